What follows belongs to an exercise in optimizing a design on an open flow for small area, a short achievable clock period and few clock cycles per item; a production flow would make more cautious choices.
Only simulation tests tie the RTL to the original design; equivalence was not proved.
Order is by start time. A run may have started before the one above it ended, and the first run may already hold edits.
Not every run is shown, and edits may drop behaviour that the tests do not exercise.

<file path="constraint.sdc">
create_clock -name core_clock -period 17.0 [get_ports {clk}]
set_input_delay 3.4000 -clock core_clock [delete_from_list [all_inputs] [get_ports {clk}]]
set_output_delay 3.4000 -clock core_clock [all_outputs]
set_load 0.01 [all_outputs]
</file>
<file path="config.mk">
export PLATFORM = sky130hd
export DESIGN_NAME = PixelSolverMultiCore
export DESIGN_NICKNAME = PixelSolverMultiCore
export VERILOG_FILES = /design/flow/design.v
export SDC_FILE = /design/flow/constraint.sdc
export NUM_CORES = 4
export LEC_CHECK = 0
export CAP_MARGIN = 20
export CORE_MARGIN = 2
export CORE_UTILIZATION = 40
export SLEW_MARGIN = 20
</file>
<file path="design.v">
`timescale 1ns/1ps
module PixelSolverMultiCore (
  input               io_cmd_valid,
  output              io_cmd_ready,
  input      [27:0]   io_cmd_payload_x,
  input      [27:0]   io_cmd_payload_y,
  output              io_rsp_valid,
  input               io_rsp_ready,
  output     [5:0]    io_rsp_payload_iteration,
  input               clk,
  input               reset
);
  reg                 streamDemux_1_io_outputs_0_ready;
  reg                 streamDemux_1_io_outputs_1_ready;
  reg                 streamDemux_1_io_outputs_2_ready;
  reg                 streamDemux_1_io_outputs_3_ready;
  reg                 pixelTaskSolver_0_io_rsp_ready;
  reg                 pixelTaskSolver_1_io_rsp_ready;
  reg                 pixelTaskSolver_2_io_rsp_ready;
  reg                 pixelTaskSolver_3_io_rsp_ready;
  wire                streamDemux_1_io_input_ready;
  wire                streamDemux_1_io_outputs_0_valid;
  wire       [27:0]   streamDemux_1_io_outputs_0_payload_x;
  wire       [27:0]   streamDemux_1_io_outputs_0_payload_y;
  wire                streamDemux_1_io_outputs_1_valid;
  wire       [27:0]   streamDemux_1_io_outputs_1_payload_x;
  wire       [27:0]   streamDemux_1_io_outputs_1_payload_y;
  wire                streamDemux_1_io_outputs_2_valid;
  wire       [27:0]   streamDemux_1_io_outputs_2_payload_x;
  wire       [27:0]   streamDemux_1_io_outputs_2_payload_y;
  wire                streamDemux_1_io_outputs_3_valid;
  wire       [27:0]   streamDemux_1_io_outputs_3_payload_x;
  wire       [27:0]   streamDemux_1_io_outputs_3_payload_y;
  wire                pixelTaskSolver_0_io_cmd_ready;
  wire                pixelTaskSolver_0_io_rsp_valid;
  wire       [5:0]    pixelTaskSolver_0_io_rsp_payload_iteration;
  wire                pixelTaskSolver_1_io_cmd_ready;
  wire                pixelTaskSolver_1_io_rsp_valid;
  wire       [5:0]    pixelTaskSolver_1_io_rsp_payload_iteration;
  wire                pixelTaskSolver_2_io_cmd_ready;
  wire                pixelTaskSolver_2_io_rsp_valid;
  wire       [5:0]    pixelTaskSolver_2_io_rsp_payload_iteration;
  wire                pixelTaskSolver_3_io_cmd_ready;
  wire                pixelTaskSolver_3_io_rsp_valid;
  wire       [5:0]    pixelTaskSolver_3_io_rsp_payload_iteration;
  wire                streamMux_1_io_inputs_0_ready;
  wire                streamMux_1_io_inputs_1_ready;
  wire                streamMux_1_io_inputs_2_ready;
  wire                streamMux_1_io_inputs_3_ready;
  wire                streamMux_1_io_output_valid;
  wire       [5:0]    streamMux_1_io_output_payload_iteration;
  wire       [1:0]    _zz__zz_io_select_1;
  wire       [0:0]    _zz__zz_io_select_1_1;
  wire       [1:0]    _zz__zz_io_select_4;
  wire       [0:0]    _zz__zz_io_select_4_1;
  reg                 _zz_io_select;
  reg        [1:0]    _zz_io_select_1;
  reg        [1:0]    _zz_io_select_2;
  wire                io_cmd_fire;
  wire                pixelResults_0_valid;
  wire                pixelResults_0_ready;
  wire       [5:0]    pixelResults_0_payload_iteration;
  reg                 pixelTaskSolver_0_io_rsp_rValid;
  reg        [5:0]    pixelTaskSolver_0_io_rsp_rData_iteration;
  wire                when_Stream_l368;
  wire                pixelResults_1_valid;
  wire                pixelResults_1_ready;
  wire       [5:0]    pixelResults_1_payload_iteration;
  reg                 pixelTaskSolver_1_io_rsp_rValid;
  reg        [5:0]    pixelTaskSolver_1_io_rsp_rData_iteration;
  wire                when_Stream_l368_1;
  wire                pixelResults_2_valid;
  wire                pixelResults_2_ready;
  wire       [5:0]    pixelResults_2_payload_iteration;
  reg                 pixelTaskSolver_2_io_rsp_rValid;
  reg        [5:0]    pixelTaskSolver_2_io_rsp_rData_iteration;
  wire                when_Stream_l368_2;
  wire                pixelResults_3_valid;
  wire                pixelResults_3_ready;
  wire       [5:0]    pixelResults_3_payload_iteration;
  reg                 pixelTaskSolver_3_io_rsp_rValid;
  reg        [5:0]    pixelTaskSolver_3_io_rsp_rData_iteration;
  wire                when_Stream_l368_3;
  reg                 _zz_io_select_3;
  reg        [1:0]    _zz_io_select_4;
  reg        [1:0]    _zz_io_select_5;
  wire                streamMux_1_io_output_fire;
  wire                streamDemux_1_io_outputs_0_m2sPipe_valid;
  wire                streamDemux_1_io_outputs_0_m2sPipe_ready;
  wire       [27:0]   streamDemux_1_io_outputs_0_m2sPipe_payload_x;
  wire       [27:0]   streamDemux_1_io_outputs_0_m2sPipe_payload_y;
  reg                 streamDemux_1_io_outputs_0_rValid;
  reg        [27:0]   streamDemux_1_io_outputs_0_rData_x;
  reg        [27:0]   streamDemux_1_io_outputs_0_rData_y;
  wire                when_Stream_l368_4;
  wire                streamDemux_1_io_outputs_1_m2sPipe_valid;
  wire                streamDemux_1_io_outputs_1_m2sPipe_ready;
  wire       [27:0]   streamDemux_1_io_outputs_1_m2sPipe_payload_x;
  wire       [27:0]   streamDemux_1_io_outputs_1_m2sPipe_payload_y;
  reg                 streamDemux_1_io_outputs_1_rValid;
  reg        [27:0]   streamDemux_1_io_outputs_1_rData_x;
  reg        [27:0]   streamDemux_1_io_outputs_1_rData_y;
  wire                when_Stream_l368_5;
  wire                streamDemux_1_io_outputs_2_m2sPipe_valid;
  wire                streamDemux_1_io_outputs_2_m2sPipe_ready;
  wire       [27:0]   streamDemux_1_io_outputs_2_m2sPipe_payload_x;
  wire       [27:0]   streamDemux_1_io_outputs_2_m2sPipe_payload_y;
  reg                 streamDemux_1_io_outputs_2_rValid;
  reg        [27:0]   streamDemux_1_io_outputs_2_rData_x;
  reg        [27:0]   streamDemux_1_io_outputs_2_rData_y;
  wire                when_Stream_l368_6;
  wire                streamDemux_1_io_outputs_3_m2sPipe_valid;
  wire                streamDemux_1_io_outputs_3_m2sPipe_ready;
  wire       [27:0]   streamDemux_1_io_outputs_3_m2sPipe_payload_x;
  wire       [27:0]   streamDemux_1_io_outputs_3_m2sPipe_payload_y;
  reg                 streamDemux_1_io_outputs_3_rValid;
  reg        [27:0]   streamDemux_1_io_outputs_3_rData_x;
  reg        [27:0]   streamDemux_1_io_outputs_3_rData_y;
  wire                when_Stream_l368_7;
  assign _zz__zz_io_select_1_1 = _zz_io_select;
  assign _zz__zz_io_select_1 = {1'd0, _zz__zz_io_select_1_1};
  assign _zz__zz_io_select_4_1 = _zz_io_select_3;
  assign _zz__zz_io_select_4 = {1'd0, _zz__zz_io_select_4_1};
  StreamDemux streamDemux_1 (
    .io_select              (_zz_io_select_2[1:0]                      ),  
    .io_input_valid         (io_cmd_valid                              ),  
    .io_input_ready         (streamDemux_1_io_input_ready              ),  
    .io_input_payload_x     (io_cmd_payload_x[27:0]                    ),  
    .io_input_payload_y     (io_cmd_payload_y[27:0]                    ),  
    .io_outputs_0_valid     (streamDemux_1_io_outputs_0_valid          ),  
    .io_outputs_0_ready     (streamDemux_1_io_outputs_0_ready          ),  
    .io_outputs_0_payload_x (streamDemux_1_io_outputs_0_payload_x[27:0]),  
    .io_outputs_0_payload_y (streamDemux_1_io_outputs_0_payload_y[27:0]),  
    .io_outputs_1_valid     (streamDemux_1_io_outputs_1_valid          ),  
    .io_outputs_1_ready     (streamDemux_1_io_outputs_1_ready          ),  
    .io_outputs_1_payload_x (streamDemux_1_io_outputs_1_payload_x[27:0]),  
    .io_outputs_1_payload_y (streamDemux_1_io_outputs_1_payload_y[27:0]),  
    .io_outputs_2_valid     (streamDemux_1_io_outputs_2_valid          ),  
    .io_outputs_2_ready     (streamDemux_1_io_outputs_2_ready          ),  
    .io_outputs_2_payload_x (streamDemux_1_io_outputs_2_payload_x[27:0]),  
    .io_outputs_2_payload_y (streamDemux_1_io_outputs_2_payload_y[27:0]),  
    .io_outputs_3_valid     (streamDemux_1_io_outputs_3_valid          ),  
    .io_outputs_3_ready     (streamDemux_1_io_outputs_3_ready          ),  
    .io_outputs_3_payload_x (streamDemux_1_io_outputs_3_payload_x[27:0]),  
    .io_outputs_3_payload_y (streamDemux_1_io_outputs_3_payload_y[27:0])   
  );
  PixelSolver pixelTaskSolver_0 (
    .io_cmd_valid             (streamDemux_1_io_outputs_0_m2sPipe_valid          ),  
    .io_cmd_ready             (pixelTaskSolver_0_io_cmd_ready                    ),  
    .io_cmd_payload_x         (streamDemux_1_io_outputs_0_m2sPipe_payload_x[27:0]),  
    .io_cmd_payload_y         (streamDemux_1_io_outputs_0_m2sPipe_payload_y[27:0]),  
    .io_rsp_valid             (pixelTaskSolver_0_io_rsp_valid                    ),  
    .io_rsp_ready             (pixelTaskSolver_0_io_rsp_ready                    ),  
    .io_rsp_payload_iteration (pixelTaskSolver_0_io_rsp_payload_iteration[5:0]   ),  
    .clk                      (clk                                               ),  
    .reset                    (reset                                             )   
  );
  PixelSolver pixelTaskSolver_1 (
    .io_cmd_valid             (streamDemux_1_io_outputs_1_m2sPipe_valid          ),  
    .io_cmd_ready             (pixelTaskSolver_1_io_cmd_ready                    ),  
    .io_cmd_payload_x         (streamDemux_1_io_outputs_1_m2sPipe_payload_x[27:0]),  
    .io_cmd_payload_y         (streamDemux_1_io_outputs_1_m2sPipe_payload_y[27:0]),  
    .io_rsp_valid             (pixelTaskSolver_1_io_rsp_valid                    ),  
    .io_rsp_ready             (pixelTaskSolver_1_io_rsp_ready                    ),  
    .io_rsp_payload_iteration (pixelTaskSolver_1_io_rsp_payload_iteration[5:0]   ),  
    .clk                      (clk                                               ),  
    .reset                    (reset                                             )   
  );
  PixelSolver pixelTaskSolver_2 (
    .io_cmd_valid             (streamDemux_1_io_outputs_2_m2sPipe_valid          ),  
    .io_cmd_ready             (pixelTaskSolver_2_io_cmd_ready                    ),  
    .io_cmd_payload_x         (streamDemux_1_io_outputs_2_m2sPipe_payload_x[27:0]),  
    .io_cmd_payload_y         (streamDemux_1_io_outputs_2_m2sPipe_payload_y[27:0]),  
    .io_rsp_valid             (pixelTaskSolver_2_io_rsp_valid                    ),  
    .io_rsp_ready             (pixelTaskSolver_2_io_rsp_ready                    ),  
    .io_rsp_payload_iteration (pixelTaskSolver_2_io_rsp_payload_iteration[5:0]   ),  
    .clk                      (clk                                               ),  
    .reset                    (reset                                             )   
  );
  PixelSolver pixelTaskSolver_3 (
    .io_cmd_valid             (streamDemux_1_io_outputs_3_m2sPipe_valid          ),  
    .io_cmd_ready             (pixelTaskSolver_3_io_cmd_ready                    ),  
    .io_cmd_payload_x         (streamDemux_1_io_outputs_3_m2sPipe_payload_x[27:0]),  
    .io_cmd_payload_y         (streamDemux_1_io_outputs_3_m2sPipe_payload_y[27:0]),  
    .io_rsp_valid             (pixelTaskSolver_3_io_rsp_valid                    ),  
    .io_rsp_ready             (pixelTaskSolver_3_io_rsp_ready                    ),  
    .io_rsp_payload_iteration (pixelTaskSolver_3_io_rsp_payload_iteration[5:0]   ),  
    .clk                      (clk                                               ),  
    .reset                    (reset                                             )   
  );
  StreamMux streamMux_1 (
    .io_select                     (_zz_io_select_5[1:0]                        ),  
    .io_inputs_0_valid             (pixelResults_0_valid                        ),  
    .io_inputs_0_ready             (streamMux_1_io_inputs_0_ready               ),  
    .io_inputs_0_payload_iteration (pixelResults_0_payload_iteration[5:0]       ),  
    .io_inputs_1_valid             (pixelResults_1_valid                        ),  
    .io_inputs_1_ready             (streamMux_1_io_inputs_1_ready               ),  
    .io_inputs_1_payload_iteration (pixelResults_1_payload_iteration[5:0]       ),  
    .io_inputs_2_valid             (pixelResults_2_valid                        ),  
    .io_inputs_2_ready             (streamMux_1_io_inputs_2_ready               ),  
    .io_inputs_2_payload_iteration (pixelResults_2_payload_iteration[5:0]       ),  
    .io_inputs_3_valid             (pixelResults_3_valid                        ),  
    .io_inputs_3_ready             (streamMux_1_io_inputs_3_ready               ),  
    .io_inputs_3_payload_iteration (pixelResults_3_payload_iteration[5:0]       ),  
    .io_output_valid               (streamMux_1_io_output_valid                 ),  
    .io_output_ready               (io_rsp_ready                                ),  
    .io_output_payload_iteration   (streamMux_1_io_output_payload_iteration[5:0])   
  );
  always @(*) begin
    _zz_io_select = 1'b0;
    if(io_cmd_fire) begin
      _zz_io_select = 1'b1;
    end
  end
  always @(*) begin
    _zz_io_select_1 = (_zz_io_select_2 + _zz__zz_io_select_1);
    if(1'b0) begin
      _zz_io_select_1 = 2'b00;
    end
  end
  assign io_cmd_fire = (io_cmd_valid && io_cmd_ready);
  assign io_cmd_ready = streamDemux_1_io_input_ready;
  always @(*) begin
    pixelTaskSolver_0_io_rsp_ready = pixelResults_0_ready;
    if(when_Stream_l368) begin
      pixelTaskSolver_0_io_rsp_ready = 1'b1;
    end
  end
  assign when_Stream_l368 = (! pixelResults_0_valid);
  assign pixelResults_0_valid = pixelTaskSolver_0_io_rsp_rValid;
  assign pixelResults_0_payload_iteration = pixelTaskSolver_0_io_rsp_rData_iteration;
  always @(*) begin
    pixelTaskSolver_1_io_rsp_ready = pixelResults_1_ready;
    if(when_Stream_l368_1) begin
      pixelTaskSolver_1_io_rsp_ready = 1'b1;
    end
  end
  assign when_Stream_l368_1 = (! pixelResults_1_valid);
  assign pixelResults_1_valid = pixelTaskSolver_1_io_rsp_rValid;
  assign pixelResults_1_payload_iteration = pixelTaskSolver_1_io_rsp_rData_iteration;
  always @(*) begin
    pixelTaskSolver_2_io_rsp_ready = pixelResults_2_ready;
    if(when_Stream_l368_2) begin
      pixelTaskSolver_2_io_rsp_ready = 1'b1;
    end
  end
  assign when_Stream_l368_2 = (! pixelResults_2_valid);
  assign pixelResults_2_valid = pixelTaskSolver_2_io_rsp_rValid;
  assign pixelResults_2_payload_iteration = pixelTaskSolver_2_io_rsp_rData_iteration;
  always @(*) begin
    pixelTaskSolver_3_io_rsp_ready = pixelResults_3_ready;
    if(when_Stream_l368_3) begin
      pixelTaskSolver_3_io_rsp_ready = 1'b1;
    end
  end
  assign when_Stream_l368_3 = (! pixelResults_3_valid);
  assign pixelResults_3_valid = pixelTaskSolver_3_io_rsp_rValid;
  assign pixelResults_3_payload_iteration = pixelTaskSolver_3_io_rsp_rData_iteration;
  always @(*) begin
    _zz_io_select_3 = 1'b0;
    if(streamMux_1_io_output_fire) begin
      _zz_io_select_3 = 1'b1;
    end
  end
  always @(*) begin
    _zz_io_select_4 = (_zz_io_select_5 + _zz__zz_io_select_4);
    if(1'b0) begin
      _zz_io_select_4 = 2'b00;
    end
  end
  assign pixelResults_0_ready = streamMux_1_io_inputs_0_ready;
  assign pixelResults_1_ready = streamMux_1_io_inputs_1_ready;
  assign pixelResults_2_ready = streamMux_1_io_inputs_2_ready;
  assign pixelResults_3_ready = streamMux_1_io_inputs_3_ready;
  assign streamMux_1_io_output_fire = (streamMux_1_io_output_valid && io_rsp_ready);
  always @(*) begin
    streamDemux_1_io_outputs_0_ready = streamDemux_1_io_outputs_0_m2sPipe_ready;
    if(when_Stream_l368_4) begin
      streamDemux_1_io_outputs_0_ready = 1'b1;
    end
  end
  assign when_Stream_l368_4 = (! streamDemux_1_io_outputs_0_m2sPipe_valid);
  assign streamDemux_1_io_outputs_0_m2sPipe_valid = streamDemux_1_io_outputs_0_rValid;
  assign streamDemux_1_io_outputs_0_m2sPipe_payload_x = streamDemux_1_io_outputs_0_rData_x;
  assign streamDemux_1_io_outputs_0_m2sPipe_payload_y = streamDemux_1_io_outputs_0_rData_y;
  assign streamDemux_1_io_outputs_0_m2sPipe_ready = pixelTaskSolver_0_io_cmd_ready;
  always @(*) begin
    streamDemux_1_io_outputs_1_ready = streamDemux_1_io_outputs_1_m2sPipe_ready;
    if(when_Stream_l368_5) begin
      streamDemux_1_io_outputs_1_ready = 1'b1;
    end
  end
  assign when_Stream_l368_5 = (! streamDemux_1_io_outputs_1_m2sPipe_valid);
  assign streamDemux_1_io_outputs_1_m2sPipe_valid = streamDemux_1_io_outputs_1_rValid;
  assign streamDemux_1_io_outputs_1_m2sPipe_payload_x = streamDemux_1_io_outputs_1_rData_x;
  assign streamDemux_1_io_outputs_1_m2sPipe_payload_y = streamDemux_1_io_outputs_1_rData_y;
  assign streamDemux_1_io_outputs_1_m2sPipe_ready = pixelTaskSolver_1_io_cmd_ready;
  always @(*) begin
    streamDemux_1_io_outputs_2_ready = streamDemux_1_io_outputs_2_m2sPipe_ready;
    if(when_Stream_l368_6) begin
      streamDemux_1_io_outputs_2_ready = 1'b1;
    end
  end
  assign when_Stream_l368_6 = (! streamDemux_1_io_outputs_2_m2sPipe_valid);
  assign streamDemux_1_io_outputs_2_m2sPipe_valid = streamDemux_1_io_outputs_2_rValid;
  assign streamDemux_1_io_outputs_2_m2sPipe_payload_x = streamDemux_1_io_outputs_2_rData_x;
  assign streamDemux_1_io_outputs_2_m2sPipe_payload_y = streamDemux_1_io_outputs_2_rData_y;
  assign streamDemux_1_io_outputs_2_m2sPipe_ready = pixelTaskSolver_2_io_cmd_ready;
  always @(*) begin
    streamDemux_1_io_outputs_3_ready = streamDemux_1_io_outputs_3_m2sPipe_ready;
    if(when_Stream_l368_7) begin
      streamDemux_1_io_outputs_3_ready = 1'b1;
    end
  end
  assign when_Stream_l368_7 = (! streamDemux_1_io_outputs_3_m2sPipe_valid);
  assign streamDemux_1_io_outputs_3_m2sPipe_valid = streamDemux_1_io_outputs_3_rValid;
  assign streamDemux_1_io_outputs_3_m2sPipe_payload_x = streamDemux_1_io_outputs_3_rData_x;
  assign streamDemux_1_io_outputs_3_m2sPipe_payload_y = streamDemux_1_io_outputs_3_rData_y;
  assign streamDemux_1_io_outputs_3_m2sPipe_ready = pixelTaskSolver_3_io_cmd_ready;
  assign io_rsp_valid = streamMux_1_io_output_valid;
  assign io_rsp_payload_iteration = streamMux_1_io_output_payload_iteration;
  always @(posedge clk or posedge reset) begin
    if(reset) begin
      _zz_io_select_2 <= 2'b00;
      pixelTaskSolver_0_io_rsp_rValid <= 1'b0;
      pixelTaskSolver_1_io_rsp_rValid <= 1'b0;
      pixelTaskSolver_2_io_rsp_rValid <= 1'b0;
      pixelTaskSolver_3_io_rsp_rValid <= 1'b0;
      _zz_io_select_5 <= 2'b00;
      streamDemux_1_io_outputs_0_rValid <= 1'b0;
      streamDemux_1_io_outputs_1_rValid <= 1'b0;
      streamDemux_1_io_outputs_2_rValid <= 1'b0;
      streamDemux_1_io_outputs_3_rValid <= 1'b0;
    end else begin
      _zz_io_select_2 <= _zz_io_select_1;
      if(pixelTaskSolver_0_io_rsp_ready) begin
        pixelTaskSolver_0_io_rsp_rValid <= pixelTaskSolver_0_io_rsp_valid;
      end
      if(pixelTaskSolver_1_io_rsp_ready) begin
        pixelTaskSolver_1_io_rsp_rValid <= pixelTaskSolver_1_io_rsp_valid;
      end
      if(pixelTaskSolver_2_io_rsp_ready) begin
        pixelTaskSolver_2_io_rsp_rValid <= pixelTaskSolver_2_io_rsp_valid;
      end
      if(pixelTaskSolver_3_io_rsp_ready) begin
        pixelTaskSolver_3_io_rsp_rValid <= pixelTaskSolver_3_io_rsp_valid;
      end
      _zz_io_select_5 <= _zz_io_select_4;
      if(streamDemux_1_io_outputs_0_ready) begin
        streamDemux_1_io_outputs_0_rValid <= streamDemux_1_io_outputs_0_valid;
      end
      if(streamDemux_1_io_outputs_1_ready) begin
        streamDemux_1_io_outputs_1_rValid <= streamDemux_1_io_outputs_1_valid;
      end
      if(streamDemux_1_io_outputs_2_ready) begin
        streamDemux_1_io_outputs_2_rValid <= streamDemux_1_io_outputs_2_valid;
      end
      if(streamDemux_1_io_outputs_3_ready) begin
        streamDemux_1_io_outputs_3_rValid <= streamDemux_1_io_outputs_3_valid;
      end
    end
  end
  always @(posedge clk) begin
    if(pixelTaskSolver_0_io_rsp_ready) begin
      pixelTaskSolver_0_io_rsp_rData_iteration <= pixelTaskSolver_0_io_rsp_payload_iteration;
    end
    if(pixelTaskSolver_1_io_rsp_ready) begin
      pixelTaskSolver_1_io_rsp_rData_iteration <= pixelTaskSolver_1_io_rsp_payload_iteration;
    end
    if(pixelTaskSolver_2_io_rsp_ready) begin
      pixelTaskSolver_2_io_rsp_rData_iteration <= pixelTaskSolver_2_io_rsp_payload_iteration;
    end
    if(pixelTaskSolver_3_io_rsp_ready) begin
      pixelTaskSolver_3_io_rsp_rData_iteration <= pixelTaskSolver_3_io_rsp_payload_iteration;
    end
    if(streamDemux_1_io_outputs_0_ready) begin
      streamDemux_1_io_outputs_0_rData_x <= streamDemux_1_io_outputs_0_payload_x;
      streamDemux_1_io_outputs_0_rData_y <= streamDemux_1_io_outputs_0_payload_y;
    end
    if(streamDemux_1_io_outputs_1_ready) begin
      streamDemux_1_io_outputs_1_rData_x <= streamDemux_1_io_outputs_1_payload_x;
      streamDemux_1_io_outputs_1_rData_y <= streamDemux_1_io_outputs_1_payload_y;
    end
    if(streamDemux_1_io_outputs_2_ready) begin
      streamDemux_1_io_outputs_2_rData_x <= streamDemux_1_io_outputs_2_payload_x;
      streamDemux_1_io_outputs_2_rData_y <= streamDemux_1_io_outputs_2_payload_y;
    end
    if(streamDemux_1_io_outputs_3_ready) begin
      streamDemux_1_io_outputs_3_rData_x <= streamDemux_1_io_outputs_3_payload_x;
      streamDemux_1_io_outputs_3_rData_y <= streamDemux_1_io_outputs_3_payload_y;
    end
  end
endmodule
module StreamMux (
  input      [1:0]    io_select,
  input               io_inputs_0_valid,
  output              io_inputs_0_ready,
  input      [5:0]    io_inputs_0_payload_iteration,
  input               io_inputs_1_valid,
  output              io_inputs_1_ready,
  input      [5:0]    io_inputs_1_payload_iteration,
  input               io_inputs_2_valid,
  output              io_inputs_2_ready,
  input      [5:0]    io_inputs_2_payload_iteration,
  input               io_inputs_3_valid,
  output              io_inputs_3_ready,
  input      [5:0]    io_inputs_3_payload_iteration,
  output              io_output_valid,
  input               io_output_ready,
  output     [5:0]    io_output_payload_iteration
);
  reg                 _zz_io_output_valid;
  reg        [5:0]    _zz_io_output_payload_iteration;
  always @(*) begin
    case(io_select)
      2'b00 : begin
        _zz_io_output_valid = io_inputs_0_valid;
        _zz_io_output_payload_iteration = io_inputs_0_payload_iteration;
      end
      2'b01 : begin
        _zz_io_output_valid = io_inputs_1_valid;
        _zz_io_output_payload_iteration = io_inputs_1_payload_iteration;
      end
      2'b10 : begin
        _zz_io_output_valid = io_inputs_2_valid;
        _zz_io_output_payload_iteration = io_inputs_2_payload_iteration;
      end
      default : begin
        _zz_io_output_valid = io_inputs_3_valid;
        _zz_io_output_payload_iteration = io_inputs_3_payload_iteration;
      end
    endcase
  end
  assign io_inputs_0_ready = ((io_select == 2'b00) && io_output_ready);
  assign io_inputs_1_ready = ((io_select == 2'b01) && io_output_ready);
  assign io_inputs_2_ready = ((io_select == 2'b10) && io_output_ready);
  assign io_inputs_3_ready = ((io_select == 2'b11) && io_output_ready);
  assign io_output_valid = _zz_io_output_valid;
  assign io_output_payload_iteration = _zz_io_output_payload_iteration;
endmodule
module PixelSolver (
  input               io_cmd_valid,
  output reg          io_cmd_ready,
  input      [27:0]   io_cmd_payload_x,
  input      [27:0]   io_cmd_payload_y,
  output reg          io_rsp_valid,
  input               io_rsp_ready,
  output     [5:0]    io_rsp_payload_iteration,
  input               clk,
  input               reset
);
  wire       [55:0]   _zz_when_PixelSolver_l46;
  wire       [55:0]   _zz_when_PixelSolver_l46_1;
  wire       [35:0]   _zz_x;
  wire       [55:0]   _zz_x_1;
  wire       [55:0]   _zz_x_2;
  wire       [55:0]   _zz_x_3;
  wire       [47:0]   _zz_x_4;
  wire       [36:0]   _zz_y;
  wire       [55:0]   _zz_y_1;
  wire       [55:0]   _zz_y_2;
  wire       [46:0]   _zz_y_3;
  reg        [27:0]   x;
  reg        [27:0]   y;
  reg        [5:0]    iteration;
  wire       [55:0]   xx;
  wire       [55:0]   yy;
  wire       [55:0]   xy;
  wire                when_PixelSolver_l46;
  assign _zz_when_PixelSolver_l46 = 56'h00040000000000;
  assign _zz_when_PixelSolver_l46_1 = ($signed(xx) + $signed(yy));
  assign _zz_x = (_zz_x_1 >>> 20);
  assign _zz_x_1 = ($signed(_zz_x_2) + $signed(_zz_x_3));
  assign _zz_x_2 = ($signed(xx) - $signed(yy));
  assign _zz_x_4 = ({20'd0,io_cmd_payload_x} <<< 20);
  assign _zz_x_3 = {{8{_zz_x_4[47]}}, _zz_x_4};
  assign _zz_y = (_zz_y_1 >>> 19);
  assign _zz_y_1 = ($signed(xy) + $signed(_zz_y_2));
  assign _zz_y_3 = ({19'd0,io_cmd_payload_y} <<< 19);
  assign _zz_y_2 = {{9{_zz_y_3[46]}}, _zz_y_3};
  assign xx = ($signed(x) * $signed(x));
  assign yy = ($signed(y) * $signed(y));
  assign xy = ($signed(x) * $signed(y));
  always @(*) begin
    io_cmd_ready = 1'b0;
    if(io_cmd_valid) begin
      if(when_PixelSolver_l46) begin
        if(io_rsp_ready) begin
          io_cmd_ready = 1'b1;
        end
      end
    end
  end
  always @(*) begin
    io_rsp_valid = 1'b0;
    if(io_cmd_valid) begin
      if(when_PixelSolver_l46) begin
        io_rsp_valid = 1'b1;
      end
    end
  end
  assign io_rsp_payload_iteration = iteration;
  assign when_PixelSolver_l46 = (($signed(_zz_when_PixelSolver_l46) <= $signed(_zz_when_PixelSolver_l46_1)) || (iteration == 6'h3f));
  always @(posedge clk or posedge reset) begin
    if(reset) begin
      x <= 28'h0;
      y <= 28'h0;
      iteration <= 6'h0;
    end else begin
      if(io_cmd_valid) begin
        if(when_PixelSolver_l46) begin
          if(io_rsp_ready) begin
            x <= 28'h0;
            y <= 28'h0;
            iteration <= 6'h0;
          end
        end else begin
          x <= _zz_x[27:0];
          y <= _zz_y[27:0];
          iteration <= (iteration + 6'h01);
        end
      end
    end
  end
endmodule
module StreamDemux (
  input      [1:0]    io_select,
  input               io_input_valid,
  output reg          io_input_ready,
  input      [27:0]   io_input_payload_x,
  input      [27:0]   io_input_payload_y,
  output reg          io_outputs_0_valid,
  input               io_outputs_0_ready,
  output     [27:0]   io_outputs_0_payload_x,
  output     [27:0]   io_outputs_0_payload_y,
  output reg          io_outputs_1_valid,
  input               io_outputs_1_ready,
  output     [27:0]   io_outputs_1_payload_x,
  output     [27:0]   io_outputs_1_payload_y,
  output reg          io_outputs_2_valid,
  input               io_outputs_2_ready,
  output     [27:0]   io_outputs_2_payload_x,
  output     [27:0]   io_outputs_2_payload_y,
  output reg          io_outputs_3_valid,
  input               io_outputs_3_ready,
  output     [27:0]   io_outputs_3_payload_x,
  output     [27:0]   io_outputs_3_payload_y
);
  wire                when_Stream_l827;
  wire                when_Stream_l827_1;
  wire                when_Stream_l827_2;
  wire                when_Stream_l827_3;
  always @(*) begin
    io_input_ready = 1'b0;
    if(!when_Stream_l827) begin
      io_input_ready = io_outputs_0_ready;
    end
    if(!when_Stream_l827_1) begin
      io_input_ready = io_outputs_1_ready;
    end
    if(!when_Stream_l827_2) begin
      io_input_ready = io_outputs_2_ready;
    end
    if(!when_Stream_l827_3) begin
      io_input_ready = io_outputs_3_ready;
    end
  end
  assign io_outputs_0_payload_x = io_input_payload_x;
  assign io_outputs_0_payload_y = io_input_payload_y;
  assign when_Stream_l827 = (2'b00 != io_select);
  always @(*) begin
    if(when_Stream_l827) begin
      io_outputs_0_valid = 1'b0;
    end else begin
      io_outputs_0_valid = io_input_valid;
    end
  end
  assign io_outputs_1_payload_x = io_input_payload_x;
  assign io_outputs_1_payload_y = io_input_payload_y;
  assign when_Stream_l827_1 = (2'b01 != io_select);
  always @(*) begin
    if(when_Stream_l827_1) begin
      io_outputs_1_valid = 1'b0;
    end else begin
      io_outputs_1_valid = io_input_valid;
    end
  end
  assign io_outputs_2_payload_x = io_input_payload_x;
  assign io_outputs_2_payload_y = io_input_payload_y;
  assign when_Stream_l827_2 = (2'b10 != io_select);
  always @(*) begin
    if(when_Stream_l827_2) begin
      io_outputs_2_valid = 1'b0;
    end else begin
      io_outputs_2_valid = io_input_valid;
    end
  end
  assign io_outputs_3_payload_x = io_input_payload_x;
  assign io_outputs_3_payload_y = io_input_payload_y;
  assign when_Stream_l827_3 = (2'b11 != io_select);
  always @(*) begin
    if(when_Stream_l827_3) begin
      io_outputs_3_valid = 1'b0;
    end else begin
      io_outputs_3_valid = io_input_valid;
    end
  end
endmodule
</file>
<file path="run.sh">
#!/bin/bash
# synth_recipe.tcl (not shown) runs the flow's synth.tcl, then flattens the netlist and writes it again
# the make line also repeats each setting of config.mk as NAME=value (left out here)
make -C /OpenROAD-flow-scripts/flow DESIGN_CONFIG=/design/flow/config.mk WORK_HOME=/design/flow/orfs CLKGATE_MAP_FILE= SYNTH_SCRIPT=/design/flow/synth_recipe.tcl finish
</file>
==> results.toml, run 1 <==
[status]
outcome = "complete, no violations"

[routing]
drc = 0
postRouteAntennaNets = 0
avgViaCountPerCell = 5.088
dr.first_iter.drc_count = 15828
drt_wl_total_um = 1018000
wl_per_cell_um = 21.88
num_vias = 236768
drtPass1Iterations = 6

[global_route]
grt_pass1_vias = 264507
antenna_found_initial = 85
grt_pass1_wl_um = 1591000
grt_use_total_pct = 24.45
grt_start_max_net_pins = 73
overflow = 0

[synthesis]
async_flop_share_pct = 51.18
synth-edff-count = 248
synth_top_area_cell = "fa_1"
syn_inst = 35474
synth_flop_cell = "dfrtp_1"
synth_top_area_share_pct = 54.44
seq_area_frac_synth_pct = 4.142
synth_area_um2 = 336900
yosysWarnings = 4
ys_types = 114
avgSynthCellArea_um2 = 9.497
ys_top_cells_by_area = "fa_1 (54%), inv_1 (11%), ha_1 (10%)"
synth-seq-cells = 508

[setup_path]
start_kind = "flop"
slowest_delay_ns = 0.65
critical_path_arrival_ns = 13.20
worstPathRequired_ns = 13.60
r2r_cells = 44
criticalPathCategory = "reg2out"
worstPathMaxFanout = 17
crit_path_frequent_cell = "fa_1"
critPathSlowestCell = "or4_4"
end_kind = "output pin"

[sta]
setup_tns_ns = 0
tightestPinTransition_ns = 1.120
fin_crit_ns = 16.60
slew_violations = 0
fin_skew_ns = 0.1047
fmax_mhz = 60.23
setup_slack_ns = 0.3964
relSlewSlack_pct = 25.33
fin_crit_sh_pct = 97.67
hold_viol = 0
setup_viol = 0

[floorplanning]
io_pins = 68
rows = 337
start_util_pct = 40.07
dieHeight_um = 921.8
dieArea_um2 = 849600
die_w_um = 921.8
core-area_um2 = 840800

[final_layout]
fin_util_pct = 42.72
area_delta_synth_final_pct = 6.603
drive_above_1_share_pct = 4.921
fin_area_um2 = 359200
final_nets = 47066
n_fill_cell = 81927

[job]
cap_violations = 0

[clocking]
cts_tree = "built"
hold_buffers = 0
clk_pin_slew_worst_paths_ns = 0.06
clk_latency_ns = 0.92
cts_root_buf = "clkbuf_16"
cts_sinks = 508
htree_levels = 3
tritoncts.num_buffers = 89
cts_buffer_depth = 4

[hold_path]
hp-class = "reg2reg"
hold_depth = 0

[placement]
pre_cts_ws_ns = -0.06201
placed_area_um2 = 352200
place_congestion = 0.9443
dp_hpwl_um = 850800
portBuffers = 67
[final timing paths]
check | startpoint | end | slack (ns)
hold reg to reg | pixelTaskSolver_3.iteration[1] | pixelTaskSolver_3_io_rsp_rData_iteration[1] | 0.52
max in group asynchronous | reset | pixelTaskSolver_3.y[27] | 11.94
setup reg to reg | pixelTaskSolver_1.x[9] | pixelTaskSolver_1.x[1] | 3.72
hold / removal | pixelTaskSolver_3.iteration[1] | pixelTaskSolver_3_io_rsp_rData_iteration[1] | 0.52
min in group asynchronous | reset | pixelTaskSolver_0.x[21] | 3.02
setup / recovery | pixelTaskSolver_1.x[9] | io_cmd_ready | 0.40
[worst max-delay path, delay by kind of cell, from the launching register on]
kind,cells,cell delay (ns)
fa+ha+maj,12,5.33
flops,1,0.58
compound gates,12,2.47
buf+inv,9,1.13
simple gates,10,2.47
xor+xnor,1,0.29
[synthesized netlist by cell type (71+ instances only)]
library cell	number
a211oi_1	73
a21o_1	339
a21oi_1	611
a22o_1	71
a31oi_1	73
and2_1	1544
and3_1	88
clkbuf_1	1351
dfrtp_1	260
edfxtp_1	248
fa_1	9162
ha_1	2714
inv_1	10062
nand2_1	4553
nand2b_1	210
nand3_1	205
nand4_1	76
nor2_1	855
nor2b_1	269
nor3_1	151
o21a_1	108
o21ai_0	447
o21bai_1	106
xnor2_1	694
xor2_1	256
[area by class of cell]
cell class | count | area, um^2 | share of cell area, %
antenna | 150 | 375.4 | 0.1045
inverter | 10113 | 38040 | 10.59
sequential | 508 | 14390 | 4.006
timing repair buffer | 996 | 8579 | 2.389
tap | 11187 | 14000 | 3.897
clock buffer | 128 | 2609 | 0.7264
clock inverter | 32 | 300.3 | 0.08361
multi-input combinational | 23422 | 280900 | 78.20
[stage by stage]
| stage | hold slack [ns] | std cells |
|---|---|---|
| 4_1_cts | 0.5158 | 46245 |
| 5_1_grt | 0.5253 | 46429 |
| 6_report | 0.5163 | 46536 |
| 3_5_place_dp | 0.5004 | 46055 |
| 2_1_floorplan | 0.4486 | 35474 |
| 3_3_place_gp | 0.4881 | 46054 |
[cells by family (layout without fill, tap and decap cells)]
kind of cell             Yosys count  after routing  synth area share (%)
adder cells (fa/ha/maj)        11888          11888                 64.56
flip-flops                       508            508                 4.142
other                              0            150                     0
buffers and inverters          11544          11269                 12.88
AO/OA/AOI/OAI                   2357           2357                 4.666
XOR/XNOR                         954            954                 2.491
AND/OR/NAND/NOR                 8168           8168                 11.07
multiplexers                      55             55                0.1957
[flip-flops by register name, summed over array words and instances (netlist names), 28 cells and up]
name                                cells
pixelTaskSolver_0.x                    28
pixelTaskSolver_0.y                    28
pixelTaskSolver_1.x                    28
pixelTaskSolver_1.y                    28
pixelTaskSolver_2.x                    28
pixelTaskSolver_2.y                    28
pixelTaskSolver_3.x                    28
pixelTaskSolver_3.y                    28
streamDemux_1_io_outputs_0_rData_x     28
streamDemux_1_io_outputs_0_rData_y     28
streamDemux_1_io_outputs_1_rData_x     28
streamDemux_1_io_outputs_1_rData_y     28
streamDemux_1_io_outputs_2_rData_x     28
streamDemux_1_io_outputs_2_rData_y     28
streamDemux_1_io_outputs_3_rData_x     28
streamDemux_1_io_outputs_3_rData_y     28
[metal layers]
metal / share of wire [%] / vias to the layer above / routed length (um) / GRT usage (%)
li1: - / 102076 / - / -
met1: 40 / 124047 / 402700 / 31.95
met2: 48 / 8757 / 485600 / 40.11
met3: 8.2 / 1866 / 83860 / 4.692
met4: 4.5 / 22 / 46080 / 9.998
met5: 0.015 / - / 151 / 0
[what timing repair did]
action                                  4_1_cts  5_1_grt
cloned                                        0        4
endpoints found under the setup margin        1        1
setup buffers                                30      137
pin swaps                                    11       76
resized for setup                            86      384
[layout by cell type, fill, tap and decap left out, types with 49 or more instances in the layout]
cell type | synthesis | final
nand2b_1 | 210 | 209
xor2_1 | 256 | 250
dfrtp_2 | 0 | 150
and3_1 | 88 | 87
fa_1 | 9162 | 9145
and2_1 | 1544 | 1540
o31ai_1 | 70 | 63
a21o_1 | 339 | 338
nor2b_1 | 269 | 269
nand3_1 | 205 | 201
buf_4 | 0 | 792
o21ai_0 | 447 | 420
nand2_1 | 4553 | 4543
dfrtp_4 | 0 | 66
a31oi_1 | 73 | 68
o211ai_1 | 50 | 50
a211oi_1 | 73 | 66
a21oi_1 | 611 | 581
ha_1 | 2714 | 2695
inv_1 | 10062 | 10043
a22o_1 | 71 | 71
or2_2 | 49 | 49
nand4_1 | 76 | 76
o21ai_1 | 35 | 52
buf_6 | 6 | 55
nor2_1 | 855 | 825
diode_2 | 0 | 150
xnor2_1 | 694 | 679
edfxtp_1 | 248 | 248
o21bai_1 | 106 | 105
or3_1 | 60 | 57
nor3_1 | 151 | 142
o21a_1 | 108 | 108
clkbuf_16 | 0 | 97
Testbench counts, summed over its fixed seeds: cycles 72,940, items 7,200.
Power of run 1 is not shown: default switching activity piles up to over one toggle a cycle in this logic, so the estimate is an artifact.
## Run 2: large edit since run 1, in outline
design.v: 608 -> 2722 lines; modules unchanged: 0
  PixelSolverMultiCore: edited, 392 -> 113 lines
  dp1: new, 2609 lines, shown in part
  removed: StreamMux, PixelSolver, StreamDemux
  code outside the modules changed too, not shown
==> module PixelSolverMultiCore as of run 2 <==
module PixelSolverMultiCore (
  input               io_cmd_valid,
  output              io_cmd_ready,
  input      [27:0]   io_cmd_payload_x,
  input      [27:0]   io_cmd_payload_y,
  output              io_rsp_valid,
  input               io_rsp_ready,
  output     [5:0]    io_rsp_payload_iteration,
  input               clk,
  input               reset
);
  reg         bv;
  reg  [27:0] bx, by;
  wire        ld;
  assign io_cmd_ready = ~bv;
  always @(posedge clk or posedge reset) begin
    if (reset) bv <= 1'b0;
    else if (bv) bv <= ~ld;
    else bv <= io_cmd_valid;
  end
  always @(posedge clk) begin
    if (!bv) begin
      bx <= io_cmd_payload_x;
      by <= io_cmd_payload_y;
    end
  end
  wire bbig = (bx[27:21] != {7{bx[21]}}) | (by[27:21] != {7{by[21]}});
  wire bcorner = (bx == 28'h8000000) & (by == 28'h8000000);
  reg  [3:0]  head, tail;
  reg  [7:0]  rob_v;
  reg  [5:0]  rob_d [0:7];
  wire robfull = (tail[3] != head[3]) & (tail[2:0] == head[2:0]);
  reg         v1;
  reg  [21:0] x1, y1, x01, y01;
  reg  [5:0]  it1;
  reg  [2:0]  tag1;
  assign ld = ~v1 & bv & ~robfull;
  wire [21:0] xs  = v1 ? x1  : bx[21:0];
  wire [21:0] ys  = v1 ? y1  : by[21:0];
  wire [21:0] x0s = v1 ? x01 : bx[21:0];
  wire [21:0] y0s = v1 ? y01 : by[21:0];
  wire [45:0] s0, s1, d0, d1, p0, p1;
  dp1 u_dp1 (.x(xs), .y(ys), .x0(x0s), .y0(y0s),
             .s0(s0), .s1(s1), .d0(d0), .d1(d1), .p0(p0), .p1(p1));
  wire [20:0] dlo = {1'b0, d0[19:0]} + {1'b0, d1[19:0]};
  wire [20:0] plo = {1'b0, p0[19:0]} + {1'b0, p1[19:0]};
  wire [42:0] slo = {1'b0, s0[41:0]} + {1'b0, s1[41:0]};
  reg         v2, fd2;
  reg  [23:0] d0h, d1h;
  reg  [24:0] p0h, p1h;
  reg  [1:0]  s0h, s1h;
  reg         cd, cp, cs;
  reg  [21:0] x02, y02;
  reg  [5:0]  it2;
  reg  [2:0]  tag2;
  always @(posedge clk or posedge reset) begin
    if (reset) v2 <= 1'b0;
    else v2 <= v1 | ld;
  end
  always @(posedge clk) begin
    d0h <= d0[43:20]; d1h <= d1[43:20]; cd <= dlo[20];
    p0h <= p0[44:20]; p1h <= p1[44:20]; cp <= plo[20];
    s0h <= s0[43:42]; s1h <= s1[43:42]; cs <= slo[42];
    x02 <= x0s; y02 <= y0s;
    it2  <= v1 ? it1 : (bcorner ? 6'd63 : 6'd1);
    tag2 <= v1 ? tag1 : tail[2:0];
    fd2  <= ~v1 & bbig;
  end
  wire [23:0] dh = d0h + d1h + {23'd0, cd};
  wire [24:0] ph = p0h + p1h + {24'd0, cp};
  wire [1:0]  sh = s0h + s1h + {1'b0, cs};
  wire esc  = sh != 2'd0;
  wire oob  = (dh[23:21] != {3{dh[21]}}) | (ph[24:21] != {4{ph[21]}});
  wire done = fd2 | esc | oob | (it2 == 6'd62);
  wire [5:0] it2p = it2 + 6'd1;
  wire [5:0] res  = (fd2 | esc) ? it2 : it2p;
  always @(posedge clk or posedge reset) begin
    if (reset) v1 <= 1'b0;
    else v1 <= v2 & ~done;
  end
  always @(posedge clk) begin
    x1 <= dh[21:0]; y1 <= ph[21:0];
    x01 <= x02; y01 <= y02;
    it1 <= it2p; tag1 <= tag2;
  end
  reg        ov;
  reg  [5:0] od;
  wire take = ~ov | io_rsp_ready;
  wire hv   = rob_v[head[2:0]];
  assign io_rsp_valid = ov;
  assign io_rsp_payload_iteration = od;
  integer i;
  always @(posedge clk or posedge reset) begin
    if (reset) begin
      ov <= 1'b0; head <= 4'd0; tail <= 4'd0; rob_v <= 8'd0;
    end else begin
      if (ld) tail <= tail + 4'd1;
      if (take) begin
        ov <= hv;
        if (hv) head <= head + 4'd1;
      end
      for (i = 0; i < 8; i = i + 1) begin
        if (v2 & done & (tag2 == i)) rob_v[i] <= 1'b1;
        else if (take & hv & (head[2:0] == i)) rob_v[i] <= 1'b0;
      end
    end
  end
  always @(posedge clk) begin
    if (take & hv) od <= rob_d[head[2:0]];
    for (i = 0; i < 8; i = i + 1)
      if (v2 & done & (tag2 == i)) rob_d[i] <= res;
  end
endmodule
==> module dp1 as of run 2, first 69 of 2609 lines <==
module dp1(input [21:0] x, input [21:0] y, input [21:0] x0, input [21:0] y0,
  output [45:0] s0, output [45:0] s1, output [45:0] d0, output [45:0] d1, output [45:0] p0, output [45:0] p1);
  wire n1 = x[0] ^ x[21];
  wire n2 = x[1] ^ x[21];
  wire n3 = x[2] ^ x[21];
  wire n4 = x[3] ^ x[21];
  wire n5 = x[4] ^ x[21];
  wire n6 = x[5] ^ x[21];
  wire n7 = x[6] ^ x[21];
  wire n8 = x[7] ^ x[21];
  wire n9 = x[8] ^ x[21];
  wire n10 = x[9] ^ x[21];
  wire n11 = x[10] ^ x[21];
  wire n12 = x[11] ^ x[21];
  wire n13 = x[12] ^ x[21];
  wire n14 = x[13] ^ x[21];
  wire n15 = x[14] ^ x[21];
  wire n16 = x[15] ^ x[21];
  wire n17 = x[16] ^ x[21];
  wire n18 = x[17] ^ x[21];
  wire n19 = x[18] ^ x[21];
  wire n20 = x[19] ^ x[21];
  wire n21 = x[20] ^ x[21];
  wire n22 = n1 & n2;
  wire n23 = n1 & n3;
  wire n24 = n1 & n4;
  wire n25 = n1 & n5;
  wire n26 = n1 & n6;
  wire n27 = n1 & n7;
  wire n28 = n1 & n8;
  wire n29 = n1 & n9;
  wire n30 = n1 & n10;
  wire n31 = n1 & n11;
  wire n32 = n1 & n12;
  wire n33 = n1 & n13;
  wire n34 = n1 & n14;
  wire n35 = n1 & n15;
  wire n36 = n1 & n16;
  wire n37 = n1 & n17;
  wire n38 = n1 & n18;
  wire n39 = n1 & n19;
  wire n40 = n1 & n20;
  wire n41 = n1 & n21;
  wire n42 = n2 & n3;
  wire n43 = n2 & n4;
  wire n44 = n2 & n5;
  wire n45 = n2 & n6;
  wire n46 = n2 & n7;
  wire n47 = n2 & n8;
  wire n48 = n2 & n9;
  wire n49 = n2 & n10;
  wire n50 = n2 & n11;
  wire n51 = n2 & n12;
  wire n52 = n2 & n13;
  wire n53 = n2 & n14;
  wire n54 = n2 & n15;
  wire n55 = n2 & n16;
  wire n56 = n2 & n17;
  wire n57 = n2 & n18;
  wire n58 = n2 & n19;
  wire n59 = n2 & n20;
  wire n60 = n2 & n21;
  wire n61 = n3 & n4;
  wire n62 = n3 & n5;
  wire n63 = n3 & n6;
  wire n64 = n3 & n7;
  wire n65 = n3 & n8;
  wire n66 = n3 & n9;
  wire n67 = n3 & n10;
==> results.toml, run 2 <==
[status]
outcome = "complete, no violations"

[sta]
tightestPinTransition_ns = 1.158
setup_viol = 0
slew_violations = 0
fin_skew_ns = 0.03167
relSlewSlack_pct = 22.53
hold_viol = 0
fin_crit_sh_pct = 53.95
setup_tns_ns = 0
fin_crit_ns = 9.172
rsz0062_at_grt = "false"
fmax_mhz = 109.0

[synthesis]
syn_inst = 5149
async_flop_share_pct = 5.263
synth_top_area_cell = "fa_1"
synthTopCellsByCount = "inv_1 (971), fa_1 (728), o21ai_0 (377), clkbuf_1 (354)"
ys_top_cells_by_area = "fa_1 (32%), dfxtp_1 (11%), inv_1 (8.0%)"
yosysWarnings = 2
synth.most_common_cell = "inv_1"
synth_flop_cell = "dfxtp_1"
ys_types = 69
synth_area_um2 = 45540
avgSynthCellArea_um2 = 8.844
synth-seq-cells = 380
seq_area_frac_synth_pct = 19.34
synth_top_area_share_pct = 32.00
synth-edff-count = 110

[clocking]
tritoncts.num_buffers = 40
cts_root_buf = "clkbuf_16"
cts_sinks = 380
cts_setup_buffers = 0
clk_pin_slew_worst_paths_ns = 0.07
htree_levels = 2
hold_buffers = 0
cts_resized = 0
cts_buffer_depth = 3
cts_tree = "built"
clk_latency_ns = 0.60

[setup_path]
start_kind = "flop"
worstPathRequired_ns = 17.47
criticalPathCategory = "reg2reg"
worstPathMaxFanout = 64
end_kind = "flop"
critical_path_arrival_ns = 9.64

[routing]
dr.first_iter.drc_count = 4402
wl_per_cell_um = 22.27
drt_wl_total_um = 145000
drc = 0
postRouteAntennaNets = 0
avgViaCountPerCell = 5.679
drtPass1Iterations = 6
num_vias = 36970

[global_route]
grt_pass1_wl_um = 223600
overflow = 0
grt_pass1_vias = 36720
grt_start_max_net_pins = 73
antenna_found_initial = 1
grt_use_total_pct = 24.84

[final_layout]
regMostFlops = "rob_d"
final_nets = 6050
seqCellArea_um2 = 8812
n_fill_cell = 11152
final_common_cell = "inv_1"
layout_common_cells = "inv_1 (969), fa_1 (728), o21ai_0 (377), nor2_1 (343), nand2_1 (338)"
area_delta_synth_final_pct = 7.369
reg_top3 = "rob_d (48), bx (28), by (28)"
largest_reg_flops = 48
multi_input_area_um2 = 31640
drive_above_1_share_pct = 5.330

[floorplanning]
dieHeight_um = 341.4
dieArea_um2 = 116600
rows = 123
die_w_um = 341.4
core-area_um2 = 112700
start_util_pct = 40.42
io_pins = 68

[placement]
portBuffers = 67
dp_hpwl_um = 110100
place_congestion = 0.9568

[job]
cap_violations = 0

[hold_path]
hp-class = "reg2reg"
[run 2: changes by cell type in the layout (fill, tap and decap cells not counted), sizes merged, moves of 236 or more]
cell	change
inv	-9087
fa	-8434
a21oi	-377
xor2	-236
nand2	-4209
xnor2	-613
dfxtp	+250
dfrtp	-240
a21o	-302
and2	-1537
buf	-863
nor2	-513
ha	-2429
[run 2: metal layers]
metal	part of all wire [%]	GRT usage, %	vias to the layer above
met5	0.0097	0	-
met4	4.2	9.425	2
met3	9.2	4.261	375
met2	44	38.54	1902
met1	42	34.73	18247
li1	-	-	16444
[run 2: metrics by stage]
step	setup slack [ns]	hold WS [ns]	utilization, %	instances	area, um^2
floorplan	8.992	0.3096	-	5149	45540
global placement	8.034	0.3096	42.16	6435	47490
detailed placement	7.939	0.3121	42.16	6435	47490
CTS	7.902	0.3044	43.39	6509	48890
global route	7.394	0.3060	43.40	6509	48890
finish	7.828	0.3077	43.40	6510	48890
[run 2: worst max-delay path, stage by stage, from the launching register on]
cell	delay (ns)
dfrtp_4	0.82
nand2b_1	0.21
and2_1	0.12
buf_4	0.38
clkinv_1	0.53
buf_4	0.45
ha_1	0.77
inv_1	0.31
ha_1	0.40
fa_1	0.39
fa_1	0.50
inv_1	0.06
fa_1	0.52
fa_1	0.53
inv_1	0.07
fa_1	0.49
inv_1	0.04
ha_1	0.30
a21o_1	0.19
a21o_1	0.17
a21oi_1	0.13
o21ai_0	0.12
a21o_1	0.19
a221oi_1	0.27
o21ai_0	0.22
a21oi_1	0.45
o31ai_1	0.12
a21o_1	0.18
[run 2: layout make-up]
type / count / share of cell area [%]
multi-input cells: 3390 / 64.72
well taps: 1500 / 3.839
flip-flops and latches: 380 / 18.02
clock inverters: 20 / 0.5118
clock buffers: 54 / 2.344
diodes: 1 / 0.005118
inverters: 999 / 7.669
repair buffers: 166 / 2.892
[run 2: worst paths after layout]
path,slack [ns],startpoint,cells past startpoint,endpoint
setup / recovery,7.83,v1,27,cs
hold / removal,0.31,y02[13],0,y01[13]
setup reg to reg,7.83,v1,27,cs
hold reg to reg,0.31,y02[13],0,y01[13]
max in group asynchronous,13.13,reset,2,v1
min in group asynchronous,3.27,reset,2,tail[0]
[run 2: cell families after synthesis]
family                   synth area share [%]
buffers and inverters                   11.38
AO/OA/AOI/OAI                           16.73
AND/OR/NAND/NOR                         10.12
adder cells (fa/ha/maj)                 39.84
flip-flops                              19.34
XOR/XNOR                                2.000
multiplexers                           0.5852
Testbench counts for the RTL of run 2, summed over its fixed seeds: cycles 141,818, items 7,200.
Power of run 2 is left out for the same reason.
## Run 3: large edit since run 2, in outline
design.v: 2722 -> 2772 lines; modules unchanged: 0
  PixelSolverMultiCore: edited, 113 -> 117 lines
  dp1: edited, 2609 -> 2127 lines, shown in part
  dp2: new, 528 lines, not shown
==> module PixelSolverMultiCore as of run 3 <==
module PixelSolverMultiCore (
  input               io_cmd_valid,
  output              io_cmd_ready,
  input      [27:0]   io_cmd_payload_x,
  input      [27:0]   io_cmd_payload_y,
  output              io_rsp_valid,
  input               io_rsp_ready,
  output     [5:0]    io_rsp_payload_iteration,
  input               clk,
  input               reset
);
  reg         bv;
  reg  [27:0] bx, by;
  wire        ld;
  assign io_cmd_ready = ~bv;
  always @(posedge clk or posedge reset) begin
    if (reset) bv <= 1'b0;
    else if (bv) bv <= ~ld;
    else bv <= io_cmd_valid;
  end
  always @(posedge clk) begin
    if (!bv) begin
      bx <= io_cmd_payload_x;
      by <= io_cmd_payload_y;
    end
  end
  wire bbig = (bx[27:21] != {7{bx[21]}}) | (by[27:21] != {7{by[21]}});
  wire bcorner = (bx == 28'h8000000) & (by == 28'h8000000);
  reg  [3:0]  head, tail;
  reg  [7:0]  rob_v;
  reg  [5:0]  rob_d [0:7];
  wire robfull = (tail[3] != head[3]) & (tail[2:0] == head[2:0]);
  reg         v1, fd1;
  reg  [21:0] x1, y1, x01, y01;
  reg  [5:0]  it1;
  reg  [2:0]  tag1;
  wire [42:0] a0, a1, b0, b1;
  wire [44:0] p0, p1;
  dp1 u_dp1 (.x(x1), .y(y1), .y0(y01),
             .a0(a0), .a1(a1), .b0(b0), .b1(b1), .p0(p0), .p1(p1));
  reg         v2, fd2;
  reg  [42:0] a0r, a1r, b0r, b1r;
  reg  [44:0] p0r, p1r;
  reg  [21:0] x02, y02;
  reg  [5:0]  it2;
  reg  [2:0]  tag2;
  always @(posedge clk or posedge reset) begin
    if (reset) v2 <= 1'b0;
    else v2 <= v1;
  end
  always @(posedge clk) begin
    a0r <= a0; a1r <= a1; b0r <= b0; b1r <= b1;
    p0r <= p0; p1r <= p1;
    x02 <= x01; y02 <= y01;
    it2 <= it1; tag2 <= tag1; fd2 <= fd1;
  end
  wire [43:0] s0r, s1r, d0r, d1r;
  dp2 u_dp2 (.a0(a0r), .a1(a1r), .b0(b0r), .b1(b1r), .x0(x02),
             .s0(s0r), .s1(s1r), .d0(d0r), .d1(d1r));
  wire [43:0] dsum = d0r + d1r;
  wire [44:0] psum = p0r + p1r;
  wire [43:0] ssum = s0r + s1r;
  wire [23:0] dh = dsum[43:20];
  wire [24:0] ph = psum[44:20];
  wire [1:0]  sh = ssum[43:42];
  wire esc  = sh != 2'd0;
  wire oob  = (dh[23:21] != {3{dh[21]}}) | (ph[24:21] != {4{ph[21]}});
  wire done = fd2 | esc | oob | (it2 == 6'd62);
  wire [5:0] it2p = it2 + 6'd1;
  wire [5:0] res  = (fd2 | esc) ? it2 : it2p;
  wire free = ~v2 | done;
  assign ld = free & bv & ~robfull;
  always @(posedge clk or posedge reset) begin
    if (reset) v1 <= 1'b0;
    else v1 <= ~free | ld;
  end
  always @(posedge clk) begin
    if (ld) begin
      x1 <= {bx[21], bx[20:0] ^ {21{bx[21]}}};
      y1 <= {by[21], by[20:0] ^ {21{by[21]}}};
      x01 <= bx[21:0]; y01 <= by[21:0];
      it1 <= bcorner ? 6'd63 : 6'd1; tag1 <= tail[2:0]; fd1 <= bbig;
    end else begin
      x1 <= {dh[21], dh[20:0] ^ {21{dh[21]}}};
      y1 <= {ph[21], ph[20:0] ^ {21{ph[21]}}};
      x01 <= x02; y01 <= y02;
      it1 <= it2p; tag1 <= tag2; fd1 <= 1'b0;
    end
  end
  reg        ov;
  reg  [5:0] od;
  wire take = ~ov | io_rsp_ready;
  wire hv   = rob_v[head[2:0]];
  assign io_rsp_valid = ov;
  assign io_rsp_payload_iteration = od;
  integer i;
  always @(posedge clk or posedge reset) begin
    if (reset) begin
      ov <= 1'b0; head <= 4'd0; tail <= 4'd0; rob_v <= 8'd0;
    end else begin
      if (ld) tail <= tail + 4'd1;
      if (take) begin
        ov <= hv;
        if (hv) head <= head + 4'd1;
      end
      for (i = 0; i < 8; i = i + 1) begin
        if (v2 & done & (tag2 == i)) rob_v[i] <= 1'b1;
        else if (take & hv & (head[2:0] == i)) rob_v[i] <= 1'b0;
      end
    end
  end
  always @(posedge clk) begin
    if (take & hv) od <= rob_d[head[2:0]];
    for (i = 0; i < 8; i = i + 1)
      if (v2 & done & (tag2 == i)) rob_d[i] <= res;
  end
endmodule
==> module dp1 as of run 3, first 62 of 2127 lines <==
module dp1(input [21:0] x, input [21:0] y, input [21:0] y0,
  output [42:0] a0, output [42:0] a1, output [42:0] b0, output [42:0] b1, output [44:0] p0, output [44:0] p1);
  wire n1 = x[0] ^ x[21];
  wire n2 = x[1] ^ x[21];
  wire n3 = x[2] ^ x[21];
  wire n4 = x[3] ^ x[21];
  wire n5 = x[4] ^ x[21];
  wire n6 = x[5] ^ x[21];
  wire n7 = x[6] ^ x[21];
  wire n8 = x[7] ^ x[21];
  wire n9 = x[8] ^ x[21];
  wire n10 = x[9] ^ x[21];
  wire n11 = x[10] ^ x[21];
  wire n12 = x[11] ^ x[21];
  wire n13 = x[12] ^ x[21];
  wire n14 = x[13] ^ x[21];
  wire n15 = x[14] ^ x[21];
  wire n16 = x[15] ^ x[21];
  wire n17 = x[16] ^ x[21];
  wire n18 = x[17] ^ x[21];
  wire n19 = x[18] ^ x[21];
  wire n20 = x[19] ^ x[21];
  wire n21 = x[20] ^ x[21];
  wire n22 = y[0] ^ y[21];
  wire n23 = y[1] ^ y[21];
  wire n24 = y[2] ^ y[21];
  wire n25 = y[3] ^ y[21];
  wire n26 = y[4] ^ y[21];
  wire n27 = y[5] ^ y[21];
  wire n28 = y[6] ^ y[21];
  wire n29 = y[7] ^ y[21];
  wire n30 = y[8] ^ y[21];
  wire n31 = y[9] ^ y[21];
  wire n32 = y[10] ^ y[21];
  wire n33 = y[11] ^ y[21];
  wire n34 = y[12] ^ y[21];
  wire n35 = y[13] ^ y[21];
  wire n36 = y[14] ^ y[21];
  wire n37 = y[15] ^ y[21];
  wire n38 = y[16] ^ y[21];
  wire n39 = y[17] ^ y[21];
  wire n40 = y[18] ^ y[21];
  wire n41 = y[19] ^ y[21];
  wire n42 = y[20] ^ y[21];
  wire n43 = x[0] & x[1];
  wire n44 = x[0] & x[2];
  wire n45 = x[0] & x[3];
  wire n46 = x[0] & x[4];
  wire n47 = x[0] & x[5];
  wire n48 = x[0] & x[6];
  wire n49 = x[0] & x[7];
  wire n50 = x[0] & x[8];
  wire n51 = x[0] & x[9];
  wire n52 = x[0] & x[10];
  wire n53 = x[0] & x[11];
  wire n54 = x[0] & x[12];
  wire n55 = x[0] & x[13];
  wire n56 = x[0] & x[14];
  wire n57 = x[0] & x[15];
  wire n58 = x[0] & x[16];
  wire n59 = x[0] & x[17];
  wire n60 = x[0] & x[18];
removed: run.sh
==> flow/run.sh (new file) <==
#!/bin/bash
# Standard ORFS layout, with repair_timing asked to over-fix setup by a
# margin, so that the layout is optimised below the design's clock period.
set -euo pipefail
export SETUP_SLACK_MARGIN=12
bash standard.sh > flow_make.log 2>&1
==> standard.sh (new file) <==
#!/bin/bash
# synth_recipe.tcl (not shown) runs the flow's synth.tcl, then flattens the netlist and writes it again
# the make line also repeats each setting of config.mk as NAME=value (left out here)
make -C /OpenROAD-flow-scripts/flow DESIGN_CONFIG=/design/flow/config.mk WORK_HOME=/design/flow/orfs CLKGATE_MAP_FILE= SYNTH_SCRIPT=/design/flow/synth_recipe.tcl "${@:-finish}"
==> results.toml, run 3 <==
[status]
outcome = "complete, no violations"

[final_layout]
instances_no_fill = 6253
final_nets = 5792
reg_top3 = "rob_d (48), p0r (43)"
drive_above_1_share_pct = 10.17
area_delta_synth_final_pct = 14.39
regMostFlops = "rob_d"
final_common_cell = "inv_1"
layout_common_cells = "inv_1 (952), fa_1 (725), dfxtp_1 (387), ha_1 (305), and2_1 (303)"
n_fill_cell = 10727
largest_reg_flops = 48
fin_area_um2 = 53850

[placement]
place_congestion = 0.8942
portBuffers = 67
dp_cells = 6069
dp_hpwl_um = 93000
placed_area_um2 = 49510

[clocking]
cts_tree = "built"
hold_buffers = 0
cts_buffer_depth = 3
tritoncts.num_buffers = 56
cts_root_buf = "clkbuf_16"
cts_sinks = 531
clk_pin_slew_worst_paths_ns = 0.06
clk_latency_ns = 0.69
htree_levels = 2

[hold_path]
hp-class = "reg2reg"
hold_depth = 0
hold_end = "x02[19]"
hold_start = "x01[19]"

[floorplanning]
core-area_um2 = 116500
io_pins = 68
dieArea_um2 = 120400
dieHeight_um = 347.1
start_util_pct = 40.40
die_w_um = 347.1
rows = 125

[routing]
wl_per_cell_um = 20.96
drtPass1Iterations = 8
drc = 0
num_vias = 32247
postRouteAntennaNets = 0
dr.first_iter.drc_count = 2550
drt_wl_total_um = 131000
avgViaCountPerCell = 5.157

[sta]
rsz0062_at_grt = "true"
fmax_mhz = 185.3
hold_viol = 0
slew_violations = 0
relSlewSlack_pct = 25.34
setup_tns_ns = 0
fin_crit_sh_pct = 31.74
fin_crit_ns = 5.396
setup_viol = 0
fin_skew_ns = 0.09444
tightestPinTransition_ns = 1.110

[synthesis]
synth_top_area_cell = "fa_1"
synth_fa_ha_area_share_pct = 39.52
seq_area_frac_synth_pct = 25.13
synth_top_area_share_pct = 30.96
synth-xor-area-share_pct = 7.014
synth-edff-count = 110
avgSynthCellArea_um2 = 10.22
synth_area_um2 = 47080
ys_types = 69
synthMuxAreaShare_pct = 1.417
async_flop_share_pct = 3.766
synthTopCellsByCount = "inv_1 (957), fa_1 (728), dfxtp_1 (401), ha_1 (322), and2_1 (304)"
syn_inst = 4607
synth_top_family_by_area = "adder cells"
synth_flop_cell = "dfxtp_1"
yosysWarnings = 2
synth.most_common_cell = "inv_1"
synth-seq-cells = 531
ys_top_cells_by_area = "fa_1 (31%), dfxtp_1 (17%), ha_1 (8.6%)"
synthSimpleGateAreaFrac_pct = 8.917
synth-compound-area-share_pct = 8.394

[setup_path]
worstPathRequired_ns = 17.54
worstPathMaxFanout = 8
start_kind = "flop"
criticalPathCategory = "reg2reg"
critical_path_arrival_ns = 5.94
r2r-start = "a0r[23]"
r2r_slack_ns = 11.60
end_kind = "flop"
reg2reg_to = "x01[6]"
r2r_cells = 21

[global_route]
use_met3_pct = 3.573
met2_usage_pct = 33.88
grt_pass1_wl_um = 203100
antenna_found_initial = 7
grtUsageMet1_pct = 31.59
busiest_layer = "met2"
grt_pass1_vias = 33916
grt_use_total_pct = 21.82
overflow = 0
grt_start_max_net_pins = 57

[job]
cap_violations = 0
## run 3: changes by cell type after synthesis, sizes merged, moves of 117 or more
cell | previous run | this run
o21ai | 385 | 95
nor2 | 343 | 110
o221ai | 122 | 5
o22ai | 166 | 1
xnor2 | 83 | 239
and2 | 10 | 304
dfxtp | 250 | 401
a22oi | 89 | 217
xor2 | 21 | 138
nand2 | 344 | 208
clkbuf | 354 | 184
## run 3: layer usage
metal / vias up / part of all wire [%] / wire (um)
li1: 14508 / - / -
met1: 16311 / 45 / 59610
met2: 1200 / 44 / 58200
met3: 222 / 7.6 / 9976
met4: 6 / 2.5 / 3216
met5: - / 0.022 / 29
## run 3: how the worst max path moves through the flow
stage	startpoint	end	slack, ns	cells past startpoint
final	a0r[23]	x01[6]	11.60	21
after floorplan	bv	io_cmd_ready	12.07	1
after detailed placement	a0r[22]	x01[6]	9.55	19
after CTS	a0r[23]	x01[6]	11.68	21
after global routing	a0r[31]	y1[0]	11.47	23
after global placement	a0r[23]	x01[1]	9.60	19
## run 3: worst max-delay path: stages, from the launching register on
cell and delay (ns):
dfxtp_2 0.34, inv_2 0.04, fa_2 0.37, fa_1 0.50, inv_2 0.04, fa_1 0.52
ha_4 0.22, a21o_1 0.20, a21o_1 0.18, a221oi_4 0.27, buf_6 0.16, nand4_1 0.39
a21oi_1 0.26, nor2_1 0.07, xor2_1 0.22, nand2_1 0.10, o21ba_4 0.27, o31ai_4 0.31
buf_12 0.20, buf_12 0.12, buf_16 0.13, mux2_2 0.34
## run 3: stage by stage
step           setup WS [ns]  hold WS [ns]  utilization, %
2_1_floorplan          12.07        0.3096               -
3_3_place_gp           9.604        0.3095           42.49
3_5_place_dp           9.549        0.3121           42.49
4_1_cts                11.68        0.3240           45.27
5_1_grt                11.47        0.3283           46.21
6_report               11.60        0.3223           46.22
## run 3: area by class of cell
cell class / count / area [um^2] / area share (%)
sequential: 531 / 11850 / 22.01
multi-input combinational: 2886 / 31730 / 58.92
timing repair buffer: 248 / 2790 / 5.181
tap: 1524 / 1907 / 3.541
antenna: 1 / 2.502 / 0.004647
clock buffer: 76 / 1623 / 3.014
clock inverter: 28 / 340.3 / 0.6320
inverter: 959 / 3608 / 6.701
## run 3: cell families (layout without fill, tap and decap cells)
family	after synthesis	after routing
adder cells (fa/ha/maj)	1050	1050
flip-flops	531	531
other	0	1
multiplexers	58	58
AND/OR/NAND/NOR	806	806
XOR/XNOR	377	377
buffers and inverters	1190	1311
AO/OA/AOI/OAI	595	595
## run 3: repair_timing
item	in CTS	in global routing
cloned	13	12
buffers inserted	30	24
setup endpoints to repair	200	172
gates resized for setup	175	169
pin swaps	42	31
Testbench counts for the RTL of run 3, summed over its fixed seeds: cycles 141,970, items 7,200.
Power of run 3 is left out for the same reason.
==> run 4, diff against run 3 <==
--- a/design.v
+++ b/design.v
@@ -32,6 +32,7 @@
   wire robfull = (tail[3] != head[3]) & (tail[2:0] == head[2:0]);
   reg         v1, fd1;
   reg  [21:0] x1, y1, x01, y01;
+  reg  [21:0] sx1, sy1;
   reg  [5:0]  it1;
   reg  [2:0]  tag1;
   wire [42:0] a0, a1, b0, b1;
@@ -42,6 +43,8 @@
   reg  [42:0] a0r, a1r, b0r, b1r;
   reg  [44:0] p0r, p1r;
   reg  [21:0] x02, y02;
+  reg  [21:0] sx2, sy2;
+  reg         cyc2;
   reg  [5:0]  it2;
   reg  [2:0]  tag2;
   always @(posedge clk or posedge reset) begin
@@ -52,6 +55,12 @@
     a0r <= a0; a1r <= a1; b0r <= b0; b1r <= b1;
     p0r <= p0; p1r <= p1;
     x02 <= x01; y02 <= y01;
+    cyc2 <= (x1 == sx1) & (y1 == sy1) & (it1 != 6'd1);
+    if (it1[1:0] == 2'd0) begin
+      sx2 <= x1; sy2 <= y1;
+    end else begin
+      sx2 <= sx1; sy2 <= sy1;
+    end
     it2 <= it1; tag2 <= tag1; fd2 <= fd1;
   end
   wire [43:0] s0r, s1r, d0r, d1r;
@@ -65,9 +74,9 @@
   wire [1:0]  sh = ssum[43:42];
   wire esc  = sh != 2'd0;
   wire oob  = (dh[23:21] != {3{dh[21]}}) | (ph[24:21] != {4{ph[21]}});
-  wire done = fd2 | esc | oob | (it2 == 6'd62);
+  wire done = fd2 | esc | oob | cyc2 | (it2 == 6'd62);
   wire [5:0] it2p = it2 + 6'd1;
-  wire [5:0] res  = (fd2 | esc) ? it2 : it2p;
+  wire [5:0] res  = (fd2 | esc) ? it2 : (cyc2 ? 6'd63 : it2p);
   wire free = ~v2 | done;
   assign ld = free & bv & ~robfull;
   always @(posedge clk or posedge reset) begin
@@ -78,12 +87,15 @@
     if (ld) begin
       x1 <= {bx[21], bx[20:0] ^ {21{bx[21]}}};
       y1 <= {by[21], by[20:0] ^ {21{by[21]}}};
+      sx1 <= {bx[21], bx[20:0] ^ {21{bx[21]}}};
+      sy1 <= {by[21], by[20:0] ^ {21{by[21]}}};
       x01 <= bx[21:0]; y01 <= by[21:0];
       it1 <= bcorner ? 6'd63 : 6'd1; tag1 <= tail[2:0]; fd1 <= bbig;
     end else begin
       x1 <= {dh[21], dh[20:0] ^ {21{dh[21]}}};
       y1 <= {ph[21], ph[20:0] ^ {21{ph[21]}}};
       x01 <= x02; y01 <= y02;
+      sx1 <= sx2; sy1 <= sy2;
       it1 <= it2p; tag1 <= tag2; fd1 <= 1'b0;
     end
   end
==> results.toml, run 4 <==
[sta]
rsz0062_at_grt = "true"
hold_viol = 0
tightestPinTransition_ns = 1.247
setup_slack_ns = 11.87
relSlewSlack_pct = 16.12
setup_viol = 0
fin_crit_ns = 5.126
fmax_mhz = 195.1
fin_crit_sh_pct = 30.15
setup_tns_ns = 0
slew_violations = 0
fin_skew_ns = 0.03827

[floorplanning]
io_pins = 68
start_util_pct = 40.41
rows = 130
dieHeight_um = 360.9
dieArea_um2 = 130200
core-area_um2 = 126100
die_w_um = 360.9

[routing]
num_vias = 35098
postRouteAntennaNets = 0
avgViaCountPerCell = 5.253
dr.first_iter.drc_count = 2696
drtPass1Iterations = 7
wl_per_cell_um = 22.34
drc = 0
drt_wl_total_um = 149200

[final_layout]
layout_common_cells = "inv_1 (977), fa_1 (724), dfxtp_1 (473), ha_1 (304), and2_1 (302)"
regMostFlops = "rob_d"
fin_area_um2 = 58380
largest_reg_flops = 48
final_nets = 6078
reg_top3 = "rob_d (48), p0r (43)"
area_delta_synth_final_pct = 14.62
n_fill_cell = 11619
drive_above_1_share_pct = 11.05
final_common_cell = "inv_1"

[clocking]
cts_tree = "built"
tritoncts.num_buffers = 74
clk_pin_slew_worst_paths_ns = 0.06
cts_sinks = 620
cts_buffer_depth = 3
htree_levels = 3
cts_root_buf = "clkbuf_16"
clk_latency_ns = 0.67

[placement]
portBuffers = 67
pre_cts_ws_ns = 9.711
dp_hpwl_um = 103100
placed_area_um2 = 53490
place_congestion = 0.9033

[synthesis]
synth_top_area_share_pct = 28.61
seq_area_frac_synth_pct = 26.72
synth_area_um2 = 50940
synth_top_area_cell = "fa_1"
synthTopCellsByCount = "inv_1 (982), fa_1 (728), dfxtp_1 (490), ha_1 (322), and2_1 (303)"
async_flop_share_pct = 3.226
synth-edff-count = 110
synth.most_common_cell = "inv_1"
ys_top_cells_by_area = "fa_1 (29%), dfxtp_1 (19%), ha_1 (7.9%)"
synth-seq-cells = 620
synth_flop_cell = "dfxtp_1"
avgSynthCellArea_um2 = 10.42
ys_types = 77
syn_inst = 4888
yosysWarnings = 2

[hold_path]
hp-class = "reg2reg"

[global_route]
met2_usage_pct = 37.04
grt_pass1_vias = 37324
grt_use_total_pct = 22.85
grt_start_max_net_pins = 48
antenna_found_initial = 3
overflow = 0
use_met3_pct = 3.724
grtUsageMet1_pct = 30.69
busiest_layer = "met2"
grt_pass1_wl_um = 226900

[setup_path]
worstPathRequired_ns = 17.53
cp.buffers_inverters = 6
crit_family = "adder cells"
criticalPathCategory = "reg2reg"
worstPathMaxFanout = 7
end_kind = "flop"
critical_path_arrival_ns = 5.66
slowest_delay_ns = 0.55
crit_chain = "inv_2 > fa_2 > fa_1 > inv_2 > fa_1 > ha_4 > a21o_1 > a311oi_2 > o31ai_4 > a21o_1 > a211o_1 > or3_4 > a21o_1 > mux2i_4 > buf_12 > a41o_4 > buf_8 > buf_12 > buf_16 > mux2_2"
start_kind = "flop"
crit_path_frequent_cell = "a21o_1"
critPathSlowestCell = "fa_1"

[status]
outcome = "complete, no violations"

[job]
cap_violations = 0
-- run 4: cells by family (layout without fill, tap and decap cells) --
family | count (synthesis) | count (layout) | synth area share, %
buffers and inverters | 1243 | 1380 | 9.285
adders and majority gates | 1050 | 1050 | 36.52
DFF | 620 | 620 | 26.72
AOI/OAI and AO/OA | 556 | 560 | 7.632
other | 0 | 1 | 0
muxes | 202 | 202 | 4.372
and+or+nand+nor | 809 | 810 | 8.393
xor gates and xnor gates | 408 | 408 | 7.072
-- run 4: layer usage --
| layer | share of wire (%) | vias to the layer above |
|---|---|---|
| met5 | 0.016 | - |
| met4 | 4.1 | 4 |
| met3 | 6.7 | 311 |
| met2 | 46 | 1241 |
| met1 | 43 | 17969 |
| li1 | - | 15573 |
-- run 4: stage by stage --
stage	std cells	utilization, %	hold slack, ns
detailed placement	6455	42.43	0.3128
global route	6680	46.31	0.3295
finish	6681	46.31	0.3240
floorplan	4888	-	0.3096
global placement	6455	42.43	0.3099
CTS	6652	45.68	0.3243
-- run 4: repair_timing --
| item | in CTS | in global routing |
|---|---|---|
| resized for setup | 168 | 106 |
| endpoints found under the setup margin | 290 | 216 |
| gates cloned | 13 | 11 |
| hold buffers | 0 | 0 |
| setup buffers | 46 | 16 |
| pin swaps | 30 | 17 |
-- run 4: area by class of cell --
type / count / area [um^2] / area share [%]
Multi-Input combinational cell: 3030 / 33530 / 57.43
Sequential cell: 620 / 13640 / 23.36
Inverter: 985 / 3724 / 6.378
Timing Repair Buffer: 256 / 2831 / 4.850
Clock buffer: 104 / 2101 / 3.598
Tap cell: 1650 / 2064 / 3.536
Clock inverter: 34 / 481.7 / 0.8251
Timing Repair inverter: 1 / 8.758 / 0.01500
Antenna cell: 1 / 2.502 / 0.004286
-- run 4: final timing paths --
kind,from,slack (ns),end,cells past startpoint
max,x02[0],11.87,x1[4],20
min,x01[4],0.32,x02[4],0
max reg2reg,x02[0],11.87,x1[4],20
min reg2reg,x01[4],0.32,x02[4],0
max in group asynchronous,reset,13.14,bv,2
min in group asynchronous,reset,3.26,ov,2
Testbench counts for the RTL of run 4, summed over its fixed seeds: cycles 114,659, items 7,200.
Power of run 4 is left out for the same reason.
==> run 5, diff against run 4 <==
--- a/design.v
+++ b/design.v
@@ -84,7 +84,7 @@
     else v1 <= ~free | ld;
   end
   always @(posedge clk) begin
-    if (ld) begin
+    if (free) begin
       x1 <= {bx[21], bx[20:0] ^ {21{bx[21]}}};
       y1 <= {by[21], by[20:0] ^ {21{by[21]}}};
       sx1 <= {bx[21], bx[20:0] ^ {21{bx[21]}}};
==> flow/run.sh (replaced) <==
#!/bin/bash
# Layout flow: the standard synthesis, then an inverter-polarity pass on the
# synthesized netlist (flow/invopt.py: full adders are self-dual, so most
# inverters between them can go), then the standard ORFS layout with
# repair_timing asked to over-fix setup by a margin, so that the layout is
# optimised below the design's clock period.
set -euo pipefail
HERE=$(pwd)
RES=$HERE/orfs/results/$FLOW_PLATFORM/PixelSolverMultiCore/base
bash standard.sh "$RES/1_2_yosys.v" > flow_synth.log 2>&1
cp "$RES/1_2_yosys.v" "$HERE/synth_standard.v"
python3 flow/invopt.py "$HERE/synth_standard.v" "$RES/1_2_yosys.v" > flow_invopt.log 2>&1
export SETUP_SLACK_MARGIN=13
bash standard.sh > flow_make.log 2>&1
==> flow/invopt.py (new file) <==
#!/usr/bin/env python3
"""Inverter polarity optimisation on a Yosys-written sky130hd netlist.

A full adder is self-dual: FA(~a, ~b, ~c) = (~sum, ~cout).  Synthesis leaves
many inverters between full adders.  This pass removes every inverter, then
chooses for each full adder whether it computes its outputs in true or in
complemented form (flipping its inputs accordingly) so that as few signals as
possible are needed in both polarities, and adds back one inverter for each
signal that still is.  Registers, ports and all other cells are unchanged.

usage: invopt.py in.v out.v
"""
import re, sys, collections

OUT_PINS = {"X", "Y", "Q", "Q_N", "SUM", "COUT", "HI", "LO"}
src = open(sys.argv[1]).read()
m = re.search(r"^module\s+(\S+)\s*\((.*?)\);", src, re.S | re.M)
ports = set(p.strip() for p in m.group(2).split(","))
inst_re = re.compile(r"^\s*(sky130_fd_sc_hd__\w+)\s+(\S+(?: )?)\s*\((.*?)\);\s*$", re.S | re.M)
pin_re = re.compile(r"\.(\w+)\(([^()]*)\)")

body_start = src.index(";", m.end() - 1) + 1
cells = []
for im in inst_re.finditer(src):
    typ, name, pins = im.group(1), im.group(2).strip(), im.group(3)
    pl = [(p, n.strip()) for p, n in pin_re.findall(pins)]
    cells.append([typ, name, pl, im.start(), im.end()])
first = cells[0][3]; last = cells[-1][4]
head = src[:first]; tail = src[last:]
assert "assign" not in src[first:last]

def is_inv(c):
    return re.match(r"sky130_fd_sc_hd__(clk)?inv_\d+$", c[0]) is not None
def is_fa(c):
    return re.match(r"sky130_fd_sc_hd__fa_\d+$", c[0]) is not None
def portnet(n):
    base = n.split("[")[0].strip().lstrip("\\")
    return base in ports or n in ports

driver = {}
for i, c in enumerate(cells):
    for p, n in c[2]:
        if p in OUT_PINS:
            driver[n] = (i, p)

# inverters eligible for removal: output not a port net
removable = set()
for i, c in enumerate(cells):
    if is_inv(c):
        y = dict(c[2])["Y"]
        if not portnet(y):
            removable.add(i)

memo = {}
def lit(n):
    """net -> (base net, polarity) following removable inverters."""
    if n in memo: return memo[n]
    d = driver.get(n)
    if d is not None and d[0] in removable:
        a = dict(cells[d[0]][2])["A"]
        b, p = lit(a)
        r = (b, p ^ 1)
    else:
        r = (n, 0)
    memo[n] = r
    return r

fa_ids = [i for i, c in enumerate(cells) if is_fa(c)]
phi = {i: 0 for i in fa_ids}
# FA driving base nets
fa_of_base = {}
for i in fa_ids:
    for p, n in cells[i][2]:
        if p in ("SUM", "COUT"):
            if portnet(n):
                phi[i] = None  # fixed, never flip
            fa_of_base[n] = i
# requirements: base -> list of (cell id or -1, pol)
req = collections.defaultdict(list)
uses = collections.defaultdict(list)  # fa id -> list of bases it consumes
for i, c in enumerate(cells):
    if i in removable: continue
    for p, n in c[2]:
        if p in OUT_PINS: continue
        if n.startswith(("1'", "0'")) or n == "": continue
        b, pol = lit(n)
        req[b].append((i, pol))
        if is_fa(c): uses[i].append(b)
# port nets driven through removable inverters cannot happen (excluded); ports read as outputs are consumers too
def prov(b):
    i = fa_of_base.get(b)
    if i is None or phi[i] is None: return 0
    return phi[i]
def eff(i, pol):
    if i in phi and phi[i]: return pol ^ 1
    return pol
def cost(b):
    p = prov(b)
    for i, pol in req[b]:
        if eff(i, pol) != p: return 1
    return 0
total0 = sum(cost(b) for b in req)
n_inv0 = len(removable)
changed = True
it = 0
while changed and it < 50:
    changed = False; it += 1
    for i in fa_ids:
        if phi[i] is None: continue
        aff = set(uses[i])
        for p, n in cells[i][2]:
            if p in ("SUM", "COUT"): aff.add(n)
        before = sum(cost(b) for b in aff)
        phi[i] ^= 1
        after = sum(cost(b) for b in aff)
        if after < before:
            changed = True
        else:
            phi[i] ^= 1
total1 = sum(cost(b) for b in req)
print(f"inverters removed {n_inv0}, signals needing inverters before {total0} after {total1}, passes {it}", file=sys.stderr)

# emit
def esc(n):
    return n + " " if n.startswith("\\") else n
inv_net = {}
new_cells = []
k = 0
for b in req:
    if cost(b):
        k += 1
        nn = f"_invopt_{k}_"
        inv_net[b] = nn
        new_cells.append(f"  sky130_fd_sc_hd__inv_1 _invopt_c{k}_ (\n    .A({esc(b)}),\n    .Y({nn})\n  );\n")
out = []
for i, c in enumerate(cells):
    if i in removable: continue
    lines = []
    for p, n in c[2]:
        if p not in OUT_PINS and not n.startswith(("1'", "0'")) and n != "":
            b, pol = lit(n)
            e = eff(i, pol)
            n = b if e == prov(b) else inv_net[b]
        lines.append(f"    .{p}({esc(n)})")
    out.append(f"  {c[0]} {esc(c[1])} (\n" + ",\n".join(lines) + "\n  );\n")
decl = "".join(f"  wire _invopt_{j}_;\n" for j in range(1, k + 1))
open(sys.argv[2], "w").write(head + decl + "".join(out) + "".join(new_cells) + tail)
==> results.toml, run 5 <==
[final_layout]
largest_reg_flops = 48
layout_common_cells = "fa_1 (629), dfxtp_1 (474), inv_1 (340), and2_1 (302), ha_1 (282)"
area_delta_synth_final_pct = 20.24
reg_top3 = "rob_d (48), p0r (43)"
drive_above_1_share_pct = 19.09
final_common_cell = "fa_1"
n_fill_cell = 10825
regMostFlops = "rob_d"
final_nets = 5622

[sta]
fmax_mhz = 197.2
slew_violations = 0
setup_viol = 0
hold_viol = 0
relSlewSlack_pct = 32.79
tightestPinTransition_ns = 0.9998
setup_tns_ns = 0
setup_slack_ns = 11.93
fin_crit_ns = 5.072
fin_skew_ns = 0.05190
fin_crit_sh_pct = 29.83
rsz0062_at_grt = "true"

[setup_path]
cp-endpoint = "x01[2]"
start_kind = "flop"
crit_start = "a0r[40]"
worstPathMaxFanout = 7
r2r_cells = 17
r2r-start = "a0r[40]"
critical_path_arrival_ns = 5.60
criticalPathCategory = "reg2reg"
end_kind = "flop"
reg2reg_to = "x01[2]"
worstPathRequired_ns = 17.53
r2r_slack_ns = 11.93

[clocking]
tritoncts.num_buffers = 73
cts_root_buf = "clkbuf_16"
clk_latency_ns = 0.68
cts_buffer_depth = 3
clk_pin_slew_worst_paths_ns = 0.06
cts_sinks = 620
cts_tree = "built"
htree_levels = 3

[global_route]
grt_use_total_pct = 24.34
grt_pass1_vias = 36436
antenna_found_initial = 3
grt_start_max_net_pins = 47
overflow = 0
grt_pass1_wl_um = 230400

[floorplanning]
core-area_um2 = 121700
io_pins = 68
rows = 128
dieArea_um2 = 125400
start_util_pct = 40.29
dieHeight_um = 354.1
die_w_um = 354.1

[routing]
avgViaCountPerCell = 5.520
dr.first_iter.drc_count = 3065
postRouteAntennaNets = 0
drt_wl_total_um = 152600
wl_per_cell_um = 24.62
num_vias = 34212
drtPass1Iterations = 8
drc = 0

[synthesis]
synth_area_um2 = 49040
yosysWarnings = 2
syn_inst = 4323
avgSynthCellArea_um2 = 11.34

[placement]
place_congestion = 0.9130
dp_hpwl_um = 102300
pre_cts_ws_ns = 9.875
portBuffers = 67

[status]
outcome = "complete, no violations"

[hold_path]
hp-class = "reg2reg"

[job]
cap_violations = 0
run 5: cell types whose count changed in the layout (fill, tap and decap cells not counted), sizes merged, moves of 9 or more:
cell,change
a21oi,+25
mux2,-43
nand3,-9
and3,+10
buf,+122
xor2,-17
xnor2,+22
nor3,-14
inv,-623
mux2i,+40
clkbuf,-13
run 5: metal layers:
layer / global-route usage [%] / wire, um / vias up
met5: 0 / 0 / -
met4: 8.593 / 5636 / 0
met3: 5.254 / 12900 / 335
met2: 37.75 / 68440 / 1438
met1: 33.66 / 65620 / 17668
li1: - / - / 14771
run 5: cell type report:
type                       count  area [um^2]  area share (%)
multi-input combinational   3087        34870           59.14
sequential                   620        13650           23.15
timing repair buffer         367         4479           7.597
tap                         1625         2033           3.448
clock buffer                  98         2026           3.436
inverter                     361         1375           2.332
clock inverter                37        514.2          0.8722
timing repair inverter         2        12.51         0.02122
antenna                        1        2.502        0.004244
run 5: metrics by stage:
step           std cells  utilization [%]  hold slack [ns]  instance area [um^2]
3_3_place_gp        5849            42.54           0.3103                 51780
6_report            6198            48.44           0.3039                 58960
4_1_cts             6156            47.64           0.3012                 57980
2_1_floorplan       4323                -           0.3096                 49580
3_5_place_dp        5849            42.54           0.3121                 51780
5_1_grt             6197            48.44           0.3244                 58960
run 5: critical path, stage by stage, from the launching register on:
cell and delay [ns]:
dfxtp_4 0.35, fa_2 0.57, fa_1 0.42, ha_1 0.30
nand4_1 0.19, or4_4 0.60, nor4_4 0.19, o211ai_1 0.12
o211ai_1 0.30, mux2i_4 0.31, buf_12 0.16, nand3_4 0.09
and3b_4 0.37, o211a_4 0.21, buf_12 0.14, buf_6 0.11
buf_16 0.14, mux2_2 0.34
run 5: timing repair:
action / 4_1_cts / 5_1_grt
gates cloned: 35 / 3
hold buffers: 0 / 0
setup buffers: 137 / 38
pin swaps: 127 / 81
resized for setup: 392 / 139
endpoints found under the setup margin: 326 / 306
run 5: worst min-delay path by stage:
stage | from | to | slack, ns | depth (start not counted)
after floorplan | fd1 | fd2 | 0.31 | 0
after global placement | x01[14] | x02[14] | 0.31 | 0
after detailed placement | x01[11] | x02[11] | 0.31 | 0
after CTS | x01[2] | x02[2] | 0.30 | 0
after global routing | x01[2] | x02[2] | 0.32 | 0
final | x01[2] | x02[2] | 0.30 | 0
Testbench counts for the RTL of run 5, summed over its fixed seeds: cycles 114,659, items 7,200.
Power of run 5 is left out for the same reason.
==> run 6, diff against run 5 <==
--- a/design.v
+++ b/design.v
@@ -9,23 +9,26 @@
   input               clk,
   input               reset
 );
-  reg         bv;
-  reg  [27:0] bx, by;
+  reg  [21:0] bx, by;
+  reg         bbig, bcorner;
   wire        ld;
-  assign io_cmd_ready = ~bv;
+  reg         rdy;
+  wire        bv = ~rdy;
+  assign io_cmd_ready = rdy;
   always @(posedge clk or posedge reset) begin
-    if (reset) bv <= 1'b0;
-    else if (bv) bv <= ~ld;
-    else bv <= io_cmd_valid;
+    if (reset) rdy <= 1'b1;
+    else if (!rdy) rdy <= ld;
+    else rdy <= ~io_cmd_valid;
   end
   always @(posedge clk) begin
-    if (!bv) begin
-      bx <= io_cmd_payload_x;
-      by <= io_cmd_payload_y;
+    if (rdy) begin
+      bx <= io_cmd_payload_x[21:0];
+      by <= io_cmd_payload_y[21:0];
+      bbig <= (io_cmd_payload_x[27:21] != {7{io_cmd_payload_x[21]}}) |
+              (io_cmd_payload_y[27:21] != {7{io_cmd_payload_y[21]}});
+      bcorner <= (io_cmd_payload_x == 28'h8000000) & (io_cmd_payload_y == 28'h8000000);
     end
   end
-  wire bbig = (bx[27:21] != {7{bx[21]}}) | (by[27:21] != {7{by[21]}});
-  wire bcorner = (bx == 28'h8000000) & (by == 28'h8000000);
   reg  [3:0]  head, tail;
   reg  [7:0]  rob_v;
   reg  [5:0]  rob_d [0:7];
@@ -89,7 +92,7 @@
       y1 <= {by[21], by[20:0] ^ {21{by[21]}}};
       sx1 <= {bx[21], bx[20:0] ^ {21{bx[21]}}};
       sy1 <= {by[21], by[20:0] ^ {21{by[21]}}};
-      x01 <= bx[21:0]; y01 <= by[21:0];
+      x01 <= bx; y01 <= by;
       it1 <= bcorner ? 6'd63 : 6'd1; tag1 <= tail[2:0]; fd1 <= bbig;
     end else begin
       x1 <= {dh[21], dh[20:0] ^ {21{dh[21]}}};
--- a/flow/run.sh
+++ b/flow/run.sh
@@ -10,5 +10,5 @@
 bash standard.sh "$RES/1_2_yosys.v" > flow_synth.log 2>&1
 cp "$RES/1_2_yosys.v" "$HERE/synth_standard.v"
 python3 flow/invopt.py "$HERE/synth_standard.v" "$RES/1_2_yosys.v" > flow_invopt.log 2>&1
-export SETUP_SLACK_MARGIN=13
+export SETUP_SLACK_MARGIN=12.2
 bash standard.sh > flow_make.log 2>&1
==> results.toml, run 6 <==
[status]
outcome = "complete, no violations"

[floorplanning]
dieArea_um2 = 123500
dieHeight_um = 351.4
rows = 127
start_util_pct = 40.28
die_w_um = 351.4
core-area_um2 = 119800
io_pins = 68

[placement]
pre_cts_ws_ns = 10.34
dp_cells = 5889
place_congestion = 0.9148
portBuffers = 67
dp_hpwl_um = 101800

[setup_path]
cp.buffers_inverters = 5
reg2reg_to = "x01[2]"
criticalPathCategory = "reg2reg"
critical_path_arrival_ns = 5.75
r2r_cells = 18
critPathSlowestCell = "fa_1"
worstPathMaxFanout = 8
start_kind = "flop"
crit_family = "adder cells"
worstPathRequired_ns = 17.53
r2r_slack_ns = 11.78
crit_chain = "fa_2 > fa_1 > fa_1 > ha_4 > and3_4 > and4_4 > o211ai_1 > buf_4 > a31oi_4 > buf_12 > o21a_4 > o211ai_4 > or4_4 > a2111oi_4 > buf_6 > buf_12 > buf_16 > mux2_2"
end_kind = "flop"
slowest_delay_ns = 0.53
r2r-start = "a0r[22]"

[sta]
whs_ns = 0.3264
fin_skew_ns = 0.03664
fmax_mhz = 191.5
rsz0062_at_grt = "true"
setup_slack_ns = 11.78
fin_crit_ns = 5.221
fin_crit_sh_pct = 30.71
hold_viol = 0
slew_violations = 0
setup_tns_ns = 0
relSlewSlack_pct = 24.24
tightestPinTransition_ns = 1.126
setup_viol = 0

[global_route]
grt_start_max_net_pins = 48
antenna_found_initial = 3
grt_use_total_pct = 23.76
grt_pass1_vias = 35360
grt_pass1_wl_um = 220400
overflow = 0

[clocking]
tritoncts.num_buffers = 70
htree_levels = 3
clk_latency_ns = 0.66
cts_tree = "built"
cts_root_buf = "clkbuf_16"
cts_buffer_depth = 3
cts_sinks = 610
clk_pin_slew_worst_paths_ns = 0.06

[hold_path]
hold_depth = 0
hold_end = "x02[17]"
hp-class = "reg2reg"
hold_start = "x01[17]"

[routing]
avgViaCountPerCell = 5.479
postRouteAntennaNets = 0
wl_per_cell_um = 23.95
drtPass1Iterations = 6
dr.first_iter.drc_count = 2625
num_vias = 33589
drt_wl_total_um = 146800
drc = 0

[final_layout]
final_common_cell = "fa_1"
layout_common_cells = "fa_1 (715), dfxtp_1 (483), inv_1 (357), and2_1 (305), ha_1 (301)"
n_fill_cell = 10982
reg_top3 = "rob_d (48), p0r (43)"
n_antenna_cell = 0
largest_reg_flops = 48
drive_above_1_share_pct = 12.79
final_nets = 5569
instances_no_fill = 6130
area_delta_synth_final_pct = 15.47
regMostFlops = "rob_d"

[synthesis]
synth_area_um2 = 48260
avgSynthCellArea_um2 = 11.04
syn_inst = 4372
yosysWarnings = 2

[job]
cap_violations = 0
==> run 6: worst max path at each step <==
stage	from	endpoint	slack [ns]	depth (start not counted)
6_report	a0r[22]	x01[2]	11.78	18
2_1_floorplan	x02[0]	x01[17]	12.19	15
5_1_grt	a0r[21]	x01[6]	11.69	18
4_1_cts	x02[11]	x01[1]	11.89	16
3_5_place_dp	a0r[21]	x01[0]	10.34	16
3_3_place_gp	a0r[21]	x01[0]	10.42	16
==> run 6: routing by layer <==
| metal | vias to the layer above | wire, um | global-route usage, % |
|---|---|---|---|
| met5 | - | 13 | 0 |
| met4 | 2 | 4772 | 8.294 |
| met3 | 235 | 11430 | 4.341 |
| met2 | 1322 | 67270 | 37.67 |
| met1 | 17338 | 63340 | 32.64 |
| li1 | 14692 | - | - |
==> run 6: layout make-up <==
type	count	area [um^2]	share of cell area, %
multi-input combinational	3133	33370	59.88
tap	1612	2017	3.619
inverter	361	1366	2.452
sequential	610	13330	23.92
clock inverter	34	431.7	0.7746
clock buffer	95	1958	3.514
timing repair buffer	285	3257	5.844
==> run 6: timing repair <==
item                                    in CTS  in global routing
setup buffers                               42                 36
hold buffers                                 0                  0
pin swaps                                   35                 20
gates cloned                                19                 15
endpoints found under the setup margin     297                259
gates resized for setup                    201                 84
==> run 6: worst register-to-register path: cells and delay by family (launching register included) <==
kind,cells,cell delay (ns)
buffers and inverters,5,0.85
AO/OA/AOI/OAI,5,0.91
AND/OR/NAND/NOR,3,0.94
adder cells (fa/ha/maj),4,1.71
multiplexers,1,0.36
flip-flops,1,0.34
==> run 6: per-stage QoR <==
step	util, %	area (um^2)
floorplan	-	48340
global placement	42.37	50760
detailed placement	42.37	50770
CTS	45.77	54840
global route	46.51	55730
finish	46.51	55730
Testbench counts for the RTL of run 6, summed over its fixed seeds: cycles 114,659, items 7,200.
Power of run 6 is left out for the same reason.
==> run 7, diff against run 6 <==
--- a/config.mk
+++ b/config.mk
@@ -7,5 +7,7 @@
 export LEC_CHECK = 0
 export CAP_MARGIN = 20
 export CORE_MARGIN = 2
-export CORE_UTILIZATION = 40
+export CORE_UTILIZATION = 55
+export CTS_CLUSTER_DIAMETER = 100
+export CTS_CLUSTER_SIZE = 30
 export SLEW_MARGIN = 20
==> results.toml, run 7 <==
[floorplanning]
core-area_um2 = 86890
io_pins = 68
start_util_pct = 55.55
rows = 108
die_w_um = 300.2
dieHeight_um = 300.2
dieArea_um2 = 90140

[sta]
fin_skew_ns = 0.04676
slew_violations = 0
setup_viol = 0
fin_crit_sh_pct = 30.81
tightestPinTransition_ns = 1.271
hold_viol = 0
fin_crit_ns = 5.238
rsz0062_at_grt = "true"
setup_tns_ns = 0
fmax_mhz = 190.9
relSlewSlack_pct = 14.13

[synthesis]
yosysWarnings = 2
avgSynthCellArea_um2 = 11.04
syn_inst = 4372
synth_area_um2 = 48260

[hold_path]
hold_depth = 0
hold_end = "x02[4]"
hp-class = "reg2reg"
hold_start = "x01[4]"

[setup_path]
end_kind = "flop"
crit_chain = "fa_2 > fa_1 > fa_1 > ha_4 > and3_4 > and4_4 > o211ai_1 > a31oi_4 > o21a_1 > o211ai_4 > or4_4 > a2111oi_4 > buf_6 > buf_16 > buf_12 > mux2_4"
reg2reg_to = "x01[9]"
critPathSlowestCell = "fa_1"
critical_path_arrival_ns = 5.81
crit_path_frequent_cell = "fa_1"
worstPathRequired_ns = 17.57
start_kind = "flop"
crit_family = "adder cells"
r2r_slack_ns = 11.76
r2r_cells = 16
criticalPathCategory = "reg2reg"
worstPathMaxFanout = 5
slowest_delay_ns = 0.53
r2r-start = "x02[2]"
cp.buffers_inverters = 3

[global_route]
grt_start_max_net_pins = 48
use_met3_pct = 4.719
overflow = 0
grtUsageMet1_pct = 47.33
busiest_layer = "met2"
grt_use_total_pct = 32.47
grt_pass1_vias = 34447
met2_usage_pct = 50.68
antenna_found_initial = 3
grt_pass1_wl_um = 218900

[final_layout]
regMostFlops = "rob_d"
area_delta_synth_final_pct = 12.59
reg_top3 = "rob_d (48), p0r (43)"
largest_reg_flops = 48
final_common_cell = "fa_1"
final_nets = 5537
drive_above_1_share_pct = 12.87
layout_common_cells = "fa_1 (719), dfxtp_1 (480), inv_1 (360), and2_1 (305), ha_1 (300)"

[status]
outcome = "complete, no violations"

[routing]
drt_wl_total_um = 148400
dr.first_iter.drc_count = 2827
drtPass1Iterations = 5
avgViaCountPerCell = 5.958
drc = 0
postRouteAntennaNets = 0
num_vias = 33416
wl_per_cell_um = 26.46

[clocking]
tritoncts.num_buffers = 30
hold_buffers = 0
clk_pin_slew_worst_paths_ns = 0.11
clk_latency_ns = 0.69
cts_tree = "built"
cts_sinks = 610
htree_levels = 1
cts_root_buf = "clkbuf_16"
cts_buffer_depth = 3

[job]
cap_violations = 0

[placement]
dp_hpwl_um = 101100
place_congestion = 0.9037
portBuffers = 67
## run 7: stage by stage
stage                     setup slack (ns)  hold WS [ns]  utilization [%]  std cells  cell area, um^2
after floorplan                      12.19        0.3096                -       4372            48340
after global placement               10.29        0.3101            57.81       5439            50230
after detailed placement             10.24        0.3121            57.81       5439            50230
after CTS                            11.85        0.3285            61.19       5564            53170
after global routing                 11.62        0.3392            62.54       5607            54340
final                                11.76        0.3317            62.54       5609            54340
## run 7: cell type report
class                   count  area, um^2
repair buffers            293        3443
well taps                1155        1445
clock inverters            17       271.5
fillers                  7119       32550
clock buffers              37       777.0
flip-flops and latches    610       13340
diodes                      3       7.507
inverters                 361        1359
multi-input cells        3133       33700
## run 7: metal layers
metal / vias to the layer above / share of wire [%]
li1: 14577 / -
met1: 17270 / 44
met2: 1359 / 45
met3: 210 / 7.8
met4: 0 / 3.3
met5: - / 0
## run 7: timing repair
item,CTS,global route
gates resized for setup,227,171
endpoints found under the setup margin,294,265
pin swaps,62,39
setup buffers,50,25
gates cloned,21,17
## run 7: worst max-delay path by stage
stage	start	end	slack [ns]	cells past startpoint
finish	x02[2]	x01[9]	11.76	16
floorplan	x02[0]	x01[17]	12.19	15
detailed placement	a0r[32]	x01[7]	10.24	15
global placement	a0r[30]	x01[4]	10.29	15
CTS	x02[11]	x01[9]	11.85	16
global route	a0r[35]	x01[9]	11.62	16
## run 7: worst register-to-register path: stages, from the launching register on
cell and delay (ns):
dfxtp_2 0.35, fa_2 0.40, fa_1 0.53, fa_1 0.46, ha_4 0.32, and3_4 0.20
and4_4 0.24, o211ai_1 0.17, a31oi_4 0.38, o21a_1 0.23, o211ai_4 0.14, or4_4 0.48
a2111oi_4 0.41, buf_6 0.23, buf_16 0.16, buf_12 0.14, mux2_4 0.30
Power of run 7 is left out for the same reason.
## Run 8: large edit since run 7, in outline
design.v: 2787 -> 3422 lines; modules unchanged: 0
  PixelSolverMultiCore: edited, 132 -> 143 lines
  dp1: edited, 2127 -> 2196 lines, shown in part
  dp2: edited, 528 -> 532 lines, not shown
  add44: new, 272 lines, not shown
  add45: new, 279 lines, not shown
==> module PixelSolverMultiCore as of run 8 <==
module PixelSolverMultiCore (
  input               io_cmd_valid,
  output              io_cmd_ready,
  input      [27:0]   io_cmd_payload_x,
  input      [27:0]   io_cmd_payload_y,
  output              io_rsp_valid,
  input               io_rsp_ready,
  output     [5:0]    io_rsp_payload_iteration,
  input               clk,
  input               reset
);
  reg  [21:0] bx, by;
  reg         bbig, bcorner;
  wire        ld;
  reg         bv;
  assign io_cmd_ready = ~bv;
  always @(posedge clk or posedge reset) begin
    if (reset) bv <= 1'b0;
    else if (bv) bv <= ~ld;
    else bv <= io_cmd_valid;
  end
  always @(posedge clk) begin
    if (!bv) begin
      bx <= io_cmd_payload_x[21:0];
      by <= io_cmd_payload_y[21:0];
      bbig <= (io_cmd_payload_x[27:21] != {7{io_cmd_payload_x[21]}}) |
              (io_cmd_payload_y[27:21] != {7{io_cmd_payload_y[21]}});
      bcorner <= (io_cmd_payload_x == 28'h8000000) & (io_cmd_payload_y == 28'h8000000);
    end
  end
  reg  [3:0]  head, tail;
  reg  [7:0]  rob_v;
  reg  [5:0]  rob_d [0:7];
  wire robfull = (tail[3] != head[3]) & (tail[2:0] == head[2:0]);
  reg         v1, new1;
  reg  [21:0] x1, y1, x01, y01;
  reg  [21:0] sx1, sy1;
  reg  [5:0]  it1;
  reg  [2:0]  tag1;
  wire [21:0] bxq = {bx[21], bx[20:0] ^ {21{bx[21]}}};
  wire [21:0] byq = {by[21], by[20:0] ^ {21{by[21]}}};
  wire [21:0] x0s = new1 ? bx : x01;
  wire [21:0] y0s = new1 ? by : y01;
  wire [43:0] a0, a1, b0, b1;
  wire [44:0] p0, p1;
  dp1 u_dp1 (.x(x1), .y(y1), .x0(x0s), .y0(y0s),
             .a0(a0), .a1(a1), .b0(b0), .b1(b1), .p0(p0), .p1(p1));
  reg         v2, fd2;
  reg  [43:0] a0r, a1r, b0r, b1r;
  reg  [44:0] p0r, p1r;
  reg  [21:0] x02, y02;
  reg  [21:0] sx2, sy2;
  reg         cyc2;
  reg  [5:0]  it2;
  reg  [2:0]  tag2;
  always @(posedge clk or posedge reset) begin
    if (reset) v2 <= 1'b0;
    else v2 <= v1;
  end
  always @(posedge clk) begin
    a0r <= a0; a1r <= a1; b0r <= b0; b1r <= b1;
    p0r <= p0; p1r <= p1;
    x02 <= x0s; y02 <= y0s;
    cyc2 <= ~new1 & (x1 == sx1) & (y1 == sy1);
    if (new1) begin
      sx2 <= bxq; sy2 <= byq;
      it2 <= bcorner ? 6'd63 : 6'd1;
      tag2 <= tail[2:0] - 3'd1;
      fd2 <= bbig;
    end else begin
      if (it1[1:0] == 2'd0) begin
        sx2 <= x1; sy2 <= y1;
      end else begin
        sx2 <= sx1; sy2 <= sy1;
      end
      it2 <= it1; tag2 <= tag1; fd2 <= 1'b0;
    end
  end
  wire [43:0] s0r, s1r, d0r, d1r;
  dp2 u_dp2 (.a0(a0r), .a1(a1r), .b0(b0r), .b1(b1r),
             .s0(s0r), .s1(s1r), .d0(d0r), .d1(d1r));
  wire [43:0] dsum, ssum;
  wire [44:0] psum;
  add44 u_dadd (.a(d0r), .b(d1r), .s(dsum));
  add45 u_padd (.a(p0r), .b(p1r), .s(psum));
  add44 u_sadd (.a(s0r), .b(s1r), .s(ssum));
  wire [23:0] dh = dsum[43:20];
  wire [24:0] ph = psum[44:20];
  wire [1:0]  sh = ssum[43:42];
  wire esc  = sh != 2'd0;
  wire oob  = (dh[23:21] != {3{dh[21]}}) | (ph[24:21] != {4{ph[21]}});
  wire done = fd2 | esc | oob | cyc2 | (it2 == 6'd62);
  wire [5:0] it2p = it2 + 6'd1;
  wire [5:0] res  = (fd2 | esc) ? it2 : (cyc2 ? 6'd63 : it2p);
  wire free = ~v2 | done;
  assign ld = free & bv & ~robfull;
  always @(posedge clk or posedge reset) begin
    if (reset) begin
      v1 <= 1'b0; new1 <= 1'b0;
    end else begin
      v1 <= ~free | ld;
      new1 <= ld;
    end
  end
  always @(posedge clk) begin
    if (free) begin
      x1 <= bxq; y1 <= byq;
    end else begin
      x1 <= {dh[21], dh[20:0] ^ {21{dh[21]}}};
      y1 <= {ph[21], ph[20:0] ^ {21{ph[21]}}};
    end
    x01 <= x02; y01 <= y02;
    sx1 <= sx2; sy1 <= sy2;
    it1 <= it2p; tag1 <= tag2;
  end
  reg        ov;
  reg  [5:0] od;
  wire take = ~ov | io_rsp_ready;
  wire hv   = rob_v[head[2:0]];
  assign io_rsp_valid = ov;
  assign io_rsp_payload_iteration = od;
  integer i;
  always @(posedge clk or posedge reset) begin
    if (reset) begin
      ov <= 1'b0; head <= 4'd0; tail <= 4'd0; rob_v <= 8'd0;
    end else begin
      if (ld) tail <= tail + 4'd1;
      if (take) begin
        ov <= hv;
        if (hv) head <= head + 4'd1;
      end
      for (i = 0; i < 8; i = i + 1) begin
        if (v2 & done & (tag2 == i)) rob_v[i] <= 1'b1;
        else if (take & hv & (head[2:0] == i)) rob_v[i] <= 1'b0;
      end
    end
  end
  always @(posedge clk) begin
    if (take & hv) od <= rob_d[head[2:0]];
    for (i = 0; i < 8; i = i + 1)
      if (v2 & done & (tag2 == i)) rob_d[i] <= res;
  end
endmodule
==> module dp1 as of run 8, first 61 of 2196 lines <==
module dp1(input [21:0] x, input [21:0] y, input [21:0] x0, input [21:0] y0,
  output [43:0] a0, output [43:0] a1, output [43:0] b0, output [43:0] b1, output [44:0] p0, output [44:0] p1);
  wire n1 = x[0] ^ x[21];
  wire n2 = x[1] ^ x[21];
  wire n3 = x[2] ^ x[21];
  wire n4 = x[3] ^ x[21];
  wire n5 = x[4] ^ x[21];
  wire n6 = x[5] ^ x[21];
  wire n7 = x[6] ^ x[21];
  wire n8 = x[7] ^ x[21];
  wire n9 = x[8] ^ x[21];
  wire n10 = x[9] ^ x[21];
  wire n11 = x[10] ^ x[21];
  wire n12 = x[11] ^ x[21];
  wire n13 = x[12] ^ x[21];
  wire n14 = x[13] ^ x[21];
  wire n15 = x[14] ^ x[21];
  wire n16 = x[15] ^ x[21];
  wire n17 = x[16] ^ x[21];
  wire n18 = x[17] ^ x[21];
  wire n19 = x[18] ^ x[21];
  wire n20 = x[19] ^ x[21];
  wire n21 = x[20] ^ x[21];
  wire n22 = y[0] ^ y[21];
  wire n23 = y[1] ^ y[21];
  wire n24 = y[2] ^ y[21];
  wire n25 = y[3] ^ y[21];
  wire n26 = y[4] ^ y[21];
  wire n27 = y[5] ^ y[21];
  wire n28 = y[6] ^ y[21];
  wire n29 = y[7] ^ y[21];
  wire n30 = y[8] ^ y[21];
  wire n31 = y[9] ^ y[21];
  wire n32 = y[10] ^ y[21];
  wire n33 = y[11] ^ y[21];
  wire n34 = y[12] ^ y[21];
  wire n35 = y[13] ^ y[21];
  wire n36 = y[14] ^ y[21];
  wire n37 = y[15] ^ y[21];
  wire n38 = y[16] ^ y[21];
  wire n39 = y[17] ^ y[21];
  wire n40 = y[18] ^ y[21];
  wire n41 = y[19] ^ y[21];
  wire n42 = y[20] ^ y[21];
  wire n43 = x[0] & x[1];
  wire n44 = x[0] & x[2];
  wire n45 = x[0] & x[3];
  wire n46 = x[0] & x[4];
  wire n47 = x[0] & x[5];
  wire n48 = x[0] & x[6];
  wire n49 = x[0] & x[7];
  wire n50 = x[0] & x[8];
  wire n51 = x[0] & x[9];
  wire n52 = x[0] & x[10];
  wire n53 = x[0] & x[11];
  wire n54 = x[0] & x[12];
  wire n55 = x[0] & x[13];
  wire n56 = x[0] & x[14];
  wire n57 = x[0] & x[15];
  wire n58 = x[0] & x[16];
  wire n59 = x[0] & x[17];
--- a/flow/run.sh
+++ b/flow/run.sh
@@ -10,5 +10,5 @@
 bash standard.sh "$RES/1_2_yosys.v" > flow_synth.log 2>&1
 cp "$RES/1_2_yosys.v" "$HERE/synth_standard.v"
 python3 flow/invopt.py "$HERE/synth_standard.v" "$RES/1_2_yosys.v" > flow_invopt.log 2>&1
-export SETUP_SLACK_MARGIN=12.2
+export SETUP_SLACK_MARGIN=12.3
 bash standard.sh > flow_make.log 2>&1
--- a/config.mk
+++ b/config.mk
@@ -8,6 +8,4 @@
 export CAP_MARGIN = 20
 export CORE_MARGIN = 2
 export CORE_UTILIZATION = 55
-export CTS_CLUSTER_DIAMETER = 100
-export CTS_CLUSTER_SIZE = 30
 export SLEW_MARGIN = 20
==> results.toml, run 8 <==
[placement]
placed_area_um2 = 49740
place_congestion = 0.8986
portBuffers = 67
dp_hpwl_um = 97190
pre_cts_ws_ns = 10.73

[global_route]
grt_start_max_net_pins = 129
grt_pass1_wl_um = 208800
grt_pass1_vias = 33469
overflow = 0
antenna_found_initial = 6
grt_use_total_pct = 31.37

[floorplanning]
io_pins = 68
dieHeight_um = 298.3
die_w_um = 298.3
start_util_pct = 55.67
core-area_um2 = 85550
rows = 107
dieArea_um2 = 88960

[synthesis]
avgSynthCellArea_um2 = 11.37
yosysWarnings = 2
syn_inst = 4187
synth_area_um2 = 47630

[setup_path]
crit_family = "adder cells"
critPathSlowestCell = "or4_4"
r2r_slack_ns = 12.03
worstPathRequired_ns = 17.52
start_kind = "flop"
end_kind = "flop"
r2r_cells = 18
slowest_delay_ns = 0.52
worstPathMaxFanout = 7
cp.depth = 18
crit_chain = "ha_2 > fa_1 > fa_1 > ha_1 > and3_4 > a221o_1 > a221oi_4 > o31ai_4 > a21oi_4 > buf_12 > o31ai_4 > and4_1 > or4_4 > nor4_4 > buf_6 > nand2_8 > buf_12 > mux2_4"
criticalPathCategory = "reg2reg"
cp.buffers_inverters = 3
critical_path_arrival_ns = 5.49

[final_layout]
drive_above_1_share_pct = 10.20
fin_area_um2 = 53740
final_common_cell = "fa_1"
area_delta_synth_final_pct = 12.84
n_fill_cell = 6934
fin_util_pct = 62.82
final_nets = 5410
n_antenna_cell = 0
regMostFlops = "rob_d"
largest_reg_flops = 48
layout_common_cells = "fa_1 (749), dfxtp_1 (483), inv_1 (410), ha_1 (307), xnor2_1 (265)"

[routing]
dr.first_iter.drc_count = 2831
avgViaCountPerCell = 5.796
drc = 0
postRouteAntennaNets = 0
drtPass1Iterations = 6
num_vias = 31737
wl_per_cell_um = 25.26
drt_wl_total_um = 138300

[clocking]
hold_buffers = 0
clk_latency_ns = 0.65
cts_root_buf = "clkbuf_16"
cts_sinks = 614
htree_levels = 3
cts_buffer_depth = 3
clk_pin_slew_worst_paths_ns = 0.06
cts_tree = "built"
tritoncts.num_buffers = 72

[sta]
setup_slack_ns = 12.03
fin_crit_ns = 4.970
setup_viol = 0
relSlewSlack_pct = 29.69
tightestPinTransition_ns = 1.055
hold_viol = 0
fmax_mhz = 201.2
fin_crit_sh_pct = 29.24
setup_tns_ns = 0
fin_skew_ns = 0.04520
rsz0062_at_grt = "true"
slew_violations = 0

[job]
cap_violations = 0

[hold_path]
hold_depth = 0
hp-class = "reg2reg"

[status]
outcome = "complete, no violations"
-- run 8: worst paths after layout --
check / startpoint / to
setup / recovery: a0r[16] / x1[5]
hold / removal: y02[0] / y01[0]
setup reg to reg: a0r[16] / x1[5]
hold reg to reg: y02[0] / y01[0]
max in group asynchronous: reset / new1
min in group asynchronous: reset / ov
-- run 8: per-stage QoR --
stage	instances	hold WS, ns
6_report	5476	0.3048
3_3_place_gp	5271	0.3099
5_1_grt	5476	0.3105
2_1_floorplan	4187	0.3096
4_1_cts	5437	0.3091
3_5_place_dp	5271	0.3121
-- run 8: final cells by class --
class / count / area, um^2 / share of cell area (%)
clock buffer: 92 / 1979 / 3.683
sequential: 614 / 13420 / 24.97
tap: 1144 / 1431 / 2.663
multi-input combinational: 2917 / 32270 / 60.04
inverter: 413 / 1562 / 2.906
timing repair buffer: 257 / 2685 / 4.996
clock inverter: 39 / 395.4 / 0.7357
-- run 8: timing repair --
action                                  in CTS  in global routing
setup buffers                               30                 25
cloned                                       5                 14
endpoints found under the setup margin     212                136
gates resized for setup                    101                108
pin swaps                                    6                 20
-- run 8: layer usage --
metal,vias to the layer above,track usage (%),part of all wire [%]
li1,13869,-,-
met1,16326,45.52,44
met2,1316,48.34,45
met3,222,5.535,8.6
met4,4,9.249,2.9
met5,-,0,0.017
Testbench counts for the RTL of run 8, summed over its fixed seeds: cycles 114,659, items 7,200.
Power of run 8 is left out for the same reason.
==> run 9, diff against run 8 <==
--- a/config.mk
+++ b/config.mk
@@ -5,6 +5,7 @@
 export SDC_FILE = /design/flow/constraint.sdc
 export NUM_CORES = 4
 export LEC_CHECK = 0
+export ABC_AREA = 1
 export CAP_MARGIN = 20
 export CORE_MARGIN = 2
 export CORE_UTILIZATION = 55
==> results.toml, run 9 <==
[placement]
portBuffers = 67
place_congestion = 0.8908
dp_hpwl_um = 98870

[routing]
drt_wl_total_um = 137400
avgViaCountPerCell = 5.521
wl_per_cell_um = 22.44
num_vias = 33805
dr.first_iter.drc_count = 3002
postRouteAntennaNets = 0
drtPass1Iterations = 6
drc = 0

[sta]
slew_violations = 0
fmax_mhz = 209.7
fin_crit_sh_pct = 28.05
setup_tns_ns = 0
setup_viol = 0
tightestPinTransition_ns = 1.019
hold_viol = 0
relSlewSlack_pct = 31.46
fin_crit_ns = 4.768
fin_skew_ns = 0.02841
rsz0062_at_grt = "true"

[clocking]
clk_latency_ns = 0.65
cts_root_buf = "clkbuf_16"
htree_levels = 3
cts_buffer_depth = 3
cts_tree = "built"
tritoncts.num_buffers = 71
cts_sinks = 614
clk_pin_slew_worst_paths_ns = 0.06

[final_layout]
final_nets = 6045
largest_reg_flops = 48
n_fill_cell = 7327
layout_common_cells = "nand2_1 (845), fa_1 (746), inv_1 (702), dfxtp_1 (491), xor2_1 (369)"
regMostFlops = "rob_d"
final_common_cell = "nand2_1"
drive_above_1_share_pct = 10.13
area_delta_synth_final_pct = 11.91

[synthesis]
yosysWarnings = 2
synth_area_um2 = 48170
syn_inst = 4837
avgSynthCellArea_um2 = 9.958

[job]
cap_violations = 0

[setup_path]
crit_start = "bv"
critical_path_arrival_ns = 1.37
end_kind = "output pin"
r2r-start = "y1[21]"
critPathSlowestCell = "dfrtp_2"
slowest_delay_ns = 0.39
start_kind = "flop"
worstPathMaxFanout = 2
criticalPathCategory = "reg2out"
worstPathRequired_ns = 13.60
crit_family = "flip-flops"
crit_chain = "clkinvlp_4 > buf_12 > buf_6"
cp.buffers_inverters = 3

[floorplanning]
io_pins = 68
dieArea_um2 = 89960
core-area_um2 = 86750
rows = 108
start_util_pct = 55.52
dieHeight_um = 299.9
die_w_um = 299.9

[global_route]
grt_pass1_wl_um = 207700
grt_pass1_vias = 34586
overflow = 0
antenna_found_initial = 1
grt_use_total_pct = 30.59
grt_start_max_net_pins = 72

[hold_path]
hold_start = "y02[10]"
hp-class = "reg2reg"

[status]
outcome = "complete, no violations"
==> run 9: area by class of cell <==
cell class                 count  area [um^2]  share of cell area (%)
timing repair inverter        25        142.6                  0.2646
tap                         1155         1445                   2.681
multi-input combinational   3218        31360                   58.19
sequential                   614        13410                   24.88
timing repair buffer         227         2211                   4.102
clock inverter                31        361.6                  0.6708
antenna                        1        2.502                0.004642
clock buffer                  99         1983                   3.679
inverter                     753         2983                   5.534
==> run 9: stage by stage <==
stage               instance area, um^2  worst slack, ns  utilization, %  instances  hold WS (ns)
finish                            53900            12.23           62.13       6123        0.3163
CTS                               52900            12.20           60.98       6054        0.3195
detailed placement                49840            10.69           57.44       5877        0.3121
global route                      53900            12.19           62.13       6122        0.3234
floorplan                         48170            12.28               -       4837        0.3096
global placement                  49840            10.85           57.44       5877        0.3095
==> run 9: per-layer routing <==
layer | GRT usage (%) | routed length, um | vias to the layer above
li1 | - | - | 15277
met1 | 44.58 | 60380 | 16832
met2 | 47.12 | 61030 | 1422
met3 | 5.709 | 12220 | 274
met4 | 8.321 | 3776 | 0
met5 | 0 | 0 | -
==> run 9: path summary, 6_finish.rpt <==
kind,end,slack (ns),cells past startpoint
worst min-delay path,y01[10],0.32,0
worst min register to register,y01[10],0.32,0
worst max register to register,p1r[29],12.26,15
worst max-delay path,io_cmd_ready,12.23,3
min in group asynchronous,head[2],3.25,2
max in group asynchronous,new1,13.11,2
==> run 9: what timing repair did <==
| action | in CTS | in global routing |
|---|---|---|
| gates cloned | 14 | 17 |
| gates resized for setup | 102 | 112 |
| setup buffers | 33 | 51 |
| hold buffers | 0 | 0 |
| endpoints found under the setup margin | 218 | 129 |
| pin swaps | 5 | 36 |
Power of run 9 is left out for the same reason.
==> run 10: too many edits to list; what changed since run 9 <==
design.v: 3422 -> 3366 lines; modules unchanged: 3
  dp1: edited, 2196 -> 2225 lines, shown in part
  dp2: edited, 532 -> 447 lines, not shown
==> module dp1 as of run 10, first 61 of 2225 lines <==
module dp1(input [21:0] x, input [21:0] y, input [21:0] x0, input [21:0] y0,
  output [43:0] a0, output [43:0] a1, output [43:0] b0, output [43:0] b1, output [44:0] p0, output [44:0] p1);
  wire n1 = x[0] ^ x[21];
  wire n2 = x[1] ^ x[21];
  wire n3 = x[2] ^ x[21];
  wire n4 = x[3] ^ x[21];
  wire n5 = x[4] ^ x[21];
  wire n6 = x[5] ^ x[21];
  wire n7 = x[6] ^ x[21];
  wire n8 = x[7] ^ x[21];
  wire n9 = x[8] ^ x[21];
  wire n10 = x[9] ^ x[21];
  wire n11 = x[10] ^ x[21];
  wire n12 = x[11] ^ x[21];
  wire n13 = x[12] ^ x[21];
  wire n14 = x[13] ^ x[21];
  wire n15 = x[14] ^ x[21];
  wire n16 = x[15] ^ x[21];
  wire n17 = x[16] ^ x[21];
  wire n18 = x[17] ^ x[21];
  wire n19 = x[18] ^ x[21];
  wire n20 = x[19] ^ x[21];
  wire n21 = x[20] ^ x[21];
  wire n22 = y[0] ^ y[21];
  wire n23 = y[1] ^ y[21];
  wire n24 = y[2] ^ y[21];
  wire n25 = y[3] ^ y[21];
  wire n26 = y[4] ^ y[21];
  wire n27 = y[5] ^ y[21];
  wire n28 = y[6] ^ y[21];
  wire n29 = y[7] ^ y[21];
  wire n30 = y[8] ^ y[21];
  wire n31 = y[9] ^ y[21];
  wire n32 = y[10] ^ y[21];
  wire n33 = y[11] ^ y[21];
  wire n34 = y[12] ^ y[21];
  wire n35 = y[13] ^ y[21];
  wire n36 = y[14] ^ y[21];
  wire n37 = y[15] ^ y[21];
  wire n38 = y[16] ^ y[21];
  wire n39 = y[17] ^ y[21];
  wire n40 = y[18] ^ y[21];
  wire n41 = y[19] ^ y[21];
  wire n42 = y[20] ^ y[21];
  wire n43 = x[0] & x[1];
  wire n44 = x[0] & x[2];
  wire n45 = x[0] & x[3];
  wire n46 = x[0] & x[4];
  wire n47 = x[0] & x[5];
  wire n48 = x[0] & x[6];
  wire n49 = x[0] & x[7];
  wire n50 = x[0] & x[8];
  wire n51 = x[0] & x[9];
  wire n52 = x[0] & x[10];
  wire n53 = x[0] & x[11];
  wire n54 = x[0] & x[12];
  wire n55 = x[0] & x[13];
  wire n56 = x[0] & x[14];
  wire n57 = x[0] & x[15];
  wire n58 = x[0] & x[16];
  wire n59 = x[0] & x[17];
==> results.toml, run 10 <==
[status]
outcome = "complete, no violations"

[sta]
hold_viol = 0
setup_viol = 0
relSlewSlack_pct = 31.40
slew_violations = 0
fin_skew_ns = 0.03259
setup_tns_ns = 0
fmax_mhz = 213.9
fin_crit_sh_pct = 27.50
fin_crit_ns = 4.675
rsz0062_at_grt = "true"
tightestPinTransition_ns = 1.020

[placement]
place_congestion = 0.8950
dp_hpwl_um = 99200
portBuffers = 67

[final_layout]
largest_reg_flops = 48
layout_common_cells = "nand2_1 (875), inv_1 (780), fa_1 (756), dfxtp_1 (492), xor2_1 (352)"
final_common_cell = "nand2_1"
final_nets = 6099
regMostFlops = "rob_d"
area_delta_synth_final_pct = 12.45
drive_above_1_share_pct = 10.06

[setup_path]
critical_path_arrival_ns = 5.15
start_kind = "primary input"
r2r_cells = 16
worstPathMaxFanout = 2
worstPathRequired_ns = 17.47
end_kind = "flop"
criticalPathCategory = "in2reg"

[global_route]
grt_pass1_wl_um = 212700
grt_start_max_net_pins = 78
antenna_found_initial = 2
overflow = 0
grt_use_total_pct = 31.43
grt_pass1_vias = 35384

[clocking]
tritoncts.num_buffers = 72
htree_levels = 3
cts_root_buf = "clkbuf_16"
cts_sinks = 616
cts_tree = "built"
clk_pin_slew_worst_paths_ns = 0.06
cts_buffer_depth = 3
clk_latency_ns = 0.64

[routing]
postRouteAntennaNets = 0
drt_wl_total_um = 140600
avgViaCountPerCell = 5.562
wl_per_cell_um = 22.65
dr.first_iter.drc_count = 3426
drtPass1Iterations = 6
drc = 0
num_vias = 34515

[hold_path]
hp-class = "reg2reg"
hold_depth = 0

[synthesis]
syn_inst = 4886
yosysWarnings = 2
synth_area_um2 = 48050
avgSynthCellArea_um2 = 9.835

[floorplanning]
rows = 108
io_pins = 68
die_w_um = 299.6
core-area_um2 = 86620
start_util_pct = 55.48
dieArea_um2 = 89750
dieHeight_um = 299.6

[job]
cap_violations = 0
## run 10: final timing paths
kind                                startpoint       to  slack (ns)
setup / recovery           io_cmd_payload_x[0]  bcorner       12.33
hold / removal                          y02[3]   y01[3]        0.32
setup reg to reg                        y1[21]  p1r[26]       12.35
hold reg to reg                         y02[3]   y01[3]        0.32
max in group asynchronous                reset     new1       13.09
min in group asynchronous                reset       ov        3.26
## run 10: layer usage
layer / vias to the layer above / wire length [um] / global-route usage [%] / part of all wire (%)
met5: - / 0 / 0 / 0
met4: 0 / 4575 / 9.369 / 3.3
met3: 323 / 13660 / 6.864 / 9.7
met2: 1607 / 61850 / 48.47 / 44
met1: 17202 / 60500 / 44.76 / 43
li1: 15383 / - / - / -
## run 10: stage by stage
step	std cells	worst slack [ns]	hold slack, ns	util (%)	area [um^2]
after floorplan	4886	12.31	0.3096	-	48060
after global placement	5921	11.08	0.3096	57.35	49680
after detailed placement	5921	10.96	0.3121	57.35	49680
after CTS	6112	12.26	0.3221	61.07	52900
after global routing	6205	12.24	0.3241	62.38	54030
final	6206	12.33	0.3220	62.38	54030
## run 10: cell type report
class,instances,area [um^2]
Antenna cell,1,2.502
Tap cell,1155,1445
Sequential cell,616,13450
Fill cell,7233,32580
Timing Repair Buffer,260,2389
Inverter,819,3214
Clock buffer,99,2014
Multi-Input combinational cell,3198,31080
Clock inverter,31,272.8
Timing Repair inverter,27,162.7
## run 10: what timing repair did
action                                  4_1_cts  5_1_grt
gates resized for setup                     141       94
endpoints found under the setup margin      208      205
buffers inserted                             40       79
gates cloned                                 21       14
hold buffers                                  0        0
pin swaps                                     7       34
## run 10: critical path, cell delays in order
cell             delay [ns]
clkdlybuf4s50_1        0.57
nor2_4                 0.25
nand3b_1               0.15
nor4b_4                0.29
nand4_1                0.26
nor3_1                 0.22
Testbench counts for the RTL of run 10, summed over its fixed seeds: cycles 114,659, items 7,200.
Power of run 10 is left out for the same reason.
==> run 11, diff against run 10 <==
--- a/config.mk
+++ b/config.mk
@@ -9,4 +9,6 @@
 export CAP_MARGIN = 20
 export CORE_MARGIN = 2
 export CORE_UTILIZATION = 55
+export CTS_CLUSTER_DIAMETER = 70
+export CTS_CLUSTER_SIZE = 20
 export SLEW_MARGIN = 20
==> results.toml, run 11 <==
[synthesis]
synth_area_um2 = 48050
syn_inst = 4886
yosysWarnings = 2
avgSynthCellArea_um2 = 9.835

[setup_path]
slowest_delay_ns = 0.71
r2r-start = "x1[21]"
end_kind = "flop"
criticalPathCategory = "in2reg"
critical_path_arrival_ns = 5.23
crit_start = "io_cmd_payload_x[19]"
cp.buffers_inverters = 1
crit_chain = "clkdlybuf4s50_1 > nor4_1 > nand4_1 > nor3_1"
worstPathMaxFanout = 2
worstPathRequired_ns = 17.50
reg2reg_to = "p1r[28]"
crit_family = "simple AND/OR/NAND/NOR gates"
critPathSlowestCell = "nor4_1"
r2r_cells = 11
r2r_slack_ns = 12.35
start_kind = "primary input"

[routing]
num_vias = 34339
avgViaCountPerCell = 5.590
drc = 0
drtPass1Iterations = 6
wl_per_cell_um = 22.87
dr.first_iter.drc_count = 3283
drt_wl_total_um = 140500
postRouteAntennaNets = 0

[sta]
setup_tns_ns = 0
fin_crit_sh_pct = 27.83
fin_crit_ns = 4.731
hold_viol = 0
fin_skew_ns = 0.05625
fmax_mhz = 211.4
relSlewSlack_pct = 34.01
rsz0062_at_grt = "true"
tightestPinTransition_ns = 0.9808
setup_viol = 0
slew_violations = 0

[clocking]
hold_buffers = 0
cts_buffer_depth = 3
cts_sinks = 616
cts_tree = "built"
clk_pin_slew_worst_paths_ns = 0.08
tritoncts.num_buffers = 49
cts_root_buf = "clkbuf_16"
clk_latency_ns = 0.66
htree_levels = 2

[final_layout]
final_nets = 6052
layout_common_cells = "nand2_1 (875), inv_1 (779), fa_1 (753), dfxtp_1 (491), xor2_1 (350)"
n_fill_cell = 7243
final_common_cell = "nand2_1"
drive_above_1_share_pct = 9.184
area_delta_synth_final_pct = 11.08
largest_reg_flops = 48
regMostFlops = "rob_d"

[floorplanning]
start_util_pct = 55.48
die_w_um = 299.6
rows = 108
io_pins = 68
dieArea_um2 = 89750
core-area_um2 = 86620
dieHeight_um = 299.6

[hold_path]
hold_start = "y02[10]"
hold_end = "y01[10]"
hp-class = "reg2reg"
hold_depth = 0

[global_route]
grt_pass1_vias = 35276
antenna_found_initial = 4
overflow = 0
grt_start_max_net_pins = 78
grt_use_total_pct = 31.48
grt_pass1_wl_um = 213500

[placement]
place_congestion = 0.8950
dp_hpwl_um = 99200
portBuffers = 67

[status]
outcome = "complete, no violations"

[job]
cap_violations = 0
-- run 11: what timing repair did --
action	in CTS	in global routing
pin swaps	10	37
endpoints found under the setup margin	193	203
cloned	26	9
gates resized for setup	161	90
buffers inserted	63	32
-- run 11: layout make-up --
cell class	count	area, um^2	area share [%]
Sequential cell	616	13450	25.21
Multi-Input combinational cell	3197	31080	58.23
Timing Repair Buffer	235	2248	4.212
Inverter	819	3219	6.031
Antenna cell	1	2.502	0.004688
Clock inverter	29	420.4	0.7876
Clock buffer	62	1339	2.508
Timing Repair inverter	29	166.4	0.3118
Tap cell	1155	1445	2.707
-- run 11: how the worst max path moves through the flow --
stage | end | slack, ns | cells after the start
after floorplan | p1r[26] | 12.31 | 17
after detailed placement | p1r[26] | 10.96 | 15
after CTS | io_cmd_ready | 12.25 | 2
after global routing | p1r[21] | 12.24 | 15
after global placement | p1r[26] | 11.08 | 15
final | bcorner | 12.27 | 4
-- run 11: worst reg2reg max path, delay by kind of cell, from the launching register on --
kind	cells	cell delay, ns
buf+inv	4	1.07
compound gates	1	0.18
fa+ha+maj	5	2.43
xor+xnor	1	0.31
flops	1	0.51
-- run 11: layer usage --
layer | GRT usage [%] | vias to the layer above | part of all wire [%]
met5 | 0 | - | 0.0093
met4 | 8.595 | 2 | 3.4
met3 | 6.443 | 337 | 9.4
met2 | 48.77 | 1588 | 44
met1 | 45.24 | 17148 | 43
li1 | - | 15264 | -
-- run 11: per-stage QoR --
step | worst slack (ns) | cell area [um^2] | hold WS (ns) | std cells | utilization (%)
floorplan | 12.31 | 48060 | 0.3096 | 4886 | -
global placement | 11.08 | 49680 | 0.3096 | 5921 | 57.35
detailed placement | 10.96 | 49680 | 0.3121 | 5921 | 57.35
CTS | 12.25 | 52590 | 0.2455 | 6101 | 60.72
global route | 12.24 | 53370 | 0.2640 | 6142 | 61.62
finish | 12.27 | 53380 | 0.2787 | 6143 | 61.62
Power of run 11 is left out for the same reason.
==> run 12, diff against run 11 <==
--- a/design.v
+++ b/design.v
@@ -10,14 +10,17 @@
   input               reset
 );
   reg  [21:0] bx, by;
-  reg         bbig, bcorner;
+  reg         bbig, bcornerhi;
   wire        ld;
-  reg         bv;
-  assign io_cmd_ready = ~bv;
+  reg         bv, rdy;
+  wire        bv_n = bv ? ~ld : (io_cmd_valid & rdy);
+  assign io_cmd_ready = rdy;
   always @(posedge clk or posedge reset) begin
-    if (reset) bv <= 1'b0;
-    else if (bv) bv <= ~ld;
-    else bv <= io_cmd_valid;
+    if (reset) begin
+      bv <= 1'b0; rdy <= 1'b0;
+    end else begin
+      bv <= bv_n; rdy <= ~bv_n;
+    end
   end
   always @(posedge clk) begin
     if (!bv) begin
@@ -25,7 +28,7 @@
       by <= io_cmd_payload_y[21:0];
       bbig <= (io_cmd_payload_x[27:21] != {7{io_cmd_payload_x[21]}}) |
               (io_cmd_payload_y[27:21] != {7{io_cmd_payload_y[21]}});
-      bcorner <= (io_cmd_payload_x == 28'h8000000) & (io_cmd_payload_y == 28'h8000000);
+      bcornerhi <= (io_cmd_payload_x[27:21] == 7'h40) & (io_cmd_payload_y[27:21] == 7'h40);
     end
   end
   reg  [3:0]  head, tail;
@@ -64,7 +67,7 @@
     cyc2 <= ~new1 & (x1 == sx1) & (y1 == sy1);
     if (new1) begin
       sx2 <= bxq; sy2 <= byq;
-      it2 <= bcorner ? 6'd63 : 6'd1;
+      it2 <= (bcornerhi & (bx == 22'd0) & (by == 22'd0)) ? 6'd63 : 6'd1;
       tag2 <= tail[2:0] - 3'd1;
       fd2 <= bbig;
     end else begin
==> results.toml, run 12 <==
[status]
outcome = "complete, no violations"

[routing]
dr.first_iter.drc_count = 2932
avgViaCountPerCell = 5.424
postRouteAntennaNets = 0
wl_per_cell_um = 21.94
drt_wl_total_um = 136600
drc = 0
num_vias = 33771
drtPass1Iterations = 5

[final_layout]
final_nets = 6140
n_antenna_cell = 0
largest_reg_flops = 48
area_delta_synth_final_pct = 10.23
regMostFlops = "rob_d"
layout_common_cells = "nand2_1 (897), inv_1 (855), fa_1 (758), dfxtp_1 (492), xor2_1 (349)"
final_common_cell = "nand2_1"
drive_above_1_share_pct = 7.868

[clocking]
clk_pin_slew_worst_paths_ns = 0.08
cts_buffer_depth = 3
clk_latency_ns = 0.66
cts_sinks = 617
cts_tree = "built"
tritoncts.num_buffers = 49
htree_levels = 2
cts_root_buf = "clkbuf_16"

[synthesis]
synth_area_um2 = 48460
avgSynthCellArea_um2 = 9.676
yosysWarnings = 2
syn_inst = 5008

[setup_path]
cp.buffers_inverters = 1
worstPathRequired_ns = 13.60
critical_path_arrival_ns = 1.25
crit_family = "flip-flops"
start_kind = "flop"
critPathSlowestCell = "edfxtp_1"
worstPathMaxFanout = 1
slowest_delay_ns = 0.36
r2r-start = "y1[21]"
crit_chain = "clkdlybuf4s15_2"
end_kind = "output pin"
criticalPathCategory = "reg2out"
crit_start = "od[3]"

[placement]
place_congestion = 0.9195
dp_hpwl_um = 100400
portBuffers = 67

[sta]
fin_crit_sh_pct = 27.35
setup_viol = 0
fmax_mhz = 215.1
fin_skew_ns = 0.03383
setup_tns_ns = 0
rsz0062_at_grt = "true"
slew_violations = 0
relSlewSlack_pct = 33.44
whs_ns = 0.3041
tightestPinTransition_ns = 0.9984
hold_viol = 0
fin_crit_ns = 4.650

[hold_path]
hold_start = "sx2[1]"
hp-class = "reg2reg"

[floorplanning]
core-area_um2 = 87020
start_util_pct = 55.68
rows = 108
io_pins = 68
dieHeight_um = 300.8
dieArea_um2 = 90490
die_w_um = 300.8

[global_route]
grt_start_max_net_pins = 74
grt_pass1_wl_um = 209500
overflow = 0
grt_use_total_pct = 30.76
antenna_found_initial = 1
grt_pass1_vias = 34895

[job]
cap_violations = 0
-- run 12: layout make-up --
| cell class | count | area (um^2) |
|---|---|---|
| Timing Repair inverter | 13 | 77.57 |
| Sequential cell | 617 | 13470 |
| Tap cell | 1155 | 1445 |
| Inverter | 882 | 3403 |
| Clock buffer | 62 | 1326 |
| Fill cell | 7503 | 33610 |
| Timing Repair Buffer | 212 | 2047 |
| Multi-Input combinational cell | 3256 | 31180 |
| Clock inverter | 29 | 460.4 |
-- run 12: worst paths after layout --
kind	depth (start not counted)	slack [ns]	to
worst min-delay path	0	0.30	sx1[1]
max in group asynchronous	2	13.06	new1
worst max-delay path	1	12.35	io_rsp_payload_iteration[3]
worst min register to register	0	0.30	sx1[1]
worst max register to register	15	12.38	p1r[23]
min in group asynchronous	2	3.26	ov
-- run 12: timing repair --
item                       4_1_cts  5_1_grt
setup buffers                   31       29
pin swaps                       11       32
setup endpoints to repair      181      200
resized for setup              135       84
hold buffers                     0        0
cloned                           9        9
-- run 12: metrics by stage --
step           worst slack, ns  instances  util (%)  area, um^2
5_1_grt                  12.22       6226     61.38       53410
6_report                 12.35       6226     61.38       53410
4_1_cts                  12.28       6188     60.54       52680
2_1_floorplan            12.31       5008         -       48460
3_5_place_dp             10.95       6057     57.66       50180
3_3_place_gp             11.04       6057     57.66       50180
-- run 12: layer usage --
| metal | wire length, um | GRT usage [%] | up-vias |
|---|---|---|---|
| met4 | 5016 | 9.962 | 2 |
| met5 | 13 | 0 | - |
| met2 | 61050 | 47.39 | 1247 |
| li1 | - | - | 15434 |
| met3 | 11320 | 7.309 | 242 |
| met1 | 59180 | 43.09 | 16846 |
Testbench counts for the RTL of run 12, summed over its fixed seeds: cycles 114,659, items 7,200.
Power of run 12 is left out for the same reason.
==> run 13, diff against run 12 <==
--- a/flow/run.sh
+++ b/flow/run.sh
@@ -11,4 +11,5 @@
 cp "$RES/1_2_yosys.v" "$HERE/synth_standard.v"
 python3 flow/invopt.py "$HERE/synth_standard.v" "$RES/1_2_yosys.v" > flow_invopt.log 2>&1
 export SETUP_SLACK_MARGIN=12.3
+export REMOVE_ABC_BUFFERS=1
 bash standard.sh > flow_make.log 2>&1
==> results.toml, run 13 <==
[sta]
setup_viol = 0
tightestPinTransition_ns = 0.9164
relSlewSlack_pct = 38.82
setup_tns_ns = 0
whs_ns = 0.3188
fin_crit_sh_pct = 27.80
hold_viol = 0
fin_skew_ns = 0.06043
rsz0062_at_grt = "true"
slew_violations = 0
fin_crit_ns = 4.727
fmax_mhz = 211.6

[routing]
drc = 0
drtPass1Iterations = 8
wl_per_cell_um = 21.78
drt_wl_total_um = 135900
num_vias = 34023
dr.first_iter.drc_count = 2987
postRouteAntennaNets = 0
avgViaCountPerCell = 5.450

[setup_path]
reg2reg_to = "p1r[18]"
slowest_delay_ns = 0.73
crit_chain = "buf_6 > ha_1 > clkinvlp_2 > o22ai_1 > xor2_1 > fa_1 > fa_1 > fa_1 > fa_1"
r2r_slack_ns = 12.27
critPathSlowestCell = "clkinvlp_2"
end_kind = "flop"
r2r_cells = 9
r2r-start = "x1[21]"
criticalPathCategory = "reg2reg"
critical_path_arrival_ns = 5.20
start_kind = "flop"
worstPathRequired_ns = 17.48
worstPathMaxFanout = 35
crit_path_frequent_cell = "fa_1"

[placement]
portBuffers = 67
dp_hpwl_um = 99260
place_congestion = 0.8967

[clocking]
clk_latency_ns = 0.66
cts_tree = "built"
htree_levels = 2
hold_buffers = 0
cts_buffer_depth = 3
cts_sinks = 617
tritoncts.num_buffers = 46
clk_pin_slew_worst_paths_ns = 0.08
cts_root_buf = "clkbuf_16"

[hold_path]
hold_end = "x01[1]"
hp-class = "reg2reg"
hold_depth = 0
hold_start = "x02[1]"

[global_route]
overflow = 0
grt_pass1_vias = 34783
grt_pass1_wl_um = 209400
grt_use_total_pct = 30.57
grt_start_max_net_pins = 73
antenna_found_initial = 1

[synthesis]
avgSynthCellArea_um2 = 9.676
synth_area_um2 = 48460
yosysWarnings = 2
syn_inst = 5008

[final_layout]
drive_above_1_share_pct = 8.137
final_common_cell = "nand2_1"
n_fill_cell = 7432
n_antenna_cell = 0
final_nets = 6163
regMostFlops = "rob_d"
largest_reg_flops = 48
area_delta_synth_final_pct = 10.25
layout_common_cells = "nand2_1 (901), inv_1 (853), fa_1 (750), dfxtp_1 (492), xor2_1 (348)"

[status]
outcome = "complete, no violations"

[floorplanning]
io_pins = 68
core-area_um2 = 87020
dieHeight_um = 300.8
start_util_pct = 55.68
rows = 108
die_w_um = 300.8
dieArea_um2 = 90490

[job]
cap_violations = 0
## run 13: metal layers
layer	share of wire, %	track usage, %	vias to the layer above
met1	45	46.15	16897
met3	8.8	5.043	223
li1	-	-	15458
met2	43	45.41	1443
met4	3.1	9.038	2
met5	0.0081	0	-
## run 13: layout make-up
type	count	area, um^2	share of cell area (%)
Clock buffer	58	1226	2.295
Clock inverter	24	301.5	0.5645
Inverter	882	3402	6.368
Multi-Input combinational cell	3256	31210	58.43
Sequential cell	617	13480	25.23
Tap cell	1155	1445	2.705
Timing Repair Buffer	239	2286	4.279
Timing Repair inverter	12	70.07	0.1312
## run 13: timing repair
item / in CTS / in global routing
cloned: 9 / 9
endpoints found under the setup margin: 185 / 175
pin swaps: 9 / 28
gates resized for setup: 118 / 103
setup buffers: 39 / 51
## run 13: worst max path at each step
stage,from,end,slack (ns),cells past startpoint
after floorplan,new1,p1r[23],10.85,9
after CTS,y1[21],p1r[27],12.28,19
after global routing,y1[21],p1r[23],12.22,16
after global placement,y1[7],p1r[27],10.82,14
final,x1[21],p1r[18],12.27,9
after detailed placement,y1[7],p1r[27],10.69,14
## run 13: metrics by stage
stage,util (%),cell area (um^2),setup WS [ns],instances
floorplan,-,47440,10.85,4754
global placement,57.63,50150,10.82,6053
detailed placement,57.63,50150,10.69,6053
CTS,60.28,52460,12.28,6183
global route,61.39,53420,12.22,6243
finish,61.39,53420,12.27,6243
## run 13: worst max-delay path: cells and delay by family, from the launching register on
| family | cells | cell delay, ns |
|---|---|---|
| buf+inv | 2 | 1.06 |
| fa+ha+maj | 5 | 2.43 |
| compound gates | 1 | 0.44 |
| flops | 1 | 0.33 |
| xor+xnor | 1 | 0.24 |
Power of run 13 is left out for the same reason.
--- run 14: outline of the changes from run 13 ---
design.v: 3369 -> 3367 lines; modules unchanged: 3
  PixelSolverMultiCore: edited, 146 -> 144 lines
  dp1: edited, 2225 -> 2225 lines, shown in part
==> module PixelSolverMultiCore, changes in run 14 <==
@@ -40,8 +40,6 @@
   reg  [21:0] sx1, sy1;
   reg  [5:0]  it1;
   reg  [2:0]  tag1;
-  wire [21:0] bxq = {bx[21], bx[20:0] ^ {21{bx[21]}}};
-  wire [21:0] byq = {by[21], by[20:0] ^ {21{by[21]}}};
   wire [21:0] x0s = new1 ? bx : x01;
   wire [21:0] y0s = new1 ? by : y01;
   wire [43:0] a0, a1, b0, b1;
@@ -66,7 +64,7 @@
     x02 <= x0s; y02 <= y0s;
     cyc2 <= ~new1 & (x1 == sx1) & (y1 == sy1);
     if (new1) begin
-      sx2 <= bxq; sy2 <= byq;
+      sx2 <= bx; sy2 <= by;
       it2 <= (bcornerhi & (bx == 22'd0) & (by == 22'd0)) ? 6'd63 : 6'd1;
       tag2 <= tail[2:0] - 3'd1;
       fd2 <= bbig;
@@ -107,10 +105,10 @@
   end
   always @(posedge clk) begin
     if (free) begin
-      x1 <= bxq; y1 <= byq;
+      x1 <= bx; y1 <= by;
     end else begin
-      x1 <= {dh[21], dh[20:0] ^ {21{dh[21]}}};
-      y1 <= {ph[21], ph[20:0] ^ {21{ph[21]}}};
+      x1 <= dh[21:0];
+      y1 <= ph[21:0];
     end
     x01 <= x02; y01 <= y02;
     sx1 <= sx2; sy1 <= sy2;
==> module dp1 as of run 14, first 69 of 2225 lines <==
module dp1(input [21:0] x, input [21:0] y, input [21:0] x0, input [21:0] y0,
  output [43:0] a0, output [43:0] a1, output [43:0] b0, output [43:0] b1, output [44:0] p0, output [44:0] p1);
  wire n1 = x[0] ^ x[21];
  wire n2 = x[1] ^ x[21];
  wire n3 = x[2] ^ x[21];
  wire n4 = x[3] ^ x[21];
  wire n5 = x[4] ^ x[21];
  wire n6 = x[5] ^ x[21];
  wire n7 = x[6] ^ x[21];
  wire n8 = x[7] ^ x[21];
  wire n9 = x[8] ^ x[21];
  wire n10 = x[9] ^ x[21];
  wire n11 = x[10] ^ x[21];
  wire n12 = x[11] ^ x[21];
  wire n13 = x[12] ^ x[21];
  wire n14 = x[13] ^ x[21];
  wire n15 = x[14] ^ x[21];
  wire n16 = x[15] ^ x[21];
  wire n17 = x[16] ^ x[21];
  wire n18 = x[17] ^ x[21];
  wire n19 = x[18] ^ x[21];
  wire n20 = x[19] ^ x[21];
  wire n21 = x[20] ^ x[21];
  wire n22 = n1 & n2;
  wire n23 = n1 & n3;
  wire n24 = n1 & n4;
  wire n25 = n1 & n5;
  wire n26 = n1 & n6;
  wire n27 = n1 & n7;
  wire n28 = n1 & n8;
  wire n29 = n1 & n9;
  wire n30 = n1 & n10;
  wire n31 = n1 & n11;
  wire n32 = n1 & n12;
  wire n33 = n1 & n13;
  wire n34 = n1 & n14;
  wire n35 = n1 & n15;
  wire n36 = n1 & n16;
  wire n37 = n1 & n17;
  wire n38 = n1 & n18;
  wire n39 = n1 & n19;
  wire n40 = n1 & n20;
  wire n41 = n1 & n21;
  wire n42 = n2 & n3;
  wire n43 = n2 & n4;
  wire n44 = n2 & n5;
  wire n45 = n2 & n6;
  wire n46 = n2 & n7;
  wire n47 = n2 & n8;
  wire n48 = n2 & n9;
  wire n49 = n2 & n10;
  wire n50 = n2 & n11;
  wire n51 = n2 & n12;
  wire n52 = n2 & n13;
  wire n53 = n2 & n14;
  wire n54 = n2 & n15;
  wire n55 = n2 & n16;
  wire n56 = n2 & n17;
  wire n57 = n2 & n18;
  wire n58 = n2 & n19;
  wire n59 = n2 & n20;
  wire n60 = n2 & n21;
  wire n61 = n3 & n4;
  wire n62 = n3 & n5;
  wire n63 = n3 & n6;
  wire n64 = n3 & n7;
  wire n65 = n3 & n8;
  wire n66 = n3 & n9;
  wire n67 = n3 & n10;
--- a/flow/run.sh
+++ b/flow/run.sh
@@ -11,5 +11,4 @@
 cp "$RES/1_2_yosys.v" "$HERE/synth_standard.v"
 python3 flow/invopt.py "$HERE/synth_standard.v" "$RES/1_2_yosys.v" > flow_invopt.log 2>&1
 export SETUP_SLACK_MARGIN=12.3
-export REMOVE_ABC_BUFFERS=1
 bash standard.sh > flow_make.log 2>&1
==> results.toml, run 14 <==
[synthesis]
synth_area_um2 = 46380
yosysWarnings = 2
syn_inst = 4575
avgSynthCellArea_um2 = 10.14

[setup_path]
critical_path_arrival_ns = 1.25
end_kind = "output pin"
crit_chain = "clkdlybuf4s15_1"
slowest_delay_ns = 0.38
critPathSlowestCell = "dfrtp_1"
r2r_slack_ns = 12.38
crit_family = "flip-flops"
r2r_cells = 11
r2r-start = "y1[15]"
cp.buffers_inverters = 1
crit_start = "rdy"
worstPathRequired_ns = 13.60
start_kind = "flop"
worstPathMaxFanout = 2
reg2reg_to = "b1r[17]"
criticalPathCategory = "reg2out"

[floorplanning]
die_w_um = 294.4
dieArea_um2 = 86660
start_util_pct = 55.51
core-area_um2 = 83560
rows = 106
io_pins = 68
dieHeight_um = 294.4

[clocking]
cts_sinks = 616
tritoncts.num_buffers = 47
cts_buffer_depth = 3
cts_tree = "built"
cts_root_buf = "clkbuf_16"
clk_latency_ns = 0.64
clk_pin_slew_worst_paths_ns = 0.08
htree_levels = 2

[job]
cap_violations = 0

[placement]
place_congestion = 0.9295
dp_hpwl_um = 97470
placed_area_um2 = 48100
portBuffers = 67

[final_layout]
final_common_cell = "fa_1"
layout_common_cells = "fa_1 (764), inv_1 (620), nand2_1 (579), dfxtp_1 (492), nor2_1 (421)"
fin_area_um2 = 49900
final_nets = 5655
regMostFlops = "rob_d"
fin_util_pct = 59.72
largest_reg_flops = 48
drive_above_1_share_pct = 5.466
multi_input_area_um2 = 29780
area_delta_synth_final_pct = 7.597
n_antenna_cell = 0
seqCellArea_um2 = 13450
n_fill_cell = 7178

[sta]
rsz0062_at_grt = "true"
slew_violations = 0
whs_ns = 0.3168
fmax_mhz = 215.2
fin_skew_ns = 0.03055
fin_crit_sh_pct = 27.34
fin_crit_ns = 4.647
tightestPinTransition_ns = 1.019
setup_viol = 0
setup_tns_ns = 0
hold_viol = 0
relSlewSlack_pct = 31.33

[status]
outcome = "complete, no violations"

[hold_path]
hp-class = "reg2reg"
hold_depth = 0
hold_end = "y01[12]"
hold_start = "y02[12]"

[routing]
drtPass1Iterations = 5
num_vias = 31830
wl_per_cell_um = 22.59
dr.first_iter.drc_count = 2426
drt_wl_total_um = 128100
drc = 0
postRouteAntennaNets = 0
avgViaCountPerCell = 5.612

[global_route]
grt_use_total_pct = 30.63
grt_start_max_net_pins = 64
grt_pass1_wl_um = 198400
overflow = 0
grt_pass1_vias = 33431
antenna_found_initial = 0
==> run 14: cell types whose count changed in the layout (fill, tap and decap cells not counted), sizes merged, moves of 17 or more <==
cell | before | now
o21ai | 169 | 198
xor2 | 353 | 296
xnor2 | 42 | 21
buf | 167 | 92
nor2 | 185 | 428
clkinvlp | 32 | 15
or2 | 30 | 4
inv | 876 | 635
nand2 | 917 | 596
==> run 14: layout make-up <==
type | instances | area share, %
well taps | 1080 | 2.708
flip-flops and latches | 616 | 26.95
clock inverters | 30 | 0.6820
repair buffers | 158 | 2.738
inverters | 631 | 4.832
clock buffers | 54 | 2.410
multi-input cells | 3102 | 59.67
repair inverters | 1 | 0.01003
==> run 14: worst max-delay path by stage <==
stage | slack [ns] | depth (start not counted) | endpoint
after floorplan | 12.34 | 13 | b1r[23]
after global placement | 11.90 | 10 | b1r[20]
after detailed placement | 11.77 | 10 | b1r[20]
after CTS | 12.30 | 13 | p1r[26]
after global routing | 12.29 | 10 | b1r[23]
final | 12.35 | 1 | io_cmd_ready
==> run 14: per-stage QoR <==
| stage | instances | worst slack [ns] |
|---|---|---|
| 2_1_floorplan | 4575 | 12.34 |
| 3_3_place_gp | 5570 | 11.90 |
| 3_5_place_dp | 5570 | 11.77 |
| 4_1_cts | 5662 | 12.30 |
| 5_1_grt | 5672 | 12.29 |
| 6_report | 5672 | 12.35 |
==> run 14: per-layer routing <==
metal,routed length (um),vias up,track usage [%]
li1,-,14327,-
met1,51800,16098,40.64
met2,62090,1173,51.23
met3,9366,232,4.887
met4,4861,0,10.63
met5,0,-,0
==> run 14: what timing repair did <==
| action | in CTS | in global routing |
|---|---|---|
| pin swaps | 1 | 1 |
| hold buffers | 0 | 0 |
| cloned | 1 | 2 |
| resized for setup | 31 | 28 |
| setup buffers | 7 | 8 |
| endpoints found under the setup margin | 95 | 112 |
Testbench counts for the RTL of run 14, summed over its fixed seeds: cycles 114,659, items 7,200.
Power of run 14 is left out for the same reason.
==> run 15, diff against run 14 <==
--- a/config.mk
+++ b/config.mk
@@ -8,7 +8,7 @@
 export ABC_AREA = 1
 export CAP_MARGIN = 20
 export CORE_MARGIN = 2
-export CORE_UTILIZATION = 55
+export CORE_UTILIZATION = 65
 export CTS_CLUSTER_DIAMETER = 70
 export CTS_CLUSTER_SIZE = 20
 export SLEW_MARGIN = 20
==> results.toml, run 15 <==
[floorplanning]
start_util_pct = 65.89
dieHeight_um = 271.1
core-area_um2 = 70390
die_w_um = 271.1
dieArea_um2 = 73500
rows = 97
io_pins = 68

[final_layout]
layout_common_cells = "fa_1 (764), inv_1 (620), nand2_1 (582), dfxtp_1 (493), nor2_1 (420)"
regMostFlops = "rob_d"
n_antenna_cell = 0
largest_reg_flops = 48
final_common_cell = "fa_1"
drive_above_1_share_pct = 5.611
n_fill_cell = 5421
area_delta_synth_final_pct = 7.476
instances_no_fill = 5538
final_nets = 5660
multi_input_area_um2 = 29840
seqCellArea_um2 = 13450

[placement]
portBuffers = 67
pre_cts_ws_ns = 11.64
dp_cells = 5427
dp_hpwl_um = 94390
place_congestion = 0.9558

[setup_path]
cp.buffers_inverters = 1
r2r-start = "y1[3]"
criticalPathCategory = "reg2out"
worstPathRequired_ns = 13.60
end_kind = "output pin"
start_kind = "flop"
slowest_delay_ns = 0.37
critical_path_arrival_ns = 1.25
crit_family = "flip-flops"
crit_start = "od[0]"
cp.depth = 1
worstPathMaxFanout = 1
critPathSlowestCell = "edfxtp_1"
r2r_cells = 14
crit_chain = "clkdlybuf4s15_1"

[sta]
fin_skew_ns = 0.02786
hold_viol = 0
setup_tns_ns = 0
rsz0062_at_grt = "true"
fmax_mhz = 215.2
setup_slack_ns = 12.35
tightestPinTransition_ns = 0.9994
slew_violations = 0
fin_crit_ns = 4.646
relSlewSlack_pct = 32.67
setup_viol = 0
fin_crit_sh_pct = 27.33

[routing]
num_vias = 32416
avgViaCountPerCell = 5.853
drt_wl_total_um = 125100
wl_per_cell_um = 22.60
dr.first_iter.drc_count = 3195
drc = 0
drtPass1Iterations = 6
postRouteAntennaNets = 0

[clocking]
cts_sinks = 616
cts_buffer_depth = 3
clk_pin_slew_worst_paths_ns = 0.08
tritoncts.num_buffers = 46
htree_levels = 2
hold_buffers = 0
cts_root_buf = "clkbuf_16"
cts_tree = "built"
clk_latency_ns = 0.64

[global_route]
grt_use_total_pct = 35.21
overflow = 0
grt_pass1_wl_um = 196000
grt_pass1_vias = 34188
antenna_found_initial = 3
grt_start_max_net_pins = 76

[synthesis]
synth_area_um2 = 46380
syn_inst = 4575
avgSynthCellArea_um2 = 10.14
yosysWarnings = 2

[job]
cap_violations = 0

[hold_path]
hold_depth = 0
hold_start = "x02[6]"
hp-class = "reg2reg"

[status]
outcome = "complete, no violations"
[run 15: layout make-up]
| type | instances | area share [%] |
|---|---|---|
| clock inverters | 27 | 0.7279 |
| flip-flops and latches | 616 | 26.97 |
| repair buffers | 164 | 2.849 |
| inverters | 631 | 4.830 |
| multi-input cells | 3102 | 59.86 |
| repair inverters | 1 | 0.01004 |
| well taps | 940 | 2.360 |
| clock buffers | 57 | 2.392 |
[run 15: what timing repair did]
| action | in CTS | in global routing |
|---|---|---|
| endpoints found under the hold margin | 0 | 0 |
| gates resized for setup | 42 | 24 |
| setup buffers | 2 | 22 |
| gates cloned | 2 | 1 |
| pin swaps | 1 | 2 |
| setup endpoints to repair | 165 | 131 |
[run 15: final timing paths]
| path | to | slack (ns) |
|---|---|---|
| min in group asynchronous | rdy | 3.23 |
| min | x01[6] | 0.33 |
| max reg2reg | p1r[24] | 12.43 |
| max | io_rsp_payload_iteration[0] | 12.35 |
| min reg2reg | x01[6] | 0.33 |
| max in group asynchronous | new1 | 13.20 |
[run 15: per-layer routing]
layer | routed length (um) | vias to the layer above | global-route usage [%]
li1 | - | 14362 | -
met1 | 48620 | 16101 | 46.60
met2 | 57840 | 1570 | 56.08
met3 | 11710 | 381 | 7.642
met4 | 6948 | 2 | 16.11
met5 | 13 | - | 0
[run 15: per-stage QoR]
step | hold WS, ns | area (um^2) | utilization (%)
2_1_floorplan | 0.3096 | 46380 | -
3_3_place_gp | 0.3097 | 47890 | 68.04
3_5_place_dp | 0.3121 | 47890 | 68.04
4_1_cts | 0.3188 | 49580 | 70.44
5_1_grt | 0.3219 | 49850 | 70.81
6_report | 0.3264 | 49850 | 70.81
Power of run 15 is left out for the same reason.
==> run 16, diff against run 15 <==
--- a/config.mk
+++ b/config.mk
@@ -8,7 +8,7 @@
 export ABC_AREA = 1
 export CAP_MARGIN = 20
 export CORE_MARGIN = 2
-export CORE_UTILIZATION = 65
+export CORE_UTILIZATION = 75
 export CTS_CLUSTER_DIAMETER = 70
 export CTS_CLUSTER_SIZE = 20
 export SLEW_MARGIN = 20
==> results.toml, run 16 <==
[job]
cap_violations = 0

[routing]
avgViaCountPerCell = 6.210
postRouteAntennaNets = 0
drtPass1Iterations = 7
wl_per_cell_um = 23.63
drt_wl_total_um = 127100
dr.first_iter.drc_count = 3707
drc = 0
num_vias = 33397

[floorplanning]
dieArea_um2 = 63840
start_util_pct = 75.57
rows = 91
io_pins = 68
dieHeight_um = 252.7
die_w_um = 252.7
core-area_um2 = 61370

[setup_path]
crit_family = "flip-flops"
cp-endpoint = "io_rsp_payload_iteration[0]"
crit_start = "od[0]"
end_kind = "output pin"
critical_path_arrival_ns = 1.27
start_kind = "flop"
r2r_cells = 11
criticalPathCategory = "reg2out"
cp.depth = 1
r2r-start = "y1[7]"
critPathSlowestCell = "edfxtp_1"
cp.buffers_inverters = 1
r2r_slack_ns = 12.39
worstPathRequired_ns = 13.60
worstPathMaxFanout = 1
reg2reg_to = "p1r[24]"
slowest_delay_ns = 0.37
crit_chain = "clkdlybuf4s15_1"

[hold_path]
hp-class = "reg2reg"

[final_layout]
layout_common_cells = "fa_1 (764), inv_1 (620), nand2_1 (579), dfxtp_1 (490), nor2_1 (421)"
drive_above_1_share_pct = 5.341
area_delta_synth_final_pct = 6.839
multi_input_area_um2 = 29830
final_nets = 5649
final_common_cell = "fa_1"
largest_reg_flops = 48
seqCellArea_um2 = 13450
n_fill_cell = 3802
fin_area_um2 = 49550
regMostFlops = "rob_d"
fin_util_pct = 80.74

[clocking]
cts_root_buf = "clkbuf_16"
cts_sinks = 616
clk_pin_slew_worst_paths_ns = 0.09
cts_tree = "built"
tritoncts.num_buffers = 45
cts_buffer_depth = 3
hold_buffers = 0
clk_latency_ns = 0.64
htree_levels = 2

[synthesis]
synth_area_um2 = 46380
syn_inst = 4575
yosysWarnings = 2
avgSynthCellArea_um2 = 10.14

[sta]
slew_violations = 0
setup_viol = 0
fmax_mhz = 214.2
hold_viol = 0
setup_tns_ns = 0
tightestPinTransition_ns = 1.060
rsz0062_at_grt = "false"
fin_crit_sh_pct = 27.46
fin_crit_ns = 4.669
relSlewSlack_pct = 29.25
fin_skew_ns = 0.04302

[global_route]
grt_use_total_pct = 41.01
antenna_found_initial = 3
overflow = 0
grt_pass1_wl_um = 196400
grt_pass1_vias = 35215
grt_start_max_net_pins = 68

[status]
outcome = "complete, no violations"

[placement]
placed_area_um2 = 47680
dp_hpwl_um = 95170
place_congestion = 1.019
portBuffers = 67
-- run 16: worst min path at each step --
stage | start | end | slack, ns | cells past startpoint
after floorplan | sx2[0] | sx1[0] | 0.31 | 0
after global placement | sx2[4] | sx1[4] | 0.31 | 0
after detailed placement | sy2[20] | sy1[20] | 0.31 | 0
after CTS | sy2[20] | sy1[20] | 0.32 | 0
after global routing | sy2[20] | sy1[20] | 0.33 | 0
final | x02[19] | x01[19] | 0.32 | 0
-- run 16: per-layer routing --
metal,global-route usage [%],wire length [um]
met1,51.50,45130
met2,64.14,58220
met3,11.81,14750
met4,23.47,8918
met5,0,34
-- run 16: cell type report --
type | instances | share of cell area [%]
timing repair buffer | 154 | 2.712
inverter | 631 | 4.858
timing repair inverter | 1 | 0.01010
clock inverter | 24 | 0.6060
antenna | 1 | 0.005050
clock buffer | 59 | 2.462
multi-input combinational | 3102 | 60.21
tap | 790 | 1.995
sequential | 616 | 27.15
-- run 16: what timing repair did --
| item | CTS | global route |
|---|---|---|
| cloned | 2 | 1 |
| setup buffers | 8 | 8 |
| resized for setup | 43 | 32 |
| hold endpoints to repair | 0 | 0 |
| setup endpoints to repair | 122 | 140 |
| pin swaps | 1 | 0 |
-- run 16: stage by stage --
step	setup slack, ns	cells	hold slack, ns
after detailed placement	11.66	5275	0.3121
after floorplan	12.34	4575	0.3096
after global routing	12.29	5377	0.3291
final	12.33	5378	0.3205
after global placement	11.75	5275	0.3096
after CTS	12.29	5368	0.3226
Power of run 16 is left out for the same reason.
==> run 17, diff against run 16 <==
--- a/config.mk
+++ b/config.mk
@@ -6,9 +6,9 @@
 export NUM_CORES = 4
 export LEC_CHECK = 0
 export ABC_AREA = 1
-export CAP_MARGIN = 20
+export CAP_MARGIN = 10
 export CORE_MARGIN = 2
-export CORE_UTILIZATION = 75
+export CORE_UTILIZATION = 65
 export CTS_CLUSTER_DIAMETER = 70
 export CTS_CLUSTER_SIZE = 20
-export SLEW_MARGIN = 20
+export SLEW_MARGIN = 10
==> results.toml, run 17 <==
[status]
outcome = "complete, no violations"

[placement]
dp_hpwl_um = 94390
portBuffers = 67
place_congestion = 0.9558

[synthesis]
yosysWarnings = 2
synth_area_um2 = 46380
avgSynthCellArea_um2 = 10.14
syn_inst = 4575

[global_route]
antenna_found_initial = 3
grt_start_max_net_pins = 76
grt_pass1_vias = 34188
overflow = 0
grt_pass1_wl_um = 196000
grt_use_total_pct = 35.21

[setup_path]
end_kind = "output pin"
cp.buffers_inverters = 1
start_kind = "flop"
crit_family = "flip-flops"
r2r_cells = 14
slowest_delay_ns = 0.37
critical_path_arrival_ns = 1.25
crit_chain = "clkdlybuf4s15_1"
criticalPathCategory = "reg2out"
worstPathMaxFanout = 1
worstPathRequired_ns = 13.60
critPathSlowestCell = "edfxtp_1"
cp.depth = 1

[routing]
drtPass1Iterations = 6
drt_wl_total_um = 125100
drc = 0
avgViaCountPerCell = 5.853
postRouteAntennaNets = 0
dr.first_iter.drc_count = 3195
wl_per_cell_um = 22.60
num_vias = 32416

[final_layout]
final_common_cell = "fa_1"
layout_common_cells = "fa_1 (764), inv_1 (620), nand2_1 (582), dfxtp_1 (493), nor2_1 (420)"
final_nets = 5660
regMostFlops = "rob_d"
drive_above_1_share_pct = 5.611
n_fill_cell = 5421
area_delta_synth_final_pct = 7.476
largest_reg_flops = 48
n_antenna_cell = 0

[sta]
slew_violations = 0
fmax_mhz = 215.2
hold_viol = 0
rsz0062_at_grt = "true"
fin_crit_sh_pct = 27.33
setup_viol = 0
fin_crit_ns = 4.646
setup_tns_ns = 0
tightestPinTransition_ns = 0.9994
relSlewSlack_pct = 32.67
fin_skew_ns = 0.02786

[hold_path]
hold_depth = 0
hp-class = "reg2reg"

[floorplanning]
dieHeight_um = 271.1
die_w_um = 271.1
dieArea_um2 = 73500
start_util_pct = 65.89
io_pins = 68
core-area_um2 = 70390
rows = 97

[clocking]
tritoncts.num_buffers = 46
cts_buffer_depth = 3
cts_root_buf = "clkbuf_16"
clk_latency_ns = 0.64
cts_sinks = 616
clk_pin_slew_worst_paths_ns = 0.08
htree_levels = 2
cts_tree = "built"

[job]
cap_violations = 0
run 17: path summary, 6_finish.rpt:
kind / to / slack (ns) / startpoint
max reg2reg: p1r[24] / 12.43 / y1[3]
min reg2reg: x01[6] / 0.33 / x02[6]
min: x01[6] / 0.33 / x02[6]
min in group asynchronous: rdy / 3.23 / reset
max in group asynchronous: new1 / 13.20 / reset
max: io_rsp_payload_iteration[0] / 12.35 / od[0]
run 17: layout make-up:
class                           count  area, um^2  area share [%]
Multi-Input combinational cell   3102       29840           59.86
Sequential cell                   616       13450           26.97
Inverter                          631        2407           4.830
Timing Repair Buffer              164        1420           2.849
Clock buffer                       57        1192           2.392
Tap cell                          940        1176           2.360
Clock inverter                     27       362.8          0.7279
Timing Repair inverter              1       5.005         0.01004
run 17: metrics by stage:
| stage | instances | setup slack [ns] | utilization, % | cell area (um^2) | hold slack, ns |
|---|---|---|---|---|---|
| after CTS | 5515 | 12.30 | 70.44 | 49580 | 0.3188 |
| after global routing | 5538 | 12.30 | 70.81 | 49850 | 0.3219 |
| after global placement | 5427 | 11.76 | 68.04 | 47890 | 0.3097 |
| after floorplan | 4575 | 12.34 | - | 46380 | 0.3096 |
| final | 5538 | 12.35 | 70.81 | 49850 | 0.3264 |
| after detailed placement | 5427 | 11.64 | 68.04 | 47890 | 0.3121 |
run 17: repair_timing:
| item | CTS | global route |
|---|---|---|
| endpoints found under the setup margin | 165 | 131 |
| setup buffers | 2 | 22 |
| resized for setup | 42 | 24 |
| pin swaps | 1 | 2 |
| cloned | 2 | 1 |
| hold buffers | 0 | 0 |
run 17: routing by layer:
metal	up-vias	part of all wire [%]	global-route usage, %
li1	14362	-	-
met5	-	0.010	0
met1	16101	39	46.60
met2	1570	46	56.08
met3	381	9.4	7.642
met4	2	5.6	16.11
Power of run 17 is left out for the same reason.
## Run 18: large edit since run 17, in outline
design.v: 3367 -> 3376 lines; modules unchanged: 3
  dp1: edited, 2225 -> 2238 lines, shown in part
  dp2: edited, 447 -> 443 lines, not shown
==> module dp1, changes in run 18, first 48 of 2392 lines <==
@@ -824,14 +824,14 @@
   wire n822 = (((n797 & x[21]) | (n798 & x[21])) ^ n799);
   wire n823 = ~n822;
   wire n824 = ~y0[21];
-  wire n825 = n9 ^ n36;
-  wire n826 = n9 & n36;
-  wire n827 = n37 ^ n55;
-  wire n828 = n37 & n55;
+  wire n825 = n9 ^ n36 ^ n54;
+  wire n826 = (n9 & n36) | (n9 & n54) | (n36 & n54);
+  wire n827 = n37 ^ n55 ^ n72;
+  wire n828 = (n37 & n55) | (n37 & n72) | (n55 & n72);
   wire n829 = n10 ^ n38 ^ n56;
   wire n830 = (n10 & n38) | (n10 & n56) | (n38 & n56);
-  wire n831 = n73 ^ n89;
-  wire n832 = n73 & n89;
+  wire n831 = n73 ^ n89 ^ n104;
+  wire n832 = (n73 & n89) | (n73 & n104) | (n89 & n104);
   wire n833 = x0[0] ^ n39 ^ n57;
   wire n834 = (x0[0] & n39) | (x0[0] & n57) | (n39 & n57);
   wire n835 = n74 ^ n90 ^ n105;
@@ -866,54 +866,54 @@
   wire n864 = (x0[6] & n111) | (x0[6] & n125) | (n111 & n125);
   wire n865 = x0[7] ^ n14 ^ n126;
   wire n866 = (x0[7] & n14) | (x0[7] & n126) | (n14 & n126);
-  wire n867 = n6 ^ n30;
-  wire n868 = n6 & n30;
-  wire n869 = n31 ^ n49;
-  wire n870 = n31 & n49;
+  wire n867 = n6 ^ n30 ^ n48;
+  wire n868 = (n6 & n30) | (n6 & n48) | (n30 & n48);
+  wire n869 = n31 ^ n49 ^ n66;
+  wire n870 = (n31 & n49) | (n31 & n66) | (n49 & n66);
   wire n871 = n7 ^ n32 ^ n50;
   wire n872 = (n7 & n32) | (n7 & n50) | (n32 & n50);
-  wire n873 = n67 ^ n83;
-  wire n874 = n67 & n83;
+  wire n873 = n67 ^ n83 ^ n98;
+  wire n874 = (n67 & n83) | (n67 & n98) | (n83 & n98);
   wire n875 = n33 ^ n51 ^ n68;
   wire n876 = (n33 & n51) | (n33 & n68) | (n51 & n68);
-  wire n877 = n84 ^ n99;
-  wire n878 = n84 & n99;
+  wire n877 = n84 ^ n99 ^ n113;
+  wire n878 = (n84 & n99) | (n84 & n113) | (n99 & n113);
   wire n879 = n8 ^ n34 ^ n52;
   wire n880 = (n8 & n34) | (n8 & n52) | (n34 & n52);
   wire n881 = n69 ^ n85 ^ n100;
--- a/config.mk
+++ b/config.mk
@@ -6,9 +6,9 @@
 export NUM_CORES = 4
 export LEC_CHECK = 0
 export ABC_AREA = 1
-export CAP_MARGIN = 10
+export CAP_MARGIN = 20
 export CORE_MARGIN = 2
 export CORE_UTILIZATION = 65
 export CTS_CLUSTER_DIAMETER = 70
 export CTS_CLUSTER_SIZE = 20
-export SLEW_MARGIN = 10
+export SLEW_MARGIN = 20
==> results.toml, run 18 <==
[synthesis]
yosysWarnings = 2
syn_inst = 4608
avgSynthCellArea_um2 = 10.10
synth_area_um2 = 46550

[sta]
hold_viol = 0
relSlewSlack_pct = 29.28
rsz0062_at_grt = "true"
slew_violations = 0
setup_viol = 0
fin_crit_ns = 4.659
tightestPinTransition_ns = 1.050
setup_tns_ns = 0
fin_crit_sh_pct = 27.41
fmax_mhz = 214.6
fin_skew_ns = 0.03405

[setup_path]
crit_chain = "clkdlybuf4s15_1"
critical_path_arrival_ns = 1.26
start_kind = "flop"
slowest_delay_ns = 0.37
r2r_cells = 10
criticalPathCategory = "reg2out"
crit_family = "flip-flops"
cp.depth = 1
worstPathMaxFanout = 1
cp.buffers_inverters = 1
end_kind = "output pin"
worstPathRequired_ns = 13.60
critPathSlowestCell = "edfxtp_1"

[final_layout]
final_common_cell = "fa_1"
layout_common_cells = "fa_1 (752), inv_1 (671), nand2_1 (574), dfxtp_1 (490), nor2_1 (397)"
n_fill_cell = 5567
final_nets = 5704
regMostFlops = "rob_d"
seqCellArea_um2 = 13470
area_delta_synth_final_pct = 7.163
drive_above_1_share_pct = 5.188
multi_input_area_um2 = 29750
largest_reg_flops = 48
n_antenna_cell = 0

[clocking]
cts_sinks = 617
tritoncts.num_buffers = 45
cts_root_buf = "clkbuf_16"
cts_tree = "built"
clk_latency_ns = 0.64
clk_pin_slew_worst_paths_ns = 0.09
cts_buffer_depth = 3
htree_levels = 2

[global_route]
grt_pass1_wl_um = 195100
overflow = 0
grt_start_max_net_pins = 57
antenna_found_initial = 3
grt_pass1_vias = 33921
grt_use_total_pct = 35.06

[floorplanning]
dieArea_um2 = 73770
rows = 98
start_util_pct = 65.34
dieHeight_um = 271.6
core-area_um2 = 71240
die_w_um = 271.6
io_pins = 68

[job]
cap_violations = 0

[routing]
wl_per_cell_um = 22.48
dr.first_iter.drc_count = 2963
drc = 0
postRouteAntennaNets = 0
drt_wl_total_um = 125300
drtPass1Iterations = 6
avgViaCountPerCell = 5.826
num_vias = 32487

[placement]
dp_hpwl_um = 95930
place_congestion = 0.9452
portBuffers = 67

[hold_path]
hp-class = "reg2reg"
hold_depth = 0

[status]
outcome = "complete, no violations"
## run 18: changes by cell type in the layout (fill, tap and decap cells not counted), sizes merged, moves of 7 or more
cell   change
o22ai      +8
ha        +25
nand3      -9
nor2      -25
inv       +51
nand2      -7
fa        -12
## run 18: area by class of cell
cell class | count | area share [%]
clock buffer | 54 | 2.345
timing repair buffer | 159 | 2.756
tap | 950 | 2.383
clock inverter | 26 | 0.6772
multi-input combinational | 3088 | 59.64
inverter | 681 | 5.187
sequential | 617 | 27.00
timing repair inverter | 1 | 0.01003
## run 18: stage by stage
step / area [um^2] / util, % / setup WS, ns / hold WS (ns) / std cells
floorplan: 46550 / - / 12.43 / 0.3096 / 4608
finish: 49890 / 70.02 / 12.34 / 0.3160 / 5576
detailed placement: 48110 / 67.53 / 11.48 / 0.3121 / 5477
global placement: 48110 / 67.53 / 11.56 / 0.3098 / 5477
CTS: 49720 / 69.80 / 12.30 / 0.3087 / 5563
global route: 49890 / 70.02 / 12.24 / 0.3266 / 5576
## run 18: final timing paths
check                             from                          end  slack [ns]
worst max-delay path             od[3]  io_rsp_payload_iteration[3]       12.34
worst min-delay path            x02[1]                       x01[1]        0.32
worst max register to register  y1[21]                      b1r[27]       12.40
worst min register to register  x02[1]                       x01[1]        0.32
max in group asynchronous        reset                     rob_v[2]       13.22
min in group asynchronous        reset                           ov        3.24
## run 18: timing repair
item	CTS	global route
buffers inserted	4	12
gates resized for setup	31	21
pin swaps	1	2
cloned	2	1
hold buffers	0	0
endpoints found under the setup margin	120	125
## run 18: routing by layer
metal  wire length (um)  GRT usage [%]
met5                 15              0
met2              58440          56.41
met4               6719          15.30
met1              48920          46.65
met3              11240          6.847
Testbench counts for the RTL of run 18, summed over its fixed seeds: cycles 114,659, items 7,200.
Power of run 18 is left out for the same reason.
==> run 19, diff against run 18 <==
--- a/flow/run.sh
+++ b/flow/run.sh
@@ -10,5 +10,5 @@
 bash standard.sh "$RES/1_2_yosys.v" > flow_synth.log 2>&1
 cp "$RES/1_2_yosys.v" "$HERE/synth_standard.v"
 python3 flow/invopt.py "$HERE/synth_standard.v" "$RES/1_2_yosys.v" > flow_invopt.log 2>&1
-export SETUP_SLACK_MARGIN=12.3
+export SETUP_SLACK_MARGIN=12.4
 bash standard.sh > flow_make.log 2>&1
==> results.toml, run 19 <==
[synthesis]
avgSynthCellArea_um2 = 10.10
yosysWarnings = 2
synth_area_um2 = 46550
syn_inst = 4608

[routing]
drc = 0
dr.first_iter.drc_count = 2914
postRouteAntennaNets = 0
avgViaCountPerCell = 5.831
drt_wl_total_um = 125500
wl_per_cell_um = 22.48
drtPass1Iterations = 6
num_vias = 32548

[sta]
fin_crit_ns = 4.567
slew_violations = 0
setup_tns_ns = 0
fmax_mhz = 219.0
fin_skew_ns = 0.03408
setup_viol = 0
relSlewSlack_pct = 27.48
rsz0062_at_grt = "true"
hold_viol = 0
tightestPinTransition_ns = 1.076
fin_crit_sh_pct = 26.86

[setup_path]
cp.buffers_inverters = 1
worstPathRequired_ns = 13.60
r2r-start = "y1[19]"
criticalPathCategory = "reg2out"
critPathSlowestCell = "dfrtp_1"
start_kind = "flop"
critical_path_arrival_ns = 1.17
worstPathMaxFanout = 2
crit_chain = "buf_2"
crit_start = "rdy"
end_kind = "output pin"
crit_family = "flip-flops"
slowest_delay_ns = 0.38

[final_layout]
seqCellArea_um2 = 13470
final_nets = 5709
largest_reg_flops = 48
area_delta_synth_final_pct = 7.314
regMostFlops = "rob_d"
fin_area_um2 = 49960
final_common_cell = "fa_1"
multi_input_area_um2 = 29770
n_fill_cell = 5555
layout_common_cells = "fa_1 (752), inv_1 (667), nand2_1 (571), dfxtp_1 (490), nor2_1 (397)"
drive_above_1_share_pct = 5.593

[job]
cap_violations = 0

[global_route]
grt_pass1_wl_um = 195300
grt_use_total_pct = 35.10
antenna_found_initial = 3
overflow = 0
grt_start_max_net_pins = 57
grt_pass1_vias = 33933

[placement]
placed_area_um2 = 48110
portBuffers = 67
dp_hpwl_um = 95930
place_congestion = 0.9452

[floorplanning]
rows = 98
die_w_um = 271.6
core-area_um2 = 71240
io_pins = 68
dieHeight_um = 271.6
start_util_pct = 65.34
dieArea_um2 = 73770

[hold_path]
hold_start = "x02[1]"
hp-class = "reg2reg"

[clocking]
cts_root_buf = "clkbuf_16"
clk_pin_slew_worst_paths_ns = 0.08
htree_levels = 2
hold_buffers = 0
cts_sinks = 617
cts_tree = "built"
clk_latency_ns = 0.65
cts_buffer_depth = 3
tritoncts.num_buffers = 45

[status]
outcome = "complete, no violations"
[run 19: changes by cell type in the layout (fill, tap and decap cells not counted), sizes merged]
cell	before	now
clkdlybuf4s15	6	0
inv	685	682
diode	0	1
clkinv	10	9
clkbuf	56	54
clkinvlp	11	15
buf	92	105
[run 19: what timing repair did]
| action | 4_1_cts | 5_1_grt |
|---|---|---|
| cloned | 3 | 0 |
| setup endpoints to repair | 134 | 140 |
| resized for setup | 52 | 28 |
| pin swaps | 1 | 3 |
| buffers inserted | 4 | 17 |
[run 19: final timing paths]
path / to / cells after the start / slack, ns
setup / recovery: io_cmd_ready / 1 / 12.43
hold / removal: x01[1] / 0 / 0.32
setup reg to reg: b1r[22] / 10 / 12.46
hold reg to reg: x01[1] / 0 / 0.32
max in group asynchronous: rob_v[2] / 2 / 13.23
min in group asynchronous: rdy / 2 / 3.24
[run 19: metal layers]
| layer | vias to the layer above | wire [um] | global-route usage [%] |
|---|---|---|---|
| li1 | 14470 | - | - |
| met1 | 16233 | 49620 | 46.77 |
| met2 | 1506 | 58710 | 56.51 |
| met3 | 337 | 10700 | 6.802 |
| met4 | 2 | 6423 | 15.20 |
| met5 | - | 15 | 0 |
[run 19: stage by stage]
step	setup slack (ns)	utilization, %	hold WS [ns]	cells
after floorplan	12.43	-	0.3096	4608
after global placement	11.56	67.53	0.3098	5477
after detailed placement	11.48	67.53	0.3121	5477
after CTS	12.38	69.77	0.3087	5564
after global routing	12.36	70.12	0.3266	5581
final	12.43	70.12	0.3232	5582
[run 19: area by class of cell]
type | count | area share (%)
timing repair inverter | 1 | 0.01002
antenna | 1 | 0.005009
inverter | 681 | 5.212
sequential | 617 | 26.96
tap | 950 | 2.379
multi-input combinational | 3088 | 59.60
clock buffer | 54 | 2.342
clock inverter | 26 | 0.6763
timing repair buffer | 164 | 2.815
Power of run 19 is left out for the same reason.
==> run 20, diff against run 19 <==
--- a/config.mk
+++ b/config.mk
@@ -9,6 +9,6 @@
 export CAP_MARGIN = 20
 export CORE_MARGIN = 2
 export CORE_UTILIZATION = 65
-export CTS_CLUSTER_DIAMETER = 70
-export CTS_CLUSTER_SIZE = 20
+export CTS_CLUSTER_DIAMETER = 80
+export CTS_CLUSTER_SIZE = 25
 export SLEW_MARGIN = 20
==> results.toml, run 20 <==
[final_layout]
layout_common_cells = "fa_1 (752), inv_1 (667), nand2_1 (571), dfxtp_1 (490), nor2_1 (397)"
largest_reg_flops = 48
area_delta_synth_final_pct = 6.771
final_common_cell = "fa_1"
final_nets = 5697
drive_above_1_share_pct = 5.265
regMostFlops = "rob_d"

[placement]
portBuffers = 67
dp_hpwl_um = 95930
place_congestion = 0.9452

[setup_path]
cp.buffers_inverters = 1
r2r_cells = 11
start_kind = "flop"
r2r_slack_ns = 12.47
crit_chain = "buf_2"
critPathSlowestCell = "dfrtp_1"
crit_family = "flip-flops"
r2r-start = "y1[5]"
reg2reg_to = "b1r[25]"
worstPathMaxFanout = 2
slowest_delay_ns = 0.40
cp-endpoint = "io_cmd_ready"
crit_start = "rdy"
worstPathRequired_ns = 13.60
end_kind = "output pin"
criticalPathCategory = "reg2out"
critical_path_arrival_ns = 1.17
cp.depth = 1

[routing]
dr.first_iter.drc_count = 2934
num_vias = 32327
drtPass1Iterations = 6
avgViaCountPerCell = 5.808
postRouteAntennaNets = 0
drc = 0
wl_per_cell_um = 22.49
drt_wl_total_um = 125200

[clocking]
cts_buffer_depth = 3
tritoncts.num_buffers = 38
clk_latency_ns = 0.64
htree_levels = 2
cts_sinks = 617
cts_root_buf = "clkbuf_16"
clk_pin_slew_worst_paths_ns = 0.10
cts_tree = "built"

[synthesis]
yosysWarnings = 2
syn_inst = 4608
avgSynthCellArea_um2 = 10.10
synth_area_um2 = 46550

[floorplanning]
die_w_um = 271.6
rows = 98
dieHeight_um = 271.6
dieArea_um2 = 73770
core-area_um2 = 71240
io_pins = 68
start_util_pct = 65.34

[sta]
fin_crit_ns = 4.573
slew_violations = 0
fin_skew_ns = 0.05269
hold_viol = 0
rsz0062_at_grt = "true"
setup_viol = 0
relSlewSlack_pct = 26.61
tightestPinTransition_ns = 1.089
setup_tns_ns = 0
fmax_mhz = 218.6
fin_crit_sh_pct = 26.90

[global_route]
grt_pass1_wl_um = 194700
grt_use_total_pct = 34.97
grt_start_max_net_pins = 57
antenna_found_initial = 4
overflow = 0
grt_pass1_vias = 33719

[hold_path]
hp-class = "reg2reg"

[job]
cap_violations = 0

[status]
outcome = "complete, no violations"
run 20: timing repair:
action                                 in CTS  in global routing
setup buffers                               4                 12
gates cloned                                3                  0
pin swaps                                   1                  3
endpoints found under the hold margin       0                  0
hold buffers                                0                  0
setup endpoints to repair                 138                137
resized for setup                          53                 29
run 20: layer usage:
| metal | global-route usage [%] | wire length, um | vias to the layer above |
|---|---|---|---|
| li1 | - | - | 14436 |
| met1 | 46.90 | 49170 | 16122 |
| met2 | 56.30 | 58640 | 1465 |
| met3 | 6.838 | 11260 | 304 |
| met4 | 14.26 | 6085 | 0 |
| met5 | 0 | 0 | - |
run 20: final cells by class:
| class | instances | area [um^2] |
|---|---|---|
| timing repair buffer | 159 | 1369 |
| clock inverter | 21 | 290.3 |
| timing repair inverter | 1 | 5.005 |
| multi-input combinational | 3088 | 29770 |
| inverter | 681 | 2603 |
| clock buffer | 48 | 998.5 |
| fill | 5602 | 21540 |
| tap | 950 | 1189 |
| antenna | 1 | 2.502 |
| sequential | 617 | 13470 |
run 20: how the worst min path moves through the flow:
| stage | end | start | cells after the start |
|---|---|---|---|
| after CTS | sy1[16] | sy2[16] | 0 |
| after global placement | x01[20] | x02[20] | 0 |
| after global routing | sx1[17] | sx2[17] | 0 |
| after floorplan | sx1[0] | sx2[0] | 0 |
| final | sy1[16] | sy2[16] | 0 |
| after detailed placement | sy1[16] | sy2[16] | 0 |
run 20: worst register-to-register path, stage by stage (launching register included):
cell	delay (ns)
dfxtp_1	0.33
buf_4	0.32
inv_1	0.14
ha_1	0.86
inv_1	0.39
nand2_1	0.20
fa_1	0.43
inv_1	0.07
ha_1	0.23
fa_1	0.46
fa_1	0.56
fa_1	0.40
run 20: through the flow:
step | area [um^2] | cells | util [%] | hold WS (ns) | setup slack (ns)
CTS | 49490 | 5553 | 69.46 | 0.3107 | 12.37
global route | 49700 | 5565 | 69.76 | 0.3190 | 12.36
finish | 49700 | 5566 | 69.77 | 0.3070 | 12.43
detailed placement | 48110 | 5477 | 67.53 | 0.3121 | 11.48
floorplan | 46550 | 4608 | - | 0.3096 | 12.43
global placement | 48110 | 5477 | 67.53 | 0.3098 | 11.56
Power of run 20 is left out for the same reason.
==> run 21, diff against run 20 <==
--- a/flow/run.sh
+++ b/flow/run.sh
@@ -10,5 +10,5 @@
 bash standard.sh "$RES/1_2_yosys.v" > flow_synth.log 2>&1
 cp "$RES/1_2_yosys.v" "$HERE/synth_standard.v"
 python3 flow/invopt.py "$HERE/synth_standard.v" "$RES/1_2_yosys.v" > flow_invopt.log 2>&1
-export SETUP_SLACK_MARGIN=12.4
+export SETUP_SLACK_MARGIN=12.5
 bash standard.sh > flow_make.log 2>&1
--- a/config.mk
+++ b/config.mk
@@ -9,6 +9,6 @@
 export CAP_MARGIN = 20
 export CORE_MARGIN = 2
 export CORE_UTILIZATION = 65
-export CTS_CLUSTER_DIAMETER = 80
-export CTS_CLUSTER_SIZE = 25
+export CTS_CLUSTER_DIAMETER = 70
+export CTS_CLUSTER_SIZE = 20
 export SLEW_MARGIN = 20
==> results.toml, run 21 <==
[hold_path]
hp-class = "reg2reg"

[sta]
tightestPinTransition_ns = 1.029
slew_violations = 0
fin_crit_sh_pct = 26.89
rsz0062_at_grt = "true"
fin_crit_ns = 4.572
whs_ns = 0.3097
hold_viol = 0
relSlewSlack_pct = 30.66
fmax_mhz = 218.7
setup_viol = 0
setup_tns_ns = 0
fin_skew_ns = 0.05421

[routing]
avgViaCountPerCell = 5.864
drtPass1Iterations = 7
num_vias = 32775
wl_per_cell_um = 22.96
drt_wl_total_um = 128400
dr.first_iter.drc_count = 3231
postRouteAntennaNets = 0
drc = 0

[setup_path]
worstPathRequired_ns = 13.60
r2r-start = "y1[15]"
criticalPathCategory = "reg2out"
critical_path_arrival_ns = 1.17
r2r_slack_ns = 12.53
cp-endpoint = "io_rsp_valid"
crit_start = "ov"
reg2reg_to = "p1r[23]"
crit_chain = "buf_2"
slowest_delay_ns = 0.38
cp.depth = 1
cp.buffers_inverters = 1
start_kind = "flop"
end_kind = "output pin"
worstPathMaxFanout = 2
r2r_cells = 13
critPathSlowestCell = "dfrtp_1"
crit_family = "flip-flops"

[global_route]
antenna_found_initial = 2
grt_use_total_pct = 35.76
overflow = 0
grt_pass1_vias = 34240
grt_pass1_wl_um = 198400
grt_start_max_net_pins = 68

[clocking]
tritoncts.num_buffers = 46
cts_buffer_depth = 3
hold_buffers = 0
cts_root_buf = "clkbuf_16"
cts_sinks = 617
cts_tree = "built"
clk_pin_slew_worst_paths_ns = 0.08
clk_latency_ns = 0.66
htree_levels = 2

[final_layout]
layout_common_cells = "fa_1 (752), inv_1 (657), nand2_1 (571), dfxtp_1 (490), nor2_1 (396)"
n_fill_cell = 5450
final_nets = 5713
final_common_cell = "fa_1"
largest_reg_flops = 48
drive_above_1_share_pct = 6.191
area_delta_synth_final_pct = 7.886
regMostFlops = "rob_d"

[synthesis]
yosysWarnings = 2
syn_inst = 4608
avgSynthCellArea_um2 = 10.10
synth_area_um2 = 46550

[job]
cap_violations = 0

[floorplanning]
die_w_um = 271.6
dieHeight_um = 271.6
start_util_pct = 65.34
rows = 98
io_pins = 68
core-area_um2 = 71240
dieArea_um2 = 73770

[placement]
portBuffers = 67
place_congestion = 0.9723
dp_hpwl_um = 96170

[status]
outcome = "complete, no violations"
run 21: timing repair:
| item | in CTS | in global routing |
|---|---|---|
| resized for setup | 87 | 41 |
| endpoints found under the hold margin | 0 | 0 |
| setup buffers | 13 | 17 |
| pin swaps | 1 | 2 |
| gates cloned | 3 | 1 |
| setup endpoints to repair | 147 | 153 |
run 21: routing by layer:
metal	track usage (%)	share of wire [%]	vias up
met1	47.33	39	16249
met4	17.22	5.7	0
met3	7.059	9.1	417
li1	-	-	14463
met2	57.03	46	1646
met5	0	0	-
run 21: layout make-up:
class | instances | area [um^2] | share of cell area, %
Timing Repair Buffer | 166 | 1478 | 2.942
Antenna cell | 3 | 7.507 | 0.01495
Timing Repair inverter | 2 | 10.01 | 0.01993
Clock buffer | 57 | 1224 | 2.437
Clock inverter | 25 | 354.1 | 0.7051
Inverter | 681 | 2629 | 5.234
Tap cell | 950 | 1189 | 2.367
Multi-Input combinational cell | 3088 | 29850 | 59.45
Sequential cell | 617 | 13480 | 26.83
run 21: per-stage QoR:
step / cell area, um^2 / worst slack, ns / util, % / instances
after floorplan: 46550 / 12.53 / - / 4608
after global placement: 48060 / 11.71 / 67.46 / 5470
after detailed placement: 48060 / 11.62 / 67.46 / 5470
after CTS: 49900 / 12.39 / 70.04 / 5568
after global routing: 50210 / 12.39 / 70.49 / 5586
final: 50220 / 12.43 / 70.50 / 5589
run 21: how the worst min path moves through the flow:
stage                     startpoint  endpoint  slack, ns  cells past startpoint
after floorplan               sx2[0]    sx1[0]       0.31                      0
after global placement       x02[17]   x01[17]       0.31                      0
after detailed placement     sy2[21]   sy1[21]       0.31                      0
after CTS                     sy2[8]    sy1[8]       0.30                      0
after global routing          sy2[8]    sy1[8]       0.32                      0
final                         sy2[8]    sy1[8]       0.31                      0
Power of run 21 is left out for the same reason.
==> run 22, diff against run 21 <==
--- a/design.v
+++ b/design.v
@@ -9,11 +9,12 @@
   input               clk,
   input               reset
 );
+  wire        cmd_in = io_cmd_valid & rdy;
   reg  [21:0] bx, by;
   reg         bbig, bcornerhi;
   wire        ld;
   reg         bv, rdy;
-  wire        bv_n = bv ? ~ld : (io_cmd_valid & rdy);
+  wire        bv_n = bv ? ~ld : (cmd_in & ~ld);
   assign io_cmd_ready = rdy;
   always @(posedge clk or posedge reset) begin
     if (reset) begin
@@ -94,7 +95,7 @@
   wire [5:0] it2p = it2 + 6'd1;
   wire [5:0] res  = (fd2 | esc) ? it2 : (cyc2 ? 6'd63 : it2p);
   wire free = ~v2 | done;
-  assign ld = free & bv & ~robfull;
+  assign ld = free & (bv | cmd_in) & ~robfull;
   always @(posedge clk or posedge reset) begin
     if (reset) begin
       v1 <= 1'b0; new1 <= 1'b0;
@@ -105,7 +106,11 @@
   end
   always @(posedge clk) begin
     if (free) begin
-      x1 <= bx; y1 <= by;
+      if (bv) begin
+        x1 <= bx; y1 <= by;
+      end else begin
+        x1 <= io_cmd_payload_x[21:0]; y1 <= io_cmd_payload_y[21:0];
+      end
     end else begin
       x1 <= dh[21:0];
       y1 <= ph[21:0];
--- a/flow/run.sh
+++ b/flow/run.sh
@@ -10,5 +10,5 @@
 bash standard.sh "$RES/1_2_yosys.v" > flow_synth.log 2>&1
 cp "$RES/1_2_yosys.v" "$HERE/synth_standard.v"
 python3 flow/invopt.py "$HERE/synth_standard.v" "$RES/1_2_yosys.v" > flow_invopt.log 2>&1
-export SETUP_SLACK_MARGIN=12.5
+export SETUP_SLACK_MARGIN=12.4
 bash standard.sh > flow_make.log 2>&1
--- a/config.mk
+++ b/config.mk
@@ -9,6 +9,6 @@
 export CAP_MARGIN = 20
 export CORE_MARGIN = 2
 export CORE_UTILIZATION = 65
-export CTS_CLUSTER_DIAMETER = 70
-export CTS_CLUSTER_SIZE = 20
+export CTS_CLUSTER_DIAMETER = 80
+export CTS_CLUSTER_SIZE = 25
 export SLEW_MARGIN = 20
==> results.toml, run 22 <==
[setup_path]
crit_start = "rdy"
start_kind = "flop"
crit_chain = "buf_2"
end_kind = "output pin"
r2r-start = "y1[15]"
crit_family = "flip-flops"
cp.buffers_inverters = 1
critical_path_arrival_ns = 1.13
worstPathMaxFanout = 2
criticalPathCategory = "reg2out"
critPathSlowestCell = "dfrtp_1"
slowest_delay_ns = 0.38
worstPathRequired_ns = 13.60

[floorplanning]
rows = 98
die_w_um = 271.9
dieHeight_um = 271.9
core-area_um2 = 71240
io_pins = 68
start_util_pct = 65.48
dieArea_um2 = 73930

[hold_path]
hold_start = "sx2[0]"
hp-class = "reg2reg"

[clocking]
cts_sinks = 617
htree_levels = 2
tritoncts.num_buffers = 40
clk_latency_ns = 0.62
clk_pin_slew_worst_paths_ns = 0.09
cts_buffer_depth = 3
hold_buffers = 0
cts_root_buf = "clkbuf_16"
cts_tree = "built"

[final_layout]
layout_common_cells = "fa_1 (752), inv_1 (689), nand2_1 (672), dfxtp_1 (533), nor2_1 (430)"
drive_above_1_share_pct = 5.444
regMostFlops = "rob_d"
largest_reg_flops = 48
area_delta_synth_final_pct = 7.459
final_common_cell = "fa_1"
final_nets = 5877
n_fill_cell = 5574

[routing]
drtPass1Iterations = 6
avgViaCountPerCell = 5.825
wl_per_cell_um = 22.52
num_vias = 33466
postRouteAntennaNets = 0
dr.first_iter.drc_count = 3324
drt_wl_total_um = 129400
drc = 0

[global_route]
grt_start_max_net_pins = 45
antenna_found_initial = 1
grt_pass1_wl_um = 200300
grt_pass1_vias = 34541
grt_use_total_pct = 35.94
overflow = 0

[sta]
fmax_mhz = 220.8
fin_skew_ns = 0.04018
setup_viol = 0
hold_viol = 0
relSlewSlack_pct = 31.89
setup_tns_ns = 0
tightestPinTransition_ns = 1.011
rsz0062_at_grt = "false"
slew_violations = 0
fin_crit_sh_pct = 26.65
fin_crit_ns = 4.530

[synthesis]
yosysWarnings = 2
syn_inst = 4782
avgSynthCellArea_um2 = 9.755
synth_area_um2 = 46650

[job]
cap_violations = 0

[placement]
portBuffers = 67
place_congestion = 0.9552
dp_hpwl_um = 97660

[status]
outcome = "complete, no violations"
[run 22: through the flow]
step	cell area (um^2)	cells	hold slack (ns)	setup slack (ns)	util, %
2_1_floorplan	46650	4782	0.3096	12.43	-
3_3_place_gp	48130	5630	0.3098	11.57	67.56
3_5_place_dp	48130	5630	0.3121	11.64	67.56
4_1_cts	49730	5718	0.2992	12.21	69.81
5_1_grt	50130	5744	0.3052	12.40	70.36
6_report	50130	5745	0.2944	12.47	70.37
[run 22: per-layer routing]
layer  global-route usage, %  part of all wire, %  vias to the layer above
li1                        -                    -                    14895
met1                   48.56                   39                    16646
met2                   57.18                   46                     1618
met3                   6.903                  9.2                      307
met4                   15.59                  5.1                        0
met5                       0                    0                        -
[run 22: what timing repair did]
action                                 CTS  global route
gates cloned                             4             2
setup endpoints to repair              192           186
pin swaps                                2             5
setup buffers                           14            24
resized for setup                       66            51
endpoints found under the hold margin    0             0
[run 22: layout make-up]
class                           count  area, um^2  area share (%)
Multi-Input combinational cell   3231       30350           60.55
Sequential cell                   617       13040           26.01
Inverter                          704        2700           5.386
Timing Repair Buffer              171        1454           2.900
Tap cell                          950        1189           2.371
Clock buffer                       46        1045           2.084
Clock inverter                     24       342.8          0.6839
Timing Repair inverter              1       5.005        0.009984
Antenna cell                        1       2.502        0.004992
[run 22: final timing paths]
path / end / slack (ns) / cells after the start
worst max-delay path: io_cmd_ready / 12.47 / 1
worst min-delay path: sx1[0] / 0.29 / 0
worst max register to register: b1r[25] / 12.52 / 11
worst min register to register: sx1[0] / 0.29 / 0
max in group asynchronous: rob_v[3] / 13.21 / 2
min in group asynchronous: tail[3] / 3.26 / 2
Testbench counts for the RTL of run 22, summed over its fixed seeds: cycles 113,812, items 7,200.
Power of run 22 is left out for the same reason.
==> run 23, diff against run 22 <==
--- a/flow/run.sh
+++ b/flow/run.sh
@@ -10,5 +10,5 @@
 bash standard.sh "$RES/1_2_yosys.v" > flow_synth.log 2>&1
 cp "$RES/1_2_yosys.v" "$HERE/synth_standard.v"
 python3 flow/invopt.py "$HERE/synth_standard.v" "$RES/1_2_yosys.v" > flow_invopt.log 2>&1
-export SETUP_SLACK_MARGIN=12.4
+export SETUP_SLACK_MARGIN=12.5
 bash standard.sh > flow_make.log 2>&1
==> results.toml, run 23 <==
[sta]
setup_viol = 0
fmax_mhz = 218.5
fin_skew_ns = 0.04608
whs_ns = 0.3124
setup_tns_ns = 0
relSlewSlack_pct = 28.30
slew_violations = 0
hold_viol = 0
rsz0062_at_grt = "true"
fin_crit_sh_pct = 26.92
tightestPinTransition_ns = 1.064
fin_crit_ns = 4.577

[synthesis]
avgSynthCellArea_um2 = 9.755
synth_area_um2 = 46650
syn_inst = 4782
yosysWarnings = 2

[setup_path]
crit_start = "od[2]"
r2r-start = "y1[13]"
critPathSlowestCell = "edfxtp_1"
end_kind = "output pin"
crit_chain = "buf_2"
criticalPathCategory = "reg2out"
worstPathRequired_ns = 13.60
start_kind = "flop"
critical_path_arrival_ns = 1.18
worstPathMaxFanout = 1
cp.buffers_inverters = 1
slowest_delay_ns = 0.38
crit_family = "flip-flops"

[global_route]
grtUsageMet1_pct = 49.17
met2_usage_pct = 57.06
grt_pass1_wl_um = 202000
grt_use_total_pct = 36.29
overflow = 0
busiest_layer = "met2"
use_met3_pct = 6.859
grt_pass1_vias = 35150
grt_start_max_net_pins = 54
antenna_found_initial = 2

[final_layout]
final_nets = 5888
area_delta_synth_final_pct = 7.931
drive_above_1_share_pct = 5.766
regMostFlops = "rob_d"
largest_reg_flops = 48
final_common_cell = "fa_1"
layout_common_cells = "fa_1 (752), inv_1 (686), nand2_1 (672), dfxtp_1 (537), nor2_1 (430)"

[floorplanning]
io_pins = 68
core-area_um2 = 71240
rows = 98
start_util_pct = 65.48
die_w_um = 271.9
dieHeight_um = 271.9
dieArea_um2 = 73930

[clocking]
tritoncts.num_buffers = 38
clk_latency_ns = 0.65
htree_levels = 2
hold_buffers = 0
cts_tree = "built"
cts_sinks = 617
clk_pin_slew_worst_paths_ns = 0.10
cts_root_buf = "clkbuf_16"
cts_buffer_depth = 3

[placement]
dp_hpwl_um = 97190
portBuffers = 67
place_congestion = 0.9744

[routing]
postRouteAntennaNets = 0
drc = 0
drt_wl_total_um = 130400
wl_per_cell_um = 22.65
num_vias = 33550
dr.first_iter.drc_count = 3216
drtPass1Iterations = 5
avgViaCountPerCell = 5.829

[job]
cap_violations = 0

[status]
outcome = "complete, no violations"

[hold_path]
hold_start = "y02[0]"
hp-class = "reg2reg"
-- run 23: path summary, 6_finish.rpt --
kind	endpoint	slack (ns)	depth (start not counted)
min in group asynchronous	bv	3.22	2
worst min register to register	y01[0]	0.31	0
worst max-delay path	io_rsp_payload_iteration[2]	12.42	1
worst min-delay path	y01[0]	0.31	0
max in group asynchronous	rob_v[2]	13.26	2
worst max register to register	p1r[23]	12.56	14
-- run 23: metrics by stage --
stage / setup WS (ns) / utilization [%] / instance area [um^2] / cells
global placement: 11.50 / 67.67 / 48210 / 5642
detailed placement: 11.41 / 67.67 / 48210 / 5642
finish: 12.42 / 70.68 / 50350 / 5756
floorplan: 12.53 / - / 46650 / 4782
global route: 12.38 / 70.67 / 50340 / 5754
CTS: 12.40 / 69.95 / 49840 / 5728
-- run 23: final cells by class --
cell class | count | area [um^2]
multi-input cells | 3229 | 30400
clock inverters | 21 | 306.5
repair buffers | 186 | 1689
repair inverters | 1 | 5.005
diodes | 2 | 5.005
flip-flops and latches | 617 | 13030
clock buffers | 46 | 1022
fillers | 5488 | 20890
inverters | 704 | 2704
well taps | 950 | 1189
-- run 23: timing repair --
item,in CTS,in global routing
endpoints found under the setup margin,229,215
setup buffers,16,25
gates resized for setup,81,62
gates cloned,3,1
pin swaps,2,4
-- run 23: routing by layer --
| layer | wire length, um | up-vias |
|---|---|---|
| li1 | - | 14907 |
| met1 | 51620 | 16682 |
| met2 | 59980 | 1618 |
| met3 | 11930 | 343 |
| met4 | 6876 | 0 |
| met5 | 0 | - |
Power of run 23 is left out for the same reason.
==> run 24, diff against run 23 <==
--- a/flow/run.sh
+++ b/flow/run.sh
@@ -10,5 +10,5 @@
 bash standard.sh "$RES/1_2_yosys.v" > flow_synth.log 2>&1
 cp "$RES/1_2_yosys.v" "$HERE/synth_standard.v"
 python3 flow/invopt.py "$HERE/synth_standard.v" "$RES/1_2_yosys.v" > flow_invopt.log 2>&1
-export SETUP_SLACK_MARGIN=12.5
+export SETUP_SLACK_MARGIN=12.4
 bash standard.sh > flow_make.log 2>&1
--- a/config.mk
+++ b/config.mk
@@ -5,7 +5,6 @@
 export SDC_FILE = /design/flow/constraint.sdc
 export NUM_CORES = 4
 export LEC_CHECK = 0
-export ABC_AREA = 1
 export CAP_MARGIN = 20
 export CORE_MARGIN = 2
 export CORE_UTILIZATION = 65
==> results.toml, run 24 <==
[setup_path]
critical_path_arrival_ns = 5.29
crit_family = "adder cells"
start_kind = "flop"
crit_path_frequent_cell = "buf_6"
crit_chain = "fa_1 > inv_1 > fa_1 > ha_4 > nand4_1 > buf_6 > buf_6 > nor4_4 > o21ai_2 > buf_6 > a21oi_4 > o21ai_4 > or3_4 > nand3_4 > o2111ai_4 > nor4_4 > buf_4 > buf_12 > buf_16 > mux2_2"
slowest_delay_ns = 0.56
worstPathMaxFanout = 6
criticalPathCategory = "reg2reg"
worstPathRequired_ns = 17.51
critPathSlowestCell = "fa_1"
end_kind = "flop"
cp.buffers_inverters = 7

[sta]
relSlewSlack_pct = 19.51
slew_violations = 0
tightestPinTransition_ns = 1.192
fin_crit_ns = 4.781
fmax_mhz = 209.2
setup_viol = 0
fin_skew_ns = 0.03622
rsz0062_at_grt = "true"
hold_viol = 0
setup_slack_ns = 12.22
setup_tns_ns = 0
fin_crit_sh_pct = 28.12

[clocking]
cts_sinks = 617
cts_root_buf = "clkbuf_16"
cts_tree = "built"
cts_buffer_depth = 3
clk_pin_slew_worst_paths_ns = 0.10
clk_latency_ns = 0.63
tritoncts.num_buffers = 39
htree_levels = 2
hold_buffers = 0

[global_route]
overflow = 0
grt_use_total_pct = 38.66
grt_start_max_net_pins = 90
antenna_found_initial = 4
grt_pass1_wl_um = 236400
grt_pass1_vias = 39427

[final_layout]
area_delta_synth_final_pct = 9.455
layout_common_cells = "fa_1 (750), inv_1 (575), dfxtp_1 (515), nor2_1 (482), a21oi_1 (307)"
drive_above_1_share_pct = 12.88
final_nets = 6249
regMostFlops = "rob_d"
final_common_cell = "fa_1"
largest_reg_flops = 48
n_fill_cell = 5898
instances_no_fill = 6206
fin_area_um2 = 55630

[placement]
place_congestion = 0.9671
pre_cts_ws_ns = 10.68
dp_cells = 6036
portBuffers = 67
placed_area_um2 = 52030
dp_hpwl_um = 109800

[routing]
dr.first_iter.drc_count = 4915
wl_per_cell_um = 24.98
drc = 0
postRouteAntennaNets = 0
avgViaCountPerCell = 6.347
drtPass1Iterations = 8
num_vias = 39387
drt_wl_total_um = 155000

[synthesis]
yosysWarnings = 2
syn_inst = 5239
synth_area_um2 = 50830
avgSynthCellArea_um2 = 9.702

[floorplanning]
die_w_um = 283.6
rows = 102
io_pins = 68
start_util_pct = 65.61
dieArea_um2 = 80450
dieHeight_um = 283.6
core-area_um2 = 77470

[job]
cap_violations = 0

[status]
outcome = "complete, no violations"

[hold_path]
hp-class = "reg2reg"
[run 24: through the flow]
stage | utilization, % | hold WS, ns
after global routing | 71.80 | 0.3379
after detailed placement | 67.16 | 0.3121
final | 71.81 | 0.3159
after floorplan | - | 0.3096
after CTS | 70.68 | 0.3182
after global placement | 67.16 | 0.3095
[run 24: worst reg2reg max path: stages, from the launching register on]
cell and delay (ns):
dfxtp_2 0.34, fa_1 0.56, inv_1 0.06, fa_1 0.49, ha_4 0.30, nand4_1 0.12
buf_6 0.16, buf_6 0.11, nor4_4 0.18, o21ai_2 0.10, buf_6 0.14, a21oi_4 0.20
o21ai_4 0.09, or3_4 0.40, nand3_4 0.11, o2111ai_4 0.16, nor4_4 0.31, buf_4 0.17
buf_12 0.14, buf_16 0.16, mux2_2 0.34
[run 24: routing by layer]
metal  up-vias  track usage [%]  part of all wire [%]
li1      17137                -                     -
met1     19463            51.67                    38
met2      2233            59.45                    45
met3       550            8.256                    11
met4         4            20.70                   6.7
met5         -                0                 0.017
[run 24: timing repair]
item / CTS / global route
cloned: 6 / 2
resized for setup: 211 / 138
setup endpoints to repair: 262 / 228
buffers inserted: 59 / 34
pin swaps: 39 / 25
[run 24: path summary, 6_finish.rpt]
check	to	start	slack, ns	cells past startpoint
worst max register to register	x1[4]	b0r[17]	12.22	20
worst min register to register	sx1[9]	sx2[9]	0.32	0
max in group asynchronous	new1	reset	13.00	2
worst max-delay path	x1[4]	b0r[17]	12.22	20
min in group asynchronous	tail[3]	reset	3.29	2
worst min-delay path	sx1[9]	sx2[9]	0.32	0
[run 24: cell type report]
cell class | count | area, um^2 | share of cell area, %
clock buffers | 44 | 1005 | 1.806
clock inverters | 22 | 345.3 | 0.6207
flip-flops and latches | 617 | 13070 | 23.48
multi-input cells | 3624 | 35030 | 62.97
inverters | 596 | 2312 | 4.156
repair buffers | 260 | 2562 | 4.606
diodes | 3 | 7.507 | 0.01349
well taps | 1040 | 1301 | 2.339
Power of run 24 is left out for the same reason.

-- what the ideal ports hide --
Ports are ideal in the flow. The routed layouts listed here were re-timed in OpenROAD. Step 1 sets driving cells, clkbuf_16 on the clock port and buf_2 on the other inputs (assumed; they add their load-dependent delay and slew). Step 2 adds t to the input delays and takes it off the output delays; t is the mean of the earliest and latest rising clock arrival at the registers after step 1. Input paths then give back, and output paths get back, about the clock's delay inside the block. Slacks: no drivers / after step 1 / after step 2; pairs: no drivers / after step 1.
run	t, ns	slack for setup (ns)	pins driven straight from the clock port
run 1	1.003	0.396 / 0.257 / 1.260	1
run 2	0.651	7.828 / 7.828 / 7.828	1
run 3	0.713	11.604 / 11.604 / 11.604	1
run 4	0.724	11.874 / 11.874 / 11.874	1
run 5	0.728	11.928 / 11.902 / 11.928	1
run 6	0.714	11.779 / 11.779 / 11.497	1
run 7	0.736	11.763 / 11.763 / 11.594	1
run 8	0.705	12.030 / 12.030 / 11.728	1
run 9	0.703	12.232 / 12.162 / 11.757	1
run 10	0.698	12.325 / 12.277 / 11.674	1
run 11	0.709	12.269 / 12.238 / 11.586	1
run 12	0.708	12.350 / 12.284 / 11.731	1
run 13	0.697	12.273 / 12.273 / 11.825	1
run 14	0.691	12.353 / 12.286 / 12.002	1
run 15	0.691	12.354 / 12.289 / 12.013	1
run 16	0.689	12.331 / 12.265 / 12.089	1
run 17	0.691	12.354 / 12.289 / 12.013	1
run 18	0.695	12.341 / 12.273 / 11.895	1
run 19	0.697	12.433 / 12.365 / 11.947	1
run 20	0.676	12.426 / 12.361 / 11.973	1
run 21	0.695	12.428 / 12.363 / 12.021	1
run 22	0.669	12.470 / 12.402 / 12.039	1
run 23	0.694	12.423 / 12.356 / 11.964	1
run 24	0.689	12.219 / 12.219 / 11.957	1
After both steps setup and hold are still met in every run listed. For run 11, which loses most, drivers alone change the setup slack by -0.031 ns; drivers and shift together by -0.683 ns.
